Background: an optimization exercise with open tools, aiming at small area. Do not read the settings as production practice. At most, simulation tests tie the RTL to the original design; equivalence was not proved. The runs stand in the order in which they began. Some may have run side by side, so a run need not build on the results above it, and the first need not be the original design. Not every run is shown, and edits may drop behaviour that the tests do not exercise. Function not checked in runs 1 to 8: the RTL went through the layout flow alone. No activity file was given, so power comes from the tool's default toggle rates.

==> design/flow/design.v <==
`timescale 1ns / 1ps
module detect_rising_edge(
    input sys_clk,
    input d_i,
    output d_o
    );
    reg d_i_ff1;
	 reg d_i_ff2;
	 reg d_i_ff3;
    always @ (posedge sys_clk)
    begin
        d_i_ff1 <= d_i;
		  d_i_ff2 <= d_i_ff1;
		  d_i_ff3 <= d_i_ff2;
    end
    assign d_o = d_i_ff2 & (d_i_ff2 ^ d_i_ff3);
endmodule
`timescale 1ns / 1ps
module detect_falling_edge(
    input sys_clk,
    input d_i,
    output d_o
    );
    reg d_i_ff1;
	 reg d_i_ff2;
	 reg d_i_ff3;
    always @ (posedge sys_clk)
    begin
        d_i_ff1 <= d_i;
		  d_i_ff2 <= d_i_ff1;
		  d_i_ff3 <= d_i_ff2;
    end
    assign d_o = d_i_ff3 & (d_i_ff3 ^ d_i_ff2);
endmodule
`timescale 1ns / 1ps
module divider #(
    parameter WIDTH=10,   
    parameter FBITS=4    
    ) (
    input wire clk,
    input wire rst,             
    input wire start,           
    output reg busy,            
    output reg valid,           
    output reg dbz,             
    output reg ovf,             
    input wire [WIDTH-1:0] x,   
    input wire [WIDTH-1:0] y,   
    output reg [WIDTH+16-1:0] q,   
    output reg [WIDTH-1:0] r,    
    input wire [15:0] w_data_i,
    output wire [15:0] r_data_o,
    output wire r_data_valid
    );
    localparam FBITSW = (FBITS) ? FBITS : 1;
    reg [WIDTH-1:0] y1;            
    reg [WIDTH-1:0] q1, q1_next;   
    reg [WIDTH:0] ac, ac_next;     
    localparam ITER = WIDTH+FBITS;   
    reg [8:0] i;      
    always @ (*)
    begin
        if (ac >= {1'b0,y1}) begin
            ac_next = ac - y1;
            {ac_next, q1_next} = {ac_next[WIDTH-1:0], q1, 1'b1};
        end else begin
            {ac_next, q1_next} = {ac, q1} << 1;
        end
    end
    always @(posedge clk) 
    begin
        if (rst) begin
            busy <= 0;
            valid <= 0;
            dbz <= 0;
            ovf <= 0;
        end else if (start) begin
            valid <= 0;
            ovf <= 0;
            i <= 0;
            if (y == 0) begin   
                busy <= 0;
                dbz <= 1;
            end else begin
                busy <= 1;
                dbz <= 0;
                y1 <= y;
                {ac, q1} <= {{WIDTH{1'b0}}, x, 1'b0};
            end
        end else if (busy) begin
            if (i == ITER-1) begin   
                busy <= 0;
                valid <= 1;
                q <= q1_next * w_data_i;
                r <= ac_next[WIDTH:1];   
            end else if (i == WIDTH-1 && q1_next[WIDTH-1:WIDTH-FBITSW]) begin  
                busy <= 0;
                ovf <= 1;
                q <= 0;
                r <= 0;
            end else begin   
                i <= i + 1;
                ac <= ac_next;
                q1 <= q1_next;
            end
        end
    end
    reg valid_ff;
    always @ (posedge clk)
    begin
        if (rst) valid_ff <= 1'b0;
        else valid_ff <= valid;
    end
    assign r_data_valid = valid & (valid ^ valid_ff);
    assign r_data_o = (q > 20'd1048575) ? 16'hFFFF : q[19:4];
endmodule
`timescale 1ns / 1ps
module ad7621(
    input sys_clk,
    input sys_rst,
    input [15:0] FPGA_OFFSETVALUE,
    input [15:0] FPGA_MAXSATVALUE,
    input ad7621_restart,
    input ad7621_start,
    input ad7621_busy,
    input [15:0] ad7621_di,
    output reg ad7621_convst,
    output wire [15:0] ad7621_fifo_do,
    output wire ad7621_flag_fifo_do
    );
    wire flag_falling_edge_busy;
    detect_falling_edge falling_edge_fifo_instant 
    (.sys_clk(sys_clk),
     .d_i(ad7621_busy),
     .d_o(flag_falling_edge_busy)
     );
    reg [15:0] cnt_rd_pixel;
    always @ (posedge sys_clk)
    begin
        if (sys_rst || ad7621_restart)
        begin
            cnt_rd_pixel <= 16'd0;
        end
        else begin
            if (ad7621_start) cnt_rd_pixel <= cnt_rd_pixel + 16'd1;
        end
    end
	reg [15:0] r_dat_temp;
	reg r_dat_valid_temp;
    always @ (posedge sys_clk)
    begin
        if (sys_rst || ad7621_restart)
        begin
            r_dat_temp <= 16'd0;
            r_dat_valid_temp <= 1'b0;
        end
        else begin
            if (flag_falling_edge_busy)
            begin
                if ( (cnt_rd_pixel >= 16'd34) && (cnt_rd_pixel <= 16'd2081) )
                begin
                    r_dat_temp <= ad7621_di - FPGA_OFFSETVALUE;
                    r_dat_valid_temp <= 1'b1;
                end
            end 
            else begin
                r_dat_valid_temp <= 1'b0;
            end
        end
    end
	divider #(.WIDTH(10), .FBITS(4)) div_instance 
	(
		.clk(sys_clk),
		.rst(sys_rst),
		.start(r_dat_valid_temp),
		.x(10'h3FF),
		.y(FPGA_MAXSATVALUE[15:6]),
		.w_data_i(r_dat_temp),
		.r_data_o(ad7621_fifo_do),
		.r_data_valid(ad7621_flag_fifo_do)
	);
		reg ad7621_start_ff1;
		reg ad7621_start_ff2; 
		always @ (posedge sys_clk)
		begin
			ad7621_start_ff1 <= ad7621_start;
			ad7621_start_ff2 <= ad7621_start_ff1;
		end
    always @ (posedge sys_clk)
    begin
        if (sys_rst || ad7621_restart)
        begin
            ad7621_convst <= 1'b1;
        end
        else begin
            if (ad7621_start) ad7621_convst <= 1'b0;
            if (ad7621_start_ff2) ad7621_convst <= 1'b1;
        end
    end
endmodule
`timescale 1ns / 1ps
module fpga_spi(
    input sys_clk,       
    input sys_rst,
    output reg [15:0] FPGA_VERION,          
    output reg [15:0] FPGA_COUNTBASE,          
    output reg [15:0] FPGA_STRBCOUNT,          
    output reg [15:0] FPGA_INTCLOCK,          
    output reg [15:0] FPGA_SSLOWDELAY,          
    output reg [15:0] FPGA_SSHIGHDELAY,          
    output reg [15:0] FPGA_LAMPENABLE,          
    output reg [15:0] FPGA_OFFSETVALUE,          
    output reg [15:0] FPGA_MAXSATVALUE,          
    input fpga_clk,          
    input fpga_cs,           
    input fpga_mosi,         
    output reg fpga_miso     
    );
    localparam version = 1;
    reg [4:0] cnt_spi;
    reg wr_or_rd;
    reg Rx_Done;
    reg [7:0] fpga_addr; 
    wire fpga_clk_rise_edge;
    detect_rising_edge fpga_clk_rise_edge_instance 
    (.sys_clk(sys_clk),
     .d_i(fpga_clk),
     .d_o(fpga_clk_rise_edge)
     );
	 wire fpga_clk_fall_edge;
    detect_falling_edge fpga_clk_fall_edge_instance 
    (.sys_clk(sys_clk),
     .d_i(fpga_clk),
     .d_o(fpga_clk_fall_edge)
     );
    wire fpga_cs_rise_edge;
    detect_rising_edge fpga_cs_rise_edge_instance 
    (.sys_clk(sys_clk),
     .d_i(fpga_cs),
     .d_o(fpga_cs_rise_edge)
     );
    reg [23:0] receive_data;
    always @ (posedge sys_clk)
    begin
        if (fpga_cs_rise_edge || sys_rst)
        begin
            cnt_spi <= 5'd0;
            Rx_Done <= 1'b0;
        end
        else if (fpga_clk_rise_edge && ~fpga_cs) begin
            cnt_spi <= cnt_spi + 5'd1;
            receive_data <= {receive_data[22:0], fpga_mosi};
            if (cnt_spi == 5'd23) Rx_Done <= 1'b1;
        end
    end
    reg [16:0] transmit_data;
    always @ (posedge sys_clk)
    begin
        if (sys_rst)
        begin
            transmit_data <= 17'd0;
        end
        else if (cnt_spi == 5'd8)
        begin
            case (fpga_addr)
                8'h04: transmit_data <= {FPGA_VERION, 1'b0};
                8'h08: transmit_data <= {FPGA_COUNTBASE, 1'b0};
                8'h0C: transmit_data <= {FPGA_STRBCOUNT, 1'b0};
                8'h18: transmit_data <= {FPGA_INTCLOCK, 1'b0};
                8'h38: transmit_data <= {FPGA_SSLOWDELAY, 1'b0};
                8'h3C: transmit_data <= {FPGA_SSHIGHDELAY, 1'b0};
                8'h40: transmit_data <= {FPGA_LAMPENABLE, 1'b0};
				8'h5C: transmit_data <= {FPGA_OFFSETVALUE, 1'b0};
				8'h68: transmit_data <= {FPGA_MAXSATVALUE, 1'b0};
                default: transmit_data <= {FPGA_VERION, 1'b0};
            endcase
        end
    end
    reg [4:0] cnt_shift_data;
    always @ (posedge sys_clk)
    begin
		if (fpga_cs_rise_edge || sys_rst)
        begin
            wr_or_rd <= 1'b0;
			fpga_addr <= 8'd0;
        end 
		else begin
			if (fpga_clk_fall_edge)
			begin
				if (cnt_spi == 5'd8) begin
					wr_or_rd <= receive_data[0];
					fpga_addr <= {receive_data[7:2], 2'b0};
				end
				if (cnt_spi >= 5'd8 && cnt_spi <= 5'd23)
				begin
					cnt_shift_data <= cnt_shift_data - 5'd1;
					fpga_miso <= transmit_data[cnt_shift_data];
				end
				else begin
					fpga_miso <= 1'b0;
					cnt_shift_data <= 5'd16;
				end
			end
		end
		if (sys_rst)
		begin
			fpga_miso <= 1'b0;
			cnt_shift_data <= 5'd16;
		end
    end
    always @ (posedge sys_clk)
    begin
        if (sys_rst) begin
            FPGA_VERION <= version;
            FPGA_COUNTBASE <= 16'd48000;
            FPGA_STRBCOUNT <= 16'd4800;
            FPGA_INTCLOCK <= 16'd6;
            FPGA_SSLOWDELAY <= 16'h0005;
            FPGA_SSHIGHDELAY <= 16'h0001;
            FPGA_LAMPENABLE <= 16'h0000;
            FPGA_OFFSETVALUE <= 16'h0000;
            FPGA_MAXSATVALUE <= 16'h55F0;
        end
        else begin
            if (Rx_Done & wr_or_rd) begin
                case ({receive_data[23:18],2'b0})
                    8'h08: FPGA_COUNTBASE <= receive_data[15:0];
                    8'h0C: FPGA_STRBCOUNT <= receive_data[15:0];
                    8'h18: FPGA_INTCLOCK <= receive_data[15:0];
                    8'h38: FPGA_SSLOWDELAY <= receive_data[15:0];
                    8'h3C: FPGA_SSHIGHDELAY <= receive_data[15:0];
                    8'h40: FPGA_LAMPENABLE <= receive_data[15:0];
					8'h5C: FPGA_OFFSETVALUE <= receive_data[15:0];
					8'h68: FPGA_MAXSATVALUE <= receive_data[15:0];
                    default: FPGA_VERION <= version;
                endcase
            end 
        end
    end
endmodule
`timescale 1ns / 1ps
module ilx511b(
    input sys_clk,
    input sys_rst,
    input [15:0] FPGA_INTCLOCK,
    input aqui_src,
    output reg ilx511b_clk,
    output reg ilx511b_rog,
    output flag_adc_start,
    output flag_adc_restart,
	 output reg flag_sel_clok,
	 output flag_en_single_strobe
    );
    wire rising_edge_fifo_rest;
    detect_rising_edge rising_edge_fifo_instant 
    (.sys_clk(sys_clk),
     .d_i(aqui_src),
     .d_o(rising_edge_fifo_rest)
     );
     assign flag_adc_restart = rising_edge_fifo_rest;
    localparam [2:0] IDLE = 0,              
                     WAIT_CLK_TO_ROG1 = 1,
                     RESET_CCD = 2,         
                     WAIT_ROG_TO_CLK1 = 3,
                     INTEGRATION = 4,       
                     LATCH_DATA = 3'd5,
                     WAIT_ROG_TO_CLK2 = 3'd6,
                     READ_SPECTRUM = 3'd7;
    reg [2:0] current_state;
    reg [2:0] next_state;
    always @ (posedge sys_clk)
    begin
        if (sys_rst)
        begin
            current_state <= 3'b000;
        end else begin
            current_state <= next_state;
        end
    end
    reg en_delay_clok_high_to_rog_low;
    reg en_delay_rog_high_to_clok_low;
    reg en_keep_rog_to_low1;
    reg en_keep_rog_to_low2;
    reg flag_start_ctr_rog1;
    reg flag_start_ctr_rog2;
    reg en_latch_data;
    reg en_integration;                       
    reg start_integration;                   
    reg integ_done;                           
    reg flag_en_smp_data;
    reg flag_smp_data;
    reg flag_en_frame;
    reg [15:0] cnt_smp;
    reg [15:0] cnt_make_smp_clk;
    reg [15:0] cnt_1khz;                      
    reg [15:0] cnt_intclk;                    
    always @ (posedge sys_clk)
    begin
        if (sys_rst)
        begin
            next_state <= IDLE;
            flag_sel_clok <= 1'b0;
            en_delay_clok_high_to_rog_low <= 1'b0;
            en_delay_rog_high_to_clok_low <= 1'b0;
            en_keep_rog_to_low1 <= 1'b0;
            en_keep_rog_to_low2 <= 1'b0;
            start_integration  <= 1'b0;
            flag_smp_data <= 1'b0;
            flag_en_frame <= 1'b0;
        end else begin
            case (current_state)
            IDLE:
            begin
                flag_sel_clok <= 1'b0;
                flag_en_frame <= 1'b0;
                if (rising_edge_fifo_rest) 
                begin
                    next_state <= WAIT_CLK_TO_ROG1;
                    en_delay_clok_high_to_rog_low <= 1'b1;
                end
            end
            WAIT_CLK_TO_ROG1:
            begin
                flag_sel_clok <= 1'b1;
                if (flag_start_ctr_rog1)
                begin
                    next_state <= RESET_CCD;
                    en_keep_rog_to_low1 <= 1'b1;
                    en_delay_clok_high_to_rog_low <= 1'b0;
                end
            end
            RESET_CCD:
            begin
                if (en_integration) 
                begin
                    next_state <= INTEGRATION;
                    en_keep_rog_to_low1 <= 1'b0;
                    start_integration  <= 1'b1;
                end
            end
            INTEGRATION:
            begin
                if ((cnt_intclk == FPGA_INTCLOCK-1)&&(cnt_1khz == 47999        - 299)) flag_sel_clok <= 1'b1;
                if ((cnt_intclk == 0)&&(cnt_1khz == 299)) flag_sel_clok <= 1'b0;
                if (integ_done)
                begin
                    next_state <= LATCH_DATA;
                    start_integration <= 1'b0;
                    en_keep_rog_to_low2 <= 1'b1;
                end
            end
            LATCH_DATA:
            begin
                if (en_latch_data)
                begin
                    next_state <= WAIT_ROG_TO_CLK2;
                    en_keep_rog_to_low2 <= 1'b0;
                    en_delay_rog_high_to_clok_low <= 1'b1;
                end
            end
            WAIT_ROG_TO_CLK2:
            begin
                if (flag_en_smp_data)
                begin
                    next_state <= READ_SPECTRUM;
                    en_delay_rog_high_to_clok_low <= 1'b0;
                    flag_smp_data <= 1'b1;
                end
            end
            READ_SPECTRUM:
            begin
                if (cnt_smp == 4200      )
                begin
                    next_state <= IDLE;
                    flag_smp_data <= 1'b0;
                    flag_en_frame <= 1'b1;
                end
            end
            default: next_state <= IDLE;
            endcase
        end
    end
    always @ (posedge sys_clk)
    begin
        if (sys_rst | flag_en_frame)
        begin
            ilx511b_rog <= 1'b1;
        end else begin
            if (flag_start_ctr_rog1 | integ_done) ilx511b_rog <= 1'b0;
            if (en_integration | en_latch_data) ilx511b_rog <= 1'b1;
        end
    end
    always @ (posedge sys_clk)
    begin
        if (sys_rst | flag_en_frame)
        begin
            ilx511b_clk <= 1'b1;
        end else begin
        end
        if (flag_smp_data)
        begin
            if (cnt_make_smp_clk == 20        - 1)
            begin
                cnt_make_smp_clk <= 16'd0;
                if (cnt_smp == 4200      )
                begin
                    cnt_smp <= 1'b0;
                end
                else begin
                    cnt_smp <= cnt_smp + 1'b1;
                    ilx511b_clk <= ~ilx511b_clk;
                end
            end
            else begin
                cnt_make_smp_clk <= cnt_make_smp_clk + 16'd1;
            end
        end
        else begin
            cnt_smp <= 1'b0;
            cnt_make_smp_clk <= 16'd0;
        end
    end
    reg [9:0] cnt_delay_rog_high_to_clok_low;
    always @ (posedge sys_clk)
    begin
        if (sys_rst | flag_en_smp_data)
        begin
            cnt_delay_rog_high_to_clok_low <= 10'd0;
            flag_en_smp_data <= 1'b0;
        end else begin
            if (en_delay_rog_high_to_clok_low)
            begin
                if (cnt_delay_rog_high_to_clok_low == 10'd299)
                begin
                    cnt_delay_rog_high_to_clok_low <= 10'd0;
                    flag_en_smp_data <= 1'b1;
                end else begin
                    cnt_delay_rog_high_to_clok_low <= cnt_delay_rog_high_to_clok_low + 10'd1;
                end
            end else begin
                cnt_delay_rog_high_to_clok_low <= 10'd0;
            end
        end
    end
    always @ (posedge sys_clk)
    begin
        if (sys_rst | integ_done)
        begin
            integ_done <= 1'b0;
            cnt_1khz <= 15'd0;
            cnt_intclk <= 15'd0;
        end else begin
            if (start_integration) begin
                if (cnt_intclk == FPGA_INTCLOCK) integ_done <= 1'b1;
                if (cnt_1khz == 47999       )
                begin
                    cnt_1khz <= 15'd0;
                    cnt_intclk <= cnt_intclk + 15'd1;
                end
                else begin
                    cnt_1khz <= cnt_1khz + 15'd1;
                end
            end
            else begin
                cnt_1khz <= 15'd0;
                cnt_intclk <= 15'd0;
            end
        end
    end
    reg [9:0] cnt_keep_rog_low1;
    always @ (posedge sys_clk)
    begin
        if (sys_rst | en_integration)
        begin
            cnt_keep_rog_low1 <= 10'd0;
            en_integration <= 1'b0;
        end else begin
            if (en_keep_rog_to_low1)
            begin
                if (cnt_keep_rog_low1 == 10'd299)
                begin
                    cnt_keep_rog_low1 <= 10'd0;
                    en_integration <= 1'b1;
                end else begin
                    cnt_keep_rog_low1 <= cnt_keep_rog_low1 + 10'd1;
                end
            end else begin
                cnt_keep_rog_low1 <= 10'd0;
            end
        end
    end
    reg [9:0] cnt_keep_rog_low2;
    always @ (posedge sys_clk)
    begin
        if (sys_rst | en_latch_data)
        begin
            cnt_keep_rog_low2 <= 10'd0;
            en_latch_data <= 1'b0;
        end else begin
            if (en_keep_rog_to_low2)
            begin
                if (cnt_keep_rog_low2 == 10'd299)
                begin
                    cnt_keep_rog_low2 <= 10'd0;
                    en_latch_data <= 1'b1;
                end else begin
                    cnt_keep_rog_low2 <= cnt_keep_rog_low2 + 10'd1;
                end
            end else begin
                cnt_keep_rog_low2 <= 10'd0;
            end
        end
    end
    reg [9:0] cnt_delay_clok_high_to_rog_low;
    always @ (posedge sys_clk)
    begin
        if (sys_rst | flag_start_ctr_rog1)
        begin
            cnt_delay_clok_high_to_rog_low <= 10'd0;
            flag_start_ctr_rog1 <= 1'b0;
        end else begin
            if (en_delay_clok_high_to_rog_low)
            begin
                if (cnt_delay_clok_high_to_rog_low == 10'd299)
                begin
                    cnt_delay_clok_high_to_rog_low <= 10'd0;
                    flag_start_ctr_rog1 <= 1'b1;
                end else begin
                    cnt_delay_clok_high_to_rog_low <= cnt_delay_clok_high_to_rog_low + 10'd1;
                end
            end else begin
                cnt_delay_clok_high_to_rog_low <= 10'd0;
            end
        end
    end
    detect_rising_edge adc_start_instant 
    (.sys_clk(sys_clk),
     .d_i((cnt_make_smp_clk == 10        ) & (ilx511b_clk == 1'b0)),
     .d_o(flag_adc_start)
     );
     assign flag_en_single_strobe = en_latch_data;
endmodule
`timescale 1ns / 1ps
module make_strobe(
	 input sys_clk,
	 input sys_rst,
	 input flag_en_single_strobe,
	 input [15:0] FPGA_COUNTBASE,
	 input [15:0] FPGA_STRBCOUNT,
	 input [15:0] FPGA_SSLOWDELAY,
	 input [15:0] FPGA_SSHIGHDELAY,
	 input [15:0] FPGA_LAMPENABLE,
	 output reg single_strobe,
	 output reg cont_strobe
    );
	 reg flag_start_single_strobe;
	 reg flag_end_single_strobe;
	 reg [15:0] cnt_mk_strobe;
	 reg [5:0] cnt_mk_2MHz;
	 always @ (posedge sys_clk)
	 begin
		if (sys_rst | (FPGA_LAMPENABLE[0] == 1'b0) | flag_end_single_strobe)
		begin
			single_strobe <= 1'b1;
			cnt_mk_2MHz <= 6'd0;
			cnt_mk_strobe <= 16'd0;
			flag_start_single_strobe <= 1'b0;
			flag_end_single_strobe <= 1'b0;
		end
		else begin
			if (cnt_mk_strobe == FPGA_SSHIGHDELAY) single_strobe <= 1'b0;
			if (cnt_mk_strobe == FPGA_SSLOWDELAY) 
			begin
				single_strobe <= 1'b1;
				flag_end_single_strobe <= 1'b1;
			end
			if (flag_en_single_strobe) flag_start_single_strobe <= 1'b1;
			if (flag_start_single_strobe)
			begin
				if (cnt_mk_2MHz == 6'd23)
				begin
					cnt_mk_strobe <= cnt_mk_strobe + 1'b1;
					cnt_mk_2MHz <= 6'd0;
				end else begin
					cnt_mk_2MHz <= cnt_mk_2MHz + 6'd1;
				end
			end else begin
				cnt_mk_2MHz <= 6'd0;
				cnt_mk_strobe <= 16'd0;
			end
		end
	 end
	 reg [15:0] prev_countbase;
	 reg [15:0] prev_strbcount;
	 wire flag_change_params;
	 always @ (posedge sys_clk)
	 begin
		prev_countbase <= FPGA_COUNTBASE;
		prev_strbcount <= FPGA_STRBCOUNT;
	 end
	 assign flag_change_params = (prev_countbase != FPGA_COUNTBASE) | (prev_strbcount != FPGA_STRBCOUNT);
	 reg [27:0] r_cnt_cont_strobe;
	 always @ (posedge sys_clk)
	 begin
		if (sys_rst | (FPGA_LAMPENABLE[0] == 1'b0) | flag_change_params)
		begin
			r_cnt_cont_strobe <= 28'd0;
			cont_strobe <= 1'b1;
		end else begin
			if ( r_cnt_cont_strobe == ( (FPGA_COUNTBASE[15:1] * (FPGA_STRBCOUNT + 1)) - 1) )
			begin
				r_cnt_cont_strobe <= 28'd0;
				cont_strobe <= ~cont_strobe;
			end else begin
				r_cnt_cont_strobe <= r_cnt_cont_strobe + 28'd1;
			end
		end
	 end
endmodule
`timescale 1ns / 1ps
module make_22500pulse(
	 input sys_clk,
	 input sys_rst,
	 output reg clk_2_5Mhz
    );
	 reg [5:0] cnt_make_2_5Mhz;
	 always @ (posedge sys_clk)
	 begin
		if (sys_rst)
		begin
			cnt_make_2_5Mhz <= 6'd0;
			clk_2_5Mhz <= 1'b0;
		end
		else
		begin
			if (cnt_make_2_5Mhz == 6'd9)
			begin
				cnt_make_2_5Mhz <= 6'd0;
				clk_2_5Mhz <= ~clk_2_5Mhz;
			end
			else begin
				cnt_make_2_5Mhz <= cnt_make_2_5Mhz + 6'd1;
			end
		end
	 end
endmodule
`timescale 1ns / 1ps
module fifo_spi(
    input sys_clk,       
    input sys_rst,
    input [15:0] fifo_data,
    input flag_fifo_data,
    output flag_rd_fifo,
    input fifo_clk,
    input fifo_cs,
    input fifo_mosi,
    output fifo_miso
    );
    wire fall_edge_fifo_cs;
    detect_falling_edge fall_edge_fifo_instant 
    (.sys_clk(sys_clk),
     .d_i(fifo_cs),
     .d_o(fall_edge_fifo_cs)
    );
    assign flag_rd_fifo = fall_edge_fifo_cs;
    reg flag_fifo_data_ff;
    always @ (posedge sys_clk)
    begin
        if (sys_rst) flag_fifo_data_ff <= 1'b0;
        else flag_fifo_data_ff <=  flag_rd_fifo;
    end
    wire rise_edge_fifo_clk;
    detect_rising_edge rise_edge_fifo_clk_instant 
    (.sys_clk(sys_clk),
     .d_i(fifo_clk),
     .d_o(rise_edge_fifo_clk)
    );
    reg [15:0] data_tranfer;
    always @ (posedge sys_clk)
    begin
        if (flag_fifo_data_ff) data_tranfer <= fifo_data;
        if (rise_edge_fifo_clk)
		  begin
			data_tranfer <= (data_tranfer << 1'b1);
		  end
        if (sys_rst) data_tranfer <= 16'd0;
    end
    assign fifo_miso = data_tranfer[15];
endmodule
`timescale 1ns / 1ps
module mux_data_spi(
    input spi_mosi,
    output spi_miso,
    output spi_miso_oe,
    input fpga_cs,
    output fpga_mosi,
    input fpga_miso,
    input fifo_cs,
    output fifo_mosi,
    input fifo_miso,
	 input e2_clk,
	 input e2_cs,
	 output eeprom_clk,
	 output eeprom_cs,
	 input adt_cs,
	 output adt7301_clk,
	 output adt7301_cs
    );
	 wire m0_scl_o;
	 assign spi_miso = m0_scl_o;
	 assign spi_miso_oe = ~(~e2_cs | ~adt_cs);
	 assign m0_scl_o = (fifo_cs == 1'b0) ? fifo_miso : (fpga_cs == 1'b0) ? fpga_miso : 1'b0;
    assign fpga_mosi = (fpga_cs == 1'b0) ? spi_mosi : 1'b0;
    assign fifo_mosi = (fifo_cs == 1'b0) ? spi_mosi : 1'b0;
	 assign eeprom_clk = e2_clk;
	 assign eeprom_cs = e2_cs;
	 assign adt7301_clk = e2_clk;
	 assign adt7301_cs = adt_cs;
endmodule
`timescale 1ns / 1ps
module top_embed(
	input sys_clk,
	input xreset,
	input fifo_rset,
	input trigger,
	output reg pixel_ready,
	output single_strobe,
	output cont_strobe,
	input spi_clk,
	input spi_mosi,
	output spi_miso,
	output spi_miso_oe,
	input fpga_cs,
	input fifo_cs,
	input e2_cs,
	input adt_cs,
	output adt7301_clk,
	output adt7301_cs,
	output eeprom_clk,
	output eeprom_cs,
	output ilx511b_clk,
	output ilx511b_rog,
	output ilx511b_shsw,
	input ad7621_busy,
	input [15:0] ad7621_di,
	output ad7621_convst,
	output fifo_rst,
	output [15:0] fifo_din,
	output fifo_wr_en,
	output fifo_rd_en,
	input [15:0] fifo_dout,
	input fifo_full,
	input fifo_empty,
	input [10:0] fifo_data_count
    );
	 wire sys_4xclk = sys_clk;
	 wire fpga_mosi;
	 wire fpga_miso;
	 wire fifo_mosi;
	 wire fifo_miso;
	 mux_data_spi mux_spi_instance (
	 .spi_mosi(spi_mosi),
	 .spi_miso(spi_miso),
	 .spi_miso_oe(spi_miso_oe),
	 .fpga_cs(fpga_cs),
	 .fpga_mosi(fpga_mosi),
	 .fpga_miso(fpga_miso),
	 .fifo_cs(fifo_cs),
	 .fifo_mosi(fifo_mosi),
	 .fifo_miso(fifo_miso),
	 .e2_clk(spi_clk),
	 .e2_cs(e2_cs),
	 .eeprom_clk(eeprom_clk),
	 .eeprom_cs(eeprom_cs),
	 .adt_cs(adt_cs),
	 .adt7301_clk(adt7301_clk),
	 .adt7301_cs(adt7301_cs)
	 );
	 wire [15:0] FPGA_COUNTBASE;
	 wire [15:0] FPGA_STRBCOUNT;
	 wire [15:0] FPGA_INTCLOCK;
	 wire [15:0] FPGA_SSLOWDELAY;
	 wire [15:0] FPGA_SSHIGHDELAY;
	 wire [15:0] FPGA_LAMPENABLE;
	 wire [15:0] FPGA_OFFSETVALUE;
	 wire [15:0] FPGA_MAXSATVALUE;
	 fpga_spi fpga_spi_instance (
	 .sys_clk(sys_4xclk),
	 .sys_rst(xreset),
	 .FPGA_COUNTBASE(FPGA_COUNTBASE),
	 .FPGA_STRBCOUNT(FPGA_STRBCOUNT),
	 .FPGA_INTCLOCK(FPGA_INTCLOCK),
	 .FPGA_SSLOWDELAY(FPGA_SSLOWDELAY),
	 .FPGA_SSHIGHDELAY(FPGA_SSHIGHDELAY),
	 .FPGA_LAMPENABLE(FPGA_LAMPENABLE),
	 .FPGA_OFFSETVALUE(FPGA_OFFSETVALUE),
	 .FPGA_MAXSATVALUE(FPGA_MAXSATVALUE),
	 .fpga_clk(spi_clk),
	 .fpga_cs(fpga_cs),
	 .fpga_mosi(fpga_mosi),
	 .fpga_miso(fpga_miso)
	 );
	 wire flag_adc_start;
	 wire flag_adc_restart;
	 wire ilx511b_clk_ff;
	 wire ilx511b_rog_ff;
	 wire flag_sel_clok;
	 wire flag_en_single_strobe;
	 ilx511b ilx_instance (
	 .sys_clk(sys_4xclk),
	 .sys_rst(xreset),
	 .FPGA_INTCLOCK(FPGA_INTCLOCK),
	 .aqui_src(fifo_rset | trigger),
	 .ilx511b_clk(ilx511b_clk_ff),
	 .ilx511b_rog(ilx511b_rog_ff),
	 .flag_adc_start(flag_adc_start),
	 .flag_adc_restart(flag_adc_restart),
	 .flag_sel_clok(flag_sel_clok),
	 .flag_en_single_strobe(flag_en_single_strobe)
	 );
	 make_strobe mk_strobe_instance
	 (
	 .sys_clk(sys_4xclk),
	 .sys_rst(xreset),
	 .flag_en_single_strobe(flag_en_single_strobe),
	 .FPGA_COUNTBASE(FPGA_COUNTBASE),
	 .FPGA_STRBCOUNT(FPGA_STRBCOUNT),
	 .FPGA_SSLOWDELAY(FPGA_SSLOWDELAY),
	 .FPGA_SSHIGHDELAY(FPGA_SSHIGHDELAY),
	 .FPGA_LAMPENABLE(FPGA_LAMPENABLE),
	 .single_strobe(single_strobe),
	 .cont_strobe(cont_strobe)
	 );
	 wire clk_2_5Mhz;
	 make_22500pulse make_pulse_instance (
	 .sys_clk(sys_4xclk),
	 .sys_rst(xreset),
	 .clk_2_5Mhz(clk_2_5Mhz)
	 );
	 assign ilx511b_clk = (flag_sel_clok == 1'b1) ? ~ilx511b_clk_ff : ~clk_2_5Mhz;
	 assign ilx511b_rog = ~ilx511b_rog_ff;
	 assign ilx511b_shsw = 1'b0;
	 wire [15:0] ad7621_fifo_do;
	 wire ad7621_flag_fifo_do;
	 ad7621 ad7621_instance (
	 .sys_clk(sys_4xclk),
	 .sys_rst(xreset),
	 .FPGA_OFFSETVALUE(FPGA_OFFSETVALUE),
	 .FPGA_MAXSATVALUE(FPGA_MAXSATVALUE),
	 .ad7621_restart(flag_adc_restart),
	 .ad7621_start(flag_adc_start),
	 .ad7621_busy(ad7621_busy),
	 .ad7621_di(ad7621_di),
	 .ad7621_convst(ad7621_convst),
	 .ad7621_fifo_do(ad7621_fifo_do),
	 .ad7621_flag_fifo_do(ad7621_flag_fifo_do)
	 );
    wire rise_edge_acqui_src;
    detect_rising_edge rise_edge_acqui_src_instant 
    (.sys_clk(sys_4xclk),
     .d_i(fifo_rset | trigger),
     .d_o(rise_edge_acqui_src)
    );
	 wire flag_rd_fifo;
	 wire [10:0] data_count = fifo_data_count;
	 wire [15:0] fifo_dout_w = fifo_dout;
	 assign fifo_rst = xreset | rise_edge_acqui_src;
	 assign fifo_din = ad7621_fifo_do;
	 assign fifo_wr_en = ad7621_flag_fifo_do & ~fifo_full;
	 assign fifo_rd_en = flag_rd_fifo & ~fifo_empty;
	 always @ (posedge sys_4xclk)
	 begin
		if (data_count >= 1)
		begin
			pixel_ready <= 1'b1;
		end else begin
			pixel_ready <= 1'b0;
		end
	 end
	 fifo_spi fifo_spi_instance (
	 .sys_clk(sys_4xclk),
	 .sys_rst(xreset),
	 .fifo_data(fifo_dout_w),
	 .flag_fifo_data(flag_rd_fifo | ~fifo_empty),
	 .flag_rd_fifo(flag_rd_fifo),
	 .fifo_clk(spi_clk),
	 .fifo_cs(fifo_cs),
	 .fifo_mosi(fifo_mosi),
	 .fifo_miso(fifo_miso)
	 );
endmodule
==> design/flow/run.sh <==
#!/bin/bash
# synth_recipe.tcl (not shown) runs the flow's synth.tcl, then flattens the netlist and writes it again
# the make line also repeats each setting of config.mk as NAME=value (left out here)
make -C /OpenROAD-flow-scripts/flow DESIGN_CONFIG=/design/flow/config.mk WORK_HOME=/design/flow/orfs CLKGATE_MAP_FILE= SYNTH_SCRIPT=/design/flow/synth_recipe.tcl finish
==> design/flow/config.mk <==
export PLATFORM = sky130hd
export DESIGN_NAME = top_embed
export DESIGN_NICKNAME = top_embed
export VERILOG_FILES = /design/flow/design.v
export SDC_FILE = /design/flow/constraint.sdc
export NUM_CORES = 4
export LEC_CHECK = 0
export CAP_MARGIN = 20
export CORE_MARGIN = 2
export CORE_UTILIZATION = 40
export SLEW_MARGIN = 20
==> design/flow/constraint.sdc <==
create_clock -name core_clock -period 20.0 [get_ports {sys_clk}]
set_input_delay 4.0000 -clock core_clock [delete_from_list [all_inputs] [get_ports {sys_clk}]]
set_output_delay 4.0000 -clock core_clock [all_outputs]
set_load 0.01 [all_outputs]
==> summary.txt, run 1 <==
Status
  • Status: complete, no violations

Clock network
  • TritonCTS clock tree: built
  • Clock-pin slew on the worst setup and hold paths: about 0.06 ns
  • Worst-Skew Late Latency: 0.68 ns
  • PostCTS Resize Cnt: 0
  • H-tree depth: 2
  • Longest Clk Path Bufs: 3
  • Sink Count: roughly 540
  • Hold Buf Count CTS: 0
  • CTS root buf: clkbuf_16
  • Post-CTS setup buffers: 0
  • CTS buffer count: 60

Synth
  • Complex-gate fraction of the synthesized area: 0.0857
  • Warnings from Yosys: 10
  • Largest family of logic cells by synthesized area: adder cells
  • Main synth FF type: dfxtp_1
  • Netlist cell types: 80
  • Asr flop ratio synth: 0
  • Mapped Cells: 4,270
  • XOR/XNOR share of the synthesized area: 0.0764
  • Syn avg cell area: a little under 9 um2
  • Mux contribution to synthesized area: 0.0268
  • Post-synthesis simple-gate area fraction: 0.206
  • Syn Nets: roughly 5,000
  • Post-synthesis adder-cell area fraction: 0.238
  • Seq/Total Area, Yosys: 0.308
  • Mapped Area: ~38,000 um2
  • Post-synth EDFFs: 86
  • Register bit total from synthesis: between 500 and 600

Setup path
  • Worst setup path startpoint: xreset
  • Worst setup SP type: primary input
  • Crit Path Class: in -> out
  • Worst reg2reg path depth: 26
  • Critical path depth: 5
  • Crit-path slowest cell: clkdlybuf4s50_1
  • Arrival time at the worst endpoint: a little under 6 ns
  • Max FO, Critical Path: 74
  • Top delay family on crit path: buffers and inverters
  • Reg-to-reg endpoint: mk_strobe_instance.r_cnt_cont_strobe[7]
  • Worst setup path end: fifo_rst
  • CP peak stage delay: 0.64 ns
  • Worst-path cell chain: buf_6 > nor2_1 > clkinv_1 > buf_4 > clkdlybuf4s50_1
  • Flop-to-flop setup slack: ~11 ns
  • CP Data Required Time: roughly 16 ns
  • Crit. End Element: output port
  • Worst r2r src: fpga_spi_instance.FPGA_STRBCOUNT[1]
  • Buf/Inv on CP: 4

Place
  • Dpl cells: about 5,400
  • Pre-CTS WS: just over 10 ns
  • GPL Wtd Cong: roughly 0.92
  • DP HPWL: 70,100 um
  • I/O Buffers: 86
  • Dpl cell area: about 40,000 um2

STA
  • Setup Viol. Count Final: 0
  • Slew Viols, Final: 0
  • RSZ-0062 raised after global routing: no
  • Rel. slew slack: 0.277
  • Worst slew pin tran: between 1 and 1.5 ns
  • Hold WS: ~0.32 ns
  • Clock Skew: 0.0503 ns
  • Final worst path period share: 0.491
  • Post-route setup TNS: 0 ns
  • Final Hold Vio Count: 0
  • Period minus WS final: roughly 9.8 ns
  • Max Freq: between 100 and 150 MHz
  • Setup ws final: around 10 ns

Global routing
  • Largest net degree at the start of global routing: 123
  • GRT Total Usage: 0.196
  • First-pass GRT wire length: 154,000 um
  • Vias in the first global route: between 20,000 and 30,000
  • Antenna violations before repair: 2
  • Grt ovf: 0

Layout
  • Final instance area: roughly 42,000 um2
  • Layout cells sized above 1: 0.0482
  • Max reg flops: 28
  • Multi-input gate area: ~24,000 um2
  • Reg with most FFs: mk_strobe_instance.r_cnt_cont_strobe
  • N_diodes: 0
  • Layout fillers: roughly 9,200
  • Non-filler cells, final: around 5,500
  • Final #Nets: ~4,800
  • Register area: 11,700 um2
  • Largest regs: mk_strobe_instance.r_cnt_cont_strobe (28), fpga_spi_instance.receive_data (24), ad7621_instance.div_instance.q (22)
  • Area growth, synth to finish: 10.5%
  • Util after Layout: 0.444

Floorplanning
  • Die width: about 310 um
  • Row count: around 110
  • I/O pin count: between 80 and 90
  • Core box area: between 90,000 and 100,000 um2
  • Die footprint: 97,700 um2
  • Initial Util: 0.402
  • Die Span Y: about 310 um

Min path
  • Hold crit path type: reg -> reg

Routing
  • Starting DRT DRC Count: just under 2,000
  • Routed vias/inst: around 5.2
  • Drc violations: 0
  • Per-cell routed wire length: 17.4 um
  • Via count: 28,900
  • TritonRoute pass-1 iters: 6
  • Post-route ant nets: 0
  • Routed WL: just under 100,000 um

Power and ir drop
  • Power Total: ~2.3 mW
  • Power per cell area: 55.3 nW/um2
  • Max rail drop VDD: 0.0763 mV
  • Leakage power: approximately 17 nW

Job
  • Max Cap Violations: 0
[logic make-up (layout without fill, tap and decap cells)]
kind of cell    after synthesis  count (layout)
xor+xnor                    332             332
buf+inv                     586             593
flops                       542             542
simple gates               1663            1663
other cells                   1               1
mux                          98              98
fa+ha+maj                   535             535
compound gates              513             513
[cells in the final DEF (no fill, tap or decap), drive strengths merged, types with 91 or more instances in the layout]
| cell type | netlist | layout |
|---|---|---|
| dfxtp | 456 | 456 |
| nor2 | 422 | 422 |
| o21ai | 91 | 91 |
| ha | 218 | 218 |
| nand3 | 108 | 108 |
| nand2 | 585 | 585 |
| xnor2 | 148 | 148 |
| and2 | 125 | 125 |
| inv | 358 | 363 |
| xor2 | 184 | 184 |
| fa | 317 | 317 |
| a21oi | 179 | 179 |
| mux2i | 92 | 92 |
[synthesized netlist by cell type, types with 38 or more instances]
cell type,count,area share
a21oi_1,178,0.023
a22oi_1,38,0.0075
and2_1,125,0.021
and3_1,50,0.0082
clkbuf_1,199,0.020
dfxtp_1,456,0.24
edfxtp_1,86,0.068
fa_1,317,0.17
ha_1,218,0.072
inv_1,358,0.035
mux2i_1,92,0.024
nand2_1,585,0.058
nand3_1,108,0.014
nand4_1,63,0.010
nor2_1,421,0.042
nor2b_1,54,0.0089
nor3_1,47,0.0062
nor4_1,43,0.0071
o21ai_0,89,0.012
xnor2_1,148,0.034
xor2_1,184,0.042
[report_power, final]
group          total, mW  internal [mW]  switching (mW)
registers           1.12           1.11         0.00761
logic             0.0562         0.0263          0.0299
clock network       1.15          0.666           0.485
[how the worst min path moves through the flow]
stage | slack [ns] | to | startpoint | depth (start not counted)
floorplan | 0.31 | ad7621_instance.ad7621_start_ff2 | ad7621_instance.ad7621_start_ff1 | 0
global placement | 0.31 | fpga_spi_instance.fpga_cs_rise_edge_instance.d_i_ff2 | fpga_spi_instance.fpga_cs_rise_edge_instance.d_i_ff1 | 0
detailed placement | 0.31 | ilx_instance.rising_edge_fifo_instant.d_i_ff2 | ilx_instance.rising_edge_fifo_instant.d_i_ff1 | 0
CTS | 0.32 | ad7621_instance.ad7621_start_ff2 | ad7621_instance.ad7621_start_ff1 | 0
global route | 0.33 | ad7621_instance.ad7621_start_ff2 | ad7621_instance.ad7621_start_ff1 | 0
finish | 0.32 | ad7621_instance.ad7621_start_ff2 | ad7621_instance.ad7621_start_ff1 | 0
[layer usage]
metal	vias to the layer above	wire length, um	track usage	part of all wire
met5	-	23	0	0.00024
met4	4	2390	0.0558	0.025
met3	130	5590	0.0354	0.058
met2	646	43800	0.312	0.45
met1	14100	44500	0.272	0.46
li1	14000	-	-	-
[cell type report]
class                           count  area share
Clock inverter                     23     0.00714
Clock buffer                       89      0.0419
Sequential cell                   542       0.278
Tap cell                         1265      0.0376
Multi-Input combinational cell   3142       0.576
Inverter                          359      0.0320
Timing Repair Buffer              122      0.0272
==> run 2: changes to the inputs <==
==> design/flow/design.v (replaced) <==
`timescale 1ns / 1ps
module ad7621(
    input sys_clk,
    input sys_rst,
    input [15:0] FPGA_OFFSETVALUE,
    input [15:0] FPGA_MAXSATVALUE,
    input ad7621_restart,
    input ad7621_start,
    input ad7621_busy,
    input [15:0] ad7621_di,
    output reg ad7621_convst,
    output wire [15:0] ad7621_fifo_do,
    output reg ad7621_flag_fifo_do
    );
    reg [2:0] busy_s;
    always @ (posedge sys_clk)
        busy_s <= {busy_s[1:0], ad7621_busy};
    wire busy_fall = busy_s[2] & ~busy_s[1];
    reg [11:0] cnt_rd_pixel;
    always @ (posedge sys_clk)
    begin
        if (sys_rst || ad7621_restart) cnt_rd_pixel <= 12'd0;
        else if (ad7621_start) cnt_rd_pixel <= cnt_rd_pixel + 12'd1;
    end
    reg [15:0] r_dat_temp;
    reg start;
    wire in_window = (cnt_rd_pixel >= 12'd34) && (cnt_rd_pixel <= 12'd2081);
    always @ (posedge sys_clk)
    begin
        if (sys_rst || ad7621_restart)
        begin
            r_dat_temp <= 16'd0;
            start <= 1'b0;
        end
        else begin
            start <= busy_fall & in_window;
            if (busy_fall & in_window) r_dat_temp <= ad7621_di - FPGA_OFFSETVALUE;
        end
    end
    wire [9:0] y = FPGA_MAXSATVALUE[15:6];
    reg busy;
    reg [3:0] iter;
    reg [9:0] y1;
    reg [10:0] ac;
    reg [19:0] acc;
    reg sat;
    wire qbit = (ac >= {1'b0, y1});
    wire [10:0] ac_sub = qbit ? (ac - {1'b0, y1}) : ac;
    wire [10:0] ac_next = {ac_sub[9:0], (iter <= 4'd8)};
    wire [21:0] acc_sum = {1'b0, acc, 1'b0} + (qbit ? {6'd0, r_dat_temp} : 22'd0);
    wire done = busy & (iter == 4'd13);
    always @ (posedge sys_clk)
    begin
        if (sys_rst) begin
            busy <= 1'b0;
            ad7621_flag_fifo_do <= 1'b0;
        end
        else begin
            ad7621_flag_fifo_do <= done & ~start;
            if (start) begin
                iter <= 4'd0;
                busy <= (y[9:4] != 6'd0);
                y1 <= y;
                ac <= 11'd1;
                acc <= 20'd0;
                sat <= 1'b0;
            end
            else if (busy) begin
                if (done) busy <= 1'b0;
                iter <= iter + 4'd1;
                ac <= ac_next;
                if (ad7621_restart & ~done) begin
                    acc <= 20'd0;
                    sat <= 1'b0;
                end else begin
                    acc <= acc_sum[19:0];
                    sat <= sat | (acc_sum[21:20] != 2'd0);
                end
            end
        end
    end
    assign ad7621_fifo_do = sat ? 16'hFFFF : acc[19:4];
    reg ad7621_start_ff1;
    reg ad7621_start_ff2;
    always @ (posedge sys_clk)
    begin
        ad7621_start_ff1 <= ad7621_start;
        ad7621_start_ff2 <= ad7621_start_ff1;
    end
    always @ (posedge sys_clk)
    begin
        if (sys_rst || ad7621_restart)
            ad7621_convst <= 1'b1;
        else begin
            if (ad7621_start) ad7621_convst <= 1'b0;
            if (ad7621_start_ff2) ad7621_convst <= 1'b1;
        end
    end
endmodule
`timescale 1ns / 1ps
module fpga_spi(
    input sys_clk,
    input sys_rst,
    input clk_rise,          
    input clk_fall,          
    output reg [15:0] FPGA_COUNTBASE,     
    output reg [15:0] FPGA_STRBCOUNT,     
    output reg [15:0] FPGA_INTCLOCK,      
    output reg [15:0] FPGA_SSLOWDELAY,    
    output reg [15:0] FPGA_SSHIGHDELAY,   
    output reg [15:0] FPGA_LAMPENABLE,    
    output reg [15:0] FPGA_OFFSETVALUE,   
    output reg [15:0] FPGA_MAXSATVALUE,   
    output reg strobe_param_change,       
    input fpga_cs,
    input fpga_mosi,
    output reg fpga_miso
    );
    localparam [15:0] version = 16'd1;
    reg [2:0] cs_s;
    always @ (posedge sys_clk)
        cs_s <= {cs_s[1:0], fpga_cs};
    wire cs_rise = cs_s[1] & ~cs_s[2];
    reg [4:0] cnt_spi;
    reg Rx_Done;
    reg [23:0] receive_data;
    always @ (posedge sys_clk)
    begin
        if (cs_rise || sys_rst)
        begin
            cnt_spi <= 5'd0;
            Rx_Done <= 1'b0;
        end
        else if (clk_rise && ~fpga_cs) begin
            cnt_spi <= cnt_spi + 5'd1;
            receive_data <= {receive_data[22:0], fpga_mosi};
            if (cnt_spi == 5'd23) Rx_Done <= 1'b1;
        end
    end
    reg wr_or_rd;
    reg [5:0] fpga_addr;
    reg [16:0] transmit_data;
    always @ (posedge sys_clk)
    begin
        if (sys_rst)
            transmit_data <= 17'd0;
        else if (cnt_spi == 5'd8)
        begin
            case (fpga_addr)
                6'h02: transmit_data <= {FPGA_COUNTBASE, 1'b0};
                6'h03: transmit_data <= {FPGA_STRBCOUNT, 1'b0};
                6'h06: transmit_data <= {FPGA_INTCLOCK, 1'b0};
                6'h0E: transmit_data <= {FPGA_SSLOWDELAY, 1'b0};
                6'h0F: transmit_data <= {FPGA_SSHIGHDELAY, 1'b0};
                6'h10: transmit_data <= {FPGA_LAMPENABLE, 1'b0};
                6'h17: transmit_data <= {FPGA_OFFSETVALUE, 1'b0};
                6'h1A: transmit_data <= {FPGA_MAXSATVALUE, 1'b0};
                default: transmit_data <= {version, 1'b0};
            endcase
        end
    end
    reg [4:0] cnt_shift_data;
    always @ (posedge sys_clk)
    begin
        if (cs_rise || sys_rst)
        begin
            wr_or_rd <= 1'b0;
            fpga_addr <= 6'd0;
        end
        else if (clk_fall)
        begin
            if (cnt_spi == 5'd8) begin
                wr_or_rd <= receive_data[0];
                fpga_addr <= receive_data[7:2];
            end
            if (cnt_spi >= 5'd8 && cnt_spi <= 5'd23)
            begin
                cnt_shift_data <= cnt_shift_data - 5'd1;
                fpga_miso <= transmit_data[cnt_shift_data];
            end
            else begin
                fpga_miso <= 1'b0;
                cnt_shift_data <= 5'd16;
            end
        end
        if (sys_rst)
        begin
            fpga_miso <= 1'b0;
            cnt_shift_data <= 5'd16;
        end
    end
    wire wr = Rx_Done & wr_or_rd;
    wire [5:0] wa = receive_data[23:18];
    wire [15:0] wd = receive_data[15:0];
    always @ (posedge sys_clk)
    begin
        if (sys_rst) begin
            FPGA_COUNTBASE <= 16'd48000;
            FPGA_STRBCOUNT <= 16'd4800;
            FPGA_INTCLOCK <= 16'd6;
            FPGA_SSLOWDELAY <= 16'h0005;
            FPGA_SSHIGHDELAY <= 16'h0001;
            FPGA_LAMPENABLE <= 16'h0000;
            FPGA_OFFSETVALUE <= 16'h0000;
            FPGA_MAXSATVALUE <= 16'h55F0;
        end
        else if (wr) begin
            case (wa)
                6'h02: FPGA_COUNTBASE <= wd;
                6'h03: FPGA_STRBCOUNT <= wd;
                6'h06: FPGA_INTCLOCK <= wd;
                6'h0E: FPGA_SSLOWDELAY <= wd;
                6'h0F: FPGA_SSHIGHDELAY <= wd;
                6'h10: FPGA_LAMPENABLE <= wd;
                6'h17: FPGA_OFFSETVALUE <= wd;
                6'h1A: FPGA_MAXSATVALUE <= wd;
                default: ;
            endcase
        end
    end
    always @ (posedge sys_clk)
    begin
        if (sys_rst) strobe_param_change <= 1'b0;
        else strobe_param_change <= wr & (((wa == 6'h02) & (wd != FPGA_COUNTBASE)) |
                                          ((wa == 6'h03) & (wd != FPGA_STRBCOUNT)));
    end
endmodule
`timescale 1ns / 1ps
module ilx511b(
    input sys_clk,
    input sys_rst,
    input [15:0] FPGA_INTCLOCK,
    input acq_rise,                  
    output reg ilx511b_clk,
    output reg ilx511b_rog,
    output flag_adc_start,
    output reg flag_sel_clok,
    output flag_en_single_strobe
    );
    localparam [2:0] IDLE = 3'd0,
                     WAIT_CLK_TO_ROG1 = 3'd1,
                     RESET_CCD = 3'd2,
                     INTEGRATION = 3'd4,
                     LATCH_DATA = 3'd5,
                     WAIT_ROG_TO_CLK2 = 3'd6,
                     READ_SPECTRUM = 3'd7;
    reg [2:0] current_state;
    reg [2:0] next_state;
    wire en_wait1 = (next_state == WAIT_CLK_TO_ROG1);
    wire en_reset = (next_state == RESET_CCD);
    wire en_integ = (next_state == INTEGRATION);
    wire en_latch = (next_state == LATCH_DATA);
    wire en_wait2 = (next_state == WAIT_ROG_TO_CLK2);
    wire en_read  = (next_state == READ_SPECTRUM);
    wire en_delay = en_wait1 | en_reset | en_latch | en_wait2;
    reg [15:0] cnt;
    reg [15:0] cnt2;
    reg read_d;          
    reg delay_done;      
    reg integ_done;
    reg flag_en_frame;
    wire f_rog1  = delay_done & en_wait1;
    wire f_integ = delay_done & en_reset;
    wire f_latch = delay_done & en_latch;
    wire f_smp   = delay_done & en_wait2;
    always @ (posedge sys_clk)
    begin
        if (sys_rst) current_state <= IDLE;
        else current_state <= next_state;
    end
    always @ (posedge sys_clk)
    begin
        if (sys_rst)
        begin
            next_state <= IDLE;
            flag_sel_clok <= 1'b0;
            flag_en_frame <= 1'b0;
        end else begin
            case (current_state)
            IDLE:
            begin
                flag_sel_clok <= 1'b0;
                flag_en_frame <= 1'b0;
                if (acq_rise) next_state <= WAIT_CLK_TO_ROG1;
            end
            WAIT_CLK_TO_ROG1:
            begin
                flag_sel_clok <= 1'b1;
                if (f_rog1) next_state <= RESET_CCD;
            end
            RESET_CCD:
                if (f_integ) next_state <= INTEGRATION;
            INTEGRATION:
            begin
                if ((cnt2 == FPGA_INTCLOCK-1)&&(cnt == 47999        - 299)) flag_sel_clok <= 1'b1;
                if ((cnt2 == 0)&&(cnt == 299)) flag_sel_clok <= 1'b0;
                if (integ_done) next_state <= LATCH_DATA;
            end
            LATCH_DATA:
                if (f_latch) next_state <= WAIT_ROG_TO_CLK2;
            WAIT_ROG_TO_CLK2:
                if (f_smp) next_state <= READ_SPECTRUM;
            READ_SPECTRUM:
                if (cnt2 == 4200      )
                begin
                    next_state <= IDLE;
                    flag_en_frame <= 1'b1;
                end
            default: next_state <= IDLE;
            endcase
        end
    end
    always @ (posedge sys_clk)
    begin
        read_d <= en_read;
        if (en_read)
        begin
            if (cnt == 20        - 1)
            begin
                cnt <= 16'd0;
                if (cnt2 == 4200      ) cnt2 <= 16'd0;
                else cnt2 <= cnt2 + 16'd1;
            end
            else cnt <= cnt + 16'd1;
        end
        else if (sys_rst | delay_done | integ_done)
        begin
            cnt <= 16'd0;
            cnt2 <= 16'd0;
        end
        else if (en_delay)
        begin
            if (cnt == 16'd299) cnt <= 16'd0;
            else cnt <= cnt + 16'd1;
            cnt2 <= 16'd0;
        end
        else if (en_integ)
        begin
            if (cnt == 47999       )
            begin
                cnt <= 16'd0;
                cnt2 <= cnt2 + 16'd1;
            end
            else cnt <= cnt + 16'd1;
        end
        else begin
            cnt <= 16'd0;
            cnt2 <= 16'd0;
        end
    end
    always @ (posedge sys_clk)
    begin
        if (sys_rst | delay_done) delay_done <= 1'b0;
        else delay_done <= en_delay & (cnt == 16'd299);
    end
    always @ (posedge sys_clk)
    begin
        if (sys_rst | integ_done) integ_done <= 1'b0;
        else integ_done <= en_integ & (cnt2 == FPGA_INTCLOCK);
    end
    always @ (posedge sys_clk)
    begin
        if (sys_rst | flag_en_frame)
            ilx511b_rog <= 1'b1;
        else begin
            if (f_rog1 | integ_done) ilx511b_rog <= 1'b0;
            if (f_integ | f_latch) ilx511b_rog <= 1'b1;
        end
    end
    always @ (posedge sys_clk)
    begin
        if (sys_rst | flag_en_frame)
            ilx511b_clk <= 1'b1;
        if (en_read && (cnt == 20        - 1) && (cnt2 != 4200      ))
            ilx511b_clk <= ~ilx511b_clk;
    end
    reg [1:0] adc_s;
    always @ (posedge sys_clk)
        adc_s <= {adc_s[0], read_d & (cnt == 10        ) & (ilx511b_clk == 1'b0)};
    assign flag_adc_start = adc_s[1];
    assign flag_en_single_strobe = f_latch;
endmodule
`timescale 1ns / 1ps
module make_strobe(
	 input sys_clk,
	 input sys_rst,
	 input flag_en_single_strobe,
	 input param_change,            
	 input [15:0] FPGA_COUNTBASE,
	 input [15:0] FPGA_STRBCOUNT,
	 input [15:0] FPGA_SSLOWDELAY,
	 input [15:0] FPGA_SSHIGHDELAY,
	 input lamp_enable,
	 output reg single_strobe,
	 output reg cont_strobe
    );
	 reg flag_start_single_strobe;
	 reg flag_end_single_strobe;
	 reg [15:0] cnt_mk_strobe;
	 reg [4:0] cnt_mk_2MHz;
	 always @ (posedge sys_clk)
	 begin
		if (sys_rst | ~lamp_enable | flag_end_single_strobe)
		begin
			single_strobe <= 1'b1;
			cnt_mk_2MHz <= 5'd0;
			cnt_mk_strobe <= 16'd0;
			flag_start_single_strobe <= 1'b0;
			flag_end_single_strobe <= 1'b0;
		end
		else begin
			if (cnt_mk_strobe == FPGA_SSHIGHDELAY) single_strobe <= 1'b0;
			if (cnt_mk_strobe == FPGA_SSLOWDELAY)
			begin
				single_strobe <= 1'b1;
				flag_end_single_strobe <= 1'b1;
			end
			if (flag_en_single_strobe) flag_start_single_strobe <= 1'b1;
			if (flag_start_single_strobe)
			begin
				if (cnt_mk_2MHz == 5'd23)
				begin
					cnt_mk_strobe <= cnt_mk_strobe + 16'd1;
					cnt_mk_2MHz <= 5'd0;
				end else begin
					cnt_mk_2MHz <= cnt_mk_2MHz + 5'd1;
				end
			end else begin
				cnt_mk_2MHz <= 5'd0;
				cnt_mk_strobe <= 16'd0;
			end
		end
	 end
	 wire [14:0] base = FPGA_COUNTBASE[15:1];
	 reg [14:0] cnt_base;
	 reg [15:0] cnt_rep;
	 reg [28:0] cnt_all;
	 wire base_end = (cnt_base == 15'd1);
	 wire period_end = base_end & (cnt_rep == 16'd0) & ~cnt_all[28] & (base != 15'd0);
	 always @ (posedge sys_clk)
	 begin
		if (sys_rst | ~lamp_enable | param_change | period_end)
		begin
			cnt_base <= base;
			cnt_rep <= FPGA_STRBCOUNT;
			cnt_all <= 29'd0;
		end else begin
			if (base_end)
			begin
				cnt_base <= base;
				cnt_rep <= cnt_rep - 16'd1;
			end
			else cnt_base <= cnt_base - 15'd1;
			cnt_all[27:0] <= cnt_all[27:0] + 28'd1;
			cnt_all[28] <= cnt_all[28] | (&cnt_all[27:0]);
		end
	 end
	 always @ (posedge sys_clk)
	 begin
		if (sys_rst | ~lamp_enable | param_change)
			cont_strobe <= 1'b1;
		else if (period_end)
			cont_strobe <= ~cont_strobe;
	 end
endmodule
`timescale 1ns / 1ps
module make_22500pulse(
	 input sys_clk,
	 input sys_rst,
	 output reg clk_2_5Mhz
    );
	 reg [3:0] cnt_make_2_5Mhz;
	 always @ (posedge sys_clk)
	 begin
		if (sys_rst)
		begin
			cnt_make_2_5Mhz <= 4'd0;
			clk_2_5Mhz <= 1'b0;
		end
		else if (cnt_make_2_5Mhz == 4'd9)
		begin
			cnt_make_2_5Mhz <= 4'd0;
			clk_2_5Mhz <= ~clk_2_5Mhz;
		end
		else cnt_make_2_5Mhz <= cnt_make_2_5Mhz + 4'd1;
	 end
endmodule
`timescale 1ns / 1ps
module fifo_spi(
    input sys_clk,
    input sys_rst,
    input [15:0] fifo_data,
    input clk_rise,
    output flag_rd_fifo,
    input fifo_cs,
    output fifo_miso
    );
    reg [2:0] cs_s;
    always @ (posedge sys_clk)
        cs_s <= {cs_s[1:0], fifo_cs};
    assign flag_rd_fifo = cs_s[2] & ~cs_s[1];
    reg flag_fifo_data_ff;
    always @ (posedge sys_clk)
    begin
        if (sys_rst) flag_fifo_data_ff <= 1'b0;
        else flag_fifo_data_ff <= flag_rd_fifo;
    end
    reg [15:0] data_tranfer;
    always @ (posedge sys_clk)
    begin
        if (sys_rst) data_tranfer <= 16'd0;
        else if (clk_rise) data_tranfer <= (data_tranfer << 1'b1);
        else if (flag_fifo_data_ff) data_tranfer <= fifo_data;
    end
    assign fifo_miso = data_tranfer[15];
endmodule
`timescale 1ns / 1ps
module top_embed(
	input sys_clk,
	input xreset,
	input fifo_rset,
	input trigger,
	output reg pixel_ready,
	output single_strobe,
	output cont_strobe,
	input spi_clk,
	input spi_mosi,
	output spi_miso,
	output spi_miso_oe,
	input fpga_cs,
	input fifo_cs,
	input e2_cs,
	input adt_cs,
	output adt7301_clk,
	output adt7301_cs,
	output eeprom_clk,
	output eeprom_cs,
	output ilx511b_clk,
	output ilx511b_rog,
	output ilx511b_shsw,
	input ad7621_busy,
	input [15:0] ad7621_di,
	output ad7621_convst,
	output fifo_rst,
	output [15:0] fifo_din,
	output fifo_wr_en,
	output fifo_rd_en,
	input [15:0] fifo_dout,
	input fifo_full,
	input fifo_empty,
	input [10:0] fifo_data_count
    );
	reg [2:0] sclk_s;
	reg [2:0] acq_s;
	always @ (posedge sys_clk)
	begin
		sclk_s <= {sclk_s[1:0], spi_clk};
		acq_s <= {acq_s[1:0], fifo_rset | trigger};
	end
	wire sclk_rise = sclk_s[1] & ~sclk_s[2];
	wire sclk_fall = sclk_s[2] & ~sclk_s[1];
	wire acq_rise = acq_s[1] & ~acq_s[2];
	wire fpga_miso;
	wire fifo_miso;
	assign spi_miso = (fifo_cs == 1'b0) ? fifo_miso : (fpga_cs == 1'b0) ? fpga_miso : 1'b0;
	assign spi_miso_oe = e2_cs & adt_cs;
	assign eeprom_clk = spi_clk;
	assign eeprom_cs = e2_cs;
	assign adt7301_clk = spi_clk;
	assign adt7301_cs = adt_cs;
	wire [15:0] FPGA_COUNTBASE;
	wire [15:0] FPGA_STRBCOUNT;
	wire [15:0] FPGA_INTCLOCK;
	wire [15:0] FPGA_SSLOWDELAY;
	wire [15:0] FPGA_SSHIGHDELAY;
	wire [15:0] FPGA_LAMPENABLE;
	wire [15:0] FPGA_OFFSETVALUE;
	wire [15:0] FPGA_MAXSATVALUE;
	wire strobe_param_change;
	fpga_spi fpga_spi_instance (
	.sys_clk(sys_clk),
	.sys_rst(xreset),
	.clk_rise(sclk_rise),
	.clk_fall(sclk_fall),
	.FPGA_COUNTBASE(FPGA_COUNTBASE),
	.FPGA_STRBCOUNT(FPGA_STRBCOUNT),
	.FPGA_INTCLOCK(FPGA_INTCLOCK),
	.FPGA_SSLOWDELAY(FPGA_SSLOWDELAY),
	.FPGA_SSHIGHDELAY(FPGA_SSHIGHDELAY),
	.FPGA_LAMPENABLE(FPGA_LAMPENABLE),
	.FPGA_OFFSETVALUE(FPGA_OFFSETVALUE),
	.FPGA_MAXSATVALUE(FPGA_MAXSATVALUE),
	.strobe_param_change(strobe_param_change),
	.fpga_cs(fpga_cs),
	.fpga_mosi(spi_mosi),
	.fpga_miso(fpga_miso)
	);
	wire flag_adc_start;
	wire ilx511b_clk_ff;
	wire ilx511b_rog_ff;
	wire flag_sel_clok;
	wire flag_en_single_strobe;
	ilx511b ilx_instance (
	.sys_clk(sys_clk),
	.sys_rst(xreset),
	.FPGA_INTCLOCK(FPGA_INTCLOCK),
	.acq_rise(acq_rise),
	.ilx511b_clk(ilx511b_clk_ff),
	.ilx511b_rog(ilx511b_rog_ff),
	.flag_adc_start(flag_adc_start),
	.flag_sel_clok(flag_sel_clok),
	.flag_en_single_strobe(flag_en_single_strobe)
	);
	make_strobe mk_strobe_instance (
	.sys_clk(sys_clk),
	.sys_rst(xreset),
	.flag_en_single_strobe(flag_en_single_strobe),
	.param_change(strobe_param_change),
	.FPGA_COUNTBASE(FPGA_COUNTBASE),
	.FPGA_STRBCOUNT(FPGA_STRBCOUNT),
	.FPGA_SSLOWDELAY(FPGA_SSLOWDELAY),
	.FPGA_SSHIGHDELAY(FPGA_SSHIGHDELAY),
	.lamp_enable(FPGA_LAMPENABLE[0]),
	.single_strobe(single_strobe),
	.cont_strobe(cont_strobe)
	);
	wire clk_2_5Mhz;
	make_22500pulse make_pulse_instance (
	.sys_clk(sys_clk),
	.sys_rst(xreset),
	.clk_2_5Mhz(clk_2_5Mhz)
	);
	assign ilx511b_clk = (flag_sel_clok == 1'b1) ? ~ilx511b_clk_ff : ~clk_2_5Mhz;
	assign ilx511b_rog = ~ilx511b_rog_ff;
	assign ilx511b_shsw = 1'b0;
	wire ad7621_flag_fifo_do;
	ad7621 ad7621_instance (
	.sys_clk(sys_clk),
	.sys_rst(xreset),
	.FPGA_OFFSETVALUE(FPGA_OFFSETVALUE),
	.FPGA_MAXSATVALUE(FPGA_MAXSATVALUE),
	.ad7621_restart(acq_rise),
	.ad7621_start(flag_adc_start),
	.ad7621_busy(ad7621_busy),
	.ad7621_di(ad7621_di),
	.ad7621_convst(ad7621_convst),
	.ad7621_fifo_do(fifo_din),
	.ad7621_flag_fifo_do(ad7621_flag_fifo_do)
	);
	wire flag_rd_fifo;
	assign fifo_rst = xreset | acq_rise;
	assign fifo_wr_en = ad7621_flag_fifo_do & ~fifo_full;
	assign fifo_rd_en = flag_rd_fifo & ~fifo_empty;
	always @ (posedge sys_clk)
		pixel_ready <= |fifo_data_count;
	fifo_spi fifo_spi_instance (
	.sys_clk(sys_clk),
	.sys_rst(xreset),
	.fifo_data(fifo_dout),
	.clk_rise(sclk_rise),
	.flag_rd_fifo(flag_rd_fifo),
	.fifo_cs(fifo_cs),
	.fifo_miso(fifo_miso)
	);
endmodule
==> summary.txt, run 2 <==
Synth
  • Synth cell count leaders: dfxtp_1, nor2_1, nand2_1
  • Post-synth top area share: 0.311
  • Asr flop ratio synth: 0
  • Mapped Area: ~22,000 um2
  • Main synth FF type: dfxtp_1
  • Syn Nets: between 2,000 and 2,500
  • Most numerous cell in the Yosys netlist: dfxtp_1
  • Mapped Cells: 2,364
  • Yosys top cell by area: dfxtp_1
  • Syn avg cell area: 9.13 um2
  • Post-synth EDFFs: slightly above 100
  • Seq/Total Area, Yosys: 0.454
  • Register bit total from synthesis: around 440
  • Warnings from Yosys: 7
  • Netlist cell types: 70
  • Top post-synthesis cells by area: dfxtp_1, edfxtp_1, xor2_1

Job
  • Max Cap Violations: 0

Setup path
  • Buf/Inv on CP: 4
  • Flop-to-flop setup slack: around 15 ns
  • CP peak stage delay: around 0.59 ns
  • Worst-path cell chain: buf_6 > nor2_1 > clkinv_1 > buf_4 > clkdlybuf4s50_1
  • CP Data Required Time: roughly 16 ns
  • Crit. End Element: output port
  • Arrival time at the worst endpoint: 5.64 ns
  • Worst setup SP type: primary input
  • Max FO, Critical Path: just over 60
  • Top delay family on crit path: buffers and inverters
  • Crit Path Class: in -> out
  • Crit-path slowest cell: clkdlybuf4s50_1

STA
  • Final worst path period share: 0.482
  • Post-route setup TNS: 0 ns
  • Period minus WS final: 9.64 ns
  • Max Freq: slightly above 100 MHz
  • Setup Viol. Count Final: 0
  • Rel. slew slack: 0.293
  • Clock Skew: about 0.017 ns
  • Final Hold Vio Count: 0
  • Slew Viols, Final: 0
  • RSZ-0062 raised after global routing: no
  • Worst slew pin tran: approximately 1.1 ns

Layout
  • Commonest non-fill, non-tap cell in the layout: dfxtp_1
  • Final instance area: between 20,000 and 25,000 um2
  • Most frequent cells in the layout: dfxtp_1, nor2_1, nand2_1
  • N_diodes: 0
  • Reg with most FFs: mk_strobe_instance.cnt_all
  • Layout cells sized above 1: 0.0592
  • Max reg flops: 29
  • Area growth, synth to finish: 14.7%
  • Final #Nets: between 2,000 and 3,000
  • Largest regs: mk_strobe_instance.cnt_all (29), fpga_spi_instance.receive_data (24), ad7621_instance.acc (20)

Floorplanning
  • Die footprint: roughly 56,000 um2
  • Initial Util: 0.403
  • Core box area: ~54,000 um2
  • Die width: between 200 and 250 um
  • Die Span Y: around 240 um
  • I/O pin count: just under 90
  • Row count: 85

Global routing
  • First-pass GRT wire length: roughly 89,000 um
  • GRT Total Usage: 0.197
  • Antenna violations before repair: 0
  • Grt ovf: 0
  • Largest net degree at the start of global routing: 70
  • Vias in the first global route: ~17,000

Power and ir drop
  • Leakage power: around 9 nW
  • Power per cell area: between 70 and 80 nW/um2
  • Max rail drop VDD: 0.0517 mV

Clock network
  • CTS root buf: clkbuf_16
  • Worst-Skew Late Latency: 0.59 ns
  • CTS buffer count: 50
  • Post-CTS setup buffers: 0
  • Sink Count: roughly 440
  • H-tree depth: 2
  • Clock-pin slew on the worst setup and hold paths: around 0.05 ns
  • TritonCTS clock tree: built
  • PostCTS Resize Cnt: 0
  • Longest Clk Path Bufs: 3
  • Hold Buf Count CTS: 0

Place
  • GPL Wtd Cong: just under 0.9
  • Dpl cell area: between 20,000 and 25,000 um2
  • DP HPWL: 38,300 um
  • I/O Buffers: 86

Routing
  • TritonRoute pass-1 iters: 6
  • Routed vias/inst: between 5 and 6
  • Per-cell routed wire length: about 18 um
  • Drc violations: 0
  • Routed WL: ~55,000 um
  • Post-route ant nets: 0
  • Via count: 17,000
  • Starting DRT DRC Count: around 1,200

Min path
  • Hold crit path type: reg -> reg

Status
  • Status: complete, no violations
run 2: cell type report:
type,count,area [um2]
Clock inverter,11,140
Timing Repair Buffer,106,1030
Tap cell,696,871
Clock buffer,81,1540
Inverter,75,282
Multi-Input combinational cell,1721,11100
Sequential cell,438,9800
Fill cell,5103,28900
run 2: routing by layer:
metal / part of all wire / up-vias / GRT usage
met3: 0.063 / 112 / 0.0377
met2: 0.46 / 496 / 0.327
li1: - / 8301 / -
met1: 0.45 / 8060 / 0.257
met5: 0 / - / 0
met4: 0.028 / 0 / 0.0660
run 2: metrics by stage:
stage	hold WS, ns	setup WS, ns	power, mW	cells	utilization
6_report	0.326	10.36	1.91	3128	0.462
5_1_grt	0.336	10.25	1.97	3128	0.462
4_1_cts	0.327	10.38	1.93	3127	0.461
3_5_place_dp	0.314	10.39	0.998	3035	0.429
3_3_place_gp	0.312	10.39	0.996	3035	0.429
2_1_floorplan	0.310	11.03	0.973	2364	-
run 2: cell families (layout without fill, tap and decap cells):
| group | Yosys count | count (layout) | synth area share |
|---|---|---|---|
| AND/OR/NAND/NOR | 935 | 935 | 0.206 |
| flip-flops | 438 | 438 | 0.454 |
| AO/OA/AOI/OAI | 362 | 362 | 0.109 |
| XOR/XNOR | 238 | 238 | 0.0966 |
| buffers and inverters | 205 | 273 | 0.0378 |
| multiplexers | 118 | 118 | 0.0568 |
| adder cells (fa/ha/maj) | 67 | 67 | 0.0399 |
| other | 1 | 1 | 0.000174 |
run 2: worst paths after layout:
check                              to  cells past startpoint                  start
setup / recovery             fifo_rst                      5                 xreset
setup reg to reg  ad7621_instance.sat                     17  ad7621_instance.y1[1]
hold / removal              sclk_s[1]                      0              sclk_s[0]
hold reg to reg             sclk_s[1]                      0              sclk_s[0]
run 2: power breakdown:
group          switching (mW)  total (mW)  internal (mW)
Clock                   0.363       0.927          0.564
Sequential            0.00958       0.919          0.909
Combinational          0.0318      0.0604         0.0286
Total                   0.405        1.91           1.50
==> run 3: changes to the inputs <==
--- a/design/flow/config.mk
+++ b/design/flow/config.mk
@@ -5,6 +5,7 @@
 export SDC_FILE = /design/flow/constraint.sdc
 export NUM_CORES = 4
 export LEC_CHECK = 0
+export ABC_AREA = 1
 export CAP_MARGIN = 20
 export CORE_MARGIN = 2
 export CORE_UTILIZATION = 40
==> summary.txt, run 3 <==
Status
  • Status: complete, no violations

Layout
  • Non-filler cells, final: around 3,700
  • Commonest non-fill, non-tap cell in the layout: nand2_1
  • N_diodes: 0
  • Largest regs: mk_strobe_instance.cnt_all (29), fpga_spi_instance.receive_data (24), ad7621_instance.acc (20)
  • Final #Nets: just over 3,000
  • Util after Layout: 0.462
  • Most frequent cells in the layout: nand2_1, inv_1, dfxtp_1
  • Layout cells sized above 1: 0.0629
  • Area growth, synth to finish: 14.0%
  • Max reg flops: 29
  • Reg with most FFs: mk_strobe_instance.cnt_all

Clock network
  • Hold Buf Count CTS: 0
  • PostCTS Resize Cnt: 0
  • CTS root buf: clkbuf_16
  • Longest Clk Path Bufs: 3
  • Post-CTS setup buffers: 0
  • Worst-Skew Late Latency: approximately 0.6 ns
  • H-tree depth: 2
  • TritonCTS clock tree: built
  • Clock-pin slew on the worst setup and hold paths: ~0.060 ns
  • CTS buffer count: a little under 50
  • Sink Count: around 440

Synth
  • Register bit total from synthesis: 438
  • Syn avg cell area: 7.75 um2
  • Asr flop ratio synth: 0
  • Post-synth EDFFs: approximately 100
  • Netlist cell types: between 60 and 70
  • Mapped Cells: between 2,000 and 3,000
  • Post-synth top area share: 0.300
  • Top post-synthesis cells by area: dfxtp_1, edfxtp_1, nand2_1
  • Main synth FF type: dfxtp_1
  • Most numerous cell in the Yosys netlist: nand2_1
  • Seq/Total Area, Yosys: 0.438
  • Mapped Area: approximately 22,000 um2
  • Syn Nets: 3,006
  • Warnings from Yosys: 7
  • Yosys top cell by area: dfxtp_1
  • Synth cell count leaders: nand2_1, inv_1, dfxtp_1

Floorplanning
  • Die footprint: 57,800 um2
  • Initial Util: 0.405
  • Core box area: 55,200 um2
  • Die width: between 200 and 250 um
  • Row count: between 80 and 90
  • I/O pin count: 88
  • Die Span Y: 240 um

Global routing
  • Vias in the first global route: ~18,000
  • First-pass GRT wire length: 97,700 um
  • Largest net degree at the start of global routing: 79
  • Antenna violations before repair: 0
  • Grt ovf: 0
  • GRT Total Usage: 0.213

STA
  • Final worst path period share: 0.512
  • Rel. slew slack: 0.394
  • Slew Viols, Final: 0
  • Post-route setup TNS: 0 ns
  • Worst slew pin tran: between 0.9 and 1 ns
  • Final Hold Vio Count: 0
  • RSZ-0062 raised after global routing: no
  • Max Freq: 97.6 MHz
  • Clock Skew: about 0.033 ns
  • Period minus WS final: 10.24 ns
  • Setup Viol. Count Final: 0
  • Setup ws final: approximately 10 ns

Routing
  • Routed vias/inst: between 5 and 6
  • Drc violations: 0
  • TritonRoute pass-1 iters: 6
  • Routed WL: a little over 60,000 um
  • Per-cell routed wire length: 16.6 um
  • Via count: between 15,000 and 20,000
  • Starting DRT DRC Count: 1,538
  • Post-route ant nets: 0

Place
  • Dpl cells: about 3,600
  • GPL Wtd Cong: roughly 0.92
  • DP HPWL: 45,100 um
  • Pre-CTS WS: slightly below 10 ns
  • I/O Buffers: between 80 and 90

Setup path
  • Max FO, Critical Path: 49
  • Worst setup SP type: primary input
  • Arrival time at the worst endpoint: ~6.2 ns
  • Crit Path Class: in -> out
  • Crit. End Element: output port
  • CP Data Required Time: approximately 16 ns

Power and ir drop
  • Max rail drop VDD: around 0.059 mV
  • Power Total: 2.05 mW
  • Power per cell area: a little over 80 nW/um2
  • Leakage power: 10.1 nW

Min path
  • Hold crit path type: reg -> reg

Job
  • Max Cap Violations: 0
## run 3: kinds of logic after synthesis
| logic type | synth area share |
|---|---|
| and+or+nand+nor | 0.215 |
| adders and majority gates | 0.0385 |
| other | 0.000168 |
| buffers and inverters | 0.0873 |
| xor gates and xnor gates | 0.0451 |
| AOI/OAI and AO/OA | 0.175 |
| DFF | 0.438 |
## run 3: worst paths after layout
check	startpoint	to	slack [ns]	cells past startpoint
max	xreset	fifo_rst	9.76	5
min	fpga_spi_instance.cs_s[0]	fpga_spi_instance.cs_s[1]	0.32	0
max reg2reg	ad7621_instance.ac[4]	ad7621_instance.acc[17]	15.43	22
min reg2reg	fpga_spi_instance.cs_s[0]	fpga_spi_instance.cs_s[1]	0.32	0
## run 3: critical path: stages
cell	delay, ns
buf_2	0.10
buf_4	0.31
nor2_1	0.72
inv_1	0.48
clkdlybuf4s50_1	0.60
## run 3: per-layer routing
metal	part of all wire	global-route usage
met5	0	0
met4	0.038	0.0845
met1	0.46	0.284
met2	0.45	0.347
met3	0.054	0.0299
## run 3: report_power, final
part	internal, mW	switching, mW
combinational	0.0584	0.106
sequential	0.925	0.0242
clock	0.559	0.379
total	1.54	0.509
## run 3: cell type report
| cell class | count | area, um2 |
|---|---|---|
| Tap cell | 748 | 936 |
| Multi-Input combinational cell | 1950 | 10600 |
| Inverter | 398 | 1500 |
| Fill cell | 5347 | 29700 |
| Clock inverter | 24 | 280 |
| Sequential cell | 438 | 9800 |
| Timing Repair Buffer | 96 | 931 |
| Clock buffer | 68 | 1410 |
## run 3: per-stage QoR
| step | hold slack, ns | instance area [um2] |
|---|---|---|
| after floorplan | 0.310 | 22400 |
| after global placement | 0.310 | 23800 |
| after detailed placement | 0.314 | 23800 |
| after CTS | 0.327 | 25500 |
| after global routing | 0.338 | 25500 |
| final | 0.325 | 25500 |
==> run 4: changes to the inputs <==
--- a/design/flow/config.mk
+++ b/design/flow/config.mk
@@ -5,8 +5,10 @@
 export SDC_FILE = /design/flow/constraint.sdc
 export NUM_CORES = 4
 export LEC_CHECK = 0
-export ABC_AREA = 1
 export CAP_MARGIN = 20
 export CORE_MARGIN = 2
 export CORE_UTILIZATION = 40
+export CTS_BUF_LIST = sky130_fd_sc_hd__clkbuf_4
+export CTS_CLUSTER_DIAMETER = 50
+export CTS_CLUSTER_SIZE = 10
 export SLEW_MARGIN = 20
==> summary.txt, run 4 <==
Layout
  • Area growth, synth to finish: 10.9%
  • Multi-input gate area: approximately 11,000 um2
  • Max reg flops: 29
  • Layout fillers: about 5,200
  • Largest regs: mk_strobe_instance.cnt_all (29), fpga_spi_instance.receive_data (24), ad7621_instance.acc (20)
  • Layout cells sized above 1: 0.0672
  • Register area: 9800 um2
  • Non-filler cells, final: approximately 3,100
  • Commonest non-fill, non-tap cell in the layout: dfxtp_1
  • Reg with most FFs: mk_strobe_instance.cnt_all
  • Util after Layout: 0.446
  • Most frequent cells in the layout: dfxtp_1, nor2_1, nand2_1
  • Final #Nets: roughly 2,500

Place
  • DP HPWL: about 38,000 um
  • GPL Wtd Cong: between 0.8 and 0.9
  • Dpl cells: roughly 3,000
  • I/O Buffers: 86

Setup path
  • Crit Path Class: in -> out
  • Worst reg2reg path depth: 16
  • CP Data Required Time: 16.00 ns
  • Crit. End Element: output port
  • Worst setup path startpoint: xreset
  • Worst r2r src: ad7621_instance.ac[6]
  • Worst setup SP type: primary input
  • Max FO, Critical Path: 61
  • Arrival time at the worst endpoint: between 5 and 6 ns

Global routing
  • Vias in the first global route: approximately 17,000
  • Grt peak-use layer: met2
  • First-pass GRT wire length: 88,900 um
  • GRT met2 Usage: 0.325
  • Largest net degree at the start of global routing: 70
  • Met1 Use GR: 0.257
  • Antenna violations before repair: 1
  • Grt met3 use: 0.0374
  • GRT Total Usage: 0.197
  • Grt ovf: 0

Routing
  • Routed vias/inst: roughly 5.4
  • Post-route ant nets: 0
  • TritonRoute pass-1 iters: 19
  • Per-cell routed wire length: approximately 18 um
  • Starting DRT DRC Count: about 1,100
  • Routed WL: 55,100 um
  • Drc violations: 0
  • Via count: roughly 17,000

STA
  • Final Hold Vio Count: 0
  • Worst slew pin tran: 1.07 ns
  • Setup Viol. Count Final: 0
  • Max Freq: around 100 MHz
  • Slew Viols, Final: 0
  • Final worst path period share: 0.482
  • Post-route setup TNS: 0 ns
  • Rel. slew slack: 0.287
  • RSZ-0062 raised after global routing: no
  • Clock Skew: 0.0758 ns
  • Period minus WS final: around 9.6 ns

Synth
  • Mapped Area: approximately 22,000 um2
  • Syn avg cell area: around 9.1 um2
  • Main synth FF type: dfxtp_1
  • Post-synth top area share: 0.311
  • Mapped Cells: 2,364
  • Most numerous cell in the Yosys netlist: dfxtp_1
  • Register bit total from synthesis: roughly 440
  • Yosys top cell by area: dfxtp_1
  • Syn Nets: roughly 2,500
  • Post-synth EDFFs: slightly above 100
  • Warnings from Yosys: 7
  • Top post-synthesis cells by area: dfxtp_1, edfxtp_1, xor2_1
  • Netlist cell types: 70
  • Seq/Total Area, Yosys: 0.454
  • Asr flop ratio synth: 0
  • Synth cell count leaders: dfxtp_1, nor2_1, nand2_1

Floorplanning
  • Die Span Y: between 200 and 250 um
  • Initial Util: 0.403
  • Row count: 85
  • Die width: around 240 um
  • Die footprint: ~56,000 um2
  • Core box area: between 50,000 and 60,000 um2
  • I/O pin count: between 80 and 90

Clock network
  • Post-CTS setup buffers: 0
  • PostCTS Resize Cnt: 0
  • CTS buffer count: ~60
  • H-tree depth: 2
  • Clock-pin slew on the worst setup and hold paths: 0.11 ns
  • Worst-Skew Late Latency: a little under 0.9 ns
  • Sink Count: 438
  • TritonCTS clock tree: built
  • CTS root buf: clkbuf_4
  • Longest Clk Path Bufs: 3
  • Hold Buf Count CTS: 0

Job
  • Max Cap Violations: 0

Min path
  • Hold_sp: sclk_s[0]
  • Hold crit path type: reg -> reg
  • WHS Path Cells: 0

Power and ir drop
  • Power Total: ~1.6 mW
  • Leakage power: 8.91 nW
  • Power per cell area: approximately 66 nW/um2
  • Max rail drop VDD: between 0.03 and 0.04 mV

Status
  • Status: complete, no violations
==> run 4: layout make-up <==
| class | count | area share |
|---|---|---|
| clock inverter | 26 | 0.0123 |
| inverter | 75 | 0.0118 |
| antenna | 2 | 0.000209 |
| tap | 696 | 0.0364 |
| multi-input combinational | 1721 | 0.463 |
| clock buffer | 75 | 0.0235 |
| timing repair buffer | 106 | 0.0431 |
| sequential | 438 | 0.410 |
==> run 4: path summary, 6_finish.rpt <==
path / end / slack, ns
max: fifo_rst / 10.36
min: sclk_s[1] / 0.32
max reg2reg: ad7621_instance.sat / 14.87
min reg2reg: sclk_s[1] / 0.32
==> run 4: metrics by stage <==
step | setup slack [ns] | area, um2 | hold WS, ns
after CTS | 10.38 | 23900 | 0.331
after global placement | 10.39 | 23000 | 0.312
after global routing | 10.25 | 23900 | 0.326
after detailed placement | 10.39 | 23000 | 0.314
after floorplan | 11.03 | 21600 | 0.310
final | 10.36 | 23900 | 0.323
==> run 4: report_power, final <==
| part | switching, mW | internal [mW] |
|---|---|---|
| registers | 0.00960 | 0.908 |
| logic | 0.0318 | 0.0286 |
| clock network | 0.333 | 0.259 |
| total | 0.375 | 1.20 |
==> run 4: cell families after synthesis <==
| family | share of synthesized area |
|---|---|
| AOI/OAI and AO/OA | 0.109 |
| xor gates and xnor gates | 0.0966 |
| adders and majority gates | 0.0399 |
| buffers and inverters | 0.0378 |
| DFF | 0.454 |
| muxes | 0.0568 |
| other | 0.000174 |
| and+or+nand+nor | 0.206 |
==> run 4: critical path, cell delays in order <==
cell and delay [ns]:
buf_6 0.40, nor2_1 0.25, clkinv_1 0.08, buf_4 0.28
clkdlybuf4s50_1 0.59
==> run 4: routing by layer <==
metal,vias up,wire length [um]
met5,-,0
met3,123,3780
met4,0,1640
met2,526,25400
li1,8337,-
met1,8032,24300
==> run 5: changes to the inputs <==
--- a/design/flow/config.mk
+++ b/design/flow/config.mk
@@ -8,7 +8,5 @@
 export CAP_MARGIN = 20
 export CORE_MARGIN = 2
 export CORE_UTILIZATION = 40
-export CTS_BUF_LIST = sky130_fd_sc_hd__clkbuf_4
-export CTS_CLUSTER_DIAMETER = 50
-export CTS_CLUSTER_SIZE = 10
+export CTS_BUF_LIST = sky130_fd_sc_hd__clkbuf_8
 export SLEW_MARGIN = 20
==> summary.txt, run 5 <==
Status
  • Status: complete, no violations

Layout
  • Layout cells sized above 1: 0.0741
  • Reg with most FFs: mk_strobe_instance.cnt_all
  • Most frequent cells in the layout: dfxtp_1, nor2_1, nand2_1
  • Largest regs: mk_strobe_instance.cnt_all (29), fpga_spi_instance.receive_data (24), ad7621_instance.acc (20)
  • Commonest non-fill, non-tap cell in the layout: dfxtp_1
  • Area growth, synth to finish: 14.6%
  • Max reg flops: 29
  • Final #Nets: ~2,500
  • Layout fillers: around 5,100

STA
  • Clock Skew: around 0.05 ns
  • RSZ-0062 raised after global routing: no
  • Final Hold Vio Count: 0
  • Post-route setup TNS: 0 ns
  • Setup Viol. Count Final: 0
  • Worst slew pin tran: about 1.1 ns
  • Max Freq: 104 MHz
  • Final worst path period share: 0.482
  • Rel. slew slack: 0.270
  • Hold WS: about 0.33 ns
  • Period minus WS final: 9.64 ns
  • Slew Viols, Final: 0

Synth
  • Synth cell count leaders: dfxtp_1, nor2_1, nand2_1
  • Syn avg cell area: slightly above 9 um2
  • Seq/Total Area, Yosys: 0.454
  • Mapped Cells: ~2,400
  • Post-synth EDFFs: between 100 and 150
  • Register bit total from synthesis: about 440
  • Netlist cell types: 70
  • Top post-synthesis cells by area: dfxtp_1, edfxtp_1, xor2_1
  • Yosys top cell by area: dfxtp_1
  • Warnings from Yosys: 7
  • Mapped Area: between 20,000 and 25,000 um2
  • Main synth FF type: dfxtp_1
  • Post-synth top area share: 0.311
  • Syn Nets: roughly 2,500
  • Asr flop ratio synth: 0
  • Most numerous cell in the Yosys netlist: dfxtp_1

Clock network
  • CTS root buf: clkbuf_8
  • TritonCTS clock tree: built
  • Clock-pin slew on the worst setup and hold paths: approximately 0.06 ns
  • Longest Clk Path Bufs: 3
  • Worst-Skew Late Latency: around 0.67 ns
  • PostCTS Resize Cnt: 0
  • Hold Buf Count CTS: 0
  • H-tree depth: 3
  • Post-CTS setup buffers: 0
  • CTS buffer count: roughly 80
  • Sink Count: about 440

Setup path
  • CP Data Required Time: ~16 ns
  • Flop-to-flop setup slack: roughly 15 ns
  • Crit-path slowest cell: clkdlybuf4s50_1
  • Worst setup SP type: primary input
  • Crit Path Class: in -> out
  • Max FO, Critical Path: 61
  • Reg-to-reg endpoint: ad7621_instance.sat
  • Arrival time at the worst endpoint: ~5.6 ns
  • CP peak stage delay: between 0.5 and 0.6 ns
  • Worst r2r src: ad7621_instance.ac[6]
  • Crit. End Element: output port
  • Worst reg2reg path depth: 16
  • Worst-path cell chain: buf_6 > nor2_1 > clkinv_1 > buf_4 > clkdlybuf4s50_1

Floorplanning
  • Die Span Y: 236 um
  • Initial Util: 0.403
  • Die footprint: ~56,000 um2
  • I/O pin count: between 80 and 90
  • Row count: 85
  • Die width: approximately 240 um
  • Core box area: roughly 54,000 um2

Power and ir drop
  • Power per cell area: about 75 nW/um2
  • Max rail drop VDD: between 0.04 and 0.05 mV
  • Leakage power: 9.34 nW

Min path
  • Hold crit path type: reg -> reg
  • WHS Path Cells: 0
  • Hold Path Sink: ilx_instance.adc_s[1]
  • Hold_sp: ilx_instance.adc_s[0]

Routing
  • Via count: between 15,000 and 20,000
  • Post-route ant nets: 0
  • TritonRoute pass-1 iters: 9
  • Per-cell routed wire length: around 17 um
  • Drc violations: 0
  • Routed vias/inst: approximately 5.4
  • Routed WL: ~56,000 um
  • Starting DRT DRC Count: around 1,100

Place
  • I/O Buffers: 86
  • DP HPWL: ~38,000 um
  • GPL Wtd Cong: roughly 0.87

Global routing
  • Grt ovf: 0
  • Antenna violations before repair: 1
  • Vias in the first global route: about 17,000
  • First-pass GRT wire length: slightly below 90,000 um
  • GRT Total Usage: 0.199
  • Largest net degree at the start of global routing: 70

Job
  • Max Cap Violations: 0
[run 5: worst max-delay path, delay by kind of cell]
| family | cells | cell delay (ns) |
|---|---|---|
| and+or+nand+nor | 1 | 0.26 |
| buffers and inverters | 4 | 1.34 |
[run 5: cells by family after synthesis]
family | Yosys count | synth area share
and+or+nand+nor | 935 | 0.206
DFF | 438 | 0.454
AOI/OAI and AO/OA | 362 | 0.109
xor gates and xnor gates | 238 | 0.0966
buffers and inverters | 205 | 0.0378
muxes | 118 | 0.0568
adders and majority gates | 67 | 0.0399
other | 1 | 0.000174
[run 5: worst max path at each step]
| stage | startpoint | endpoint | slack (ns) | cells after the start |
|---|---|---|---|---|
| 3_5_place_dp | xreset | fifo_rst | 10.39 | 5 |
| 5_1_grt | xreset | fifo_rst | 10.25 | 5 |
| 2_1_floorplan | xreset | fifo_rst | 11.03 | 4 |
| 3_3_place_gp | xreset | fifo_rst | 10.39 | 5 |
| 6_report | xreset | fifo_rst | 10.36 | 5 |
| 4_1_cts | xreset | fifo_rst | 10.38 | 5 |
[run 5: layout make-up]
type,count,area [um2],area share
well taps,696,871,0.0352
multi-input cells,1721,11100,0.448
repair buffers,106,1030,0.0417
clock buffers,94,1290,0.0523
clock inverters,48,367,0.0148
inverters,75,282,0.0114
flip-flops and latches,438,9800,0.396
diodes,2,5.00,0.000202
[run 5: report_power, final]
group / internal, mW / leakage, nW / switching [mW]
Sequential: 0.910 / 3.70 / 0.00959
Clock: 0.504 / 0.932 / 0.378
Combinational: 0.0286 / 4.70 / 0.0318
[run 5: routing by layer]
| metal | track usage | vias up | wire length (um) |
|---|---|---|---|
| li1 | - | 8370 | - |
| met1 | 0.256 | 8123 | 24600 |
| met2 | 0.326 | 517 | 25700 |
| met3 | 0.0391 | 114 | 3510 |
| met4 | 0.0825 | 0 | 1680 |
| met5 | 0 | - | 0 |
[run 5: through the flow]
| step | instance area [um2] | std cells | utilization | setup slack, ns | total power, mW |
|---|---|---|---|---|---|
| 5_1_grt | 24700 | 3180 | 0.461 | 10.25 | 1.93 |
| 2_1_floorplan | 21600 | 2364 | - | 11.03 | 0.973 |
| 3_3_place_gp | 23000 | 3035 | 0.429 | 10.39 | 0.996 |
| 4_1_cts | 24700 | 3177 | 0.460 | 10.38 | 1.89 |
| 3_5_place_dp | 23000 | 3035 | 0.429 | 10.39 | 0.998 |
| 6_report | 24700 | 3180 | 0.461 | 10.36 | 1.86 |
==> run 6: changes to the inputs <==
==> design/flow/flow/run.sh (new file) <==
#!/bin/bash
cp standard.sh standard_copy.log
export BUFFER_PORTS_ARGS="-buffer_cell sky130_fd_sc_hd__buf_1"
export CTS_ARGS="-sink_clustering_enable -repair_clock_nets -dont_use_dummy_load -buf_list sky130_fd_sc_hd__clkbuf_4 -sink_clustering_size 10 -sink_clustering_max_diameter 50"
bash standard.sh > standard_flow.log 2>&1
==> design/flow/standard.sh (new file) <==
#!/bin/bash
# synth_recipe.tcl (not shown) runs the flow's synth.tcl, then flattens the netlist and writes it again
# the make line also repeats each setting of config.mk as NAME=value (left out here)
make -C /OpenROAD-flow-scripts/flow DESIGN_CONFIG=/design/flow/config.mk WORK_HOME=/design/flow/orfs CLKGATE_MAP_FILE= SYNTH_SCRIPT=/design/flow/synth_recipe.tcl "${@:-finish}"
--- a/design/flow/config.mk
+++ b/design/flow/config.mk
@@ -8,5 +8,4 @@
 export CAP_MARGIN = 20
 export CORE_MARGIN = 2
 export CORE_UTILIZATION = 40
-export CTS_BUF_LIST = sky130_fd_sc_hd__clkbuf_8
 export SLEW_MARGIN = 20
removed: design/flow/run.sh
==> summary.txt, run 6 <==
Layout
  • Max reg flops: 29
  • Non-filler cells, final: 3,097
  • Commonest non-fill, non-tap cell in the layout: dfxtp_1
  • Multi-input gate area: roughly 11,000 um2
  • Register area: about 9800 um2
  • Area growth, synth to finish: 6.39%
  • Layout fillers: 5,242
  • Layout cells sized above 1: 0.0517
  • Most frequent cells in the layout: dfxtp_1, nor2_1, nand2_1
  • Reg with most FFs: mk_strobe_instance.cnt_all
  • Largest regs: mk_strobe_instance.cnt_all (29), fpga_spi_instance.receive_data (24), ad7621_instance.acc (20)
  • Final #Nets: 2,522

Routing
  • Routed vias/inst: roughly 5.4
  • Routed WL: 54,300 um
  • Met2 WL: roughly 25,000 um
  • Met3 routed wirelength: 3420 um
  • Drc violations: 0
  • Top layer in use: met4
  • TritonRoute pass-1 iters: 5
  • Per-cell routed wire length: roughly 18 um
  • Met1 Wirelength: approximately 25,000 um
  • Via count: 16,900
  • Post-route ant nets: 0
  • Starting DRT DRC Count: 1,373

Global routing
  • Largest net degree at the start of global routing: 159
  • Grt ovf: 0
  • GRT Total Usage: 0.193
  • Vias in the first global route: approximately 16,000
  • Antenna violations before repair: 3
  • First-pass GRT wire length: 87,300 um

Synth
  • Synth cell count leaders: dfxtp_1, nor2_1, nand2_1
  • Yosys top cell by area: dfxtp_1
  • Asr flop ratio synth: 0
  • Post-synth top area share: 0.311
  • Syn Nets: between 2,000 and 2,500
  • Seq/Total Area, Yosys: 0.454
  • Mapped Area: approximately 22,000 um2
  • Register bit total from synthesis: about 440
  • Top post-synthesis cells by area: dfxtp_1, edfxtp_1, xor2_1
  • Most numerous cell in the Yosys netlist: dfxtp_1
  • Mapped Cells: roughly 2,400
  • Post-synth EDFFs: between 100 and 150
  • Syn avg cell area: 9.13 um2
  • Warnings from Yosys: 7
  • Netlist cell types: 70
  • Main synth FF type: dfxtp_1

Clock network
  • Worst-Skew Late Latency: 0.90 ns
  • Hold Buf Count CTS: 0
  • TritonCTS clock tree: built
  • Sink Count: around 440
  • Clock-pin slew on the worst setup and hold paths: ~0.1 ns
  • CTS buffer count: between 50 and 60
  • H-tree depth: 2
  • CTS root buf: clkbuf_4
  • PostCTS Resize Cnt: 0
  • Post-CTS setup buffers: 0
  • Longest Clk Path Bufs: 3

STA
  • Post-route setup TNS: 0 ns
  • Final worst path period share: 0.493
  • Slew Viols, Final: 0
  • Period minus WS final: approximately 9.9 ns
  • Setup Viol. Count Final: 0
  • Hold WS: about 0.31 ns
  • Final Hold Vio Count: 0
  • Max Freq: about 100 MHz
  • Clock Skew: around 0.095 ns
  • Rel. slew slack: 0.240
  • Setup ws final: 10.14 ns
  • Worst slew pin tran: ~1.1 ns
  • RSZ-0062 raised after global routing: no

Min path
  • Hold crit path type: reg -> reg
  • WHS Path Cells: 0

Setup path
  • Crit. End Element: output port
  • Worst setup SP type: primary input
  • CP Data Required Time: approximately 16 ns
  • Max FO, Critical Path: 32
  • Arrival time at the worst endpoint: between 5 and 6 ns
  • Crit Path Class: in -> out
  • Worst reg2reg path depth: 17

Place
  • I/O Buffers: 86
  • GPL Wtd Cong: around 0.89
  • DP HPWL: approximately 38,000 um
  • Pre-CTS WS: about 10 ns
  • Dpl cells: just over 3,000

Floorplanning
  • Die width: ~240 um
  • I/O pin count: 88
  • Row count: between 80 and 90
  • Die Span Y: roughly 240 um
  • Core box area: between 50,000 and 60,000 um2
  • Die footprint: between 50,000 and 60,000 um2
  • Initial Util: 0.403

Power and ir drop
  • Power per cell area: around 61 nW/um2
  • Leakage power: 8.43 nW
  • Max rail drop VDD: ~0.041 mV

Job
  • Max Cap Violations: 0

Status
  • Status: complete, no violations
-- run 6: path summary, 6_finish.rpt --
path                                       endpoint  slack, ns                  start
worst min-delay path                      sclk_s[1]       0.31              sclk_s[0]
worst min register to register            sclk_s[1]       0.31              sclk_s[0]
worst max-delay path                       fifo_rst      10.14                 xreset
worst max register to register  ad7621_instance.sat      14.82  ad7621_instance.y1[1]
-- run 6: kinds of logic after synthesis --
kind of cell,share of synthesized area
xor gates and xnor gates,0.0966
and+or+nand+nor,0.206
muxes,0.0568
buffers and inverters,0.0378
DFF,0.454
other,0.000174
AOI/OAI and AO/OA,0.109
adders and majority gates,0.0399
-- run 6: critical path: stages --
cell and delay [ns]:
clkbuf_4 0.29, nor2_1 0.47, clkinv_1 0.75, buf_1 0.31
-- run 6: stage by stage --
stage	cell area (um2)	power, mW	utilization
floorplan	21600	0.973	-
global placement	22500	0.987	0.419
detailed placement	22500	0.989	0.419
CTS	22900	1.42	0.428
global route	23000	1.47	0.428
finish	23000	1.40	0.428
-- run 6: cell type report --
type	count	area share
Clock buffer	59	0.0193
Antenna cell	4	0.000436
Timing Repair Buffer	104	0.0207
Tap cell	696	0.0379
Inverter	75	0.0123
Sequential cell	438	0.427
Multi-Input combinational cell	1721	0.483
-- run 6: routing by layer --
metal / vias up / track usage
met2: 513 / 0.313
met5: - / 0
met3: 99 / 0.0335
met4: 0 / 0.0581
met1: 7966 / 0.262
li1: 8294 / -
-- run 6: power breakdown --
part           leakage (nW)  internal (mW)  switching [mW]
Combinational          4.45         0.0208          0.0304
Sequential             3.70          0.908         0.00950
Clock                 0.271          0.134           0.299
Total                  8.43           1.06           0.339
==> run 7: changes to the inputs <==
--- a/design/flow/design.v
+++ b/design/flow/design.v
@@ -192,32 +192,16 @@
     wire wr = Rx_Done & wr_or_rd;
     wire [5:0] wa = receive_data[23:18];
     wire [15:0] wd = receive_data[15:0];
-    always @ (posedge sys_clk)
-    begin
-        if (sys_rst) begin
-            FPGA_COUNTBASE <= 16'd48000;
-            FPGA_STRBCOUNT <= 16'd4800;
-            FPGA_INTCLOCK <= 16'd6;
-            FPGA_SSLOWDELAY <= 16'h0005;
-            FPGA_SSHIGHDELAY <= 16'h0001;
-            FPGA_LAMPENABLE <= 16'h0000;
-            FPGA_OFFSETVALUE <= 16'h0000;
-            FPGA_MAXSATVALUE <= 16'h55F0;
-        end
-        else if (wr) begin
-            case (wa)
-                6'h02: FPGA_COUNTBASE <= wd;
-                6'h03: FPGA_STRBCOUNT <= wd;
-                6'h06: FPGA_INTCLOCK <= wd;
-                6'h0E: FPGA_SSLOWDELAY <= wd;
-                6'h0F: FPGA_SSHIGHDELAY <= wd;
-                6'h10: FPGA_LAMPENABLE <= wd;
-                6'h17: FPGA_OFFSETVALUE <= wd;
-                6'h1A: FPGA_MAXSATVALUE <= wd;
-                default: ;
-            endcase
-        end
-    end
+    wire [7:0] we = {8{wr}} & {wa == 6'h1A, wa == 6'h17, wa == 6'h10, wa == 6'h0F,
+                               wa == 6'h0E, wa == 6'h06, wa == 6'h03, wa == 6'h02};
+    always @ (posedge sys_clk) if (sys_rst | we[0]) FPGA_COUNTBASE   <= sys_rst ? 16'd48000 : wd;
+    always @ (posedge sys_clk) if (sys_rst | we[1]) FPGA_STRBCOUNT   <= sys_rst ? 16'd4800  : wd;
+    always @ (posedge sys_clk) if (sys_rst | we[2]) FPGA_INTCLOCK    <= sys_rst ? 16'd6     : wd;
+    always @ (posedge sys_clk) if (sys_rst | we[3]) FPGA_SSLOWDELAY  <= sys_rst ? 16'h0005 : wd;
+    always @ (posedge sys_clk) if (sys_rst | we[4]) FPGA_SSHIGHDELAY <= sys_rst ? 16'h0001 : wd;
+    always @ (posedge sys_clk) if (sys_rst | we[5]) FPGA_LAMPENABLE  <= sys_rst ? 16'h0000 : wd;
+    always @ (posedge sys_clk) if (sys_rst | we[6]) FPGA_OFFSETVALUE <= sys_rst ? 16'h0000 : wd;
+    always @ (posedge sys_clk) if (sys_rst | we[7]) FPGA_MAXSATVALUE <= sys_rst ? 16'h55F0 : wd;
     always @ (posedge sys_clk)
     begin
         if (sys_rst) strobe_param_change <= 1'b0;
@@ -253,8 +237,16 @@
     wire en_wait2 = (next_state == WAIT_ROG_TO_CLK2);
     wire en_read  = (next_state == READ_SPECTRUM);
     wire en_delay = en_wait1 | en_reset | en_latch | en_wait2;
+    localparam [15:0] CNT_0 = 16'h0001,
+                      CNT_10 = 16'h0444,
+                      CNT_19 = 16'h88d0,
+                      CNT_299 = 16'h7c7b,
+                      CNT_47700 = 16'h9078,
+                      CNT_47999 = 16'hb8c5;
     reg [15:0] cnt;
     reg [15:0] cnt2;
+    wire [15:0] cnt_step = {cnt[14:0], cnt[15] ^ cnt[14] ^ cnt[12] ^ cnt[3]};
+    wire [16:0] cnt2_inc = cnt2 + 17'd1;
     reg read_d;          
     reg delay_done;      
     reg integ_done;
@@ -292,8 +284,8 @@
                 if (f_integ) next_state <= INTEGRATION;
             INTEGRATION:
             begin
-                if ((cnt2 == FPGA_INTCLOCK-1)&&(cnt == 47999        - 299)) flag_sel_clok <= 1'b1;
-                if ((cnt2 == 0)&&(cnt == 299)) flag_sel_clok <= 1'b0;
+                if ((cnt2_inc == {1'b0, FPGA_INTCLOCK})&&(cnt == CNT_47700)) flag_sel_clok <= 1'b1;
+                if ((cnt2 == 0)&&(cnt == CNT_299)) flag_sel_clok <= 1'b0;
                 if (integ_done) next_state <= LATCH_DATA;
             end
             LATCH_DATA:
@@ -315,43 +307,43 @@
         read_d <= en_read;
         if (en_read)
         begin
-            if (cnt == 20        - 1)
+            if (cnt == CNT_19)
             begin
-                cnt <= 16'd0;
+                cnt <= CNT_0;
                 if (cnt2 == 4200      ) cnt2 <= 16'd0;
-                else cnt2 <= cnt2 + 16'd1;
+                else cnt2 <= cnt2_inc[15:0];
             end
-            else cnt <= cnt + 16'd1;
+            else cnt <= cnt_step;
         end
         else if (sys_rst | delay_done | integ_done)
         begin
-            cnt <= 16'd0;
+            cnt <= CNT_0;
             cnt2 <= 16'd0;
         end
         else if (en_delay)
         begin
-            if (cnt == 16'd299) cnt <= 16'd0;
-            else cnt <= cnt + 16'd1;
+            if (cnt == CNT_299) cnt <= CNT_0;
+            else cnt <= cnt_step;
             cnt2 <= 16'd0;
         end
         else if (en_integ)
         begin
-            if (cnt == 47999       )
+            if (cnt == CNT_47999)
             begin
-                cnt <= 16'd0;
-                cnt2 <= cnt2 + 16'd1;
+                cnt <= CNT_0;
+                cnt2 <= cnt2_inc[15:0];
             end
-            else cnt <= cnt + 16'd1;
+            else cnt <= cnt_step;
         end
         else begin
-            cnt <= 16'd0;
+            cnt <= CNT_0;
             cnt2 <= 16'd0;
         end
     end
     always @ (posedge sys_clk)
     begin
         if (sys_rst | delay_done) delay_done <= 1'b0;
-        else delay_done <= en_delay & (cnt == 16'd299);
+        else delay_done <= en_delay & (cnt == CNT_299);
     end
     always @ (posedge sys_clk)
     begin
@@ -371,12 +363,12 @@
     begin
         if (sys_rst | flag_en_frame)
             ilx511b_clk <= 1'b1;
-        if (en_read && (cnt == 20        - 1) && (cnt2 != 4200      ))
+        if (en_read && (cnt == CNT_19) && (cnt2 != 4200      ))
             ilx511b_clk <= ~ilx511b_clk;
     end
     reg [1:0] adc_s;
     always @ (posedge sys_clk)
-        adc_s <= {adc_s[0], read_d & (cnt == 10        ) & (ilx511b_clk == 1'b0)};
+        adc_s <= {adc_s[0], read_d & (cnt == CNT_10) & (ilx511b_clk == 1'b0)};
     assign flag_adc_start = adc_s[1];
     assign flag_en_single_strobe = f_latch;
 endmodule
@@ -434,16 +426,20 @@
 	 wire [14:0] base = FPGA_COUNTBASE[15:1];
 	 reg [14:0] cnt_base;
 	 reg [15:0] cnt_rep;
-	 reg [28:0] cnt_all;
+	 reg [27:0] lfsr;
+	 reg lfsr_run;
+	 reg wrapped;
 	 wire base_end = (cnt_base == 15'd1);
-	 wire period_end = base_end & (cnt_rep == 16'd0) & ~cnt_all[28] & (base != 15'd0);
+	 wire period_end = base_end & (cnt_rep == 16'd0) & ~wrapped & (base != 15'd0);
 	 always @ (posedge sys_clk)
 	 begin
 		if (sys_rst | ~lamp_enable | param_change | period_end)
 		begin
 			cnt_base <= base;
 			cnt_rep <= FPGA_STRBCOUNT;
-			cnt_all <= 29'd0;
+			lfsr <= 28'd1;
+			lfsr_run <= 1'b0;
+			wrapped <= 1'b0;
 		end else begin
 			if (base_end)
 			begin
@@ -451,8 +447,9 @@
 				cnt_rep <= cnt_rep - 16'd1;
 			end
 			else cnt_base <= cnt_base - 15'd1;
-			cnt_all[27:0] <= cnt_all[27:0] + 28'd1;
-			cnt_all[28] <= cnt_all[28] | (&cnt_all[27:0]);
+			lfsr <= {lfsr[26:0], lfsr[27] ^ lfsr[24]};
+			lfsr_run <= 1'b1;
+			wrapped <= wrapped | (lfsr_run & (lfsr == 28'd1));
 		end
 	 end
 	 always @ (posedge sys_clk)
==> design/flow/flow/run.sh (replaced) <==
#!/bin/bash
export BUFFER_PORTS_ARGS="-buffer_cell sky130_fd_sc_hd__buf_1"
export CTS_ARGS="-sink_clustering_enable -repair_clock_nets -dont_use_dummy_load -buf_list sky130_fd_sc_hd__clkbuf_4 -sink_clustering_size 8 -sink_clustering_max_diameter 40"
bash standard.sh > standard_flow.log 2>&1
==> summary.txt, run 7 <==
Status
  • Status: complete, no violations

Power and ir drop
  • Logic pwr share: 0.056
  • Power share of the clock group: 0.304
  • Max rail drop VDD: about 0.043 mV
  • Power Total: roughly 1.6 mW
  • Leakage power: 7.97 nW
  • P_sw: approximately 0.38 mW
  • Internal: ~1.2 mW
  • Switch share: 0.242
  • Power per cell area: a little under 70 nW/um2
  • Reg power frac: 0.639

Place
  • DP HPWL: roughly 36,000 um
  • GPL Wtd Cong: slightly below 0.9
  • I/O Buffers: 86
  • Dpl cells: roughly 2,700

Clock network
  • Sink Count: 439
  • H-tree depth: 3
  • Longest Clk Path Bufs: 3
  • CTS root buf: clkbuf_4
  • Hold Buf Count CTS: 0
  • Clock-pin slew on the worst setup and hold paths: approximately 0.09 ns
  • Post-CTS setup buffers: 0
  • CTS buffer count: 76
  • Worst-Skew Late Latency: just over 0.8 ns
  • PostCTS Resize Cnt: 0
  • TritonCTS clock tree: built

STA
  • Rel. slew slack: 0.349
  • Clock Skew: about 0.10 ns
  • Post-route setup TNS: 0 ns
  • Max Freq: about 110 MHz
  • Final worst path period share: 0.467
  • Slew Viols, Final: 0
  • Final Hold Vio Count: 0
  • Worst slew pin tran: a little under 1 ns
  • Period minus WS final: between 9 and 10 ns
  • Setup Viol. Count Final: 0
  • RSZ-0062 raised after global routing: no

Setup path
  • Arrival time at the worst endpoint: 5.33 ns
  • Worst r2r src: ad7621_instance.y1[1]
  • Crit. End Element: output port
  • Worst reg2reg path depth: 18
  • Max FO, Critical Path: 25
  • Worst-path cell chain: clkbuf_4 > nor2_1 > clkinv_1 > buf_4 > buf_1
  • CP Data Required Time: between 15 and 20 ns
  • CP peak stage delay: approximately 0.56 ns
  • Flop-to-flop setup slack: approximately 15 ns
  • Crit Path Class: in -> out
  • Worst setup SP type: primary input
  • Reg-to-reg endpoint: ad7621_instance.acc[19]
  • Crit-path slowest cell: nor2_1

Floorplanning
  • Core box area: 51,400 um2
  • Die footprint: 54,000 um2
  • Die width: roughly 230 um
  • I/O pin count: 88
  • Row count: 83
  • Die Span Y: approximately 230 um
  • Initial Util: 0.406

Routing
  • Routed WL: 50,800 um
  • Drc violations: 0
  • Post-route ant nets: 0
  • Starting DRT DRC Count: ~1,300
  • Routed vias/inst: 5.44
  • TritonRoute pass-1 iters: 5
  • Per-cell routed wire length: ~18 um
  • Via count: 14,900

Synth
  • Main synth FF type: edfxtp_1
  • Syn avg cell area: 10.6 um2
  • Most numerous cell in the Yosys netlist: edfxtp_1
  • Post-synth EDFFs: about 230
  • Mapped Area: ~21,000 um2
  • Warnings from Yosys: 7
  • Yosys top cell by area: edfxtp_1
  • Register bit total from synthesis: between 400 and 500
  • Mapped Cells: a little under 2,000
  • Asr flop ratio synth: 0
  • Seq/Total Area, Yosys: 0.532
  • Netlist cell types: 75
  • Top post-synthesis cells by area: edfxtp_1, dfxtp_1, xor2_1
  • Synth cell count leaders: edfxtp_1, dfxtp_1, nor2_1
  • Post-synth top area share: 0.333
  • Syn Nets: around 2,100

Layout
  • Max reg flops: 28
  • Layout fillers: approximately 4,900
  • Non-filler cells, final: 2,748
  • Commonest non-fill, non-tap cell in the layout: edfxtp_1
  • Util after Layout: 0.437
  • Area growth, synth to finish: 7.80%
  • Multi-input gate area: 9160 um2
  • Reg with most FFs: mk_strobe_instance.lfsr
  • Layout cells sized above 1: 0.0784
  • Register area: approximately 11,000 um2
  • Largest regs: mk_strobe_instance.lfsr (28), fpga_spi_instance.receive_data (24), ad7621_instance.acc (20)
  • Most frequent cells in the layout: edfxtp_1, dfxtp_1, nor2_1
  • Final #Nets: about 2,200

Min path
  • Hold_sp: fifo_spi_instance.cs_s[0]
  • Hold Path Sink: fifo_spi_instance.cs_s[1]
  • Hold crit path type: reg -> reg
  • WHS Path Cells: 0

Global routing
  • First-pass GRT wire length: 79,400 um
  • Grt ovf: 0
  • GRT Total Usage: 0.188
  • Largest net degree at the start of global routing: 65
  • Vias in the first global route: ~14,000
  • Antenna violations before repair: 1

Job
  • Max Cap Violations: 0
-- run 7: routing by layer --
layer	GRT usage	routed length (um)	vias to the layer above
met2	0.304	23500	469
met5	0	0	-
li1	-	-	7262
met4	0.0727	1430	0
met3	0.0338	3420	109
met1	0.248	22400	7108
-- run 7: worst max-delay path, delay by kind of cell --
kind,cells,cell delay (ns)
buffers and inverters,4,0.76
and+or+nand+nor,1,0.56
-- run 7: area by class of cell --
class / count / area share
Antenna cell: 2 / 0.000223
Inverter: 72 / 0.0121
Clock buffer: 76 / 0.0254
Timing Repair Buffer: 110 / 0.0234
Tap cell: 680 / 0.0378
Sequential cell: 439 / 0.494
Multi-Input combinational cell: 1369 / 0.407
-- run 7: worst max-delay path by stage --
stage | cells after the start | slack [ns] | startpoint | end
2_1_floorplan | 3 | 11.44 | xreset | fifo_rst
3_3_place_gp | 5 | 10.70 | xreset | fifo_rst
3_5_place_dp | 5 | 10.65 | xreset | fifo_rst
4_1_cts | 5 | 10.66 | xreset | fifo_rst
5_1_grt | 5 | 10.56 | xreset | fifo_rst
6_report | 5 | 10.67 | xreset | fifo_rst
-- run 7: cell families (layout without fill, tap and decap cells) --
logic type	count (synthesis)	after routing	synth area share
and+or+nand+nor	743	743	0.187
DFF	439	439	0.532
AOI/OAI and AO/OA	322	322	0.104
xor gates and xnor gates	185	185	0.0777
buffers and inverters	156	258	0.0312
adders and majority gates	65	65	0.0401
muxes	53	53	0.0275
other	1	3	0.000180
-- run 7: power groups by stage --
stage,Sequential [mW],Clock (mW),Combinational [mW]
after floorplan,1.00,0,0.0674
after global placement,1.02,0,0.0859
after detailed placement,1.02,0,0.0878
after CTS,0.996,0.493,0.0881
after global routing,0.999,0.526,0.0984
final,0.996,0.474,0.0878
-- run 7: through the flow --
stage          hold WS (ns)  setup slack, ns  instance area [um2]
2_1_floorplan         0.310            11.44                20900
3_3_place_gp          0.312            10.70                21900
3_5_place_dp          0.315            10.65                21900
4_1_cts               0.318            10.66                22500
5_1_grt               0.318            10.56                22500
6_report              0.317            10.67                22500
==> run 8: changes to the inputs <==
==> design/flow/flow/run.sh (replaced) <==
#!/bin/bash
export BUFFER_PORTS_ARGS="-buffer_cell sky130_fd_sc_hd__buf_1"
export CTS_ARGS="-sink_clustering_enable -repair_clock_nets -dont_use_dummy_load -buf_list sky130_fd_sc_hd__clkbuf_8 -sink_clustering_size 16 -sink_clustering_max_diameter 60"
bash standard.sh > standard_flow.log 2>&1
==> summary.txt, run 8 <==
Power and ir drop
  • Leakage power: 7.92 nW
  • Power per cell area: between 60 and 70 nW/um2
  • Max rail drop VDD: about 0.053 mV

Place
  • Dpl cell area: 21,900 um2
  • GPL Wtd Cong: 0.885
  • DP HPWL: around 36,000 um
  • Pre-CTS WS: 10.65 ns
  • Dpl cells: 2,669
  • I/O Buffers: 86

Clock network
  • H-tree depth: 2
  • Worst-Skew Late Latency: around 0.63 ns
  • Sink Count: 439
  • Hold Buf Count CTS: 0
  • PostCTS Resize Cnt: 0
  • TritonCTS clock tree: built
  • Post-CTS setup buffers: 0
  • CTS root buf: clkbuf_8
  • CTS buffer count: 42
  • Clock-pin slew on the worst setup and hold paths: ~0.10 ns
  • Longest Clk Path Bufs: 3

Synth
  • Main synth FF type: edfxtp_1
  • Yosys top cell by area: edfxtp_1
  • Synth cell count leaders: edfxtp_1, dfxtp_1, nor2_1
  • Asr flop ratio synth: 0
  • Netlist cell types: 75
  • Register bit total from synthesis: ~440
  • Mapped Area: 20,900 um2
  • Most numerous cell in the Yosys netlist: edfxtp_1
  • Post-synth EDFFs: between 200 and 250
  • Syn avg cell area: between 10 and 15 um2
  • Post-synth top area share: 0.333
  • Seq/Total Area, Yosys: 0.532
  • Syn Nets: around 2,100
  • Mapped Cells: ~2,000
  • Top post-synthesis cells by area: edfxtp_1, dfxtp_1, xor2_1
  • Warnings from Yosys: 7

Setup path
  • Crit. End Element: output port
  • Worst setup path startpoint: xreset
  • CP Data Required Time: ~16 ns
  • Crit Path Class: in -> out
  • Max FO, Critical Path: 25
  • Worst-path cell chain: clkbuf_4 > nor2_1 > clkinv_1 > buf_4 > buf_1
  • Arrival time at the worst endpoint: around 5.3 ns
  • CP peak stage delay: about 0.56 ns
  • Crit-path slowest cell: nor2_1
  • Worst setup SP type: primary input
  • Worst r2r src: ad7621_instance.y1[1]

STA
  • Final worst path period share: 0.467
  • Clock Skew: roughly 0.072 ns
  • Final Hold Vio Count: 0
  • Setup ws final: between 10 and 15 ns
  • Slew Viols, Final: 0
  • Period minus WS final: a little over 9 ns
  • Post-route setup TNS: 0 ns
  • Max Freq: 107 MHz
  • RSZ-0062 raised after global routing: no
  • Rel. slew slack: 0.351
  • Setup Viol. Count Final: 0
  • Worst slew pin tran: ~0.97 ns

Layout
  • Area growth, synth to finish: 7.82%
  • Util after Layout: 0.438
  • Max reg flops: 28
  • N_diodes: 0
  • Reg with most FFs: mk_strobe_instance.lfsr
  • Final #Nets: around 2,200
  • Commonest non-fill, non-tap cell in the layout: edfxtp_1
  • Final instance area: ~22,000 um2
  • Layout cells sized above 1: 0.0630
  • Largest regs: mk_strobe_instance.lfsr (28), fpga_spi_instance.receive_data (24), ad7621_instance.acc (20)
  • Non-filler cells, final: between 2,000 and 3,000
  • Most frequent cells in the layout: edfxtp_1, dfxtp_1, nor2_1

Routing
  • Per-cell routed wire length: 18.6 um
  • Routed vias/inst: 5.45
  • TritonRoute pass-1 iters: 8
  • Via count: 14,800
  • Routed WL: roughly 50,000 um
  • Starting DRT DRC Count: approximately 1,200
  • Drc violations: 0
  • Post-route ant nets: 0

Floorplanning
  • Core box area: ~50,000 um2
  • I/O pin count: approximately 90
  • Row count: slightly above 80
  • Initial Util: 0.406
  • Die footprint: about 54,000 um2
  • Die width: between 200 and 250 um
  • Die Span Y: ~230 um

Global routing
  • Grt ovf: 0
  • Vias in the first global route: approximately 14,000
  • Antenna violations before repair: 0
  • GRT Total Usage: 0.185
  • First-pass GRT wire length: slightly below 80,000 um
  • Largest net degree at the start of global routing: 65

Min path
  • Hold crit path type: reg -> reg
  • Hold_sp: ilx_instance.adc_s[0]

Status
  • Status: complete, no violations

Job
  • Max Cap Violations: 0
==> run 8: changes by cell type in the layout (fill, tap and decap cells not counted) <==
cell,previous run,this run
diode_2,2,0
clkbuf_4,77,1
clkbuf_8,0,42
==> run 8: final timing paths <==
| path | to | slack [ns] | cells past startpoint |
|---|---|---|---|
| max | fifo_rst | 10.66 | 5 |
| min | ilx_instance.adc_s[1] | 0.30 | 0 |
| max reg2reg | ad7621_instance.acc[19] | 15.21 | 18 |
| min reg2reg | ilx_instance.adc_s[1] | 0.30 | 0 |
==> run 8: critical path, delay by kind of cell <==
kind	cells	cell delay (ns)
buf+inv	4	0.76
simple gates	1	0.56
==> run 8: final cells by class <==
class	count	area [um2]
multi-input combinational	1369	9160
tap	680	851
sequential	439	11100
inverter	72	273
clock buffer	42	578
timing repair buffer	110	527
fill	4823	28900
==> run 8: report_power, final <==
part	total, mW	internal, mW	switching (mW)	leakage [nW]
sequential	0.996	0.971	0.0247	3.97
clock	0.474	0.187	0.287	0.302
combinational	0.0878	0.0353	0.0524	3.65
==> run 8: cells by family (layout without fill, tap and decap cells) <==
| kind of cell | Yosys count | in the layout | synth area share |
|---|---|---|---|
| buffers and inverters | 156 | 224 | 0.0312 |
| other | 1 | 1 | 0.000180 |
| and+or+nand+nor | 743 | 743 | 0.187 |
| adders and majority gates | 65 | 65 | 0.0401 |
| muxes | 53 | 53 | 0.0275 |
| DFF | 439 | 439 | 0.532 |
| xor gates and xnor gates | 185 | 185 | 0.0777 |
| AOI/OAI and AO/OA | 322 | 322 | 0.104 |
==> run 8: per-layer routing <==
metal	global-route usage	wire [um]
met1	0.250	22300
met2	0.303	23500
met3	0.0286	3140
met4	0.0611	1410
met5	0	0
==> run 8: per-stage QoR <==
stage,hold WS (ns),total power [mW]
after floorplan,0.310,1.07
after global placement,0.312,1.10
after detailed placement,0.315,1.10
after CTS,0.312,1.58
after global routing,0.316,1.62
final,0.305,1.56
==> run 9: changes to the inputs <==
--- a/design/flow/design.v
+++ b/design/flow/design.v
@@ -12,6 +12,21 @@
     output wire [15:0] ad7621_fifo_do,
     output reg ad7621_flag_fifo_do
     );
+    function [22:0] radd;
+        input [21:0] a;
+        input [21:0] b;
+        input cin;
+        integer i;
+        reg c;
+        begin
+            c = cin;
+            for (i = 0; i < 22; i = i + 1) begin
+                radd[i] = a[i] ^ b[i] ^ c;
+                c = (a[i] & b[i]) | (c & (a[i] ^ b[i]));
+            end
+            radd[22] = c;
+        end
+    endfunction
     reg [2:0] busy_s;
     always @ (posedge sys_clk)
         busy_s <= {busy_s[1:0], ad7621_busy};
@@ -22,6 +37,7 @@
         if (sys_rst || ad7621_restart) cnt_rd_pixel <= 12'd0;
         else if (ad7621_start) cnt_rd_pixel <= cnt_rd_pixel + 12'd1;
     end
+    wire [22:0] pix_sub = radd({6'd0, ad7621_di}, {6'd0, ~FPGA_OFFSETVALUE}, 1'b1);
     reg [15:0] r_dat_temp;
     reg start;
     wire in_window = (cnt_rd_pixel >= 12'd34) && (cnt_rd_pixel <= 12'd2081);
@@ -34,7 +50,7 @@
         end
         else begin
             start <= busy_fall & in_window;
-            if (busy_fall & in_window) r_dat_temp <= ad7621_di - FPGA_OFFSETVALUE;
+            if (busy_fall & in_window) r_dat_temp <= pix_sub[15:0];
         end
     end
     wire [9:0] y = FPGA_MAXSATVALUE[15:6];
@@ -44,10 +60,13 @@
     reg [10:0] ac;
     reg [19:0] acc;
     reg sat;
-    wire qbit = (ac >= {1'b0, y1});
-    wire [10:0] ac_sub = qbit ? (ac - {1'b0, y1}) : ac;
-    wire [10:0] ac_next = {ac_sub[9:0], (iter <= 4'd8)};
-    wire [21:0] acc_sum = {1'b0, acc, 1'b0} + (qbit ? {6'd0, r_dat_temp} : 22'd0);
+    wire [22:0] ac_sub_full = radd({11'd0, ac}, {11'd0, 1'b1, ~y1}, 1'b1);
+    wire [11:0] ac_diff = {~ac_sub_full[11], ac_sub_full[10:0]};
+    wire qbit = ~ac_diff[11];
+    wire [10:0] ac_sub = qbit ? ac_diff[10:0] : ac;
+    wire [10:0] ac_next = {ac_sub[9:0], ~(iter[3] & (iter[2:0] != 3'd0))};    
+    wire [22:0] acc_sum_full = radd({1'b0, acc, 1'b0}, qbit ? {6'd0, r_dat_temp} : 22'd0, 1'b0);
+    wire [21:0] acc_sum = acc_sum_full[21:0];
     wire done = busy & (iter == 4'd13);
     always @ (posedge sys_clk)
     begin
@@ -57,28 +76,32 @@
         end
         else begin
             ad7621_flag_fifo_do <= done & ~start;
-            if (start) begin
-                iter <= 4'd0;
-                busy <= (y[9:4] != 6'd0);
-                y1 <= y;
-                ac <= 11'd1;
+            if (start) busy <= (y[9:4] != 6'd0);
+            else if (done) busy <= 1'b0;
+        end
+    end
+    always @ (posedge sys_clk)
+    begin
+        if (start) begin
+            iter <= 4'd0;
+            ac <= 11'd1;
+            acc <= 20'd0;
+            sat <= 1'b0;
+        end
+        else begin
+            iter <= iter + 4'd1;
+            ac <= ac_next;
+            if (ad7621_restart & ~done) begin
                 acc <= 20'd0;
                 sat <= 1'b0;
-            end
-            else if (busy) begin
-                if (done) busy <= 1'b0;
-                iter <= iter + 4'd1;
-                ac <= ac_next;
-                if (ad7621_restart & ~done) begin
-                    acc <= 20'd0;
-                    sat <= 1'b0;
-                end else begin
-                    acc <= acc_sum[19:0];
-                    sat <= sat | (acc_sum[21:20] != 2'd0);
-                end
+            end else begin
+                acc <= acc_sum[19:0];
+                sat <= sat | (acc_sum[21:20] != 2'd0);
             end
         end
     end
+    always @ (posedge sys_clk)
+        if (start) y1 <= y;
     assign ad7621_fifo_do = sat ? 16'hFFFF : acc[19:4];
     reg ad7621_start_ff1;
     reg ad7621_start_ff2;
@@ -173,7 +196,7 @@
                 wr_or_rd <= receive_data[0];
                 fpga_addr <= receive_data[7:2];
             end
-            if (cnt_spi >= 5'd8 && cnt_spi <= 5'd23)
+            if (cnt_spi[4] ^ cnt_spi[3])     
             begin
                 cnt_shift_data <= cnt_shift_data - 5'd1;
                 fpga_miso <= transmit_data[cnt_shift_data];
==> design/flow/flow/run.sh (replaced) <==
#!/bin/bash
export BUFFER_PORTS_ARGS="-buffer_cell sky130_fd_sc_hd__buf_1"
export CTS_ARGS="-sink_clustering_enable -repair_clock_nets -dont_use_dummy_load -buf_list sky130_fd_sc_hd__clkbuf_4 -sink_clustering_size 8 -sink_clustering_max_diameter 40"
bash standard.sh > standard_flow.log 2>&1
==> summary.txt, run 9 <==
Status
  • Status: complete, no violations

Layout
  • Most frequent cells in the layout: dfxtp_1, edfxtp_1, nor2_1
  • Commonest non-fill, non-tap cell in the layout: dfxtp_1
  • Final instance area: around 21,000 um2
  • Largest regs: mk_strobe_instance.lfsr (28), fpga_spi_instance.receive_data (24), ad7621_instance.acc (20)
  • Area growth, synth to finish: 7.52%
  • Register area: around 11,000 um2
  • Layout fillers: ~4,700
  • Multi-input gate area: 8340 um2
  • Reg with most FFs: mk_strobe_instance.lfsr
  • Final #Nets: 2,010
  • Max reg flops: 28
  • Layout cells sized above 1: 0.100

Clock network
  • Longest Clk Path Bufs: 3
  • TritonCTS clock tree: built
  • CTS root buf: clkbuf_4
  • CTS buffer count: 79
  • Hold Buf Count CTS: 0
  • Sink Count: around 440
  • PostCTS Resize Cnt: 0
  • Clock-pin slew on the worst setup and hold paths: ~0.080 ns
  • Post-CTS setup buffers: 0
  • Worst-Skew Late Latency: 0.81 ns
  • H-tree depth: 3

Min path
  • Hold crit path type: reg -> reg

STA
  • Setup ws final: between 9 and 10 ns
  • Setup Viol. Count Final: 0
  • Rel. slew slack: 0.300
  • Final Hold Vio Count: 0
  • Post-route setup TNS: 0 ns
  • Period minus WS final: around 11 ns
  • RSZ-0062 raised after global routing: no
  • Hold WS: roughly 0.33 ns
  • Final worst path period share: 0.534
  • Slew Viols, Final: 0
  • Max Freq: 93.6 MHz
  • Worst slew pin tran: between 1 and 1.5 ns
  • Clock Skew: approximately 0.11 ns

Global routing
  • Vias in the first global route: about 13,000
  • Grt ovf: 0
  • Antenna violations before repair: 1
  • Grt peak-use layer: met2
  • Met1 Use GR: 0.267
  • GRT Total Usage: 0.188
  • Grt met3 use: 0.0393
  • GRT met2 Usage: 0.286
  • First-pass GRT wire length: between 70,000 and 80,000 um
  • Largest net degree at the start of global routing: just under 80

Place
  • Pre-CTS WS: a little over 9 ns
  • DP HPWL: ~34,000 um
  • I/O Buffers: 86
  • Dpl cell area: 20,600 um2
  • GPL Wtd Cong: roughly 0.9

Routing
  • Per-cell routed wire length: around 19 um
  • Post-route ant nets: 0
  • TritonRoute pass-1 iters: 5
  • Drc violations: 0
  • Via count: roughly 14,000
  • Routed WL: between 40,000 and 50,000 um
  • Routed vias/inst: roughly 5.3
  • Starting DRT DRC Count: between 1,000 and 1,500

Setup path
  • Flop-to-flop setup slack: 9.32 ns
  • Crit. End Element: register
  • Max FO, Critical Path: 33
  • Crit-path slowest cell: or2_2
  • CP Data Required Time: around 21 ns
  • Top delay family on crit path: adder cells
  • Crit Path Class: reg -> reg
  • Crit path top cell by count: fa_1
  • Arrival time at the worst endpoint: ~11 ns
  • Worst setup SP type: register
  • Buf/Inv on CP: 6
  • CP peak stage delay: approximately 0.5 ns

Synth
  • Most numerous cell in the Yosys netlist: dfxtp_1
  • Main synth FF type: dfxtp_1
  • Seq/Total Area, Yosys: 0.544
  • Top post-synthesis cells by area: edfxtp_1, dfxtp_1, xor2_1
  • Syn Nets: slightly below 2,000
  • Post-synth EDFFs: 195
  • Asr flop ratio synth: 0
  • Register bit total from synthesis: 439
  • Netlist cell types: between 70 and 80
  • Synth cell count leaders: dfxtp_1, edfxtp_1, nor2_1
  • Mapped Area: just under 20,000 um2
  • Post-synth top area share: 0.297
  • Yosys top cell by area: edfxtp_1
  • Mapped Cells: 1,799
  • Warnings from Yosys: 7
  • Syn avg cell area: ~11 um2

Floorplanning
  • Die Span Y: approximately 230 um
  • Initial Util: 0.404
  • I/O pin count: 88
  • Row count: 81
  • Die footprint: between 50,000 and 60,000 um2
  • Die width: roughly 230 um
  • Core box area: approximately 49,000 um2

Power and ir drop
  • Max rail drop VDD: about 0.037 mV
  • Leakage power: between 7 and 8 nW
  • Power per cell area: ~80 nW/um2

Job
  • Max Cap Violations: 0
-- run 9: cell type report --
class	instances	area share
inverters	68	0.0120
flip-flops and latches	439	0.506
well taps	664	0.0392
multi-input cells	1198	0.393
diodes	1	0.000118
repair buffers	102	0.0214
clock buffers	79	0.0280
-- run 9: final timing paths --
check / start / endpoint / cells past startpoint
max reg2reg: ad7621_instance.ac[0] / ad7621_instance.acc[19] / 38
min reg2reg: ad7621_instance.busy_s[0] / ad7621_instance.busy_s[1] / 0
min: ad7621_instance.busy_s[0] / ad7621_instance.busy_s[1] / 0
max: ad7621_instance.ac[0] / ad7621_instance.acc[19] / 38
-- run 9: report_power, final --
part           switching [mW]  internal (mW)  total (mW)
clock network           0.303          0.181       0.484
logic                  0.0938         0.0681       0.162
registers              0.0446          0.982        1.03
-- run 9: per-stage QoR --
| step | util | instances | power [mW] |
|---|---|---|---|
| 6_report | 0.434 | 2551 | 1.67 |
| 5_1_grt | 0.434 | 2551 | 1.76 |
| 4_1_cts | 0.434 | 2549 | 1.70 |
| 3_5_place_dp | 0.422 | 2470 | 1.21 |
| 3_3_place_gp | 0.421 | 2470 | 1.20 |
| 2_1_floorplan | - | 1799 | 1.16 |
-- run 9: cell families after synthesis --
family / count (synthesis) / synth area share
buf+inv: 162 / 0.0350
compound gates: 260 / 0.0882
mux: 36 / 0.0205
xor+xnor: 166 / 0.0737
simple gates: 669 / 0.182
flops: 439 / 0.544
fa+ha+maj: 66 / 0.0559
other cells: 1 / 0.000190
-- run 9: per-layer routing --
metal  wire length (um)  part of all wire  vias up
met4               1160             0.024        0
met3               3480             0.073      101
met2              20900              0.44      471
met5                  0                 0        -
met1              22100              0.46     6520
li1                   -                 -     6493
==> run 10: changes to the inputs <==
--- a/design/flow/design.v
+++ b/design/flow/design.v
@@ -12,6 +12,30 @@
     output wire [15:0] ad7621_fifo_do,
     output reg ad7621_flag_fifo_do
     );
+    function [31:0] rinc;
+        input [31:0] a;
+        integer i;
+        reg c;
+        begin
+            c = 1'b1;
+            for (i = 0; i < 32; i = i + 1) begin
+                rinc[i] = a[i] ^ c;
+                c = a[i] & c;
+            end
+        end
+    endfunction
+    function [31:0] rdec;
+        input [31:0] a;
+        integer i;
+        reg b;
+        begin
+            b = 1'b1;
+            for (i = 0; i < 32; i = i + 1) begin
+                rdec[i] = a[i] ^ b;
+                b = ~a[i] & b;
+            end
+        end
+    endfunction
     function [22:0] radd;
         input [21:0] a;
         input [21:0] b;
@@ -35,12 +59,14 @@
     always @ (posedge sys_clk)
     begin
         if (sys_rst || ad7621_restart) cnt_rd_pixel <= 12'd0;
-        else if (ad7621_start) cnt_rd_pixel <= cnt_rd_pixel + 12'd1;
+        else if (ad7621_start) cnt_rd_pixel <= rinc({20'd0, cnt_rd_pixel});
     end
     wire [22:0] pix_sub = radd({6'd0, ad7621_di}, {6'd0, ~FPGA_OFFSETVALUE}, 1'b1);
     reg [15:0] r_dat_temp;
     reg start;
-    wire in_window = (cnt_rd_pixel >= 12'd34) && (cnt_rd_pixel <= 12'd2081);
+    wire ge34 = (cnt_rd_pixel[11:6] != 6'd0) | (cnt_rd_pixel[5] & (cnt_rd_pixel[4:1] != 4'd0));
+    wire le2081 = ~cnt_rd_pixel[11] | ((cnt_rd_pixel[10:6] == 5'd0) & (~cnt_rd_pixel[5] | (cnt_rd_pixel[4:1] == 4'd0)));
+    wire in_window = ge34 & le2081;
     always @ (posedge sys_clk)
     begin
         if (sys_rst || ad7621_restart)
@@ -89,7 +115,7 @@
             sat <= 1'b0;
         end
         else begin
-            iter <= iter + 4'd1;
+            iter <= rinc({28'd0, iter});
             ac <= ac_next;
             if (ad7621_restart & ~done) begin
                 acc <= 20'd0;
@@ -140,6 +166,30 @@
     output reg fpga_miso
     );
     localparam [15:0] version = 16'd1;
+    function [31:0] rinc;
+        input [31:0] a;
+        integer i;
+        reg c;
+        begin
+            c = 1'b1;
+            for (i = 0; i < 32; i = i + 1) begin
+                rinc[i] = a[i] ^ c;
+                c = a[i] & c;
+            end
+        end
+    endfunction
+    function [31:0] rdec;
+        input [31:0] a;
+        integer i;
+        reg b;
+        begin
+            b = 1'b1;
+            for (i = 0; i < 32; i = i + 1) begin
+                rdec[i] = a[i] ^ b;
+                b = ~a[i] & b;
+            end
+        end
+    endfunction
     reg [2:0] cs_s;
     always @ (posedge sys_clk)
         cs_s <= {cs_s[1:0], fpga_cs};
@@ -155,7 +205,7 @@
             Rx_Done <= 1'b0;
         end
         else if (clk_rise && ~fpga_cs) begin
-            cnt_spi <= cnt_spi + 5'd1;
+            cnt_spi <= rinc({27'd0, cnt_spi});
             receive_data <= {receive_data[22:0], fpga_mosi};
             if (cnt_spi == 5'd23) Rx_Done <= 1'b1;
         end
@@ -166,7 +216,7 @@
     always @ (posedge sys_clk)
     begin
         if (sys_rst)
-            transmit_data <= 17'd0;
+            transmit_data[16] <= 1'b0;
         else if (cnt_spi == 5'd8)
         begin
             case (fpga_addr)
@@ -198,7 +248,7 @@
             end
             if (cnt_spi[4] ^ cnt_spi[3])     
             begin
-                cnt_shift_data <= cnt_shift_data - 5'd1;
+                cnt_shift_data <= rdec({27'd0, cnt_shift_data});
                 fpga_miso <= transmit_data[cnt_shift_data];
             end
             else begin
@@ -207,10 +257,7 @@
             end
         end
         if (sys_rst)
-        begin
             fpga_miso <= 1'b0;
-            cnt_shift_data <= 5'd16;
-        end
     end
     wire wr = Rx_Done & wr_or_rd;
     wire [5:0] wa = receive_data[23:18];
@@ -244,6 +291,30 @@
     output reg flag_sel_clok,
     output flag_en_single_strobe
     );
+    function [31:0] rinc;
+        input [31:0] a;
+        integer i;
+        reg c;
+        begin
+            c = 1'b1;
+            for (i = 0; i < 32; i = i + 1) begin
+                rinc[i] = a[i] ^ c;
+                c = a[i] & c;
+            end
+        end
+    endfunction
+    function [31:0] rdec;
+        input [31:0] a;
+        integer i;
+        reg b;
+        begin
+            b = 1'b1;
+            for (i = 0; i < 32; i = i + 1) begin
+                rdec[i] = a[i] ^ b;
+                b = ~a[i] & b;
+            end
+        end
+    endfunction
     localparam [2:0] IDLE = 3'd0,
                      WAIT_CLK_TO_ROG1 = 3'd1,
                      RESET_CCD = 3'd2,
@@ -269,7 +340,8 @@
     reg [15:0] cnt;
     reg [15:0] cnt2;
     wire [15:0] cnt_step = {cnt[14:0], cnt[15] ^ cnt[14] ^ cnt[12] ^ cnt[3]};
-    wire [16:0] cnt2_inc = cnt2 + 17'd1;
+    wire [31:0] cnt2_inc32 = rinc({16'd0, cnt2});
+    wire [16:0] cnt2_inc = cnt2_inc32[16:0];
     reg read_d;          
     reg delay_done;      
     reg integ_done;
@@ -409,6 +481,30 @@
 	 output reg single_strobe,
 	 output reg cont_strobe
     );
+    function [31:0] rinc;
+        input [31:0] a;
+        integer i;
+        reg c;
+        begin
+            c = 1'b1;
+            for (i = 0; i < 32; i = i + 1) begin
+                rinc[i] = a[i] ^ c;
+                c = a[i] & c;
+            end
+        end
+    endfunction
+    function [31:0] rdec;
+        input [31:0] a;
+        integer i;
+        reg b;
+        begin
+            b = 1'b1;
+            for (i = 0; i < 32; i = i + 1) begin
+                rdec[i] = a[i] ^ b;
+                b = ~a[i] & b;
+            end
+        end
+    endfunction
 	 reg flag_start_single_strobe;
 	 reg flag_end_single_strobe;
 	 reg [15:0] cnt_mk_strobe;
@@ -435,10 +531,10 @@
 			begin
 				if (cnt_mk_2MHz == 5'd23)
 				begin
-					cnt_mk_strobe <= cnt_mk_strobe + 16'd1;
+					cnt_mk_strobe <= rinc({16'd0, cnt_mk_strobe});
 					cnt_mk_2MHz <= 5'd0;
 				end else begin
-					cnt_mk_2MHz <= cnt_mk_2MHz + 5'd1;
+					cnt_mk_2MHz <= rinc({27'd0, cnt_mk_2MHz});
 				end
 			end else begin
 				cnt_mk_2MHz <= 5'd0;
@@ -467,9 +563,9 @@
 			if (base_end)
 			begin
 				cnt_base <= base;
-				cnt_rep <= cnt_rep - 16'd1;
+				cnt_rep <= rdec({16'd0, cnt_rep});
 			end
-			else cnt_base <= cnt_base - 15'd1;
+			else cnt_base <= rdec({17'd0, cnt_base});
 			lfsr <= {lfsr[26:0], lfsr[27] ^ lfsr[24]};
 			lfsr_run <= 1'b1;
 			wrapped <= wrapped | (lfsr_run & (lfsr == 28'd1));
@@ -489,6 +585,30 @@
 	 input sys_rst,
 	 output reg clk_2_5Mhz
     );
+    function [31:0] rinc;
+        input [31:0] a;
+        integer i;
+        reg c;
+        begin
+            c = 1'b1;
+            for (i = 0; i < 32; i = i + 1) begin
+                rinc[i] = a[i] ^ c;
+                c = a[i] & c;
+            end
+        end
+    endfunction
+    function [31:0] rdec;
+        input [31:0] a;
+        integer i;
+        reg b;
+        begin
+            b = 1'b1;
+            for (i = 0; i < 32; i = i + 1) begin
+                rdec[i] = a[i] ^ b;
+                b = ~a[i] & b;
+            end
+        end
+    endfunction
 	 reg [3:0] cnt_make_2_5Mhz;
 	 always @ (posedge sys_clk)
 	 begin
@@ -502,7 +622,7 @@
 			cnt_make_2_5Mhz <= 4'd0;
 			clk_2_5Mhz <= ~clk_2_5Mhz;
 		end
-		else cnt_make_2_5Mhz <= cnt_make_2_5Mhz + 4'd1;
+		else cnt_make_2_5Mhz <= rinc({28'd0, cnt_make_2_5Mhz});
 	 end
 endmodule
 `timescale 1ns / 1ps
==> summary.txt, run 10 <==
Layout
  • Commonest non-fill, non-tap cell in the layout: dfxtp_1
  • Layout cells sized above 1: 0.107
  • Final #Nets: 1,939
  • Register area: around 11,000 um2
  • Reg with most FFs: mk_strobe_instance.lfsr
  • Area growth, synth to finish: 7.90%
  • Most frequent cells in the layout: dfxtp_1, edfxtp_1, nor2_1
  • Non-filler cells, final: between 2,000 and 2,500
  • Multi-input gate area: roughly 8000 um2
  • Util after Layout: 0.439
  • Max reg flops: 28
  • Layout fillers: ~4,500
  • Largest regs: mk_strobe_instance.lfsr (28), fpga_spi_instance.receive_data (24), ad7621_instance.acc (20)

Synth
  • Main synth FF type: dfxtp_1
  • Synth cell count leaders: dfxtp_1, edfxtp_1, nor2_1
  • Mapped Cells: roughly 1,600
  • Asr flop ratio synth: 0
  • Register bit total from synthesis: about 440
  • Post-synth EDFFs: 215
  • Netlist cell types: between 60 and 70
  • Warnings from Yosys: 7
  • Most numerous cell in the Yosys netlist: dfxtp_1
  • Yosys top cell by area: edfxtp_1
  • Post-synth top area share: 0.332
  • Syn Nets: approximately 1,800
  • Seq/Total Area, Yosys: 0.562
  • Syn avg cell area: 11.9 um2
  • Mapped Area: between 15,000 and 20,000 um2
  • Top post-synthesis cells by area: edfxtp_1, dfxtp_1, ha_1

Power and ir drop
  • Power share of the clock group: 0.295
  • Internal: approximately 1.2 mW
  • Leakage power: just over 8 nW
  • Power per cell area: just under 80 nW/um2
  • Logic pwr share: 0.084
  • P_sw: slightly above 0.4 mW
  • Reg power frac: 0.622
  • Max rail drop VDD: between 0.02 and 0.03 mV
  • Switch share: 0.254

Setup path
  • Crit path top cell by count: fa_1
  • Max FO, Critical Path: 33
  • Worst setup SP type: register
  • CP peak stage delay: just over 0.5 ns
  • Arrival time at the worst endpoint: 11.40 ns
  • Top delay family on crit path: adder cells
  • Flop-to-flop setup slack: between 9 and 10 ns
  • Buf/Inv on CP: 6
  • Crit-path slowest cell: or2_2
  • Crit Path Class: reg -> reg
  • Crit. End Element: register
  • CP Data Required Time: between 20 and 25 ns

Place
  • Pre-CTS WS: just over 9 ns
  • GPL Wtd Cong: between 0.8 and 0.9
  • I/O Buffers: 86
  • DP HPWL: approximately 33,000 um
  • Dpl cells: 2,285

Clock network
  • Sink Count: between 400 and 500
  • Worst-Skew Late Latency: 0.81 ns
  • PostCTS Resize Cnt: 0
  • Clock-pin slew on the worst setup and hold paths: 0.07 ns
  • Longest Clk Path Bufs: 3
  • Hold Buf Count CTS: 0
  • H-tree depth: 3
  • CTS buffer count: approximately 80
  • TritonCTS clock tree: built
  • CTS root buf: clkbuf_4
  • Post-CTS setup buffers: 0

Routing
  • Via count: approximately 13,000
  • Routed vias/inst: between 5 and 6
  • Post-route ant nets: 0
  • Per-cell routed wire length: 19.4 um
  • Starting DRT DRC Count: roughly 1,100
  • TritonRoute pass-1 iters: 6
  • Routed WL: 45,900 um
  • Drc violations: 0

Floorplanning
  • Initial Util: 0.407
  • Row count: 80
  • Core box area: about 48,000 um2
  • Die footprint: 50,500 um2
  • I/O pin count: a little under 90
  • Die Span Y: roughly 220 um
  • Die width: around 220 um

STA
  • Clock Skew: around 0.078 ns
  • Period minus WS final: about 11 ns
  • Setup Viol. Count Final: 0
  • Slew Viols, Final: 0
  • Rel. slew slack: 0.316
  • Max Freq: about 93 MHz
  • RSZ-0062 raised after global routing: no
  • Final Hold Vio Count: 0
  • Final worst path period share: 0.535
  • Worst slew pin tran: approximately 1.0 ns
  • Setup ws final: 9.29 ns
  • Post-route setup TNS: 0 ns

Job
  • Max Cap Violations: 0

Global routing
  • Vias in the first global route: approximately 13,000
  • GRT Total Usage: 0.186
  • Grt ovf: 0
  • Largest net degree at the start of global routing: between 60 and 70
  • First-pass GRT wire length: ~72,000 um
  • Antenna violations before repair: 1

Min path
  • Hold crit path type: reg -> reg

Status
  • Status: complete, no violations
[run 10: changes by cell type in the layout (fill, tap and decap cells not counted), sizes merged, moves of 19 or more]
| cell | change |
|---|---|
| nor2 | -43 |
| nand2 | -35 |
| dfxtp | -20 |
| ha | +66 |
| xnor2 | -30 |
| edfxtp | +20 |
| o21ai | -24 |
| xor2 | -19 |
[run 10: power groups by stage]
stage / logic (mW) / registers [mW] / clock network [mW]
after global routing: 0.160 / 1.02 / 0.535
after detailed placement: 0.139 / 1.04 / 0
after CTS: 0.140 / 1.02 / 0.503
after floorplan: 0.108 / 1.02 / 0
final: 0.137 / 1.02 / 0.482
after global placement: 0.133 / 1.03 / 0
[run 10: stage by stage]
stage                     hold WS [ns]  instance area [um2]  power (mW)
after floorplan                  0.310                19500        1.13
after global placement           0.312                20400        1.17
after detailed placement         0.315                20400        1.18
after CTS                        0.332                21000        1.66
after global routing             0.338                21000        1.72
final                            0.330                21000        1.63
[run 10: metal layers]
layer	routed length, um	GRT usage	vias to the layer above	share of wire
met5	0	0	-	0
met4	1350	0.0735	0	0.029
met3	3510	0.0456	89	0.076
met2	20800	0.291	424	0.45
met1	20300	0.249	6134	0.44
li1	-	-	6006	-
[run 10: layout make-up]
cell class / instances / share of cell area
Multi-Input combinational cell: 1040 / 0.377
Inverter: 86 / 0.0154
Timing Repair Buffer: 105 / 0.0223
Sequential cell: 439 / 0.521
Clock buffer: 79 / 0.0282
Antenna cell: 1 / 0.000119
Tap cell: 615 / 0.0366
[run 10: path summary, 6_finish.rpt]
path / start / endpoint / cells after the start
max reg2reg: ad7621_instance.ac[0] / ad7621_instance.acc[19] / 38
min: acq_s[0] / acq_s[1] / 0
min reg2reg: acq_s[0] / acq_s[1] / 0
max: ad7621_instance.ac[0] / ad7621_instance.acc[19] / 38
[run 10: cells by family (layout without fill, tap and decap cells)]
family | after synthesis | after routing | synth area share
AOI/OAI and AO/OA | 201 | 201 | 0.0746
other | 1 | 2 | 0.000193
buffers and inverters | 157 | 270 | 0.0324
and+or+nand+nor | 544 | 544 | 0.154
DFF | 439 | 439 | 0.562
adders and majority gates | 132 | 132 | 0.0991
xor gates and xnor gates | 117 | 117 | 0.0526
muxes | 45 | 45 | 0.0254
==> run 11: changes to the inputs <==
--- a/design/flow/design.v
+++ b/design/flow/design.v
@@ -232,7 +232,8 @@
             endcase
         end
     end
-    reg [4:0] cnt_shift_data;
+    reg [4:0] ncnt_shift;        
+    wire [4:0] cnt_shift_data = ~ncnt_shift;
     always @ (posedge sys_clk)
     begin
         if (cs_rise || sys_rst)
@@ -248,12 +249,12 @@
             end
             if (cnt_spi[4] ^ cnt_spi[3])     
             begin
-                cnt_shift_data <= rdec({27'd0, cnt_shift_data});
+                ncnt_shift <= rinc({27'd0, ncnt_shift});
                 fpga_miso <= transmit_data[cnt_shift_data];
             end
             else begin
                 fpga_miso <= 1'b0;
-                cnt_shift_data <= 5'd16;
+                ncnt_shift <= ~5'd16;
             end
         end
         if (sys_rst)
@@ -323,7 +324,19 @@
                      WAIT_ROG_TO_CLK2 = 3'd6,
                      READ_SPECTRUM = 3'd7;
     reg [2:0] current_state;
-    reg [2:0] next_state;
+    reg pending;
+    reg [2:0] succ_state;
+    always @ (*)
+        case (current_state)
+        IDLE:             succ_state = WAIT_CLK_TO_ROG1;
+        WAIT_CLK_TO_ROG1: succ_state = RESET_CCD;
+        RESET_CCD:        succ_state = INTEGRATION;
+        INTEGRATION:      succ_state = LATCH_DATA;
+        LATCH_DATA:       succ_state = WAIT_ROG_TO_CLK2;
+        WAIT_ROG_TO_CLK2: succ_state = READ_SPECTRUM;
+        default:          succ_state = IDLE;
+        endcase
+    wire [2:0] next_state = pending ? succ_state : current_state;
     wire en_wait1 = (next_state == WAIT_CLK_TO_ROG1);
     wire en_reset = (next_state == RESET_CCD);
     wire en_integ = (next_state == INTEGRATION);
@@ -350,16 +363,33 @@
     wire f_integ = delay_done & en_reset;
     wire f_latch = delay_done & en_latch;
     wire f_smp   = delay_done & en_wait2;
+    reg trigger;
+    always @ (*)
+        case (current_state)
+        IDLE:             trigger = acq_rise;
+        WAIT_CLK_TO_ROG1: trigger = f_rog1;
+        RESET_CCD:        trigger = f_integ;
+        INTEGRATION:      trigger = integ_done;
+        LATCH_DATA:       trigger = f_latch;
+        WAIT_ROG_TO_CLK2: trigger = f_smp;
+        READ_SPECTRUM:    trigger = (cnt2 == 4200      );
+        default:          trigger = 1'b1;
+        endcase
     always @ (posedge sys_clk)
     begin
-        if (sys_rst) current_state <= IDLE;
-        else current_state <= next_state;
+        if (sys_rst)
+        begin
+            current_state <= IDLE;
+            pending <= 1'b0;
+        end else begin
+            current_state <= next_state;
+            pending <= trigger & ~pending;
+        end
     end
     always @ (posedge sys_clk)
     begin
         if (sys_rst)
         begin
-            next_state <= IDLE;
             flag_sel_clok <= 1'b0;
             flag_en_frame <= 1'b0;
         end else begin
@@ -368,32 +398,17 @@
             begin
                 flag_sel_clok <= 1'b0;
                 flag_en_frame <= 1'b0;
-                if (acq_rise) next_state <= WAIT_CLK_TO_ROG1;
             end
             WAIT_CLK_TO_ROG1:
-            begin
                 flag_sel_clok <= 1'b1;
-                if (f_rog1) next_state <= RESET_CCD;
-            end
-            RESET_CCD:
-                if (f_integ) next_state <= INTEGRATION;
             INTEGRATION:
             begin
                 if ((cnt2_inc == {1'b0, FPGA_INTCLOCK})&&(cnt == CNT_47700)) flag_sel_clok <= 1'b1;
                 if ((cnt2 == 0)&&(cnt == CNT_299)) flag_sel_clok <= 1'b0;
-                if (integ_done) next_state <= LATCH_DATA;
             end
-            LATCH_DATA:
-                if (f_latch) next_state <= WAIT_ROG_TO_CLK2;
-            WAIT_ROG_TO_CLK2:
-                if (f_smp) next_state <= READ_SPECTRUM;
             READ_SPECTRUM:
-                if (cnt2 == 4200      )
-                begin
-                    next_state <= IDLE;
-                    flag_en_frame <= 1'b1;
-                end
-            default: next_state <= IDLE;
+                if (cnt2 == 4200      ) flag_en_frame <= 1'b1;
+            default: ;
             endcase
         end
     end
@@ -543,29 +558,29 @@
 		end
 	 end
 	 wire [14:0] base = FPGA_COUNTBASE[15:1];
-	 reg [14:0] cnt_base;
-	 reg [15:0] cnt_rep;
+	 reg [14:0] ncnt_base;
+	 reg [15:0] ncnt_rep;
 	 reg [27:0] lfsr;
 	 reg lfsr_run;
 	 reg wrapped;
-	 wire base_end = (cnt_base == 15'd1);
-	 wire period_end = base_end & (cnt_rep == 16'd0) & ~wrapped & (base != 15'd0);
+	 wire base_end = (ncnt_base == 15'h7ffe);       
+	 wire period_end = base_end & (ncnt_rep == 16'hffff) & ~wrapped & (base != 15'd0);
 	 always @ (posedge sys_clk)
 	 begin
 		if (sys_rst | ~lamp_enable | param_change | period_end)
 		begin
-			cnt_base <= base;
-			cnt_rep <= FPGA_STRBCOUNT;
+			ncnt_base <= ~base;
+			ncnt_rep <= ~FPGA_STRBCOUNT;
 			lfsr <= 28'd1;
 			lfsr_run <= 1'b0;
 			wrapped <= 1'b0;
 		end else begin
 			if (base_end)
 			begin
-				cnt_base <= base;
-				cnt_rep <= rdec({16'd0, cnt_rep});
+				ncnt_base <= ~base;
+				ncnt_rep <= rinc({16'd0, ncnt_rep});
 			end
-			else cnt_base <= rdec({17'd0, cnt_base});
+			else ncnt_base <= rinc({17'd0, ncnt_base});
 			lfsr <= {lfsr[26:0], lfsr[27] ^ lfsr[24]};
 			lfsr_run <= 1'b1;
 			wrapped <= wrapped | (lfsr_run & (lfsr == 28'd1));
==> summary.txt, run 11 <==
Floorplanning
  • Core box area: around 48,000 um2
  • Die footprint: about 50,000 um2
  • Initial Util: 0.404
  • I/O pin count: slightly below 90
  • Die Span Y: between 200 and 250 um
  • Die width: around 220 um
  • Row count: 80

Global routing
  • Largest net degree at the start of global routing: between 60 and 70
  • Met1 Use GR: 0.252
  • Vias in the first global route: between 10,000 and 15,000
  • GRT Total Usage: 0.182
  • GRT met2 Usage: 0.278
  • Antenna violations before repair: 2
  • First-pass GRT wire length: around 70,000 um
  • Grt met3 use: 0.0391
  • Grt ovf: 0
  • Grt peak-use layer: met2

STA
  • Final Hold Vio Count: 0
  • Period minus WS final: ~11 ns
  • Slew Viols, Final: 0
  • RSZ-0062 raised after global routing: no
  • Final worst path period share: 0.533
  • Max Freq: roughly 94 MHz
  • Clock Skew: a little under 0.1 ns
  • Rel. slew slack: 0.303
  • Post-route setup TNS: 0 ns
  • Hold WS: around 0.33 ns
  • Setup Viol. Count Final: 0
  • Worst slew pin tran: about 1.0 ns

Synth
  • Seq/Total Area, Yosys: 0.568
  • Top post-synthesis cells by area: edfxtp_1, dfxtp_1, ha_1
  • Mapped Cells: 1,597
  • Syn avg cell area: between 10 and 15 um2
  • Most numerous cell in the Yosys netlist: dfxtp_1
  • Warnings from Yosys: 7
  • Asr flop ratio synth: 0
  • Register bit total from synthesis: between 400 and 500
  • Mapped Area: 19,200 um2
  • Yosys top cell by area: edfxtp_1
  • Synth cell count leaders: dfxtp_1, edfxtp_1, nor2_1
  • Main synth FF type: dfxtp_1
  • Netlist cell types: a little under 70
  • Post-synth top area share: 0.336
  • Post-synth EDFFs: about 220
  • Syn Nets: around 1,800

Setup path
  • Crit-path slowest cell: or2_2
  • CP peak stage delay: slightly above 0.5 ns
  • Max FO, Critical Path: 33
  • Arrival time at the worst endpoint: about 11 ns
  • Crit. End Element: register
  • Crit Path Class: reg -> reg
  • Crit path top cell by count: fa_1
  • Worst setup SP type: register
  • CP Data Required Time: a little over 20 ns

Job
  • Max Cap Violations: 0

Layout
  • Multi-input gate area: roughly 7800 um2
  • Reg with most FFs: mk_strobe_instance.lfsr
  • Util after Layout: 0.437
  • Area growth, synth to finish: 8.23%
  • Max reg flops: 28
  • Register area: between 10,000 and 15,000 um2
  • Most frequent cells in the layout: dfxtp_1, edfxtp_1, nor2_1
  • Layout fillers: between 4,000 and 5,000
  • Layout cells sized above 1: 0.0879
  • Commonest non-fill, non-tap cell in the layout: dfxtp_1
  • Largest regs: mk_strobe_instance.lfsr (28), fpga_spi_instance.receive_data (24), ad7621_instance.acc (20)
  • Final instance area: ~21,000 um2
  • Final #Nets: 1,901

Routing
  • Drc violations: 0
  • Starting DRT DRC Count: about 1,100
  • Via count: between 10,000 and 15,000
  • Routed vias/inst: 5.38
  • TritonRoute pass-1 iters: 7
  • Post-route ant nets: 0
  • Per-cell routed wire length: 19.2 um
  • Routed WL: about 45,000 um

Clock network
  • TritonCTS clock tree: built
  • CTS root buf: clkbuf_4
  • Sink Count: ~440
  • H-tree depth: 3
  • CTS buffer count: 73
  • Hold Buf Count CTS: 0
  • Longest Clk Path Bufs: 3
  • Post-CTS setup buffers: 0
  • PostCTS Resize Cnt: 0
  • Clock-pin slew on the worst setup and hold paths: around 0.080 ns
  • Worst-Skew Late Latency: around 0.80 ns

Power and ir drop
  • Logic pwr share: 0.085
  • Reg power frac: 0.628
  • Power per cell area: 77.7 nW/um2
  • P_sw: roughly 0.4 mW
  • Internal: 1.20 mW
  • Power share of the clock group: 0.287
  • Switch share: 0.254
  • Max rail drop VDD: slightly above 0.03 mV
  • Leakage power: about 8 nW

Place
  • GPL Wtd Cong: between 0.8 and 0.9
  • I/O Buffers: 86
  • DP HPWL: roughly 32,000 um
  • Dpl cell area: 20,200 um2

Status
  • Status: complete, no violations

Min path
  • Hold crit path type: reg -> reg
run 11: cell types whose count changed after synthesis, sizes merged, moves of 6 or more:
| cell | previous run | this run |
|---|---|---|
| inv | 86 | 55 |
| mux2i | 37 | 44 |
| nand4 | 35 | 41 |
| nor2 | 126 | 119 |
| nor2b | 59 | 53 |
| nor3 | 25 | 18 |
| nor4 | 44 | 36 |
| xnor2 | 39 | 48 |
| xor2 | 78 | 67 |
run 11: path summary, 6_finish.rpt:
check | cells past startpoint | to | slack (ns) | from
min | 0 | fpga_spi_instance.cs_s[1] | 0.33 | fpga_spi_instance.cs_s[0]
max | 38 | ad7621_instance.acc[19] | 9.34 | ad7621_instance.ac[0]
max reg2reg | 38 | ad7621_instance.acc[19] | 9.34 | ad7621_instance.ac[0]
min reg2reg | 0 | fpga_spi_instance.cs_s[1] | 0.33 | fpga_spi_instance.cs_s[0]
run 11: power by group through the flow:
stage	Combinational (mW)	Sequential [mW]	Clock [mW]
2_1_floorplan	0.108	1.02	0
3_3_place_gp	0.133	1.03	0
5_1_grt	0.159	1.02	0.514
4_1_cts	0.140	1.01	0.483
6_report	0.137	1.01	0.463
3_5_place_dp	0.139	1.03	0
run 11: area by class of cell:
| type | instances | share of cell area |
|---|---|---|
| Clock buffer | 73 | 0.0264 |
| Timing Repair Buffer | 105 | 0.0239 |
| Antenna cell | 1 | 0.000120 |
| Sequential cell | 437 | 0.525 |
| Tap cell | 615 | 0.0370 |
| Inverter | 55 | 0.00994 |
| Multi-Input combinational cell | 1037 | 0.378 |
run 11: logic make-up (layout without fill, tap and decap cells):
| kind of cell | after synthesis | in the layout | synth area share |
|---|---|---|---|
| AOI/OAI and AO/OA | 205 | 205 | 0.0728 |
| adders and majority gates | 136 | 136 | 0.103 |
| other | 1 | 2 | 0.000195 |
| xor gates and xnor gates | 115 | 115 | 0.0525 |
| muxes | 48 | 48 | 0.0265 |
| and+or+nand+nor | 532 | 532 | 0.151 |
| DFF | 437 | 437 | 0.568 |
| buffers and inverters | 123 | 233 | 0.0256 |
run 11: metrics by stage:
step / setup WS [ns] / total power, mW / std cells
floorplan: 9.66 / 1.13 / 1597
finish: 9.34 / 1.61 / 2323
CTS: 9.18 / 1.64 / 2321
detailed placement: 9.17 / 1.17 / 2248
global route: 8.75 / 1.69 / 2323
global placement: 9.33 / 1.16 / 2247
run 11: per-layer routing:
metal  up-vias  part of all wire  wire length (um)
met5         -                 0                 0
met4         0             0.028              1260
met3        79             0.073              3250
met2       446              0.45             19900
met1      6068              0.45             20200
li1       5907                 -                 -
run 11: worst max-delay path, delay by kind of cell (launching register included):
kind	cells	cell delay, ns
and+or+nand+nor	3	0.90
DFF	1	0.32
buffers and inverters	6	0.35
adders and majority gates	29	8.96
==> run 12: changes to the inputs <==
--- a/design/flow/config.mk
+++ b/design/flow/config.mk
@@ -7,5 +7,5 @@
 export LEC_CHECK = 0
 export CAP_MARGIN = 20
 export CORE_MARGIN = 2
-export CORE_UTILIZATION = 40
+export CORE_UTILIZATION = 65
 export SLEW_MARGIN = 20
==> summary.txt, run 12 <==
Power and ir drop
  • Power Total: around 1.6 mW
  • Leakage power: around 8 nW
  • Power per cell area: just under 80 nW/um2
  • Max rail drop VDD: 0.0445 mV

Clock network
  • PostCTS Resize Cnt: 0
  • Longest Clk Path Bufs: 3
  • Sink Count: ~440
  • H-tree depth: 3
  • Hold Buf Count CTS: 0
  • Post-CTS setup buffers: 0
  • CTS buffer count: 67
  • Worst-Skew Late Latency: between 0.6 and 0.7 ns
  • Clock-pin slew on the worst setup and hold paths: about 0.080 ns
  • CTS root buf: clkbuf_4
  • TritonCTS clock tree: built

STA
  • Rel. slew slack: 0.335
  • Period minus WS final: about 11 ns
  • Slew Viols, Final: 0
  • Max Freq: roughly 94 MHz
  • Final Hold Vio Count: 0
  • RSZ-0062 raised after global routing: no
  • Setup Viol. Count Final: 0
  • Worst slew pin tran: 0.998 ns
  • Post-route setup TNS: 0 ns
  • Final worst path period share: 0.532
  • Clock Skew: approximately 0.082 ns

Setup path
  • Crit path top cell by count: fa_1
  • Max FO, Critical Path: 33
  • Crit Path Class: reg -> reg
  • CP Data Required Time: around 20 ns
  • Worst setup path startpoint: ad7621_instance.ac[0]
  • CP peak stage delay: about 0.50 ns
  • Worst r2r src: ad7621_instance.ac[0]
  • Crit-path slowest cell: or2_2
  • Worst setup SP type: register
  • Crit. End Element: register
  • Arrival time at the worst endpoint: 11.18 ns

Routing
  • Post-route ant nets: 0
  • Per-cell routed wire length: 20.5 um
  • Routed vias/inst: 5.97
  • Drc violations: 0
  • Via count: approximately 12,000
  • TritonRoute pass-1 iters: 7
  • Routed WL: 42,800 um
  • Starting DRT DRC Count: between 1,000 and 1,500

Synth
  • Register bit total from synthesis: 437
  • Top post-synthesis cells by area: edfxtp_1, dfxtp_1, ha_1
  • Netlist cell types: between 60 and 70
  • Warnings from Yosys: 7
  • Yosys top cell by area: edfxtp_1
  • Mapped Cells: 1,597
  • Mapped Area: roughly 19,000 um2
  • Most numerous cell in the Yosys netlist: dfxtp_1
  • Post-synth EDFFs: ~220
  • Synth cell count leaders: dfxtp_1, edfxtp_1, nor2_1
  • Asr flop ratio synth: 0
  • Syn avg cell area: approximately 12 um2
  • Seq/Total Area, Yosys: 0.568
  • Post-synth top area share: 0.336
  • Syn Nets: roughly 1,800
  • Main synth FF type: dfxtp_1

Place
  • GPL Wtd Cong: 0.904
  • I/O Buffers: 86
  • DP HPWL: 30,600 um

Layout
  • Final #Nets: 1,895
  • Max reg flops: 28
  • Most frequent cells in the layout: dfxtp_1, edfxtp_1, nor2_1
  • Largest regs: mk_strobe_instance.lfsr (28), fpga_spi_instance.receive_data (24), ad7621_instance.acc (20)
  • Area growth, synth to finish: 6.38%
  • Layout cells sized above 1: 0.0852
  • Commonest non-fill, non-tap cell in the layout: dfxtp_1
  • Reg with most FFs: mk_strobe_instance.lfsr

Global routing
  • Largest net degree at the start of global routing: 61
  • Vias in the first global route: 12,100
  • First-pass GRT wire length: 66,100 um
  • Grt ovf: 0
  • GRT Total Usage: 0.282
  • Antenna violations before repair: 1

Min path
  • Hold crit path type: reg -> reg
  • Hold_sp: ilx_instance.adc_s[0]

Floorplanning
  • Die width: roughly 180 um
  • Die footprint: between 30,000 and 40,000 um2
  • Die Span Y: ~180 um
  • Row count: slightly above 60
  • Core box area: 28,900 um2
  • Initial Util: 0.665
  • I/O pin count: between 80 and 90

Status
  • Status: complete, no violations

Job
  • Max Cap Violations: 0
run 12: cell counts after synthesis:
Identical to the previous run, type by type.
run 12: through the flow:
stage	instances	cell area [um2]	hold slack, ns	setup WS [ns]	util
global placement	2017	19900	0.311	9.36	0.689
global route	2086	20400	0.346	8.78	0.707
detailed placement	2017	19900	0.313	9.28	0.689
floorplan	1597	19200	0.310	9.66	-
CTS	2084	20400	0.333	9.24	0.707
finish	2086	20400	0.331	9.37	0.707
run 12: final timing paths:
kind	depth (start not counted)	slack, ns	end
worst max register to register	38	9.37	ad7621_instance.acc[19]
worst max-delay path	38	9.37	ad7621_instance.acc[19]
worst min-delay path	0	0.33	ilx_instance.adc_s[1]
worst min register to register	0	0.33	ilx_instance.adc_s[1]
run 12: layer usage:
layer / GRT usage / routed length, um / up-vias
met2: 0.422 / 18600 / 535
met5: 0 / 0 / -
met1: 0.397 / 18600 / 5930
met4: 0.107 / 1340 / 0
li1: - / - / 5888
met3: 0.0762 / 4250 / 105
run 12: worst max-delay path: cells and delay by family (launching register included):
kind / cells / cell delay, ns
adders and majority gates: 29 / 8.95
buffers and inverters: 6 / 0.34
DFF: 1 / 0.32
and+or+nand+nor: 3 / 0.88
run 12: where the power goes:
group	leakage [nW]	switching [mW]	total (mW)	internal, mW
Clock	0.308	0.283	0.438	0.155
Combinational	3.76	0.0792	0.136	0.0570
Sequential	3.93	0.0336	1.01	0.979
run 12: cells by family after synthesis:
logic type / synth area share
buf+inv: 0.0256
flops: 0.568
compound gates: 0.0728
fa+ha+maj: 0.103
other cells: 0.000195
xor+xnor: 0.0525
mux: 0.0265
simple gates: 0.151
run 12: area by class of cell:
| class | count | area, um2 |
|---|---|---|
| antenna | 1 | 2.50 |
| tap | 384 | 480 |
| multi-input combinational | 1037 | 7850 |
| inverter | 55 | 206 |
| timing repair buffer | 105 | 474 |
| fill | 2189 | 8440 |
| clock buffer | 67 | 503 |
| sequential | 437 | 10900 |
==> run 13: changes to the inputs <==
==> design/flow/config.mk (replaced) <==
export PLATFORM = sky130hd
export DESIGN_NAME = top_embed
export DESIGN_NICKNAME = top_embed
export VERILOG_FILES = /design/flow/design.v
export SDC_FILE = /design/flow/constraint.sdc
export NUM_CORES = 4
export LEC_CHECK = 0
export CAP_MARGIN = 0
export CORE_MARGIN = 2
export CORE_UTILIZATION = 80
export SLEW_MARGIN = 0
==> summary.txt, run 13 <==
Status
  • Status: complete, no violations

Layout
  • Register area: approximately 11,000 um2
  • Multi-input gate area: between 7000 and 8000 um2
  • Layout cells sized above 1: 0.0775
  • Reg with most FFs: mk_strobe_instance.lfsr
  • Area growth, synth to finish: 5.47%
  • Max reg flops: 28
  • Most frequent cells in the layout: dfxtp_1, edfxtp_1, nor2_1
  • Commonest non-fill, non-tap cell in the layout: dfxtp_1
  • Non-filler cells, final: ~2,000
  • Layout fillers: between 1,000 and 1,500
  • Final #Nets: 1,885
  • Largest regs: mk_strobe_instance.lfsr (28), fpga_spi_instance.receive_data (24), ad7621_instance.acc (20)

Global routing
  • Grt ovf: 0
  • Largest net degree at the start of global routing: 61
  • Vias in the first global route: 12,900
  • Antenna violations before repair: 5
  • GRT Total Usage: 0.352
  • First-pass GRT wire length: between 60,000 and 70,000 um

Floorplanning
  • Die width: approximately 160 um
  • Row count: between 50 and 60
  • I/O pin count: a little under 90
  • Die Span Y: about 160 um
  • Initial Util: 0.815
  • Core box area: 23,500 um2
  • Die footprint: approximately 25,000 um2

Setup path
  • Buf/Inv on CP: 6
  • CP Data Required Time: approximately 21 ns
  • Crit Path Class: reg -> reg
  • Max FO, Critical Path: 33
  • Crit-path slowest cell: or2_2
  • Top delay family on crit path: adder cells
  • Crit. End Element: register
  • Worst setup SP type: register
  • Arrival time at the worst endpoint: between 10 and 15 ns
  • Crit path top cell by count: fa_1
  • CP peak stage delay: 0.52 ns

Synth
  • Mapped Area: between 15,000 and 20,000 um2
  • Asr flop ratio synth: 0
  • Post-synth EDFFs: roughly 220
  • Post-synth top area share: 0.336
  • Netlist cell types: 68
  • Top post-synthesis cells by area: edfxtp_1, dfxtp_1, ha_1
  • Syn avg cell area: about 12 um2
  • Yosys top cell by area: edfxtp_1
  • Mapped Cells: 1,597
  • Most numerous cell in the Yosys netlist: dfxtp_1
  • Synth cell count leaders: dfxtp_1, edfxtp_1, nor2_1
  • Register bit total from synthesis: between 400 and 500
  • Main synth FF type: dfxtp_1
  • Warnings from Yosys: 7
  • Seq/Total Area, Yosys: 0.568
  • Syn Nets: ~1,800

Place
  • Dpl cells: between 1,500 and 2,000
  • GPL Wtd Cong: between 0.9 and 1
  • Pre-CTS WS: roughly 9.1 ns
  • I/O Buffers: 86
  • DP HPWL: between 30,000 and 40,000 um

STA
  • Final worst path period share: 0.540
  • Period minus WS final: around 11 ns
  • Worst slew pin tran: 1.22 ns
  • Hold WS: about 0.33 ns
  • Setup Viol. Count Final: 0
  • Slew Viols, Final: 0
  • Post-route setup TNS: 0 ns
  • Final Hold Vio Count: 0
  • Clock Skew: 0.0559 ns
  • Setup ws final: just over 9 ns
  • RSZ-0062 raised after global routing: no
  • Rel. slew slack: 0.186
  • Max Freq: just over 90 MHz

Power and ir drop
  • Leakage power: around 7.9 nW
  • Max rail drop VDD: around 0.063 mV
  • Power per cell area: between 70 and 80 nW/um2

Clock network
  • CTS buffer count: between 60 and 70
  • H-tree depth: 2
  • PostCTS Resize Cnt: 0
  • Longest Clk Path Bufs: 3
  • CTS root buf: clkbuf_4
  • Post-CTS setup buffers: 0
  • TritonCTS clock tree: built
  • Worst-Skew Late Latency: between 0.7 and 0.8 ns
  • Sink Count: between 400 and 500
  • Clock-pin slew on the worst setup and hold paths: ~0.1 ns
  • Hold Buf Count CTS: 0

Routing
  • Routed vias/inst: about 6.5
  • Routed WL: roughly 44,000 um
  • Via count: approximately 13,000
  • Post-route ant nets: 0
  • Starting DRT DRC Count: around 1,700
  • TritonRoute pass-1 iters: 6
  • Per-cell routed wire length: 22.0 um
  • Drc violations: 0

Min path
  • Hold crit path type: reg -> reg

Job
  • Max Cap Violations: 0
[run 13: cell types whose count changed in the layout (fill, tap and decap cells not counted), sizes merged]
cell    before  now
buf        105  101
clkbuf      67   61
diode        1    3
[run 13: through the flow]
stage | total power [mW] | instance area, um2 | util
finish | 1.57 | 20200 | 0.860
global placement | 1.16 | 19800 | 0.840
floorplan | 1.13 | 19200 | -
CTS | 1.57 | 20200 | 0.859
global route | 1.63 | 20200 | 0.860
detailed placement | 1.17 | 19800 | 0.840
[run 13: routing by layer]
metal | global-route usage | vias to the layer above | part of all wire
met5 | 0 | - | 0.0011
met4 | 0.142 | 2 | 0.046
met3 | 0.0870 | 165 | 0.12
met2 | 0.566 | 891 | 0.46
met1 | 0.465 | 6145 | 0.38
li1 | - | 5872 | -
[run 13: cell type report]
cell class,count,area share
diodes,3,0.000371
repair buffers,101,0.0216
multi-input cells,1037,0.387
flip-flops and latches,437,0.539
inverters,55,0.0102
clock buffers,61,0.0226
well taps,319,0.0197
[run 13: cells by family after synthesis]
kind of cell,after synthesis,share of synthesized area
other,1,0.000195
flip-flops,437,0.568
AND/OR/NAND/NOR,532,0.151
adder cells (fa/ha/maj),136,0.103
AO/OA/AOI/OAI,205,0.0728
buffers and inverters,123,0.0256
XOR/XNOR,115,0.0525
multiplexers,48,0.0265
[run 13: power by group]
part / total [mW] / leakage [nW] / internal, mW / switching, mW
clock: 0.415 / 0.281 / 0.139 / 0.276
combinational: 0.142 / 3.73 / 0.0574 / 0.0848
sequential: 1.01 / 3.93 / 0.979 / 0.0350
total: 1.57 / 7.94 / 1.18 / 0.396
[run 13: final timing paths]
path	cells after the start	start	to	slack, ns
setup / recovery	38	ad7621_instance.ac[0]	ad7621_instance.acc[19]	9.20
hold reg to reg	0	ad7621_instance.busy_s[0]	ad7621_instance.busy_s[1]	0.33
hold / removal	0	ad7621_instance.busy_s[0]	ad7621_instance.busy_s[1]	0.33
setup reg to reg	38	ad7621_instance.ac[0]	ad7621_instance.acc[19]	9.20

==> re-timing with driven ports <==
In the flow no input, the clock included, has a driving cell. The finished layouts below were timed again as built, in two steps.
Step 1 (the two cells are an assumption about what drives the block):
set clk [get_ports {sys_clk}]
set_driving_cell -lib_cell sky130_fd_sc_hd__clkbuf_16 $clk
set_driving_cell -lib_cell sky130_fd_sc_hd__buf_2 [delete_from_list [all_inputs] $clk]
Step 2 also shifts input and output timing later by t, the mid clock arrival at the registers, as if the neighbouring blocks saw the same clock.
Three values: ideal, step 1, step 2; two values: the first two.
| run | t (ns) | setup WS [ns] | worst setup path after step 2 | worst register clock-pin slew, ns | pins driven straight from the clock port |
|---|---|---|---|---|---|
| run 1 | 0.727 | 10.185 / 10.147 / 10.147 | input to output | 0.08 / 0.08 | 1 |
| run 2 | 0.637 | 10.357 / 10.296 / 10.296 | input to output | 0.06 / 0.06 | 1 |
| run 3 | 0.648 | 9.756 / 9.737 / 9.737 | input to output | 0.06 / 0.06 | 1 |
| run 4 | 0.892 | 10.364 / 10.303 / 10.303 | input to output | 0.12 / 0.12 | 1 |
| run 5 | 0.701 | 10.360 / 10.300 / 10.300 | input to output | 0.07 / 0.07 | 1 |
| run 6 | 0.901 | 10.141 / 10.119 / 10.119 | input to output | 0.12 / 0.12 | 1 |
| run 7 | 0.828 | 10.667 / 10.643 / 10.643 | input to output | 0.10 / 0.10 | 1 |
| run 8 | 0.650 | 10.663 / 10.638 / 10.638 | input to output | 0.11 / 0.11 | 1 |
| run 9 | 0.809 | 9.318 / 9.318 / 9.318 | register to register | 0.10 / 0.10 | 1 |
| run 10 | 0.818 | 9.295 / 9.295 / 9.295 | register to register | 0.10 / 0.10 | 1 |
| run 11 | 0.806 | 9.341 / 9.341 / 9.341 | register to register | 0.10 / 0.10 | 1 |
| run 12 | 0.707 | 9.369 / 9.369 / 9.369 | register to register | 0.10 / 0.10 | 1 |
| run 13 | 0.788 | 9.202 / 9.202 / 9.202 | register to register | 0.10 / 0.10 | 1 |
After both steps every run listed still meets setup and hold.
